Source: an optimization exercise on an open RTL-to-GDS flow (aim: small area, a short achievable clock period and few clock cycles per item). Production flows keep margins and buffers that such runs may drop.
RTL that was checked went through simulation tests only; none was proved equivalent to the original.
Runs are listed by start time; runs that overlapped did not see each other's results, and the first one shown may already differ from the original design.
The series may have gaps, and a smaller design here may also do less where the tests do not look.
For runs 2 to 5, 20 and 27, only the layout was checked, not whether the RTL still works.
Power and IR drop assume default switching activity.

**design/flow/run.sh**
```bash
#!/bin/bash
# synth_recipe.tcl (not shown) runs the flow's synth.tcl, then flattens the netlist and writes it again
# the make line also repeats each setting of config.mk as NAME=value (left out here)
make -C /OpenROAD-flow-scripts/flow DESIGN_CONFIG=/design/flow/config.mk WORK_HOME=/design/flow/orfs CLKGATE_MAP_FILE= SYNTH_SCRIPT=/design/flow/synth_recipe.tcl finish
```
**design/flow/config.mk**
```make
export PLATFORM = sky130hd
export DESIGN_NAME = multicycle_arithmetic
export DESIGN_NICKNAME = multicycle_arithmetic
export VERILOG_FILES = /design/flow/design.v
export SDC_FILE = /design/flow/constraint.sdc
export NUM_CORES = 4
export LEC_CHECK = 0
export CAP_MARGIN = 20
export CORE_MARGIN = 2
export CORE_UTILIZATION = 40
export SLEW_MARGIN = 20
```
**design/flow/constraint.sdc**
```tcl
create_clock -name core_clock -period 35.0 [get_ports {clk}]
set_input_delay 7.0000 -clock core_clock [delete_from_list [all_inputs] [get_ports {clk}]]
set_output_delay 7.0000 -clock core_clock [all_outputs]
set_load 0.01 [all_outputs]
```
**design/flow/design.v**
```verilog
module multicycle_arithmetic(
    input clk, rst, start, 
    input [1:0] op, 
    input [7:0] a, b, 
    output reg done, 
    output reg [15:0] result
);
    reg [2:0] state;
    parameter IDLE = 3'b000, LOAD = 3'b001, ADD = 3'b010, SUB = 3'b011, 
              MUL = 3'b100, DIV = 3'b101, DONE = 3'b110;
    always @(posedge clk or posedge rst) begin
        if (rst) begin
            state <= IDLE;
            done <= 0;
            result <= 0;
        end else begin
            case (state)
                IDLE: begin
                    done <= 0;
                    if (start) state <= LOAD;
                end
                LOAD: begin
                    case (op)
                        2'b00: state <= ADD;
                        2'b01: state <= SUB;
                        2'b10: state <= MUL;
                        2'b11: state <= DIV;
                        default: state <= DONE;
                    endcase
                end
                ADD: begin
                    result <= a + b;
                    state <= DONE;
                end
                SUB: begin
                    result <= a - b;
                    state <= DONE;
                end
                MUL: begin
                    result <= a * b;
                    state <= DONE;
                end
                DIV: begin
                    result <= (b != 0) ? a / b : 16'hFFFF;  
                    state <= DONE;
                end
                DONE: begin
                    done <= 1;
                    state <= IDLE;
                end
                default: state <= IDLE;
            endcase
        end
    end
endmodule
```
==> results of run 1 <==
==> layout by cell type, fill, tap and decap left out, drive strengths merged, types with 8 or more instances in the layout <==
cell type and count:
buf 32, a21oi 88, or3 13, dfrtp 20, and2 9, nand3 21, o21ai 78, ha 154
xnor2 33, o21a 45, o31ai 15, xor2 23, nand2 110, nor3 53, conb 8, o211ai 10
nand4 15, fa 38, inv 99, clkdlybuf4s50 36, nor2b 11, o21bai 11, nor2 126, mux2 27
a21o 14, mux2i 14, nand2b 16
==> area by class of cell <==
class	count	area (sq um)
clock inverter	1	30.0
multi-input combinational	1038	8050
timing repair buffer	69	613
fill	2211	11900
sequential	20	500
tap	280	350
clock buffer	3	75.1
inverter	102	383
==> per-layer routing <==
| layer | up-vias | part of all wire, % |
|---|---|---|
| li1 | 4385 | - |
| met1 | 4145 | 49 |
| met2 | 223 | 45 |
| met3 | 34 | 4.8 |
| met4 | 0 | 1.8 |
| met5 | - | 0 |
==> per-stage QoR <==
step,hold slack [ns],TNS [ns]
5_1_grt,0.509,-0.0510
2_1_floorplan,0.516,0
3_5_place_dp,0.472,-0.302
3_3_place_gp,0.466,0
4_1_cts,0.486,0
6_report,0.484,0
==> worst paths after layout <==
| check | startpoint | to | slack [ns] | depth (start not counted) |
|---|---|---|---|---|
| setup / recovery | b[0] | result[0] | 1.60 | 122 |
| hold / removal | result[6] | result[6] | 0.48 | 2 |
| setup reg to reg | state[2] | result[3] | 32.31 | 9 |
| hold reg to reg | result[6] | result[6] | 0.48 | 2 |
| max in group asynchronous | rst | result[3] | 27.27 | 2 |
| min in group asynchronous | rst | result[12] | 7.21 | 2 |
==> where the power goes <==
part,internal (uW),switching (uW)
clock,22.8,10.1
sequential,34.4,14.5
combinational,405,492
==> flip-flops by register name, summed over array words and instances (netlist names) <==
register,flops
done,1
result,16
state,3
==> cell families after synthesis <==
family | Yosys count | synth area share (%)
compound gates | 337 | 25.7
xor+xnor | 56 | 5.49
fa+ha+maj | 192 | 30.1
buf+inv | 134 | 5.76
flops | 20 | 5.60
mux | 41 | 5.06
other cells | 1 | 0.0420
simple gates | 404 | 22.3
==> critical path: cells and delay by family <==
family | cells | cell delay (ns)
compound gates | 70 | 14.05
buf+inv | 7 | 1.53
mux | 6 | 1.90
simple gates | 25 | 4.91
fa+ha+maj | 14 | 4.09
==> repair_timing <==
item,in CTS,in global routing
buffers inserted,0,7
endpoints found under the hold margin,0,0
pin swaps,0,5
setup endpoints to repair,1,2
gates resized for setup,1,26
==> flow_metrics.tcl, run 1 <==
set metrics [dict create \
    period_needed_ns 33.40 \
    place_area_sq_um 9740 \
    synth.most_common_cell "ha_1" \
    syn_area_sq_um 8930 \
    die_h_um 153 \
    cts_buffer_depth 2 \
    synth-edff-count 0 \
    grt_pass1_vias 8373 \
    coreArea_sq_um 21900 \
    io_buffers 37 \
    synthTopCellsByCount "ha_1, nor2_1, nand2_1" \
    tritoncts_num_sinks 20 \
    dieArea_sq_um 23500 \
    clkTransAtPathRegs_ns 0.06 \
    dpl.hpwl_mm 21.6 \
    finalNonFillerCells 1513 \
    ant_nets 0 \
    grt_max_degree 32 \
    drt_iter0_markers 569 \
    cts_hold_buf 0 \
    p_leak_uw 0.00469 \
    power_density_nw_per_um2 97.8 \
    met2_usage_pct 37.3 \
    diodes 0 \
    synth_cell_type_count 90 \
    drv_slew 0 \
    path_max_fanout 16 \
    die-width_um 153 \
    fin_skew_ns 0.00216 \
    hold_viol_final 0 \
    yosysTopAreaCellShare_pct 21.6 \
    max-cap-violations 0 \
    utilization_pct 45.7 \
    synth-seq-area-share_pct 5.60 \
    grt_overflow 0 \
    netlist_top_cells_area "ha_1, fa_1, dfrtp_1" \
    fin_crit_sh_pct 95.4 \
    htree_levels 1 \
    area_growth_pct 11.9 \
    grt_util_met3_pct 1.90 \
    drt_first_pass_iters 5 \
    cts_made_buffers 3 \
    synthesis.instances 1185 \
    slowest_delay_ns 0.58 \
    vdd_drop_max_mv 0.0866 \
    slew_headroom_pct 30.9 \
    synth_seq_cells 20 \
    routed_wl_mm 27.2 \
    fin_ws_ns 1.60 \
    fin_total_pwr_uw 978 \
    crit_type "input port to flip-flop" \
    cts_tree "built" \
    yosys_warnings 1 \
    root_buffer "clkbuf_16" \
    hp-class "flip-flop to flip-flop" \
    dp_slack_ns -0.302 \
    wl_per_cell_um 18.0 \
    grtUsageMet1_pct 31.9 \
    rows 54 \
    dpl.cell_count 1502 \
    setup-violations-final 0 \
    critPathSlowestCell "or4_1" \
    max_freq_mhz 29.9 \
    postSynthAreaPerCell_sq_um 7.54 \
    final_net_count 1447 \
    crit_path_end_kind "flip-flop" \
    cp.arrival_ns 33.52 \
    pin_count 38 \
    gp_congestion 0.886 \
    vias_per_cell 5.81 \
    status "finished clean" \
    start_util_pct 40.8 \
    vias 8787 \
    cp_common_cell "o21a_1" \
    synth-async-reset-ratio_pct 100 \
    worst_pin_slew_ns 1.03 \
    clock_latency_ns 0.26 \
    yosys.area.top_type "ha_1" \
    drive_gt1_share_pct 9.00 \
    track_usage_pct 22.6 \
    post-route-cell-area_sq_um 10000 \
    cp.required_ns 35.12 \
    ys.flop_type "dfrtp_1" \
    route.detailed.drc 0 \
    antenna_found_initial 0 \
    grt_pass1_wl_mm 43.6 \
    cp-start-kind "input port" \
    top_usage_layer "met2" \
]
Testbench counts, summed over its fixed seeds: cycles 12,800, items 3,200.
==> inputs of run 2 (changes only) <==
==> design/flow/design.v (replaced) <==
module multicycle_arithmetic(
    input clk, rst, start,
    input [1:0] op,
    input [7:0] a, b,
    output reg done,
    output [15:0] result
);
    reg        busy;
    reg [1:0]  opr;
    reg [1:0]  cnt;
    reg [7:0]  B;
    reg [15:0] W;
    assign result = W;
    wire [1:0] j = (b[7] | b[6]) ? 2'd3 :
                   (b[5] | b[4]) ? 2'd2 :
                   (b[3] | b[2]) ? 2'd1 : 2'd0;
    reg [15:0] a_sh;
    always @* begin
        case (j)
            2'd0: a_sh = {8'b0, a};
            2'd1: a_sh = {6'b0, a, 2'b0};
            2'd2: a_sh = {4'b0, a, 4'b0};
            default: a_sh = {2'b0, a, 6'b0};
        endcase
    end
    wire is_mul = (opr == 2'd2);
    wire is_div = (opr == 2'd3);
    wire last   = (cnt == 2'd0);
    wire bz     = (B == 8'd0);
    wire [8:0] as_sum = {1'b0, W[7:0]} + {1'b0, B ^ {8{opr[0]}}} + {8'b0, opr[0]};
    wire [15:0] as_res = {{7{opr[0] & ~as_sum[8]}}, opr[0] ^ as_sum[8], as_sum[7:0]};
    wire [8:0] m1 = {1'b0, W[15:8]} + {1'b0, W[0] ? B : 8'd0};
    wire [8:0] m2 = {1'b0, m1[8:1]} + {1'b0, W[1] ? B : 8'd0};
    wire [15:0] mul_res = {m2, m1[0], W[7:2]};
    wire [8:0] x1 = {W[15:8], W[7]};
    wire [9:0] t1 = {1'b0, x1} - {2'b0, B};
    wire       g1 = ~t1[9];
    wire [7:0] r1 = g1 ? t1[7:0] : x1[7:0];
    wire [8:0] x2 = {r1, W[6]};
    wire [9:0] t2 = {1'b0, x2} - {2'b0, B};
    wire       g2 = ~t2[9];
    wire [7:0] r2 = g2 ? t2[7:0] : x2[7:0];
    wire [15:0] div_res = {last ? {8{bz}} : r2, W[5:0], g1, g2};
    always @(posedge clk or posedge rst) begin
        if (rst) begin
            busy <= 1'b0;
            done <= 1'b0;
        end else begin
            done <= busy & last;
            if (busy) begin
                if (last) busy <= 1'b0;
            end else if (start) begin
                busy <= 1'b1;
            end
        end
    end
    always @(posedge clk) begin
        if (busy) begin
            cnt <= cnt - 2'd1;
            case (opr)
                2'd0, 2'd1: W <= as_res;
                2'd2:       W <= mul_res;
                default:    W <= div_res;
            endcase
        end else begin
            B   <= b;
            opr <= op;
            if (op == 2'd3) begin
                W   <= a_sh;
                cnt <= 2'd3 - j;
            end else begin
                W   <= {8'b0, a};
                cnt <= op[1] ? 2'd3 : 2'd0;
            end
        end
    end
endmodule
==> run 2 against run 1 <==
Still clean. Flip-flop and latch count grew 10. Combinational power down 61%. Clock power decreased by 5%. Final cell count decreased by 63%. First-iteration DRC count shrank 69%. Worst setup slack improved by 25 ns. Die area decreased by 60%. Sequential power rose by 61%. Fmax grew to 3.9 times the previous value. Wire length decreased by 65%. Hold slack got worse by 0.018 ns. Critical path depth shrank 116. Critical path type unchanged. Largest cell class unchanged.
==> flow_metrics.tcl, run 2 <==
set metrics [dict create \
    cts_buffer_depth 2 \
    vias 3240 \
    mostFrequentLayoutCells "ha_1, clkdlybuf4s50_1, inv_1" \
    vias_per_cell 5.82 \
    grt_overflow 0 \
    cp.required_ns 35.20 \
    r2r.worst_path.cells 15 \
    route.detailed.drc 0 \
    synthTopCellsByCount "ha_1, inv_1, nor2_1" \
    ys.flop_type "dfxtp_1" \
    die_h_um 96.7 \
    die-width_um 96.7 \
    drt_iter0_markers 176 \
    io_buffers 37 \
    worst_pin_slew_ns 0.786 \
    n_fill_cell 842 \
    ant_nets 0 \
    period_needed_ns 8.62 \
    synth_top_family_by_area "compound AO/OA/AOI/OAI gates" \
    clock_latency_ns 0.29 \
    synth-seq-area-share_pct 20.7 \
    antenna_found_initial 0 \
    regMostFlops "W" \
    rows 33 \
    cp.arrival_ns 8.82 \
    r2r_start "B[6]" \
    tns_ns 0 \
    p_leak_uw 0.00171 \
    hp-start "cnt[0]" \
    root_buffer "clkbuf_8" \
    setup-violations-final 0 \
    crit_type "input port to flip-flop" \
    post_cts.repair.setup_buffers 0 \
    cts_tree "built" \
    final_common_cell "ha_1" \
    synth-edff-count 10 \
    cts_hold_buf 0 \
    rsz0062_at_grt "false" \
    yosys.area.top_type "ha_1" \
    path_max_fanout 6 \
    yosysTopAreaCellShare_pct 15.3 \
    synthMuxAreaShare_pct 4.91 \
    status "finished clean" \
    synth.most_common_cell "ha_1" \
    drt_first_pass_iters 5 \
    synth_xor_area_share_pct 6.88 \
    worst_hold_path.endpoint "cnt[0]" \
    max_freq_mhz 116 \
    reg2reg_slack_ns 30.09 \
    synth-async-reset-ratio_pct 6.67 \
    crit_path_end_kind "flip-flop" \
    largest_reg_flops 16 \
    area_growth_pct 15.7 \
    gp_congestion 0.889 \
    vdd_drop_max_mv 0.0484 \
    synthSimpleGateAreaFrac_pct 16.7 \
    max-cap-violations 0 \
    htree_levels 2 \
    cts_made_buffers 5 \
    pin_count 38 \
    diodes 0 \
    synth_seq_cells 30 \
    reg2reg_to "W[14]" \
    netlist_top_cells_area "ha_1, dfxtp_1, edfxtp_1" \
    fin_crit_sh_pct 24.6 \
    dieArea_sq_um 9360 \
    synth_cell_type_count 62 \
    final_net_count 519 \
    dpl.hpwl_mm 7.54 \
    synthesis.instances 418 \
    hp-class "flip-flop to flip-flop" \
    grt_pass1_wl_mm 15.3 \
    track_usage_pct 20.1 \
    coreArea_sq_um 8260 \
    fin_skew_ns 0.00926 \
    grt_pass1_vias 2876 \
    routed_wl_mm 9.54 \
    synthAdderAreaFrac_pct 18.2 \
    drive_gt1_share_pct 5.53 \
    postSynthAreaPerCell_sq_um 8.23 \
    holdPathStages 1 \
    wl_per_cell_um 17.1 \
    grt_max_degree 30 \
    power_density_nw_per_um2 116 \
    drv_slew 0 \
    syn_area_sq_um 3440 \
    largestRegisters "W: 16 flops, B: 8 flops" \
    start_util_pct 41.7 \
    slew_headroom_pct 47.5 \
    ctsResizeCount 0 \
    tritoncts_num_sinks 30 \
    cp-start-kind "input port" \
    clkTransAtPathRegs_ns 0.07 \
    synth_compound_area_share_pct 27.0 \
    yosys_warnings 1 \
    hold_viol_final 0 \
    utilization_pct 48.2 \
]
==> run 2: cell types whose count changed in the layout (fill, tap and decap cells not counted), sizes merged, moves of 19 or more <==
cell / before / now
o21ai: 78 / 33
nor3: 53 / 7
fa: 38 / 5
nor2: 126 / 31
inv: 99 / 35
ha: 154 / 42
mux2: 27 / 4
a21oi: 88 / 24
buf: 32 / 1
nand2: 110 / 26
xnor2: 33 / 14
o21a: 45 / 12
==> run 2: area by class of cell <==
cell class	instances	area [sq um]	area share, %
tap	105	131	3.30
timing repair buffer	38	378	9.49
clock inverter	2	12.5	0.314
multi-input combinational	341	2530	63.7
clock buffer	6	82.6	2.07
sequential	30	711	17.9
inverter	35	131	3.30
==> run 2: how the worst max path moves through the flow <==
stage | startpoint | end | slack [ns] | cells after the start
after CTS | b[2] | W[5] | 26.42 | 6
after global placement | b[2] | W[5] | 26.20 | 6
after detailed placement | b[2] | W[5] | 26.12 | 6
after global routing | b[2] | W[5] | 26.28 | 6
final | b[2] | W[5] | 26.38 | 6
after floorplan | b[2] | W[5] | 26.79 | 5
==> run 2: power by group <==
part / switching (uW) / leakage, uW / internal (uW) / total, uW
Combinational: 188 / 0.00139 / 163 / 352
Clock: 15.3 / 0.0000472 / 15.8 / 31.1
Sequential: 25.9 / 0.000274 / 52.9 / 78.8
Total: 230 / 0.00171 / 232 / 461
==> run 2: routing by layer <==
layer / vias up / share of wire, % / global-route usage, %
met3: 11 / 5.4 / 2.75
met5: - / 0 / 0
met1: 1524 / 46 / 28.2
met2: 110 / 47 / 32.6
met4: 0 / 1.8 / 5.31
li1: 1595 / - / -
==> run 2: logic make-up after synthesis <==
kind of cell,after synthesis
flip-flops,30
buffers and inverters,47
adder cells (fa/ha/maj),47
multiplexers,16
AND/OR/NAND/NOR,116
AO/OA/AOI/OAI,135
XOR/XNOR,27
==> run 2: worst max-delay path, cell delays in order <==
cell,delay (ns)
clkdlybuf4s50_1,0.44
nor2_1,0.41
mux2i_1,0.14
a2111oi_0,0.45
a21oi_1,0.08
a221oi_1,0.30
==> run 2: stage by stage <==
stage	hold slack, ns	instances	setup WS [ns]	total power, uW	area, sq um
finish	0.466	557	26.38	461	3980
global route	0.484	557	26.28	507	3980
CTS	0.469	557	26.42	460	3980
detailed placement	0.455	549	26.12	427	3880
global placement	0.446	549	26.20	423	3880
floorplan	0.427	418	26.79	344	3440
==> inputs of run 3 (changes only) <==
--- a/design/flow/design.v
+++ b/design/flow/design.v
@@ -23,12 +23,10 @@
             default: a_sh = {2'b0, a, 6'b0};
         endcase
     end
-    wire is_mul = (opr == 2'd2);
-    wire is_div = (opr == 2'd3);
-    wire last   = (cnt == 2'd0);
+        wire last   = (cnt == 2'd0);
     wire bz     = (B == 8'd0);
-    wire [8:0] as_sum = {1'b0, W[7:0]} + {1'b0, B ^ {8{opr[0]}}} + {8'b0, opr[0]};
-    wire [15:0] as_res = {{7{opr[0] & ~as_sum[8]}}, opr[0] ^ as_sum[8], as_sum[7:0]};
+    wire [8:0] as_sum = {1'b0, a} + {1'b0, b ^ {8{op[0]}}} + {8'b0, op[0]};
+    wire [15:0] as_res = {{7{op[0] & ~as_sum[8]}}, op[0] ^ as_sum[8], as_sum[7:0]};
     wire [8:0] m1 = {1'b0, W[15:8]} + {1'b0, W[0] ? B : 8'd0};
     wire [8:0] m2 = {1'b0, m1[8:1]} + {1'b0, W[1] ? B : 8'd0};
     wire [15:0] mul_res = {m2, m1[0], W[7:2]};
@@ -46,10 +44,10 @@
             busy <= 1'b0;
             done <= 1'b0;
         end else begin
-            done <= busy & last;
+            done <= busy ? last : (start & ~op[1]);
             if (busy) begin
                 if (last) busy <= 1'b0;
-            end else if (start) begin
+            end else if (start & op[1]) begin
                 busy <= 1'b1;
             end
         end
@@ -57,20 +55,19 @@
     always @(posedge clk) begin
         if (busy) begin
             cnt <= cnt - 2'd1;
-            case (opr)
-                2'd0, 2'd1: W <= as_res;
-                2'd2:       W <= mul_res;
-                default:    W <= div_res;
-            endcase
+            W <= opr[0] ? div_res : mul_res;
         end else begin
             B   <= b;
             opr <= op;
             if (op == 2'd3) begin
                 W   <= a_sh;
                 cnt <= 2'd3 - j;
+            end else if (op == 2'd2) begin
+                W   <= {8'b0, a};
+                cnt <= 2'd3;
             end else begin
-                W   <= {8'b0, a};
-                cnt <= op[1] ? 2'd3 : 2'd0;
+                W   <= as_res;
+                cnt <= 2'd0;
             end
         end
     end
==> run 3 against run 2 <==
Final cell count shrank 3.4%. Utilization down 0.63 points. First-iteration DRC count is 21% lower. Largest cell class unchanged.
==> flow_metrics.tcl, run 3 <==
set metrics [dict create \
    worstPathCellList "clkdlybuf4s50_1 -> xor2_1 -> inv_1 -> fa_1 -> nor2b_1 -> o21ai_0 -> a21boi_0 -> o21a_1 -> o21a_1 -> o21a_1 -> nor2_1 -> ha_1 -> nand2b_1 -> and2_1 -> o21ai_0 -> o211ai_1 -> a31oi_1" \
    yosysTopAreaCellShare_pct 15.3 \
    grt_max_degree 26 \
    path_max_fanout 16 \
    ys.flop_type "dfxtp_1" \
    die-width_um 95.6 \
    cp_common_cell "o21a_1" \
    clkTransAtPathRegs_ns 0.06 \
    track_usage_pct 20.9 \
    yosys_warnings 1 \
    p_leak_uw 0.00171 \
    postSynthAreaPerCell_sq_um 8.36 \
    cp.arrival_ns 10.42 \
    ctsResizeCount 0 \
    max_freq_mhz 97.5 \
    mostFrequentLayoutCells "ha_1, clkdlybuf4s50_1, inv_1" \
    power_density_nw_per_um2 114 \
    start_util_pct 41.1 \
    route.detailed.drc 0 \
    coreArea_sq_um 8180 \
    grt_pass1_vias 3049 \
    cts_made_buffers 5 \
    area_growth_pct 15.8 \
    dieArea_sq_um 9150 \
    p_comb_share_pct 77.1 \
    hp-class "flip-flop to flip-flop" \
    critical_path.top_delay_family "compound AO/OA/AOI/OAI gates" \
    reg2reg_slack_ns 30.05 \
    clock_latency_ns 0.29 \
    path_buf_inv 2 \
    regMostFlops "W" \
    final_net_count 499 \
    tritoncts_num_sinks 29 \
    drt_iter0_markers 139 \
    synth_cell_type_count 65 \
    grt_pass1_wl_mm 14.8 \
    ant_nets 0 \
    vias 3076 \
    drv_slew 0 \
    grt_overflow 0 \
    period_needed_ns 10.26 \
    critPathSlowestCell "clkdlybuf4s50_1" \
    syn_area_sq_um 3360 \
    cts_buffer_depth 2 \
    n_fill_cell 818 \
    rsz0062_at_grt "false" \
    io_buffers 37 \
    routed_wl_mm 8.94 \
    wl_per_cell_um 16.6 \
    synth.most_common_cell "ha_1" \
    status "finished clean" \
    fin_skew_ns 0.00673 \
    swShare_pct 49.7 \
    post_cts.repair.setup_buffers 0 \
    vias_per_cell 5.72 \
    antenna_found_initial 0 \
    gp_congestion 0.958 \
    synth-seq-area-share_pct 20.3 \
    pin_count 38 \
    largestRegisters "W: 16 flops, B: 8 flops, cnt: 2 flops" \
    drt_first_pass_iters 4 \
    post-route-cell-area_sq_um 3890 \
    p_switching_uw 221 \
    diodes 0 \
    slowest_delay_ns 0.89 \
    max-cap-violations 0 \
    worst_pin_slew_ns 1.00 \
    crit_path_end_kind "flip-flop" \
    seq_power_share_pct 16.6 \
    dpl.hpwl_mm 7.22 \
    place_area_sq_um 3800 \
    tns_ns 0 \
    cp.required_ns 35.16 \
    slew_headroom_pct 32.9 \
    synth_seq_cells 29 \
    setup-violations-final 0 \
    synthTopCellsByCount "ha_1, inv_1, a21oi_1" \
    vdd_drop_max_mv 0.0386 \
    crit_type "input port to flip-flop" \
    largest_reg_flops 16 \
    netlist_top_cells_area "ha_1, dfxtp_1, edfxtp_1" \
    synth-edff-count 9 \
    p_clk_share_pct 6.4 \
    final_common_cell "ha_1" \
    synthesis.instances 402 \
    hold_viol_final 0 \
    synth-async-reset-ratio_pct 6.90 \
    drive_gt1_share_pct 4.85 \
    rows 33 \
    fin_crit_sh_pct 29.3 \
    yosys.area.top_type "ha_1" \
    cts_tree "built" \
    p_int_uw 223 \
    root_buffer "clkbuf_8" \
    cp-start-kind "input port" \
    die_h_um 95.6 \
    htree_levels 2 \
    cts_hold_buf 0 \
]
run 3: changes by cell type after synthesis, sizes merged, moves of 6 or more:
| cell | change |
|---|---|
| inv | -6 |
| o21a | -6 |
| nand2 | -13 |
| nor3 | +6 |
| and2 | +12 |
| a211oi | +7 |
| o21ai | -8 |
run 3: metrics by stage:
step,cells,hold slack [ns],util [%],setup slack (ns),power [uW]
after floorplan,402,0.427,-,25.33,324
after global placement,530,0.444,46.5,24.49,408
after detailed placement,530,0.468,46.5,24.47,414
after CTS,538,0.480,47.6,24.74,444
after global routing,538,0.522,47.6,24.35,490
final,538,0.473,47.6,24.74,444
run 3: layout make-up:
class / instances / area [sq um] / area share, %
multi-input cells: 330 / 2510 / 64.5
flip-flops and latches: 29 / 681 / 17.5
repair buffers: 37 / 370 / 9.52
well taps: 105 / 131 / 3.38
inverters: 29 / 109 / 2.80
clock buffers: 8 / 90.1 / 2.32
run 3: worst paths after layout:
path                             start  endpoint  depth (start not counted)
worst max-delay path             op[0]     W[11]                         17
worst min-delay path            cnt[0]    cnt[0]                          1
worst max register to register    B[1]      W[9]                         15
worst min register to register  cnt[0]    cnt[0]                          1
max in group asynchronous          rst      busy                          2
min in group asynchronous          rst      done                          2
run 3: logic make-up after synthesis:
group	after synthesis	share of synthesized area, %
buffers and inverters	43	5.10
and+or+nand+nor	112	17.9
DFF	29	20.3
adders and majority gates	46	18.2
xor gates and xnor gates	27	7.04
AOI/OAI and AO/OA	125	25.2
muxes	20	6.26
run 3: routing by layer:
metal	routed length, um	track usage, %	part of all wire [%]	up-vias
met1	4110	28.6	46	1459
met5	0	0	0	-
met4	134	5.60	1.5	0
met2	4340	35.1	49	73
met3	350	2.06	3.9	11
li1	-	-	-	1533
run 3: power by group through the flow:
stage / Clock (uW) / Sequential [uW] / Combinational, uW
after CTS: 28.5 / 74.0 / 342
after floorplan: 0 / 67.5 / 256
after detailed placement: 0 / 74.9 / 339
after global placement: 0 / 74.6 / 333
final: 28.2 / 73.5 / 342
after global routing: 29.9 / 76.6 / 383
==> inputs of run 4 (changes only) <==
==> design/flow/design.v (replaced) <==
module multicycle_arithmetic(
    input clk, rst, start,
    input [1:0] op,
    input [7:0] a, b,
    output reg done,
    output [15:0] result
);
    reg        busy;
    reg [1:0]  opr;
    reg [1:0]  cnt;
    reg [7:0]  B;
    reg [16:0] W;
    assign result = W[15:0];
    function [8:0] rca8(input [7:0] x, input [7:0] y, input ci);
        integer i;
        reg c;
        begin
            c = ci;
            for (i = 0; i < 8; i = i + 1) begin
                rca8[i] = x[i] ^ y[i] ^ c;
                c = (x[i] & y[i]) | (x[i] & c) | (y[i] & c);
            end
            rca8[8] = c;
        end
    endfunction
    wire [1:0] j = (b[7] | b[6]) ? 2'd3 :
                   (b[5] | b[4]) ? 2'd2 :
                   (b[3] | b[2]) ? 2'd1 : 2'd0;
    reg [16:0] div_init;
    always @* begin
        case (j)
            2'd0: div_init = {8'b0, a, 1'b0};
            2'd1: div_init = {6'b0, a, 3'b0};
            2'd2: div_init = {4'b0, a, 5'b0};
            default: div_init = {2'b0, a, 7'b0};
        endcase
    end
    wire is_mul = (opr == 2'd2);
    wire is_div = (opr == 2'd3);
    wire inv    = opr[0];           
    wire last   = (cnt == 2'd0);
    wire bz     = (B == 8'd0);
    wire [7:0] y1 = (B & {8{~is_mul | W[0]}}) ^ {8{inv}};
    wire [8:0] s1 = rca8(W[15:8], y1, inv);
    wire       g1 = W[16] | s1[8];
    wire [7:0] r1 = g1 ? s1[7:0] : W[15:8];
    wire [7:0] x2 = is_mul ? s1[8:1] : {r1[6:0], W[7]};
    wire [7:0] y2 = (B & {8{~is_mul | W[1]}}) ^ {8{~is_mul}};
    wire [8:0] s2 = rca8(x2, y2, ~is_mul);
    wire       g2 = r1[7] | s2[8];
    wire [7:0] r2 = g2 ? s2[7:0] : x2;
    wire [16:0] as_res  = {1'b0, {7{inv & ~s1[8]}}, inv ^ s1[8], s1[7:0]};
    wire [16:0] mul_res = {1'b0, s2, s1[0], W[7:2]};
    wire [16:0] div_res = {last ? {9{bz}} : {r2, W[6]}, W[5:0], g1, g2};
    always @(posedge clk or posedge rst) begin
        if (rst) begin
            busy <= 1'b0;
            done <= 1'b0;
        end else begin
            done <= busy & last;
            if (busy) begin
                if (last) busy <= 1'b0;
            end else if (start) begin
                busy <= 1'b1;
            end
        end
    end
    always @(posedge clk) begin
        B   <= b;
        opr <= op;
        if (busy) begin
            cnt <= cnt - 2'd1;
            W   <= is_div ? div_res : is_mul ? mul_res : as_res;
        end else begin
            case (op)
                2'd3:    begin W <= div_init;            cnt <= 2'd3 - j; end
                2'd2:    begin W <= {9'b0, a};           cnt <= 2'd3;     end
                default: begin W <= {1'b0, a, 8'b0};     cnt <= 2'd0;     end
            endcase
        end
    end
endmodule
==> run 4 against run 3 <==
Still clean. Sequential power shrank 18%. Wire length down 21%. Flip-flop and latch count grew 2. Clock-buffer cell count decreased by 3. Largest cell class unchanged. Global-route usage is 0.48 points lower. Combinational power down 39%.
==> flow_metrics.tcl, run 4 <==
set metrics [dict create \
    drt_iter0_markers 237 \
    final-seq-area_sq_um 631 \
    fin_skew_ns 0.00930 \
    dp_slack_ns 26.02 \
    worst_pin_slew_ns 1.02 \
    synth_cell_type_count 54 \
    crit_path_end_kind "flip-flop" \
    path_max_fanout 11 \
    largestRegisters "W: 17 flops, B: 8 flops" \
    yosys.area.top_type "dfxtp_1" \
    yosysTopAreaCellShare_pct 22.3 \
    synth_seq_cells 31 \
    slowest_delay_ns 0.66 \
    ys.flop_type "dfxtp_1" \
    htree_levels 2 \
    worstPathCellList "clkdlybuf4s50_1 -> nor2_1 -> mux2_2 -> a221oi_1 -> a21oi_1" \
    fin_crit_sh_pct 24.8 \
    synth-edff-count 0 \
    antenna_found_initial 0 \
    drt_first_pass_iters 7 \
    critical_path.top_delay_family "simple AND/OR/NAND/NOR gates" \
    hold_viol_final 0 \
    root_buffer "clkbuf_8" \
    synth-async-reset-ratio_pct 6.45 \
    tritoncts_num_sinks 31 \
    dieArea_sq_um 7170 \
    critPathSlowestCell "nor2_1" \
    final_net_count 362 \
    rsz0062_at_grt "false" \
    post-route-cell-area_sq_um 2970 \
    cts_buffer_depth 2 \
    grt_overflow 0 \
    slew_headroom_pct 32.3 \
    area_growth_pct 14.2 \
    gp_congestion 0.969 \
    period_needed_ns 8.69 \
    cts_tree "built" \
    synth-seq-area-share_pct 24.2 \
    mostFrequentLayoutCells "clkdlybuf4s50_1, a21oi_1, dfxtp_1" \
    p_leak_uw 0.00117 \
    synthTopCellsByCount "a21oi_1, dfxtp_1, nor2_1" \
    routed_wl_mm 7.06 \
    power_density_nw_per_um2 99.9 \
    yosys_warnings 1 \
    fin_ws_ns 26.31 \
    clock_latency_ns 0.29 \
    die-width_um 84.7 \
    cp.arrival_ns 8.85 \
    multi_input_area_sq_um 1710 \
    setup-violations-final 0 \
    dpl.cell_count 395 \
    regMostFlops "W" \
    pin_count 38 \
    synth.most_common_cell "a21oi_1" \
    synthesis.instances 313 \
    vias_per_cell 5.86 \
    postSynthAreaPerCell_sq_um 8.32 \
    path_buf_inv 1 \
    grt_pass1_vias 2210 \
    cts_hold_buf 0 \
    io_buffers 37 \
    tns_ns 0 \
    hold_ws_ns 0.496 \
    cp-start-kind "input port" \
    drv_slew 0 \
    track_usage_pct 20.4 \
    crit_type "input port to flip-flop" \
    coreArea_sq_um 6310 \
    ctsResizeCount 0 \
    grt_max_degree 35 \
    status "finished clean" \
    clkTransAtPathRegs_ns 0.07 \
    cts_made_buffers 5 \
    start_util_pct 41.2 \
    n_fill_cell 645 \
    wl_per_cell_um 17.5 \
    dpl.hpwl_mm 5.38 \
    vias 2362 \
    diodes 0 \
    die_h_um 84.7 \
    netlist_top_cells_area "dfxtp_1, fa_1, mux2i_1" \
    final_common_cell "clkdlybuf4s50_1" \
    vdd_drop_max_mv 0.0428 \
    ant_nets 0 \
    syn_area_sq_um 2600 \
    cp.required_ns 35.16 \
    finalNonFillerCells 403 \
    grt_pass1_wl_mm 11.6 \
    post_cts.repair.setup_buffers 0 \
    route.detailed.drc 0 \
    drive_gt1_share_pct 8.28 \
    rows 29 \
    largest_reg_flops 17 \
    max_freq_mhz 115 \
    place_area_sq_um 2890 \
    max-cap-violations 0 \
    hp-class "flip-flop to flip-flop" \
]
run 4: metrics by stage:
stage	total power, uW	utilization [%]
finish	297	47.1
global route	319	47.1
detailed placement	265	45.7
CTS	295	47.1
floorplan	213	-
global placement	265	45.7
run 4: where the power goes:
part / leakage (uW) / total, uW / switching (uW) / internal, uW
logic: 0.000861 / 208 / 113 / 94.4
clock network: 0.0000402 / 28.8 / 15.0 / 13.8
registers: 0.000268 / 60.5 / 11.5 / 49.0
total: 0.00117 / 297 / 140 / 157
run 4: cell type report:
type / count / area share [%]
Tap cell: 77 / 3.24
Clock buffer: 5 / 2.31
Sequential cell: 31 / 21.2
Inverter: 14 / 1.77
Multi-Input combinational cell: 233 / 57.6
Clock inverter: 3 / 0.673
Timing Repair Buffer: 40 / 13.2
run 4: path summary, 6_finish.rpt:
| path | startpoint | to | slack (ns) | cells after the start |
|---|---|---|---|---|
| setup / recovery | b[2] | W[3] | 26.31 | 5 |
| hold / removal | cnt[0] | cnt[0] | 0.50 | 2 |
| setup reg to reg | opr[1] | W[12] | 26.61 | 29 |
| hold reg to reg | cnt[0] | cnt[0] | 0.50 | 2 |
| max in group asynchronous | rst | busy | 28.04 | 2 |
| min in group asynchronous | rst | done | 6.85 | 2 |
run 4: cells by family (layout without fill, tap and decap cells):
kind of cell | Yosys count | in the layout | share of synthesized area (%)
AO/OA/AOI/OAI | 98 | 98 | 24.1
XOR/XNOR | 4 | 4 | 1.35
adder cells (fa/ha/maj) | 16 | 16 | 11.7
buffers and inverters | 49 | 62 | 9.99
flip-flops | 31 | 31 | 24.2
multiplexers | 32 | 32 | 12.7
AND/OR/NAND/NOR | 83 | 83 | 15.9
run 4: per-layer routing:
metal	track usage [%]	vias to the layer above	wire length [um]
met5	0	-	0
met4	4.04	0	74
met3	3.24	11	415
met2	32.4	112	3210
met1	29.7	1111	3350
li1	-	1128	-
run 4: tightest hold or removal path: stages (launching register included):
cell,delay (ns)
dfxtp_1,0.30
inv_1,0.06
a21o_1,0.11
==> inputs of run 5 (changes only) <==
==> design/flow/flow/run.sh (new file) <==
#!/bin/bash
# Standard ORFS layout, with the port buffers made from the smallest
# plain buffer instead of the delay cell buffer_ports picks by default.
set -euo pipefail
export BUFFER_PORTS_ARGS="-buffer_cell sky130_fd_sc_hd__buf_1"
bash standard.sh > standard.log 2>&1
==> design/flow/standard.sh (new file) <==
#!/bin/bash
# synth_recipe.tcl (not shown) runs the flow's synth.tcl, then flattens the netlist and writes it again
# the make line also repeats each setting of config.mk as NAME=value (left out here)
make -C /OpenROAD-flow-scripts/flow DESIGN_CONFIG=/design/flow/config.mk WORK_HOME=/design/flow/orfs CLKGATE_MAP_FILE= SYNTH_SCRIPT=/design/flow/synth_recipe.tcl "${@:-finish}"
removed: design/flow/run.sh
==> run 5 against run 4 <==
Final cell count down 0.25%. Fmax up 1.9%. Utilization down 3.8 points. Design area down 8.0%. Die area unchanged.
==> flow_metrics.tcl, run 5 <==
set metrics [dict create \
    reg2reg_to "W[11]" \
    rows 29 \
    r2r_start "opr[1]" \
    coreArea_sq_um 6310 \
    die_h_um 84.7 \
    slew_headroom_pct 30.8 \
    cts_hold_buf 0 \
    cts_made_buffers 5 \
    htree_levels 2 \
    drive_gt1_share_pct 8.00 \
    dpl.hpwl_mm 5.68 \
    fin_skew_ns 0.00652 \
    status "finished clean" \
    final_net_count 361 \
    gp_congestion 0.943 \
    p_leak_uw 0.00107 \
    wl_per_cell_um 18.2 \
    area_growth_pct 5.05 \
    setup-violations-final 0 \
    synth_seq_cells 31 \
    synth_top_family_by_area "compound AO/OA/AOI/OAI gates" \
    fin_total_pwr_uw 283 \
    crit_type "input port to flip-flop" \
    cp.arrival_ns 8.69 \
    tritoncts_num_sinks 31 \
    route.detailed.drc 0 \
    power_density_nw_per_um2 103 \
    drv_slew 0 \
    hold_viol_final 0 \
    holdPathStages 2 \
    yosys.area.top_type "dfxtp_1" \
    clock_latency_ns 0.29 \
    start_util_pct 41.2 \
    synth-seq-area-share_pct 24.2 \
    cts_buffer_depth 2 \
    drt_first_pass_iters 5 \
    grt_max_degree 36 \
    syn_area_sq_um 2600 \
    synthSimpleGateAreaFrac_pct 15.9 \
    max-cap-violations 0 \
    synth.most_common_cell "a21oi_1" \
    synth_xor_area_share_pct 1.35 \
    tns_ns 0 \
    cts_tree "built" \
    clkTransAtPathRegs_ns 0.07 \
    crit_path_end_kind "flip-flop" \
    ctsResizeCount 0 \
    synthTopCellsByCount "a21oi_1, dfxtp_1, nor2_1" \
    reg2reg_slack_ns 26.54 \
    rsz0062_at_grt "false" \
    vias_per_cell 5.83 \
    grt_overflow 0 \
    cp-start-kind "input port" \
    synth-edff-count 0 \
    synth_cell_type_count 54 \
    cp.required_ns 35.16 \
    yosys_warnings 1 \
    ys.flop_type "dfxtp_1" \
    mostFrequentLayoutCells "buf_1, a21oi_1, dfxtp_1" \
    hp-class "flip-flop to flip-flop" \
    hp-start "cnt[0]" \
    synth-async-reset-ratio_pct 6.45 \
    die-width_um 84.7 \
    path_max_fanout 11 \
    dieArea_sq_um 7170 \
    synth_compound_area_share_pct 24.1 \
    routed_wl_mm 7.33 \
    root_buffer "clkbuf_8" \
    worst_pin_slew_ns 1.04 \
    r2r.worst_path.cells 28 \
    pin_count 38 \
    drt_iter0_markers 152 \
    antenna_found_initial 0 \
    synthMuxAreaShare_pct 12.7 \
    max_freq_mhz 117 \
    fin_crit_sh_pct 24.4 \
    largestRegisters "W: 17 flops, B: 8 flops" \
    io_buffers 37 \
    netlist_top_cells_area "dfxtp_1, fa_1, mux2i_1" \
    post_cts.repair.setup_buffers 0 \
    yosysTopAreaCellShare_pct 22.3 \
    ant_nets 0 \
    synthAdderAreaFrac_pct 11.7 \
    final_common_cell "buf_1" \
    grt_pass1_wl_mm 11.7 \
    regMostFlops "W" \
    diodes 0 \
    synthesis.instances 313 \
    vias 2344 \
    track_usage_pct 21.0 \
    period_needed_ns 8.52 \
    largest_reg_flops 17 \
    postSynthAreaPerCell_sq_um 8.32 \
    vdd_drop_max_mv 0.0435 \
    worst_hold_path.endpoint "cnt[0]" \
    grt_pass1_vias 2209 \
]
==> run 5: cells by family (layout without fill, tap and decap cells) <==
logic type,Yosys count,in the layout
xor+xnor,4,4
buf+inv,49,61
compound gates,98,98
mux,32,32
flops,31,31
fa+ha+maj,16,16
simple gates,83,83
==> run 5: area by class of cell <==
type / count / area (sq um)
Clock buffer: 5 / 68.8
Clock inverter: 3 / 20.0
Fill cell: 684 / 3580
Inverter: 14 / 52.6
Multi-Input combinational cell: 233 / 1710
Sequential cell: 31 / 631
Tap cell: 77 / 96.3
Timing Repair Buffer: 39 / 154
==> run 5: power breakdown <==
| part | switching [uW] | leakage [uW] | total (uW) | internal, uW |
|---|---|---|---|---|
| clock | 15.9 | 0.0000402 | 29.7 | 13.8 |
| combinational | 111 | 0.000757 | 192 | 80.9 |
| sequential | 12.6 | 0.000268 | 61.6 | 48.9 |
| total | 139 | 0.00107 | 283 | 144 |
==> run 5: worst max path at each step <==
| stage | from | to | slack (ns) | depth (start not counted) |
|---|---|---|---|---|
| after floorplan | b[4] | W[9] | 26.86 | 6 |
| after global placement | b[3] | W[4] | 26.26 | 5 |
| after detailed placement | b[3] | W[4] | 26.23 | 5 |
| after CTS | b[3] | W[4] | 26.54 | 5 |
| after global routing | opr[1] | W[16] | 25.98 | 28 |
| final | b[2] | W[4] | 26.48 | 5 |
==> run 5: stage by stage <==
stage	instance area, sq um	worst slack (ns)	instances	utilization, %	hold slack [ns]
finish	2740	26.48	402	43.3	0.493
global route	2740	25.98	402	43.3	0.538
CTS	2740	26.54	402	43.3	0.501
detailed placement	2650	26.23	394	41.9	0.483
global placement	2650	26.26	394	41.9	0.469
floorplan	2600	26.86	313	-	0.460
==> run 5: critical path: stages <==
cell,delay (ns)
buf_1,0.09
nor2_1,0.68
mux2_2,0.41
a221oi_1,0.43
a21oi_1,0.07
==> run 5: routing by layer <==
layer | GRT usage, % | share of wire [%] | up-vias
li1 | - | - | 1129
met1 | 30.1 | 47 | 1118
met2 | 32.8 | 46 | 88
met3 | 4.13 | 5.9 | 9
met4 | 4.62 | 0.93 | 0
met5 | 0 | 0 | -
==> inputs of run 6 (changes only) <==
--- a/design/flow/design.v
+++ b/design/flow/design.v
@@ -8,7 +8,7 @@
     reg        busy;
     reg [1:0]  opr;
     reg [1:0]  cnt;
-    reg [7:0]  B;
+    reg [7:0]  Bx;      
     reg [16:0] W;
     assign result = W[15:0];
     function [8:0] rca8(input [7:0] x, input [7:0] y, input ci);
@@ -23,29 +23,18 @@
             rca8[8] = c;
         end
     endfunction
-    wire [1:0] j = (b[7] | b[6]) ? 2'd3 :
-                   (b[5] | b[4]) ? 2'd2 :
-                   (b[3] | b[2]) ? 2'd1 : 2'd0;
-    reg [16:0] div_init;
-    always @* begin
-        case (j)
-            2'd0: div_init = {8'b0, a, 1'b0};
-            2'd1: div_init = {6'b0, a, 3'b0};
-            2'd2: div_init = {4'b0, a, 5'b0};
-            default: div_init = {2'b0, a, 7'b0};
-        endcase
-    end
+    wire big = b[7] | b[6];
     wire is_mul = (opr == 2'd2);
     wire is_div = (opr == 2'd3);
     wire inv    = opr[0];           
     wire last   = (cnt == 2'd0);
-    wire bz     = (B == 8'd0);
-    wire [7:0] y1 = (B & {8{~is_mul | W[0]}}) ^ {8{inv}};
+    wire bz     = &Bx;              
+    wire [7:0] y1 = Bx & {8{~is_mul | W[0]}};
     wire [8:0] s1 = rca8(W[15:8], y1, inv);
     wire       g1 = W[16] | s1[8];
     wire [7:0] r1 = g1 ? s1[7:0] : W[15:8];
     wire [7:0] x2 = is_mul ? s1[8:1] : {r1[6:0], W[7]};
-    wire [7:0] y2 = (B & {8{~is_mul | W[1]}}) ^ {8{~is_mul}};
+    wire [7:0] y2 = Bx & {8{~is_mul | W[1]}};
     wire [8:0] s2 = rca8(x2, y2, ~is_mul);
     wire       g2 = r1[7] | s2[8];
     wire [7:0] r2 = g2 ? s2[7:0] : x2;
@@ -66,14 +55,15 @@
         end
     end
     always @(posedge clk) begin
-        B   <= b;
+        Bx  <= b ^ {8{op[0]}};
         opr <= op;
         if (busy) begin
             cnt <= cnt - 2'd1;
             W   <= is_div ? div_res : is_mul ? mul_res : as_res;
         end else begin
             case (op)
-                2'd3:    begin W <= div_init;            cnt <= 2'd3 - j; end
+                2'd3:    begin W <= big ? {2'b0, a, 7'b0} : {8'b0, a, 1'b0};
+                               cnt <= big ? 2'd0 : 2'd3; end
                 2'd2:    begin W <= {9'b0, a};           cnt <= 2'd3;     end
                 default: begin W <= {1'b0, a, 8'b0};     cnt <= 2'd0;     end
             endcase
==> run 6 against run 5 <==
Still clean on timing, DRC and antenna. Flip-flop and latch count unchanged. Clock-buffer cell count up 1. Total power up 1.6%. Clock power down 4%. Synthesized cell count down 13%. Global-route usage down 0.30 points. Die area down 10%. Sequential power up 7.8%. Combinational power about the same. Register-to-register slack worse by 0.19 ns. Utilization up 0.47 points. Largest cell class unchanged.
==> flow_metrics.tcl, run 6 <==
set metrics [dict create \
    fin_crit_sh_pct 24.7 \
    max-cap-violations 0 \
    yosysTopAreaCellShare_pct 25.0 \
    synthesis.instances 272 \
    cp.arrival_ns 8.82 \
    period_needed_ns 8.65 \
    wl_per_cell_um 17.1 \
    final-seq-area_sq_um 631 \
    root_buffer "clkbuf_8" \
    yosys_warnings 1 \
    p_leak_uw 0.000980 \
    synth.most_common_cell "a21oi_1" \
    syn_area_sq_um 2320 \
    route.detailed.drc 0 \
    hp-class "flip-flop to flip-flop" \
    cts_buffer_depth 2 \
    antenna_found_initial 0 \
    fin_skew_ns 0.00792 \
    netlist_top_cells_area "dfxtp_1, fa_1, a21oi_1" \
    synth-async-reset-ratio_pct 6.45 \
    grt_pass1_vias 1898 \
    ys.flop_type "dfxtp_1" \
    mostFrequentLayoutCells "buf_1, a21oi_1, dfxtp_1" \
    pin_count 38 \
    cp_common_cell "fa_1" \
    grt_max_degree 30 \
    final_common_cell "buf_1" \
    synth_seq_cells 31 \
    coreArea_sq_um 5570 \
    track_usage_pct 20.7 \
    grt_pass1_wl_mm 9.93 \
    n_fill_cell 589 \
    slowest_delay_ns 0.80 \
    drv_slew 0 \
    synth-seq-area-share_pct 27.1 \
    power_density_nw_per_um2 118 \
    path_max_fanout 21 \
    routed_wl_mm 6.11 \
    ctsResizeCount 0 \
    p_clk_share_pct 9.9 \
    area_growth_pct 5.06 \
    multi_input_area_sq_um 1410 \
    worst_pin_slew_ns 1.00 \
    tns_ns 0 \
    critPathSlowestCell "dfxtp_1" \
    ant_nets 0 \
    grt_util_met3_pct 4.16 \
    dpl.hpwl_mm 4.67 \
    synth_cell_type_count 43 \
    largest_reg_flops 17 \
    post_cts.repair.setup_buffers 0 \
    diodes 0 \
    postSynthAreaPerCell_sq_um 8.54 \
    drive_gt1_share_pct 8.04 \
    gp_congestion 0.882 \
    status "finished clean" \
    clock_latency_ns 0.29 \
    max_freq_mhz 116 \
    p_comb_share_pct 67.0 \
    top_usage_layer "met2" \
    drt_first_pass_iters 4 \
    cp-start-kind "flip-flop" \
    setup-violations-final 0 \
    crit_type "flip-flop to flip-flop" \
    vias 2055 \
    post-route-cell-area_sq_um 2440 \
    cp.required_ns 35.17 \
    p_int_uw 146 \
    die-width_um 80.2 \
    tritoncts_num_sinks 31 \
    vdd_drop_max_mv 0.0531 \
    largestRegisters "W: 17 flops, Bx: 8 flops" \
    grt_overflow 0 \
    hold_viol_final 0 \
    place_area_sq_um 2360 \
    p_switching_uw 142 \
    cts_made_buffers 5 \
    cts_hold_buf 0 \
    dieArea_sq_um 6430 \
    synth-edff-count 0 \
    start_util_pct 41.7 \
    die_h_um 80.2 \
    final_net_count 324 \
    drt_iter0_markers 194 \
    met2_usage_pct 31.8 \
    crit_path_end_kind "flip-flop" \
    io_buffers 37 \
    rsz0062_at_grt "false" \
    yosys.area.top_type "dfxtp_1" \
    vias_per_cell 5.74 \
    clkTransAtPathRegs_ns 0.07 \
    regMostFlops "W" \
    synthTopCellsByCount "a21oi_1, dfxtp_1, nor2_1" \
    swShare_pct 49.3 \
    rows 27 \
    cts_tree "built" \
    htree_levels 2 \
    slew_headroom_pct 32.6 \
    grtUsageMet1_pct 27.3 \
    seq_power_share_pct 23.1 \
]
run 6: changes by cell type in the layout (fill, tap and decap cells not counted), moves of 4 or more:
cell and change:
inv_1 +6, or3_2 +4, nand2b_1 -4, o21ai_0 -5
o22ai_1 +4, mux2i_1 -13, a221oi_1 +7, xor2_1 +7
mux2_2 -4, nand2_1 -7, a211oi_1 -7, o211ai_1 -4
run 6: path summary, 6_finish.rpt:
check,start,end,slack (ns),depth (start not counted)
min,cnt[0],cnt[0],0.45,1
max reg2reg,opr[0],W[10],26.35,29
min reg2reg,cnt[0],cnt[0],0.45,1
max in group asynchronous,rst,done,28.38,2
max,opr[0],W[10],26.35,29
min in group asynchronous,rst,busy,6.52,2
run 6: logic make-up after synthesis:
kind of cell	synth area share, %
mux	6.73
fa+ha+maj	14.5
buf+inv	12.0
xor+xnor	3.39
simple gates	12.6
compound gates	23.6
flops	27.1
run 6: final cells by class:
class / count / share of cell area, %
tap: 72 / 3.69
multi-input combinational: 189 / 57.9
timing repair buffer: 38 / 6.00
sequential: 31 / 25.8
inverter: 20 / 3.08
clock inverter: 2 / 0.513
clock buffer: 6 / 2.97
run 6: critical path: cells and delay by family (launching register included):
| kind | cells | cell delay, ns |
|---|---|---|
| adder cells (fa/ha/maj) | 15 | 5.42 |
| flip-flops | 1 | 0.80 |
| AO/OA/AOI/OAI | 5 | 1.09 |
| buffers and inverters | 4 | 0.44 |
| AND/OR/NAND/NOR | 5 | 0.78 |
run 6: power by group through the flow:
stage	logic, uW	registers, uW	clock network, uW
floorplan	163	57.3	0
global placement	192	67.5	0
detailed placement	189	67.3	0
CTS	191	66.6	29.2
global route	214	68.9	30.8
finish	193	66.4	28.4
run 6: layer usage:
layer	routed length, um	up-vias	share of wire, %
met1	2490	971	41
met2	2850	98	47
met4	269	0	4.4
met5	0	-	0
met3	497	24	8.1
li1	-	962	-
run 6: per-stage QoR:
step	hold WS (ns)	power (uW)	util, %	std cells	setup WS [ns]
after global placement	0.432	259	42.3	350	26.15
after detailed placement	0.446	257	42.3	350	26.13
after CTS	0.458	287	43.8	358	26.40
after global routing	0.499	314	43.8	358	25.86
final	0.446	287	43.8	358	26.35
after floorplan	0.411	220	-	272	27.08
Testbench counts for the RTL of run 6, summed over its fixed seeds: cycles 9,343, items 3,200.
==> inputs of run 7 (changes only) <==
==> design/flow/flow/run.sh (replaced) <==
#!/bin/bash
# Standard ORFS layout, with the port buffers made from the smallest
# plain buffer, and timing repair asked to leave 27 ns of setup slack.
set -euo pipefail
export BUFFER_PORTS_ARGS="-buffer_cell sky130_fd_sc_hd__buf_1"
export SETUP_SLACK_MARGIN=27
bash standard.sh > standard.log 2>&1
==> run 7 against run 6 <==
Still clean on timing, DRC and antenna. Clock-buffer cell count unchanged. Global-route usage is 0.17 points higher. Flip-flop and latch count stayed put. Critical path depth fell by 24. Fmax increased by 8.5%. First-iteration DRC count is 2.6% lower. Non-clock buffer count increased by 7. Critical endpoint is now W[14]. Largest cell class unchanged.
==> flow_metrics.tcl, run 7 <==
set metrics [dict create \
    slew_headroom_pct 42.5 \
    p_clk_share_pct 9.2 \
    worstPathCellList "buf_2 -> nand2_1 -> nor2_2 -> a221oi_1 -> a21oi_1" \
    synth-async-reset-ratio_pct 6.45 \
    vdd_drop_max_mv 0.0494 \
    largestRegisters "W: 17 flops, Bx: 8 flops" \
    tns_ns 0 \
    die-width_um 80.2 \
    tritoncts_num_sinks 31 \
    slowest_delay_ns 0.31 \
    netlist_top_cells_area "dfxtp_1, fa_1, a21oi_1" \
    rows 27 \
    synth-edff-count 0 \
    dieArea_sq_um 6430 \
    p_switching_uw 150 \
    cp.depth 5 \
    grt_pass1_vias 1936 \
    synthTopCellsByCount "a21oi_1, dfxtp_1, nor2_1" \
    clock_latency_ns 0.29 \
    hold_viol_final 0 \
    power_density_nw_per_um2 119 \
    route.detailed.drc 0 \
    yosys_warnings 1 \
    dpl.hpwl_mm 4.67 \
    finalNonFillerCells 365 \
    grt_overflow 0 \
    start_util_pct 41.7 \
    yosysTopAreaCellShare_pct 25.0 \
    synthesis.instances 272 \
    vias 2119 \
    post-route-cell-area_sq_um 2590 \
    cp.arrival_ns 8.17 \
    cts_hold_buf 0 \
    period_needed_ns 7.97 \
    area_growth_pct 11.6 \
    seq_power_share_pct 21.7 \
    swShare_pct 48.9 \
    grt_pass1_wl_mm 10.0 \
    hp-class "flip-flop to flip-flop" \
    critPathSlowestCell "nor2_2" \
    max_freq_mhz 125 \
    p_int_uw 157 \
    max-cap-violations 0 \
    routed_wl_mm 6.50 \
    dpl.cell_count 350 \
    cts_made_buffers 5 \
    mostFrequentLayoutCells "buf_1, a21oi_1, dfxtp_1" \
    cp-start-kind "input port" \
    fin_crit_sh_pct 22.8 \
    fin_total_pwr_uw 307 \
    fin_skew_ns 0.00723 \
    crit_type "input port to flip-flop" \
    place_area_sq_um 2360 \
    crit_path_end_kind "flip-flop" \
    diodes 0 \
    path_buf_inv 1 \
    vias_per_cell 5.81 \
    final_common_cell "buf_1" \
    synth_cell_type_count 43 \
    synth.most_common_cell "a21oi_1" \
    largest_reg_flops 17 \
    drt_first_pass_iters 5 \
    drt_iter0_markers 189 \
    synth-seq-area-share_pct 27.1 \
    cp.required_ns 35.20 \
    clkTransAtPathRegs_ns 0.07 \
    wl_per_cell_um 17.8 \
    hold_ws_ns 0.449 \
    yosys.area.top_type "dfxtp_1" \
    status "finished clean" \
    antenna_found_initial 0 \
    cts_tree "built" \
    regMostFlops "W" \
    htree_levels 2 \
    final_net_count 331 \
    rsz0062_at_grt "true" \
    ant_nets 0 \
    die_h_um 80.2 \
    setup-violations-final 0 \
    root_buffer "clkbuf_8" \
    path_max_fanout 12 \
    synth_seq_cells 31 \
    gp_congestion 0.882 \
    syn_area_sq_um 2320 \
    worst_pin_slew_ns 0.862 \
    postSynthAreaPerCell_sq_um 8.54 \
    r2r.worst_path.cells 29 \
    io_buffers 37 \
    cts_buffer_depth 2 \
    ys.flop_type "dfxtp_1" \
    pin_count 38 \
    critical_path.top_delay_family "simple AND/OR/NAND/NOR gates" \
    p_leak_uw 0.00103 \
    drive_gt1_share_pct 15.0 \
    grt_max_degree 30 \
    n_fill_cell 566 \
    coreArea_sq_um 5570 \
    p_comb_share_pct 69.0 \
    holdPathStages 1 \
    drv_slew 0 \
    track_usage_pct 20.8 \
]
==> run 7: cell counts after synthesis <==
Identical to the previous run, type by type.
==> run 7: repair_timing <==
action                                  in CTS  in global routing
cloned                                       0                  0
endpoints found under the setup margin      17                 17
pin swaps                                    0                  5
gates resized for setup                     10                 12
buffers inserted                             0                  7
==> run 7: layer usage <==
metal | wire length (um) | share of wire [%] | global-route usage [%]
met3 | 472 | 7.3 | 4.27
met4 | 290 | 4.5 | 11.4
met2 | 3030 | 47 | 31.6
met5 | 0 | 0 | 0
met1 | 2710 | 42 | 27.6
==> run 7: worst register-to-register path, delay by kind of cell (launching register included) <==
kind / cells / cell delay [ns]
buffers and inverters: 4 / 0.37
adder cells (fa/ha/maj): 15 / 5.04
flip-flops: 1 / 0.39
AND/OR/NAND/NOR: 3 / 0.35
AO/OA/AOI/OAI: 7 / 1.39
==> run 7: area by class of cell <==
type                    count  area [sq um]  area share [%]
clock inverters             2          12.5           0.483
clock buffers               6          72.6            2.80
multi-input cells         189          1490            57.4
flip-flops and latches     31           638            24.6
inverters                  20          75.1            2.90
repair buffers             45           216            8.35
well taps                  72          90.1            3.47
==> run 7: final timing paths <==
check / from / to / slack [ns]
min in group asynchronous: rst / busy / 6.52
worst min register to register: cnt[0] / cnt[0] / 0.45
worst max register to register: opr[1] / W[14] / 27.35
max in group asynchronous: rst / done / 28.38
worst min-delay path: cnt[0] / cnt[0] / 0.45
worst max-delay path: op[0] / W[14] / 27.03
==> run 7: through the flow <==
stage	setup slack, ns	util (%)
after floorplan	27.08	-
after global placement	26.15	42.3
after detailed placement	26.13	42.3
after CTS	26.99	44.2
after global routing	26.97	46.5
final	27.03	46.5
==> run 7: power groups by stage <==
stage          clock [uW]  combinational, uW  sequential [uW]
2_1_floorplan           0                163             57.3
3_3_place_gp            0                192             67.5
3_5_place_dp            0                189             67.3
4_1_cts              29.2                193             66.7
5_1_grt              30.8                233             69.0
6_report             28.4                212             66.8
==> run 7: cell families after synthesis <==
group / share of synthesized area [%]
AO/OA/AOI/OAI: 23.6
multiplexers: 6.73
flip-flops: 27.1
buffers and inverters: 12.0
AND/OR/NAND/NOR: 12.6
XOR/XNOR: 3.39
adder cells (fa/ha/maj): 14.5
==> inputs of run 8 (changes only) <==
==> design/flow/flow/run.sh (replaced) <==
#!/bin/bash
# Standard ORFS layout, with the port buffers made from the smallest
# plain buffer, and timing repair asked to leave 26 ns of setup slack.
set -euo pipefail
export BUFFER_PORTS_ARGS="-buffer_cell sky130_fd_sc_hd__buf_1"
export SETUP_SLACK_MARGIN=26
bash standard.sh > standard.log 2>&1
==> run 8 against run 7 <==
Still clean on timing, DRC and antenna. Area after synthesis unchanged. Non-clock buffer count decreased by 7. Combinational power decreased by 9%. Clock skew increased by 0.00070 ns. Register-to-register slack got worse by 0.85 ns. Wire length decreased by 6.1%. Total power decreased by 6.5%. Design area decreased by 5.8%. Utilization decreased by 2.7 points. Critical path depth unchanged. Clock power about the same. Sequential share of layout area increased by 1.3 points. Critical endpoint is now W[6]. Largest cell class unchanged.
==> flow_metrics.tcl, run 8 <==
set metrics [dict create \
    max_freq_mhz 116 \
    coreArea_sq_um 5570 \
    synth_seq_cells 31 \
    grt_max_degree 30 \
    hold_viol_final 0 \
    synthMuxAreaShare_pct 6.73 \
    fin_ws_ns 26.37 \
    synth_compound_area_share_pct 23.6 \
    p_clk_share_pct 9.9 \
    hp-class "flip-flop to flip-flop" \
    netlist_top_cells_area "dfxtp_1, fa_1, a21oi_1" \
    slew_headroom_pct 32.6 \
    synthSimpleGateAreaFrac_pct 12.6 \
    start_util_pct 41.7 \
    regMostFlops "W" \
    period_needed_ns 8.63 \
    synth_top_family_by_area "compound AO/OA/AOI/OAI gates" \
    synthAdderAreaFrac_pct 14.5 \
    swShare_pct 49.3 \
    post_cts.repair.setup_buffers 0 \
    final_common_cell "buf_1" \
    yosys_warnings 1 \
    cts_made_buffers 5 \
    multi_input_area_sq_um 1410 \
    vias_per_cell 5.74 \
    vdd_drop_max_mv 0.0531 \
    tritoncts_num_sinks 31 \
    tns_ns 0 \
    crit_path_end_kind "flip-flop" \
    cts_hold_buf 0 \
    root_buffer "clkbuf_8" \
    die-width_um 80.2 \
    largestRegisters "W: 17 flops, Bx: 8 flops" \
    mostFrequentLayoutCells "buf_1, a21oi_1, dfxtp_1" \
    synth_cell_type_count 43 \
    p_switching_uw 142 \
    wl_per_cell_um 17.1 \
    synth-seq-area-share_pct 27.1 \
    r2r.worst_path.cells 29 \
    track_usage_pct 20.7 \
    r2r_start "opr[1]" \
    worst_hold_path.endpoint "cnt[0]" \
    postSynthAreaPerCell_sq_um 8.54 \
    cts_buffer_depth 2 \
    grt_overflow 0 \
    cp.required_ns 35.22 \
    max-cap-violations 0 \
    hp-start "cnt[0]" \
    synthesis.instances 272 \
    rsz0062_at_grt "false" \
    status "finished clean" \
    worst_pin_slew_ns 1.00 \
    final-seq-area_sq_um 632 \
    setup-violations-final 0 \
    cp.arrival_ns 8.85 \
    p_int_uw 146 \
    synth.most_common_cell "a21oi_1" \
    ant_nets 0 \
    drt_iter0_markers 194 \
    antenna_found_initial 0 \
    vias 2055 \
    rows 27 \
    syn_area_sq_um 2320 \
    fin_skew_ns 0.00792 \
    hold_ws_ns 0.446 \
    path_max_fanout 12 \
    synth-async-reset-ratio_pct 6.45 \
    cp-start-kind "input port" \
    p_leak_uw 0.000980 \
    area_growth_pct 5.12 \
    grt_pass1_vias 1898 \
    yosysTopAreaCellShare_pct 25.0 \
    routed_wl_mm 6.11 \
    finalNonFillerCells 358 \
    grt_pass1_wl_mm 9.93 \
    ys.flop_type "dfxtp_1" \
    fin_total_pwr_uw 287 \
    drv_slew 0 \
    io_buffers 37 \
    pin_count 38 \
    drt_first_pass_iters 4 \
    power_density_nw_per_um2 118 \
    largest_reg_flops 17 \
    synth_xor_area_share_pct 3.39 \
    clock_latency_ns 0.29 \
    die_h_um 80.2 \
    dp_slack_ns 26.13 \
    n_fill_cell 588 \
    dpl.hpwl_mm 4.67 \
    reg2reg_slack_ns 26.50 \
    crit_type "input port to flip-flop" \
    final_net_count 324 \
    holdPathStages 1 \
    clkTransAtPathRegs_ns 0.07 \
    yosys.area.top_type "dfxtp_1" \
    htree_levels 2 \
    dpl.cell_count 350 \
    ctsResizeCount 0 \
    reg2reg_to "W[10]" \
    fin_crit_sh_pct 24.7 \
    synthTopCellsByCount "a21oi_1, dfxtp_1, nor2_1" \
    cts_tree "built" \
    p_comb_share_pct 67.0 \
    seq_power_share_pct 23.1 \
    diodes 0 \
    dieArea_sq_um 6430 \
    route.detailed.drc 0 \
    gp_congestion 0.882 \
    drive_gt1_share_pct 8.39 \
    synth-edff-count 0 \
]
## run 8: cell counts after synthesis
No cell type changed its count.
## run 8: power by group through the flow
stage                     Clock (uW)  Sequential (uW)  Combinational [uW]
after floorplan                    0             57.3                 163
after global placement             0             67.5                 192
after detailed placement           0             67.3                 189
after CTS                       29.2             66.6                 191
after global routing            30.8             68.9                 214
final                           28.4             66.5                 193
## run 8: worst max-delay path, cell delays in order
cell and delay [ns]:
buf_1 0.48, nand2_1 0.15, nor3_1 0.79, a221oi_1 0.27
a21oi_1 0.16
## run 8: logic make-up after synthesis
kind of cell / after synthesis
buf+inv: 52
xor+xnor: 9
simple gates: 63
flops: 31
compound gates: 84
mux: 15
fa+ha+maj: 18
## run 8: metrics by stage
step	util, %	instance area [sq um]
floorplan	-	2320
global placement	42.3	2360
detailed placement	42.3	2360
CTS	43.8	2440
global route	43.8	2440
finish	43.8	2440
## run 8: cell type report
class,instances,share of cell area (%)
well taps,72,3.69
clock inverters,2,0.512
flip-flops and latches,31,25.9
multi-input cells,189,57.9
repair buffers,38,5.99
inverters,20,3.07
clock buffers,6,2.97
## run 8: worst max path at each step
| stage | to | start |
|---|---|---|
| floorplan | W[7] | op[0] |
| global placement | W[6] | op[0] |
| detailed placement | W[4] | op[0] |
| CTS | W[4] | op[0] |
| global route | W[16] | opr[1] |
| finish | W[6] | op[0] |
## run 8: metal layers
layer  vias up  GRT usage (%)  part of all wire, %
li1        962              -                    -
met1       971           27.3                   41
met2        98           31.8                   47
met3        24           4.16                  8.1
met4         0           10.5                  4.4
met5         -              0                    0
==> inputs of run 9 (changes only) <==
==> design/flow/flow/run.sh (replaced) <==
#!/bin/bash
# Standard ORFS layout, with the port buffers made from the smallest
# plain buffer, and timing repair asked to leave 28 ns of setup slack.
set -euo pipefail
export BUFFER_PORTS_ARGS="-buffer_cell sky130_fd_sc_hd__buf_1"
export SETUP_SLACK_MARGIN=28
bash standard.sh > standard.log 2>&1
==> run 9 against run 8 <==
Still clean. Wire length grew 20%. Sequential power grew 5.6%. Global-route usage grew 3.0 points. Critical endpoint is now result[6]. Highest routed layer unchanged.
==> flow_metrics.tcl, run 9 <==
set metrics [dict create \
    synth-edff-count 0 \
    slowest_delay_ns 0.37 \
    diodes 0 \
    rsz0062_at_grt "true" \
    dieArea_sq_um 6430 \
    final_common_cell "buf_4" \
    final-seq-area_sq_um 667 \
    coreArea_sq_um 5570 \
    synth_seq_cells 31 \
    grt_max_degree 30 \
    post-route-cell-area_sq_um 3460 \
    root_buffer "clkbuf_8" \
    drive_gt1_share_pct 49.4 \
    vias 2325 \
    htree_levels 2 \
    cp-start-kind "flip-flop" \
    path_max_fanout 3 \
    final_net_count 368 \
    cp.arrival_ns 0.77 \
    worst_hold_path.endpoint "cnt[0]" \
    grt_overflow 0 \
    worst_pin_slew_ns 0.734 \
    drv_slew 0 \
    tns_ns 0 \
    wl_per_cell_um 18.2 \
    hold_viol_final 0 \
    die_h_um 80.2 \
    period_needed_ns 7.77 \
    routed_wl_mm 7.32 \
    dpl.hpwl_mm 4.62 \
    reg2reg_to "W[14]" \
    tritoncts_num_sinks 31 \
    cts_tree "built" \
    io_buffers 37 \
    track_usage_pct 23.6 \
    vdd_drop_max_mv 0.0532 \
    fin_crit_sh_pct 22.2 \
    ys.flop_type "dfxtp_1" \
    largestRegisters "W: 17 flops, Bx: 8 flops" \
    die-width_um 80.2 \
    grt_pass1_vias 2264 \
    cts_buffer_depth 2 \
    place_area_sq_um 2440 \
    yosys_warnings 1 \
    r2r_start "opr[1]" \
    synth-seq-area-share_pct 27.1 \
    worstPathCellList "buf_6" \
    r2r.worst_path.cells 30 \
    synthTopCellsByCount "a21oi_1, dfxtp_1, nor2_1" \
    holdPathStages 1 \
    area_growth_pct 48.7 \
    start_util_pct 41.7 \
    max-cap-violations 0 \
    synth.most_common_cell "a21oi_1" \
    grt_pass1_wl_mm 11.5 \
    syn_area_sq_um 2320 \
    synthesis.instances 272 \
    status "finished clean" \
    pin_count 38 \
    vias_per_cell 5.78 \
    rows 27 \
    critPathSlowestCell "dfxtp_2" \
    multi_input_area_sq_um 1740 \
    clkTransAtPathRegs_ns 0.07 \
    ant_nets 0 \
    drt_first_pass_iters 5 \
    crit_path_end_kind "output pin" \
    hp-class "flip-flop to flip-flop" \
    yosys.area.top_type "dfxtp_1" \
    drt_iter0_markers 237 \
    regMostFlops "W" \
    fin_ws_ns 27.23 \
    n_fill_cell 460 \
    fin_skew_ns 0.00881 \
    p_leak_uw 0.00144 \
    mostFrequentLayoutCells "buf_4, buf_6, a21oi_1" \
    cts_made_buffers 5 \
    path_buf_inv 1 \
    postSynthAreaPerCell_sq_um 8.54 \
    setup-violations-final 0 \
    synth_cell_type_count 43 \
    slew_headroom_pct 51.1 \
    power_density_nw_per_um2 110 \
    reg2reg_slack_ns 27.91 \
    cp.required_ns 28.00 \
    gp_congestion 0.931 \
    cts_hold_buf 0 \
    hp-start "cnt[0]" \
    critical_path.top_delay_family "flip-flops" \
    yosysTopAreaCellShare_pct 25.0 \
    max_freq_mhz 129 \
    largest_reg_flops 17 \
    hold_ws_ns 0.437 \
    netlist_top_cells_area "dfxtp_1, fa_1, a21oi_1" \
    route.detailed.drc 0 \
    clock_latency_ns 0.29 \
    dp_slack_ns 26.41 \
    synth-async-reset-ratio_pct 6.45 \
    antenna_found_initial 0 \
    crit_type "flip-flop to output pin" \
]
run 9: changes by cell type in the layout (fill, tap and decap cells not counted), moves of 11 or more:
| cell | change |
|---|---|
| a221oi_1 | -15 |
| dfxtp_1 | -17 |
| fa_2 | +14 |
| a221oi_2 | +11 |
| buf_1 | -23 |
| fa_1 | -14 |
| buf_4 | +28 |
| buf_6 | +27 |
| dfxtp_2 | +12 |
run 9: cell type report:
type / count / area share [%]
Multi-Input combinational cell: 189 / 50.2
Timing Repair inverter: 1 / 0.471
Tap cell: 72 / 2.61
Inverter: 20 / 2.53
Clock inverter: 2 / 1.01
Sequential cell: 31 / 19.3
Clock buffer: 6 / 2.39
Timing Repair Buffer: 81 / 21.5
run 9: metal layers:
| layer | GRT usage (%) | part of all wire (%) | vias up |
|---|---|---|---|
| li1 | - | - | 1054 |
| met1 | 31.0 | 41 | 1133 |
| met2 | 38.3 | 49 | 114 |
| met3 | 4.38 | 6.8 | 24 |
| met4 | 9.49 | 3.3 | 0 |
| met5 | 0 | 0 | - |
run 9: logic make-up after synthesis:
kind of cell             after synthesis  share of synthesized area [%]
flip-flops                            31                           27.1
XOR/XNOR                               9                           3.39
adder cells (fa/ha/maj)               18                           14.5
buffers and inverters                 52                           12.0
AO/OA/AOI/OAI                         84                           23.6
multiplexers                          15                           6.73
AND/OR/NAND/NOR                       63                           12.6
run 9: worst max path at each step:
stage                     startpoint   endpoint  slack [ns]  depth (start not counted)
after floorplan                 b[6]       W[7]       27.27                          5
after global placement         op[0]       W[4]       26.47                          5
after detailed placement       op[0]       W[5]       26.41                          5
after CTS                       done       done       27.24                          1
after global routing            done       done       27.21                          1
final                           W[6]  result[6]       27.23                          1
run 9: repair_timing:
action | 4_1_cts | 5_1_grt
setup buffers | 33 | 10
pin swaps | 27 | 22
gates cloned | 1 | 0
gates resized for setup | 102 | 28
hold endpoints to repair | 0 | 0
setup endpoints to repair | 46 | 46
run 9: metrics by stage:
step                      util, %  std cells  power [uW]
after CTS                    57.8        392         360
after global placement       43.7        350         261
after floorplan                 -        272         234
after global routing         62.0        402         408
after detailed placement     43.7        350         264
final                        62.0        402         381
run 9: power by group:
part / internal (uW) / switching (uW) / total (uW)
clock network: 23.0 / 14.5 / 37.6
registers: 52.3 / 17.9 / 70.2
logic: 138 / 135 / 274
total: 214 / 168 / 381
==> inputs of run 10 (changes only) <==
==> design/flow/flow/run.sh (replaced) <==
#!/bin/bash
# Standard ORFS layout, with the port buffers made from the smallest
# plain buffer, and timing repair asked to leave 27.5 ns of setup slack.
set -euo pipefail
export BUFFER_PORTS_ARGS="-buffer_cell sky130_fd_sc_hd__buf_1"
export SETUP_SLACK_MARGIN=27.5
bash standard.sh > standard.log 2>&1
==> run 10 against run 9 <==
Critical path depth unchanged. Worst setup slack lost 0.0047 ns. Clock skew is 0.00061 ns lower. Still clean on timing, DRC and antenna. Utilization decreased by 5.0 points. Hold slack improved by 0.0076 ns. Critical endpoint is now done. Critical path type unchanged.
==> flow_metrics.tcl, run 10 <==
set metrics [dict create \
    status "finished clean" \
    largestRegisters "W: 17 flops, Bx: 8 flops" \
    mostFrequentLayoutCells "buf_4, a21oi_1, nor2_1, buf_6, inv_1" \
    htree_levels 2 \
    drt_first_pass_iters 5 \
    setup-violations-final 0 \
    pin_count 38 \
    clkTransAtPathRegs_ns 0.07 \
    path_buf_inv 1 \
    postSynthAreaPerCell_sq_um 8.54 \
    cts_buffer_depth 2 \
    fin_skew_ns 0.00820 \
    antenna_found_initial 0 \
    critPathSlowestCell "dfrtp_1" \
    synth-async-reset-ratio_pct 6.45 \
    synth_xor_area_share_pct 3.39 \
    hold_viol_final 0 \
    tritoncts_num_sinks 31 \
    synthesis.instances 272 \
    synthSimpleGateAreaFrac_pct 12.6 \
    final_net_count 360 \
    clock_latency_ns 0.29 \
    critical_path.top_delay_family "flip-flops" \
    drive_gt1_share_pct 41.6 \
    synth_top_family_by_area "compound AO/OA/AOI/OAI gates" \
    max_freq_mhz 129 \
    crit_type "flip-flop to output pin" \
    synthTopCellsByCount "a21oi_1, dfxtp_1, nor2_1" \
    cp.depth 1 \
    largest_reg_flops 17 \
    slowest_delay_ns 0.36 \
    wl_per_cell_um 17.9 \
    area_growth_pct 36.8 \
    rows 27 \
    holdPathStages 1 \
    vias_per_cell 5.64 \
    die-width_um 80.2 \
    route.detailed.drc 0 \
    grt_overflow 0 \
    grt_pass1_wl_mm 10.9 \
    grt_pass1_vias 2064 \
    rsz0062_at_grt "true" \
    path_max_fanout 1 \
    yosys.area.top_type "dfxtp_1" \
    synth-seq-area-share_pct 27.1 \
    regMostFlops "W" \
    diodes 0 \
    start_util_pct 41.7 \
    cp-start-kind "flip-flop" \
    die_h_um 80.2 \
    synthMuxAreaShare_pct 6.73 \
    yosys_warnings 1 \
    grt_max_degree 30 \
    cp.arrival_ns 0.77 \
    period_needed_ns 7.77 \
    cts_tree "built" \
    gp_congestion 0.976 \
    vias 2222 \
    synthAdderAreaFrac_pct 14.5 \
    place_area_sq_um 2390 \
    hold_ws_ns 0.445 \
    crit_path_end_kind "output pin" \
    syn_area_sq_um 2320 \
    vdd_drop_max_mv 0.0519 \
    synth_compound_area_share_pct 23.6 \
    n_fill_cell 505 \
    max-cap-violations 0 \
    routed_wl_mm 7.06 \
    dieArea_sq_um 6430 \
    p_leak_uw 0.00132 \
    drv_slew 0 \
    post-route-cell-area_sq_um 3180 \
    synth_seq_cells 31 \
    drt_iter0_markers 232 \
    fin_total_pwr_uw 351 \
    power_density_nw_per_um2 111 \
    cp.required_ns 28.00 \
    hp-class "flip-flop to flip-flop" \
    ys.flop_type "dfxtp_1" \
    final_common_cell "buf_4" \
    root_buffer "clkbuf_8" \
    track_usage_pct 22.6 \
    worstPathCellList "clkbuf_2" \
    yosysTopAreaCellShare_pct 25.0 \
    cts_made_buffers 5 \
    worst_pin_slew_ns 1.18 \
    synth_cell_type_count 43 \
    utilization_pct 57.0 \
    dpl.hpwl_mm 4.70 \
    coreArea_sq_um 5570 \
    tns_ns 0 \
    io_buffers 37 \
    netlist_top_cells_area "dfxtp_1, fa_1, a21oi_1" \
    synth-edff-count 0 \
    fin_crit_sh_pct 22.2 \
    slew_headroom_pct 21.1 \
    r2r.worst_path.cells 29 \
    ant_nets 0 \
    cts_hold_buf 0 \
    synth.most_common_cell "a21oi_1" \
]
## run 10: kinds of logic (layout without fill, tap and decap cells)
group	Yosys count	in the layout
adders and majority gates	18	18
AOI/OAI and AO/OA	84	84
xor gates and xnor gates	9	9
buffers and inverters	52	102
and+or+nand+nor	63	63
DFF	31	31
muxes	15	15
## run 10: cell type report
cell class	instances	area, sq um	area share (%)
Clock buffer	7	76.3	2.40
Clock inverter	1	5.00	0.157
Inverter	20	82.6	2.60
Multi-Input combinational cell	189	1640	51.7
Sequential cell	31	666	20.9
Tap cell	72	90.1	2.83
Timing Repair Buffer	74	614	19.3
## run 10: through the flow
step                std cells  setup slack [ns]
global placement          350             26.13
global route              394             27.20
CTS                       378             27.23
floorplan                 272             27.27
detailed placement        350             26.10
finish                    394             27.23
## run 10: layer usage
| layer | GRT usage (%) | wire length, um | vias to the layer above |
|---|---|---|---|
| met5 | 0 | 0 | - |
| li1 | - | - | 1035 |
| met1 | 30.0 | 3020 | 1068 |
| met4 | 8.47 | 150 | 0 |
| met2 | 37.0 | 3440 | 107 |
| met3 | 3.48 | 457 | 12 |
## run 10: repair_timing
action	in CTS	in global routing
gates cloned	0	0
endpoints found under the setup margin	44	34
buffers inserted	20	16
endpoints found under the hold margin	0	0
resized for setup	104	15
pin swaps	20	17
## run 10: path summary, 6_finish.rpt
check | start | to | slack [ns]
min in group asynchronous | rst | busy | 6.52
worst min register to register | cnt[0] | cnt[0] | 0.44
max in group asynchronous | rst | busy | 28.38
worst min-delay path | cnt[0] | cnt[0] | 0.44
worst max-delay path | done | done | 27.23
worst max register to register | opr[1] | W[10] | 27.72
## run 10: power by group
group | internal (uW) | leakage [uW] | total (uW) | switching [uW]
Combinational | 125 | 0.00101 | 254 | 129
Sequential | 52.2 | 0.000272 | 69.5 | 17.3
Clock | 13.9 | 0.0000422 | 27.7 | 13.8
==> inputs of run 11 (changes only) <==
==> design/flow/flow/run.sh (replaced) <==
#!/bin/bash
# Standard ORFS layout, with the port buffers made from the smallest
# plain buffer, and timing repair asked to leave 27 ns of setup slack.
set -euo pipefail
export BUFFER_PORTS_ARGS="-buffer_cell sky130_fd_sc_hd__buf_1"
export SETUP_SLACK_MARGIN=27
bash standard.sh > standard.log 2>&1
--- a/design/flow/config.mk
+++ b/design/flow/config.mk
@@ -7,5 +7,5 @@
 export LEC_CHECK = 0
 export CAP_MARGIN = 20
 export CORE_MARGIN = 2
-export CORE_UTILIZATION = 40
+export CORE_UTILIZATION = 65
 export SLEW_MARGIN = 20
==> run 11 against run 10 <==
Still clean on timing, DRC and antenna. Via count shrank 6.8%. Global-route usage grew 6.5 points. First-iteration DRC count shrank 4.7%. Clock power shrank 27%. Combinational power shrank 21%. Hold slack lost 0.0071 ns. Critical endpoint is now result[15]. Largest power group unchanged.
==> flow_metrics.tcl, run 11 <==
set metrics [dict create \
    cp.depth 1 \
    synthesis.instances 272 \
    dp_slack_ns 26.12 \
    mostFrequentLayoutCells "buf_1, a21oi_1, dfxtp_1" \
    start_util_pct 68.5 \
    yosysTopAreaCellShare_pct 25.0 \
    dieArea_sq_um 4070 \
    hold_ws_ns 0.438 \
    startpoint "W[15]" \
    utilization_pct 73.2 \
    synth_seq_cells 31 \
    final_common_cell "buf_1" \
    worstPathCellList "buf_1" \
    routed_wl_mm 5.76 \
    final_net_count 328 \
    worst_pin_slew_ns 0.821 \
    fin_total_pwr_uw 287 \
    critPathSlowestCell "dfxtp_1" \
    clock_latency_ns 0.34 \
    path_buf_inv 1 \
    grt_pass1_wl_mm 9.05 \
    cts_tree "built" \
    reg2reg_slack_ns 27.34 \
    slew_headroom_pct 45.3 \
    tritoncts_num_sinks 31 \
    antenna_found_initial 0 \
    max_freq_mhz 125 \
    synth-edff-count 0 \
    cts_made_buffers 5 \
    synth_cell_type_count 43 \
    drive_gt1_share_pct 14.1 \
    drt_first_pass_iters 5 \
    setup-violations-final 0 \
    fin_skew_ns 0.0109 \
    largestRegisters "W: 17 flops, Bx: 8 flops" \
    gp_congestion 0.964 \
    cp.required_ns 28.00 \
    drt_iter0_markers 221 \
    cp-start-kind "flip-flop" \
    ant_nets 0 \
    grt_pass1_vias 1827 \
    r2r_start "opr[0]" \
    hold_viol_final 0 \
    critical_path.top_delay_family "flip-flops" \
    regMostFlops "W" \
    cts_buffer_depth 2 \
    rsz0062_at_grt "false" \
    tns_ns 0 \
    crit_type "flip-flop to output pin" \
    area_growth_pct 6.79 \
    clkTransAtPathRegs_ns 0.09 \
    syn_area_sq_um 2320 \
    yosys_warnings 1 \
    cp.arrival_ns 0.97 \
    io_buffers 37 \
    drv_slew 0 \
    synth-async-reset-ratio_pct 6.45 \
    hp-class "flip-flop to flip-flop" \
    p_leak_uw 0.00100 \
    track_usage_pct 29.1 \
    root_buffer "clkbuf_4" \
    netlist_top_cells_area "dfxtp_1, fa_1, a21oi_1" \
    rows 21 \
    crit_path_end_kind "output pin" \
    synthTopCellsByCount "a21oi_1, dfxtp_1, nor2_1" \
    fin_crit_sh_pct 22.8 \
    diodes 0 \
    die-width_um 63.8 \
    reg2reg_to "W[11]" \
    vias 2072 \
    synth-seq-area-share_pct 27.1 \
    htree_levels 2 \
    path_max_fanout 4 \
    yosys.area.top_type "dfxtp_1" \
    grt_overflow 0 \
    postSynthAreaPerCell_sq_um 8.54 \
    largest_reg_flops 17 \
    r2r.worst_path.cells 30 \
    fin_ws_ns 27.03 \
    max-cap-violations 0 \
    slowest_delay_ns 0.47 \
    power_density_nw_per_um2 116 \
    pin_count 38 \
    die_h_um 63.8 \
    synth.most_common_cell "a21oi_1" \
    wl_per_cell_um 17.1 \
    ys.flop_type "dfxtp_1" \
    status "finished clean" \
    route.detailed.drc 0 \
    vias_per_cell 6.17 \
    crit_end "result[15]" \
    dpl.hpwl_mm 4.12 \
    period_needed_ns 7.97 \
    vdd_drop_max_mv 0.0822 \
    grt_max_degree 30 \
    coreArea_sq_um 3390 \
]
[run 11: cell type report]
class,instances,area (sq um)
multi-input cells,189,1470
clock buffers,7,45.0
fillers,300,908
inverters,20,75.1
repair buffers,42,190
clock inverters,1,5.00
flip-flops and latches,31,636
well taps,46,57.6
[run 11: repair_timing]
item                       in CTS  in global routing
hold buffers                    0                  0
buffers inserted                2                  1
gates resized for setup         8                 14
pin swaps                       1                  1
setup endpoints to repair      18                 16
[run 11: cell families (layout without fill, tap and decap cells)]
group	after synthesis	count (layout)	synth area share, %
AND/OR/NAND/NOR	63	63	12.6
buffers and inverters	52	70	12.0
multiplexers	15	15	6.73
AO/OA/AOI/OAI	84	84	23.6
XOR/XNOR	9	9	3.39
flip-flops	31	31	27.1
adder cells (fa/ha/maj)	18	18	14.5
[run 11: report_power, final]
| part | switching (uW) | leakage, uW | total (uW) | internal (uW) |
|---|---|---|---|---|
| sequential | 16.6 | 0.000270 | 66.1 | 49.5 |
| combinational | 112 | 0.000706 | 201 | 88.9 |
| clock | 12.4 | 0.0000293 | 20.2 | 7.82 |
| total | 141 | 0.00100 | 287 | 146 |
[run 11: per-stage QoR]
| step | cell area [sq um] | instances |
|---|---|---|
| after CTS | 2420 | 335 |
| after global placement | 2330 | 325 |
| after global routing | 2480 | 336 |
| final | 2480 | 336 |
| after detailed placement | 2330 | 325 |
| after floorplan | 2320 | 272 |
[run 11: worst min-delay path by stage]
stage	startpoint	endpoint	slack [ns]	depth (start not counted)
3_5_place_dp	cnt[0]	cnt[0]	0.43	1
2_1_floorplan	cnt[0]	cnt[0]	0.41	1
4_1_cts	cnt[0]	cnt[0]	0.45	1
3_3_place_gp	cnt[0]	cnt[0]	0.43	1
6_report	cnt[0]	cnt[0]	0.44	1
5_1_grt	cnt[0]	cnt[0]	0.48	1
[run 11: routing by layer]
metal	wire [um]	GRT usage [%]	up-vias	share of wire (%)
li1	-	-	975	-
met1	2390	40.1	984	41
met2	2870	46.9	105	50
met3	423	5.46	8	7.3
met4	78	7.88	0	1.4
met5	0	0	-	0
==> inputs of run 12 (changes only) <==
--- a/design/flow/config.mk
+++ b/design/flow/config.mk
@@ -7,5 +7,8 @@
 export LEC_CHECK = 0
 export CAP_MARGIN = 20
 export CORE_MARGIN = 2
-export CORE_UTILIZATION = 65
+export CORE_UTILIZATION = 40
+export CTS_BUF_LIST = sky130_fd_sc_hd__clkbuf_4
+export CTS_CLUSTER_DIAMETER = 100
+export CTS_CLUSTER_SIZE = 40
 export SLEW_MARGIN = 20
==> run 12 against run 11 <==
Via count increased by 2.8%. Design area increased by 2.3%. Synthesized cell count unchanged. Total power increased by 5.1%. Area after synthesis unchanged. Clock-buffer cell count decreased by 1. First-iteration DRC count increased by 3.2%. Fmax increased by 0.11%. Register-to-register slack got worse by 0.07 ns. Wire length increased by 12%. Highest routed layer unchanged. Combinational power increased by 6%.
==> flow_metrics.tcl, run 12 <==
set metrics [dict create \
    p_leak_uw 0.00101 \
    n_fill_cell 577 \
    tns_ns 0 \
    antenna_found_initial 0 \
    mostFrequentLayoutCells "buf_1, a21oi_1, dfxtp_1" \
    multi_input_area_sq_um 1480 \
    grt_pass1_wl_mm 10.0 \
    final_common_cell "buf_1" \
    syn_area_sq_um 2320 \
    synthTopCellsByCount "a21oi_1, dfxtp_1, nor2_1" \
    p_int_uw 152 \
    vdd_drop_max_mv 0.0500 \
    power_density_nw_per_um2 119 \
    dpl.hpwl_mm 4.67 \
    fin_skew_ns 0.0119 \
    root_buffer "clkbuf_4" \
    rows 27 \
    p_comb_share_pct 70.4 \
    synth.most_common_cell "a21oi_1" \
    final-seq-area_sq_um 641 \
    critPathSlowestCell "dfxtp_1" \
    p_clk_share_pct 7.4 \
    worstPathCellList "buf_1" \
    slowest_delay_ns 0.44 \
    netlist_top_cells_area "dfxtp_1, fa_1, a21oi_1" \
    swShare_pct 49.6 \
    r2r.worst_path.cells 29 \
    synth_seq_cells 31 \
    htree_levels 2 \
    cts_hold_buf 0 \
    path_max_fanout 4 \
    tritoncts_num_sinks 31 \
    rsz0062_at_grt "true" \
    crit_path_end_kind "output pin" \
    reg2reg_to "W[14]" \
    ant_nets 0 \
    cp.required_ns 28.00 \
    period_needed_ns 7.96 \
    largest_reg_flops 17 \
    diodes 0 \
    wl_per_cell_um 17.7 \
    path_buf_inv 1 \
    final_net_count 330 \
    route.detailed.drc 0 \
    ys.flop_type "dfxtp_1" \
    postSynthAreaPerCell_sq_um 8.54 \
    hold_ws_ns 0.456 \
    yosysTopAreaCellShare_pct 25.0 \
    hp-class "flip-flop to flip-flop" \
    regMostFlops "W" \
    grt_overflow 0 \
    hold_viol_final 0 \
    status "finished clean" \
    max-cap-violations 0 \
    crit_type "flip-flop to output pin" \
    area_growth_pct 9.26 \
    drive_gt1_share_pct 15.8 \
    critical_path.top_delay_family "flip-flops" \
    track_usage_pct 20.8 \
    vias 2129 \
    cp-start-kind "flip-flop" \
    seq_power_share_pct 22.2 \
    synth-seq-area-share_pct 27.1 \
    cts_tree "built" \
    coreArea_sq_um 5570 \
    yosys_warnings 1 \
    die-width_um 80.2 \
    clkTransAtPathRegs_ns 0.11 \
    fin_crit_sh_pct 22.8 \
    hp-start "cnt[0]" \
    synth-async-reset-ratio_pct 6.45 \
    cts_buffer_depth 2 \
    vias_per_cell 5.85 \
    drv_slew 0 \
    max_freq_mhz 126 \
    worst_hold_path.endpoint "cnt[0]" \
    r2r_start "opr[1]" \
    clock_latency_ns 0.35 \
    synthesis.instances 272 \
    grt_max_degree 30 \
    yosys.area.top_type "dfxtp_1" \
    drt_iter0_markers 228 \
    cp.arrival_ns 0.96 \
    largestRegisters "W: 17 flops, Bx: 8 flops" \
    drt_first_pass_iters 5 \
    setup-violations-final 0 \
    dieArea_sq_um 6430 \
    routed_wl_mm 6.44 \
    io_buffers 37 \
    holdPathStages 1 \
    gp_congestion 0.882 \
    die_h_um 80.2 \
    synth-edff-count 0 \
    worst_pin_slew_ns 0.852 \
    pin_count 38 \
    slew_headroom_pct 43.2 \
    cts_made_buffers 5 \
    p_switching_uw 150 \
    reg2reg_slack_ns 27.27 \
    start_util_pct 41.7 \
    grt_pass1_vias 1936 \
    synth_cell_type_count 43 \
]
## run 12: layout make-up
| type | count | share of cell area (%) |
|---|---|---|
| Inverter | 20 | 2.96 |
| Clock inverter | 2 | 0.493 |
| Timing Repair Buffer | 44 | 7.59 |
| Clock buffer | 6 | 1.77 |
| Sequential cell | 31 | 25.2 |
| Tap cell | 72 | 3.55 |
| Multi-Input combinational cell | 189 | 58.4 |
## run 12: power by group through the flow
| stage | logic [uW] | clock network [uW] | registers, uW |
|---|---|---|---|
| 2_1_floorplan | 163 | 0 | 57.3 |
| 3_3_place_gp | 192 | 0 | 67.5 |
| 3_5_place_dp | 189 | 0 | 67.3 |
| 4_1_cts | 193 | 22.9 | 66.8 |
| 5_1_grt | 233 | 24.8 | 69.2 |
| 6_report | 213 | 22.4 | 66.9 |
## run 12: per-layer routing
layer	vias to the layer above	GRT usage, %	wire length (um)
li1	980	-	-
met1	991	27.7	2560
met2	134	31.5	2990
met3	24	4.61	640
met4	0	10.3	247
met5	-	0	0
## run 12: stage by stage
step | setup WS (ns) | total power [uW] | cells | util, % | cell area, sq um
detailed placement | 26.13 | 257 | 350 | 42.3 | 2360
finish | 27.04 | 302 | 364 | 45.5 | 2540
global route | 26.92 | 327 | 364 | 45.5 | 2540
CTS | 27.00 | 283 | 358 | 43.8 | 2440
global placement | 26.15 | 259 | 350 | 42.3 | 2360
floorplan | 27.08 | 220 | 272 | - | 2320
## run 12: logic make-up (layout without fill, tap and decap cells)
logic type,count (synthesis),count (layout),share of synthesized area [%]
flip-flops,31,31,27.1
AND/OR/NAND/NOR,63,63,12.6
adder cells (fa/ha/maj),18,18,14.5
buffers and inverters,52,72,12.0
XOR/XNOR,9,9,3.39
multiplexers,15,15,6.73
AO/OA/AOI/OAI,84,84,23.6
## run 12: worst max path at each step
stage,cells after the start,slack (ns),start,to
after global placement,5,26.15,op[0],W[6]
after CTS,1,27.00,W[15],result[15]
after global routing,29,26.92,opr[1],W[14]
final,1,27.04,W[7],result[7]
after detailed placement,5,26.13,op[0],W[4]
after floorplan,5,27.08,op[0],W[7]
## run 12: what timing repair did
action | 4_1_cts | 5_1_grt
setup endpoints to repair | 18 | 18
setup buffers | 0 | 6
endpoints found under the hold margin | 0 | 0
gates resized for setup | 11 | 11
pin swaps | 0 | 4
==> inputs of run 13 (changes only) <==
--- a/design/flow/config.mk
+++ b/design/flow/config.mk
@@ -7,8 +7,8 @@
 export LEC_CHECK = 0
 export CAP_MARGIN = 20
 export CORE_MARGIN = 2
-export CORE_UTILIZATION = 40
-export CTS_BUF_LIST = sky130_fd_sc_hd__clkbuf_4
-export CTS_CLUSTER_DIAMETER = 100
+export CORE_UTILIZATION = 80
+export CTS_BUF_LIST = sky130_fd_sc_hd__clkbuf_2 sky130_fd_sc_hd__clkbuf_4
+export CTS_CLUSTER_DIAMETER = 200
 export CTS_CLUSTER_SIZE = 40
 export SLEW_MARGIN = 20
==> run 13 against run 12 <==
Utilization is 46 points higher. Total power up 3.3%. Area after synthesis unchanged. Register-to-register slack lost 0.21 ns. Hold slack better by 0.022 ns. Non-clock buffer count rose by 1. Combinational power increased by 4%. Critical endpoint is now result[1]. Highest routed layer unchanged.
==> flow_metrics.tcl, run 13 <==
set metrics [dict create \
    htree_levels 2 \
    cp.arrival_ns 0.95 \
    path_buf_inv 1 \
    clkTransAtPathRegs_ns 0.10 \
    dpl.hpwl_mm 4.21 \
    diodes 0 \
    worst_pin_slew_ns 0.905 \
    vdd_drop_max_mv 0.119 \
    slew_headroom_pct 39.7 \
    drive_gt1_share_pct 18.1 \
    cp.required_ns 28.00 \
    yosysTopAreaCellShare_pct 25.0 \
    critPathSlowestCell "dfxtp_2" \
    yosys.area.top_type "dfxtp_1" \
    max_freq_mhz 126 \
    antenna_found_initial 0 \
    start_util_pct 84.3 \
    swShare_pct 49.6 \
    gp_congestion 0.949 \
    io_buffers 37 \
    crit_path_end_kind "output pin" \
    synth-seq-area-share_pct 27.1 \
    regMostFlops "W" \
    final_common_cell "buf_1" \
    dp_slack_ns 26.14 \
    wl_per_cell_um 20.7 \
    fin_crit_sh_pct 22.7 \
    grt_pass1_wl_mm 9.24 \
    synth-async-reset-ratio_pct 6.45 \
    route.detailed.drc 0 \
    pin_count 38 \
    area_growth_pct 8.13 \
    hp-class "flip-flop to flip-flop" \
    slowest_delay_ns 0.44 \
    cts_buffer_depth 2 \
    period_needed_ns 7.95 \
    p_switching_uw 155 \
    cts_tree "built" \
    tritoncts_num_sinks 31 \
    synth_seq_cells 31 \
    worstPathCellList "buf_1" \
    synth.most_common_cell "a21oi_1" \
    syn_area_sq_um 2320 \
    drt_iter0_markers 360 \
    postSynthAreaPerCell_sq_um 8.54 \
    die-width_um 57.9 \
    ys.flop_type "dfxtp_1" \
    vias 2326 \
    synthesis.instances 272 \
    seq_power_share_pct 21.6 \
    netlist_top_cells_area "dfxtp_1, fa_1, a21oi_1" \
    p_int_uw 157 \
    hold_viol_final 0 \
    p_leak_uw 0.00102 \
    vias_per_cell 7.18 \
    drt_first_pass_iters 6 \
    track_usage_pct 36.9 \
    place_area_sq_um 2300 \
    post-route-cell-area_sq_um 2510 \
    grt_overflow 0 \
    yosys_warnings 1 \
    synth-edff-count 0 \
    cts_made_buffers 5 \
    p_clk_share_pct 7.1 \
    final_net_count 331 \
    ant_nets 0 \
    root_buffer "clkbuf_4" \
    largestRegisters "W: 17 flops, Bx: 8 flops" \
    routed_wl_mm 6.71 \
    crit_type "flip-flop to output pin" \
    status "finished clean" \
    tns_ns 0 \
    cp-start-kind "flip-flop" \
    fin_skew_ns 0.00911 \
    max-cap-violations 0 \
    path_max_fanout 7 \
    power_density_nw_per_um2 124 \
    setup-violations-final 0 \
    grt_max_degree 30 \
    die_h_um 57.9 \
    dieArea_sq_um 3350 \
    largest_reg_flops 17 \
    synthTopCellsByCount "a21oi_1, dfxtp_1, nor2_1" \
    p_comb_share_pct 71.3 \
    finalNonFillerCells 324 \
    fin_total_pwr_uw 312 \
    dpl.cell_count 309 \
    clock_latency_ns 0.34 \
    mostFrequentLayoutCells "buf_1, a21oi_1, dfxtp_1" \
    rsz0062_at_grt "true" \
    grt_pass1_vias 2005 \
    cts_hold_buf 0 \
    fin_ws_ns 27.05 \
    coreArea_sq_um 2760 \
    synth_cell_type_count 43 \
    critical_path.top_delay_family "flip-flops" \
    drv_slew 0 \
    rows 19 \
]
## run 13: worst paths after layout
kind | from | endpoint | slack [ns] | depth (start not counted)
min in group asynchronous | rst | done | 6.48 | 2
hold reg to reg | cnt[0] | cnt[0] | 0.48 | 1
setup reg to reg | opr[1] | W[9] | 27.06 | 30
max in group asynchronous | rst | busy | 28.41 | 2
setup / recovery | W[1] | result[1] | 27.05 | 1
hold / removal | cnt[0] | cnt[0] | 0.48 | 1
## run 13: power by group through the flow
stage                     sequential (uW)  combinational [uW]  clock (uW)
final                                67.4                 222        22.1
after global routing                 68.2                 240        23.2
after CTS                            65.9                 192        21.6
after detailed placement             66.1                 184           0
after global placement               65.4                 178           0
after floorplan                      57.3                 163           0
## run 13: stage by stage
step / utilization [%] / hold slack [ns]
floorplan: - / 0.411
global placement: 83.6 / 0.427
detailed placement: 83.6 / 0.432
CTS: 87.5 / 0.445
global route: 91.1 / 0.485
finish: 91.1 / 0.477
## run 13: routing by layer
metal  vias to the layer above  GRT usage [%]  routed length, um
li1                        985              -                  -
met1                      1057           46.8               2350
met2                       217           60.7               3110
met3                        67           7.37                794
met4                         0           17.3                454
met5                         -              0                  0
## run 13: cells by family (layout without fill, tap and decap cells)
group | Yosys count | count (layout) | synth area share [%]
compound gates | 84 | 84 | 23.6
simple gates | 63 | 63 | 12.6
buf+inv | 52 | 73 | 12.0
flops | 31 | 31 | 27.1
fa+ha+maj | 18 | 18 | 14.5
mux | 15 | 15 | 6.73
xor+xnor | 9 | 9 | 3.39
## run 13: repair_timing
action / CTS / global route
setup endpoints to repair: 18 / 18
pin swaps: 1 / 6
gates resized for setup: 12 / 16
hold endpoints to repair: 0 / 0
setup buffers: 2 / 5
## run 13: layout make-up
| cell class | instances | area, sq um |
|---|---|---|
| clock buffer | 7 | 52.6 |
| fill | 121 | 245 |
| inverter | 20 | 75.1 |
| clock inverter | 1 | 5.00 |
| multi-input combinational | 189 | 1500 |
| timing repair buffer | 45 | 200 |
| sequential | 31 | 641 |
| tap | 31 | 38.8 |
==> inputs of run 14 (changes only) <==
--- a/design/flow/config.mk
+++ b/design/flow/config.mk
@@ -7,8 +7,8 @@
 export LEC_CHECK = 0
 export CAP_MARGIN = 20
 export CORE_MARGIN = 2
-export CORE_UTILIZATION = 80
-export CTS_BUF_LIST = sky130_fd_sc_hd__clkbuf_2 sky130_fd_sc_hd__clkbuf_4
-export CTS_CLUSTER_DIAMETER = 200
+export CORE_UTILIZATION = 65
+export CTS_BUF_LIST = sky130_fd_sc_hd__clkbuf_4
+export CTS_CLUSTER_DIAMETER = 100
 export CTS_CLUSTER_SIZE = 40
 export SLEW_MARGIN = 20
==> run 14 against run 13 <==
Still clean on timing, DRC and antenna. Utilization decreased by 17 points. Final cell count grew 4.0%. Total power shrank 6.1%. Worst setup slack got worse by 0.020 ns. Hold slack worse by 0.039 ns. Critical path type unchanged. Critical endpoint is now result[15]. Largest cell class unchanged.
==> flow_metrics.tcl, run 14 <==
set metrics [dict create \
    track_usage_pct 29.0 \
    cp.arrival_ns 0.97 \
    htree_levels 2 \
    slowest_delay_ns 0.46 \
    cp-start-kind "flip-flop" \
    area_growth_pct 7.70 \
    seq_power_share_pct 22.6 \
    p_clk_share_pct 7.4 \
    worstPathCellList "buf_1" \
    synthAdderAreaFrac_pct 14.5 \
    gp_congestion 0.964 \
    n_fill_cell 291 \
    hold_viol_final 0 \
    grt_pass1_wl_mm 9.06 \
    mostFrequentLayoutCells "buf_1, a21oi_1, dfxtp_1" \
    slew_headroom_pct 44.2 \
    power_density_nw_per_um2 117 \
    tns_ns 0 \
    path_buf_inv 1 \
    cts_made_buffers 5 \
    drive_gt1_share_pct 15.5 \
    ys.flop_type "dfxtp_1" \
    regMostFlops "W" \
    clkTransAtPathRegs_ns 0.09 \
    grt_overflow 0 \
    synth_top_family_by_area "compound AO/OA/AOI/OAI gates" \
    status "finished clean" \
    yosys_warnings 1 \
    drt_iter0_markers 217 \
    io_buffers 37 \
    tritoncts_num_sinks 31 \
    cts_buffer_depth 2 \
    rows 21 \
    rsz0062_at_grt "false" \
    synth-edff-count 0 \
    path_max_fanout 4 \
    finalNonFillerCells 337 \
    p_comb_share_pct 70.0 \
    synth_xor_area_share_pct 3.39 \
    crit_type "flip-flop to output pin" \
    p_int_uw 150 \
    largestRegisters "W: 17 flops, Bx: 8 flops" \
    yosysTopAreaCellShare_pct 25.0 \
    vdd_drop_max_mv 0.0832 \
    critical_path.top_delay_family "flip-flops" \
    route.detailed.drc 0 \
    vias_per_cell 6.13 \
    ant_nets 0 \
    synth_compound_area_share_pct 23.6 \
    hp-class "flip-flop to flip-flop" \
    multi_input_area_sq_um 1480 \
    netlist_top_cells_area "dfxtp_1, fa_1, a21oi_1" \
    synthTopCellsByCount "a21oi_1, dfxtp_1, nor2_1" \
    synthMuxAreaShare_pct 6.73 \
    fin_skew_ns 0.00945 \
    syn_area_sq_um 2320 \
    crit_path_end_kind "output pin" \
    diodes 0 \
    postSynthAreaPerCell_sq_um 8.54 \
    dpl.hpwl_mm 4.12 \
    synth.most_common_cell "a21oi_1" \
    synth_seq_cells 31 \
    die_h_um 63.8 \
    wl_per_cell_um 17.1 \
    pin_count 38 \
    swShare_pct 48.7 \
    max-cap-violations 0 \
    cts_hold_buf 0 \
    synth-async-reset-ratio_pct 6.45 \
    clock_latency_ns 0.34 \
    start_util_pct 68.5 \
    grt_max_degree 30 \
    synth_cell_type_count 43 \
    largest_reg_flops 17 \
    fin_crit_sh_pct 22.8 \
    grt_pass1_vias 1813 \
    synth-seq-area-share_pct 27.1 \
    root_buffer "clkbuf_4" \
    coreArea_sq_um 3390 \
    dpl.cell_count 325 \
    synthesis.instances 272 \
    worst_pin_slew_ns 0.836 \
    dieArea_sq_um 4070 \
    synthSimpleGateAreaFrac_pct 12.6 \
    max_freq_mhz 125 \
    final-seq-area_sq_um 636 \
    routed_wl_mm 5.77 \
    utilization_pct 73.8 \
    cp.required_ns 28.00 \
    drv_slew 0 \
    period_needed_ns 7.97 \
    die-width_um 63.8 \
    final_common_cell "buf_1" \
    p_leak_uw 0.00102 \
    final_net_count 329 \
    yosys.area.top_type "dfxtp_1" \
    critPathSlowestCell "dfxtp_1" \
    p_switching_uw 143 \
    antenna_found_initial 0 \
    setup-violations-final 0 \
    drt_first_pass_iters 6 \
    cts_tree "built" \
    vias 2067 \
]
[run 14: cell types whose count changed in the layout (fill, tap and decap cells not counted), moves of 2 or more]
| cell | before | now |
|---|---|---|
| buf_4 | 7 | 5 |
| fa_1 | 9 | 12 |
| fa_2 | 6 | 3 |
| dfxtp_1 | 25 | 27 |
[run 14: path summary, 6_finish.rpt]
path | slack [ns] | start | cells after the start | endpoint
worst min-delay path | 0.44 | cnt[0] | 1 | cnt[0]
min in group asynchronous | 6.47 | rst | 2 | busy
worst max-delay path | 27.03 | W[15] | 1 | result[15]
worst min register to register | 0.44 | cnt[0] | 1 | cnt[0]
worst max register to register | 27.31 | opr[0] | 30 | W[11]
max in group asynchronous | 28.43 | rst | 2 | done
[run 14: power groups by stage]
stage	Sequential (uW)	Combinational (uW)	Clock [uW]
final	66.1	205	21.8
after CTS	65.4	188	22.3
after floorplan	57.3	163	0
after global placement	65.7	182	0
after detailed placement	65.9	183	0
after global routing	67.8	224	23.7
[run 14: layout make-up]
cell class / count / share of cell area [%]
Sequential cell: 31 / 25.4
Multi-Input combinational cell: 189 / 59.1
Clock inverter: 1 / 0.200
Clock buffer: 7 / 2.10
Inverter: 20 / 3.00
Tap cell: 46 / 2.30
Timing Repair Buffer: 43 / 7.90
[run 14: repair_timing]
action | in CTS | in global routing
pin swaps | 1 | 2
gates resized for setup | 8 | 15
buffers inserted | 2 | 2
endpoints found under the setup margin | 18 | 17
[run 14: cell families after synthesis]
kind of cell,count (synthesis)
multiplexers,15
XOR/XNOR,9
buffers and inverters,52
AO/OA/AOI/OAI,84
flip-flops,31
adder cells (fa/ha/maj),18
AND/OR/NAND/NOR,63
[run 14: through the flow]
step / worst slack (ns) / area [sq um] / power (uW) / hold WS (ns)
after floorplan: 27.08 / 2320 / 220 / 0.411
after global placement: 26.28 / 2330 / 248 / 0.427
after detailed placement: 26.12 / 2330 / 249 / 0.431
after CTS: 27.01 / 2420 / 276 / 0.448
after global routing: 26.96 / 2500 / 316 / 0.482
final: 27.03 / 2500 / 293 / 0.438
[run 14: metal layers]
| layer | global-route usage [%] | vias to the layer above | share of wire (%) |
|---|---|---|---|
| met5 | 0 | - | 0 |
| met4 | 7.61 | 0 | 1.2 |
| met3 | 5.46 | 12 | 6.6 |
| met2 | 46.9 | 95 | 50 |
| met1 | 40.0 | 984 | 43 |
| li1 | - | 976 | - |
==> inputs of run 15 (changes only) <==
==> design/flow/flow/run.sh (replaced) <==
#!/bin/bash
# The standard ORFS layout (standard.sh) with three changes:
#  - synthesis maps the logic with an area-oriented ABC script
#    (flow/abc_area.script, via flow/synth.tcl);
#  - port buffers are the smallest plain buffer (buf_1) instead of a
#    delay cell;
#  - timing repair keeps 27 ns of setup slack, i.e. aims at an 8 ns
#    period instead of stopping at the 35 ns clock.
# make's output goes to standard.log; ORFS keeps each step's log in orfs/logs.
set -euo pipefail
export FLOW_WORK=$PWD
export MY_ABC_SCRIPT=$PWD/flow/abc_area.script
export BUFFER_PORTS_ARGS="-buffer_cell sky130_fd_sc_hd__buf_1"
export SETUP_SLACK_MARGIN=27
sed "s#SYNTH_SCRIPT=[^ ]*#SYNTH_SCRIPT=$PWD/flow/synth.tcl#" standard.sh > flow_standard.sh
grep -q "SYNTH_SCRIPT=$PWD/flow/synth.tcl" flow_standard.sh
bash flow_standard.sh > standard.log 2>&1
==> design/flow/flow/abc_area.script (new file) <==
&get -n
&st

&dch -f
&nf -R 1000 -F 8 -A 4
&put
mfs2
&get -n
&st
&dch -f
&nf -R 1000 -F 8 -A 4
&put
topo
stime -c
buffer -c
upsize -c
dnsize -c
==> design/flow/flow/synth.tcl (new file) <==
# The standard synthesis (synth_recipe.tcl, which sources ORFS's
# synth.tcl), except that the final ABC technology mapping of the
# combinational logic uses flow/abc_area.script. Registers are mapped
# before ABC runs, so they are the standard synthesis's.
proc abc {args} {
  set i [lsearch -exact $args -script]
  if {$i >= 0} { lset args [expr {$i + 1}] $::env(MY_ABC_SCRIPT) }
  yosys abc {*}$args
}
source $::env(FLOW_WORK)/synth_recipe.tcl
--- a/design/flow/config.mk
+++ b/design/flow/config.mk
@@ -8,7 +8,4 @@
 export CAP_MARGIN = 20
 export CORE_MARGIN = 2
 export CORE_UTILIZATION = 65
-export CTS_BUF_LIST = sky130_fd_sc_hd__clkbuf_4
-export CTS_CLUSTER_DIAMETER = 100
-export CTS_CLUSTER_SIZE = 40
 export SLEW_MARGIN = 20
==> run 15 against run 14 <==
Still clean. Sequential power shrank 1%. Clock skew about the same. Clock power down 7%. Hold slack got worse by 0.0070 ns. Largest cell class unchanged. Largest power group unchanged. Highest routed layer unchanged.
==> flow_metrics.tcl, run 15 <==
set metrics [dict create \
    r2r.worst_path.cells 34 \
    synthTopCellsByCount "nand2_1, dfxtp_1, a21oi_1" \
    clkTransAtPathRegs_ns 0.10 \
    fin_ws_ns 27.04 \
    reg2reg_to "W[9]" \
    synth_seq_cells 31 \
    cp-start-kind "flip-flop" \
    p_clk_share_pct 7.4 \
    synthesis.instances 266 \
    synth-edff-count 0 \
    vdd_drop_max_mv 0.0770 \
    ant_nets 0 \
    yosysTopAreaCellShare_pct 26.8 \
    p_leak_uw 0.000919 \
    netlist_top_cells_area "dfxtp_1, fa_1, nand2_1" \
    final_net_count 326 \
    p_switching_uw 137 \
    die_h_um 61.8 \
    area_growth_pct 6.06 \
    die-width_um 61.8 \
    hp-start "cnt[0]" \
    grt_max_degree 29 \
    worstPathCellList "buf_1" \
    start_util_pct 69.9 \
    dpl.hpwl_mm 4.25 \
    period_needed_ns 7.96 \
    largest_reg_flops 17 \
    synth.most_common_cell "nand2_1" \
    fin_skew_ns 0.00921 \
    p_int_uw 136 \
    dieArea_sq_um 3820 \
    drt_iter0_markers 156 \
    pin_count 38 \
    cts_made_buffers 5 \
    post-route-cell-area_sq_um 2300 \
    mostFrequentLayoutCells "nand2_1, buf_1, a21oi_1" \
    r2r_start "opr[1]" \
    path_max_fanout 5 \
    yosys.area.top_type "dfxtp_1" \
    hold_viol_final 0 \
    largestRegisters "W: 17 flops, Bx: 8 flops" \
    io_buffers 37 \
    postSynthAreaPerCell_sq_um 8.16 \
    path_buf_inv 1 \
    synth_cell_type_count 35 \
    power_density_nw_per_um2 119 \
    cp.required_ns 28.00 \
    rows 20 \
    max_freq_mhz 126 \
    slew_headroom_pct 42.5 \
    holdPathStages 1 \
    dp_slack_ns 26.46 \
    cts_tree "built" \
    yosys_warnings 1 \
    track_usage_pct 32.7 \
    crit_path_end_kind "output pin" \
    htree_levels 2 \
    synth-async-reset-ratio_pct 6.45 \
    drv_slew 0 \
    vias 2055 \
    grt_pass1_wl_mm 8.71 \
    worst_hold_path.endpoint "cnt[0]" \
    fin_total_pwr_uw 273 \
    synth-seq-area-share_pct 29.1 \
    critPathSlowestCell "dfxtp_1" \
    grt_pass1_vias 1842 \
    drive_gt1_share_pct 10.4 \
    syn_area_sq_um 2170 \
    gp_congestion 0.956 \
    ys.flop_type "dfxtp_1" \
    clock_latency_ns 0.34 \
    route.detailed.drc 0 \
    root_buffer "clkbuf_4" \
    cts_buffer_depth 2 \
    worst_pin_slew_ns 0.860 \
    cp.arrival_ns 0.96 \
    diodes 0 \
    seq_power_share_pct 23.9 \
    routed_wl_mm 5.74 \
    regMostFlops "W" \
    grt_overflow 0 \
    drt_first_pass_iters 5 \
    hp-class "flip-flop to flip-flop" \
    vias_per_cell 6.19 \
    swShare_pct 50.3 \
    tns_ns 0 \
    setup-violations-final 0 \
    critical_path.top_delay_family "flip-flops" \
    coreArea_sq_um 3100 \
    wl_per_cell_um 17.3 \
    slowest_delay_ns 0.44 \
    place_area_sq_um 2190 \
    crit_type "flip-flop to output pin" \
    final_common_cell "nand2_1" \
    fin_crit_sh_pct 22.7 \
    max-cap-violations 0 \
    reg2reg_slack_ns 27.35 \
    antenna_found_initial 0 \
    p_comb_share_pct 68.7 \
    status "finished clean" \
    tritoncts_num_sinks 31 \
    rsz0062_at_grt "true" \
]
## run 15: cell types whose count changed in the layout (fill, tap and decap cells not counted), sizes merged, moves of 3 or more
| cell | change |
|---|---|
| a221oi | -5 |
| mux2 | -5 |
| mux2i | -10 |
| nand2 | +21 |
| o21a | +3 |
| o21ai | -3 |
| o221ai | +7 |
| o22ai | +3 |
| o31a | -3 |
| or3 | -3 |
## run 15: power by group through the flow
stage	Combinational [uW]	Clock (uW)	Sequential, uW
2_1_floorplan	151	0	57.7
3_3_place_gp	173	0	65.3
3_5_place_dp	176	0	65.2
4_1_cts	177	20.1	64.5
5_1_grt	210	21.8	66.9
6_report	188	20.2	65.2
## run 15: area by class of cell
cell class / count / area [sq um]
Multi-Input combinational cell: 189 / 1320
Clock inverter: 1 / 5.00
Inverter: 19 / 71.3
Fill cell: 267 / 802
Tap cell: 44 / 55.1
Timing Repair Buffer: 41 / 170
Sequential cell: 31 / 637
Clock buffer: 7 / 45.0
## run 15: cells by family after synthesis
kind of cell,count (synthesis),synth area share [%]
compound gates,86,25.5
xor+xnor,8,3.23
fa+ha+maj,18,15.6
buf+inv,46,11.4
flops,31,29.1
simple gates,77,15.2
## run 15: worst max-delay path by stage
stage                       from   endpoint  slack (ns)  cells past startpoint
final                       W[7]  result[7]       27.04                      1
after global routing       op[0]      W[11]       27.00                      5
after CTS                 opr[1]       W[9]       26.87                     34
after detailed placement   op[0]      W[11]       26.46                      5
after global placement     op[0]      W[11]       26.53                      5
after floorplan            op[0]       W[1]       27.00                      6
## run 15: timing repair
item	4_1_cts	5_1_grt
pin swaps	0	1
hold endpoints to repair	0	0
cloned	0	0
endpoints found under the setup margin	20	10
setup buffers	0	3
hold buffers	0	0
gates resized for setup	3	12
## run 15: layer usage
metal	up-vias	GRT usage, %	share of wire, %
met5	-	0	0
met1	978	45.5	43
met4	0	14.3	2.6
met3	18	6.63	7.0
li1	963	-	-
met2	96	49.6	48
## run 15: per-stage QoR
stage / hold WS, ns / cells / util, %
CTS: 0.435 / 329 / 72.6
global route: 0.457 / 332 / 74.2
detailed placement: 0.422 / 321 / 70.7
global placement: 0.416 / 321 / 70.7
floorplan: 0.404 / 266 / -
finish: 0.431 / 332 / 74.2
==> inputs of run 16 (changes only) <==
--- a/design/flow/config.mk
+++ b/design/flow/config.mk
@@ -8,4 +8,7 @@
 export CAP_MARGIN = 20
 export CORE_MARGIN = 2
 export CORE_UTILIZATION = 65
+export CTS_BUF_LIST = sky130_fd_sc_hd__clkbuf_4
+export CTS_CLUSTER_DIAMETER = 100
+export CTS_CLUSTER_SIZE = 40
 export SLEW_MARGIN = 20
==> run 16 against run 15 <==
Still clean on timing, DRC and antenna. Non-clock buffer count unchanged. Wire length is essentially flat. Fmax about the same. Sequential power barely moved. Combinational power about the same. Design area grew 0.33%. Largest cell class unchanged.
==> flow_metrics.tcl, run 16 <==
set metrics [dict create \
    root_buffer "clkbuf_4" \
    period_needed_ns 7.95 \
    route.detailed.drc 0 \
    antenna_found_initial 0 \
    synthTopCellsByCount "nand2_1, dfxtp_1, a21oi_1" \
    grt_pass1_vias 1836 \
    worstPathCellList "buf_1" \
    coreArea_sq_um 3100 \
    largest_reg_flops 17 \
    vias 2036 \
    cts_tree "built" \
    track_usage_pct 32.8 \
    worst_pin_slew_ns 0.867 \
    fin_crit_sh_pct 22.7 \
    synthesis.instances 266 \
    grtUsageMet1_pct 45.9 \
    hp-class "flip-flop to flip-flop" \
    cp.arrival_ns 0.95 \
    regMostFlops "W" \
    setup-violations-final 0 \
    crit_path_end_kind "output pin" \
    die_h_um 61.8 \
    finalNonFillerCells 332 \
    clkTransAtPathRegs_ns 0.10 \
    slowest_delay_ns 0.44 \
    grt_util_met3_pct 6.63 \
    netlist_top_cells_area "dfxtp_1, fa_1, nand2_1" \
    grt_pass1_wl_mm 8.76 \
    ant_nets 0 \
    drt_first_pass_iters 4 \
    tritoncts_num_sinks 31 \
    ys.flop_type "dfxtp_1" \
    critical_path.top_delay_family "flip-flops" \
    area_growth_pct 6.40 \
    cts_buffer_depth 2 \
    top_usage_layer "met2" \
    max_freq_mhz 126 \
    cts_made_buffers 5 \
    diodes 0 \
    crit_type "flip-flop to output pin" \
    cp-start-kind "flip-flop" \
    hold_viol_final 0 \
    yosys_warnings 1 \
    drt_iter0_markers 176 \
    power_density_nw_per_um2 119 \
    drive_gt1_share_pct 11.1 \
    n_fill_cell 264 \
    max-cap-violations 0 \
    synth_cell_type_count 35 \
    vdd_drop_max_mv 0.0780 \
    grt_max_degree 29 \
    drv_slew 0 \
    clock_latency_ns 0.34 \
    dpl.cell_count 321 \
    rows 20 \
    postSynthAreaPerCell_sq_um 8.16 \
    htree_levels 2 \
    grt_overflow 0 \
    pin_count 38 \
    path_max_fanout 5 \
    critPathSlowestCell "dfxtp_1" \
    vias_per_cell 6.13 \
    met2_usage_pct 49.9 \
    die-width_um 61.8 \
    final_net_count 326 \
    wl_per_cell_um 17.3 \
    dpl.hpwl_mm 4.25 \
    mostFrequentLayoutCells "nand2_1, buf_1, a21oi_1" \
    yosys.area.top_type "dfxtp_1" \
    fin_skew_ns 0.00530 \
    routed_wl_mm 5.74 \
    start_util_pct 69.9 \
    yosysTopAreaCellShare_pct 26.8 \
    final_common_cell "nand2_1" \
    status "finished clean" \
    p_leak_uw 0.000926 \
    io_buffers 37 \
    synth-async-reset-ratio_pct 6.45 \
    dieArea_sq_um 3820 \
    synth-edff-count 0 \
    synth_seq_cells 31 \
    cp.required_ns 28.00 \
    synth.most_common_cell "nand2_1" \
    syn_area_sq_um 2170 \
    slew_headroom_pct 42.0 \
    largestRegisters "W: 17 flops, Bx: 8 flops" \
    rsz0062_at_grt "true" \
    synth-seq-area-share_pct 29.1 \
    path_buf_inv 1 \
    gp_congestion 0.956 \
    tns_ns 0 \
]
[run 16: cell counts after synthesis]
Identical to the previous run, type by type.
[run 16: cell families after synthesis]
kind of cell / after synthesis / synth area share, %
AOI/OAI and AO/OA: 86 / 25.5
xor gates and xnor gates: 8 / 3.23
adders and majority gates: 18 / 15.6
buffers and inverters: 46 / 11.4
DFF: 31 / 29.1
and+or+nand+nor: 77 / 15.2
[run 16: power by group]
group          internal [uW]  switching, uW  total [uW]
clock network           9.37           12.3        21.7
logic                   78.7            109         188
registers               49.4           15.8        65.2
[run 16: path summary, 6_finish.rpt]
| path | startpoint | to | slack [ns] | depth (start not counted) |
|---|---|---|---|---|
| worst min register to register | cnt[0] | cnt[0] | 0.43 | 1 |
| worst max-delay path | W[7] | result[7] | 27.05 | 1 |
| worst min-delay path | cnt[0] | cnt[0] | 0.43 | 1 |
| max in group asynchronous | rst | done | 28.43 | 2 |
| min in group asynchronous | rst | busy | 6.47 | 2 |
| worst max register to register | opr[1] | W[9] | 27.34 | 34 |
[run 16: area by class of cell]
cell class	instances	area, sq um	share of cell area (%)
clock inverters	1	5.00	0.217
well taps	44	55.1	2.38
clock buffers	7	52.6	2.28
repair buffers	41	170	7.37
multi-input cells	189	1320	57.1
flip-flops and latches	31	637	27.6
inverters	19	71.3	3.09
[run 16: what timing repair did]
action                                  4_1_cts  5_1_grt
resized for setup                             3       12
buffers inserted                              0        3
pin swaps                                     0        1
endpoints found under the setup margin       20        9
hold buffers                                  0        0
gates cloned                                  0        0
[run 16: metal layers]
layer	vias to the layer above	share of wire [%]
li1	963	-
met1	958	41
met2	99	48
met3	16	8.6
met4	0	2.4
met5	-	0
[run 16: through the flow]
stage | power (uW) | setup WS [ns] | hold WS [ns] | area, sq um | utilization, %
6_report | 275 | 27.05 | 0.433 | 2310 | 74.4
5_1_grt | 301 | 27.00 | 0.458 | 2310 | 74.4
4_1_cts | 263 | 26.87 | 0.435 | 2260 | 72.8
3_5_place_dp | 241 | 26.46 | 0.422 | 2190 | 70.7
3_3_place_gp | 239 | 26.53 | 0.416 | 2190 | 70.7
2_1_floorplan | 208 | 27.00 | 0.404 | 2170 | -
==> inputs of run 17 (changes only) <==
==> design/flow/flow/abc_area.script (replaced) <==
&get -n
&st
&deepsyn -T 30
&nf -R 1000 -F 8 -A 4
&put
mfs2
&get -n
&st
&dch -f
&nf -R 1000 -F 8 -A 4
&put
topo
stime -c
buffer -c
upsize -c
dnsize -c
--- a/design/flow/config.mk
+++ b/design/flow/config.mk
@@ -8,7 +8,4 @@
 export CAP_MARGIN = 20
 export CORE_MARGIN = 2
 export CORE_UTILIZATION = 65
-export CTS_BUF_LIST = sky130_fd_sc_hd__clkbuf_4
-export CTS_CLUSTER_DIAMETER = 100
-export CTS_CLUSTER_SIZE = 40
 export SLEW_MARGIN = 20
==> run 17 against run 16 <==
Flip-flop and latch count unchanged. Final cell count shrank 3.6%. Sequential power fell by 3%. Hold slack improved by 0.015 ns. Worst setup slack worse by 0.0072 ns. Clock power up 34%. Combinational power fell by 4%. Clock-buffer cell count decreased by 2. Critical path type unchanged. Largest power group unchanged.
==> flow_metrics.tcl, run 17 <==
set metrics [dict create \
    yosys_warnings 1 \
    syn_area_sq_um 2110 \
    synthSimpleGateAreaFrac_pct 17.4 \
    path_max_fanout 3 \
    cp.arrival_ns 0.96 \
    clock_latency_ns 0.36 \
    wl_met2_mm 2.65 \
    r2r.worst_path.cells 30 \
    start_util_pct 68.6 \
    worst_hold_path.endpoint "cnt[0]" \
    rows 20 \
    final_common_cell "buf_1" \
    max-cap-violations 0 \
    synth_xor_area_share_pct 3.32 \
    drt_first_pass_iters 5 \
    routed_wl_mm 5.77 \
    reg2reg_slack_ns 27.27 \
    drt_iter0_markers 240 \
    synth_cell_type_count 40 \
    max_freq_mhz 126 \
    fin_crit_sh_pct 22.7 \
    synth_seq_cells 31 \
    dieArea_sq_um 3720 \
    r2r_start "opr[0]" \
    tritoncts_num_sinks 31 \
    clkTransAtPathRegs_ns 0.10 \
    critPathSlowestCell "dfxtp_1" \
    pin_count 38 \
    ys.flop_type "dfxtp_1" \
    synth-edff-count 0 \
    synth-seq-area-share_pct 29.9 \
    synth_compound_area_share_pct 21.6 \
    antenna_found_initial 0 \
    grt_pass1_vias 1826 \
    die_h_um 61 \
    synth-async-reset-ratio_pct 6.45 \
    setup-violations-final 0 \
    diodes 0 \
    worst_pin_slew_ns 0.832 \
    coreArea_sq_um 3080 \
    drv_slew 0 \
    area_growth_pct 10.5 \
    io_buffers 37 \
    die-width_um 61 \
    yosysTopAreaCellShare_pct 27.5 \
    synthTopCellsByCount "nand2_1, dfxtp_1, nor2_1" \
    postSynthAreaPerCell_sq_um 8.45 \
    tns_ns 0 \
    top_layer_used "met4" \
    worstPathCellList "buf_1" \
    hp-class "flip-flop to flip-flop" \
    slowest_delay_ns 0.44 \
    htree_levels 2 \
    track_usage_pct 34.3 \
    critical_path.top_delay_family "flip-flops" \
    cts_made_buffers 5 \
    synth.most_common_cell "nand2_1" \
    path_buf_inv 1 \
    gp_congestion 0.917 \
    vdd_drop_max_mv 0.0688 \
    slew_headroom_pct 44.4 \
    cts_buffer_depth 2 \
    yosys.area.top_type "dfxtp_1" \
    netlist_top_cells_area "dfxtp_1, fa_1, buf_4" \
    root_buffer "clkbuf_4" \
    synthAdderAreaFrac_pct 16.0 \
    wl_per_cell_um 18.0 \
    fin_total_pwr_uw 272 \
    mostFrequentLayoutCells "buf_1, nand2_1, dfxtp_1" \
    status "finished clean" \
    rsz0062_at_grt "false" \
    synthMuxAreaShare_pct 0.711 \
    p_leak_uw 0.000969 \
    hp-start "cnt[0]" \
    crit_type "flip-flop to output pin" \
    synthesis.instances 250 \
    largestRegisters "W: 17 flops, Bx: 8 flops" \
    cp-start-kind "flip-flop" \
    largest_reg_flops 17 \
    cts_tree "built" \
    grt_overflow 0 \
    grt_max_degree 14 \
    fin_skew_ns 0.0206 \
    reg2reg_to "W[14]" \
    power_density_nw_per_um2 117 \
    route.detailed.drc 0 \
    grt_pass1_wl_mm 9.03 \
    met3_length_um 706 \
    vias 1995 \
    hold_viol_final 0 \
    dpl.hpwl_mm 4.30 \
    ant_nets 0 \
    vias_per_cell 6.23 \
    holdPathStages 1 \
    drive_gt1_share_pct 13.0 \
    m1WireLength_mm 2.19 \
    period_needed_ns 7.96 \
    cp.required_ns 28.00 \
    regMostFlops "W" \
    crit_path_end_kind "output pin" \
    final_net_count 314 \
    synth_top_family_by_area "compound AO/OA/AOI/OAI gates" \
]
-- run 17: changes by cell type after synthesis, moves of 5 or more --
cell,before,now
a21oi_1,28,8
inv_1,15,21
nand2_1,38,30
nor3_1,0,5
o21ai_0,3,22
o21ai_1,12,1
o221ai_1,8,3
-- run 17: per-layer routing --
metal,vias to the layer above,track usage [%]
met2,164,53.5
li1,901,-
met5,-,0
met4,0,15.2
met3,31,9.81
met1,899,44.4
-- run 17: worst max path at each step --
stage | from | to | slack [ns] | cells after the start
after global placement | op[0] | W[1] | 26.16 | 6
after detailed placement | op[0] | W[1] | 26.16 | 6
final | W[0] | result[0] | 27.04 | 1
after global routing | opr[0] | W[9] | 26.98 | 31
after floorplan | b[7] | W[6] | 27.04 | 5
after CTS | opr[0] | W[12] | 27.00 | 29
-- run 17: final cells by class --
class                   instances  area [sq um]
repair buffers                 42           180
inverters                      21          78.8
clock inverters                 3          43.8
clock buffers                   5          37.5
fillers                       254           743
flip-flops and latches         31           633
well taps                      44          55.1
multi-input cells             174          1310
-- run 17: what timing repair did --
item,CTS,global route
gates cloned,1,0
setup buffers,1,4
pin swaps,2,3
hold buffers,0,0
gates resized for setup,10,9
endpoints found under the setup margin,18,14
-- run 17: cell families (layout without fill, tap and decap cells) --
family                     Yosys count  count (layout)
muxes                                1               1
xor gates and xnor gates             8               8
buffers and inverters               46              71
adders and majority gates           18              18
and+or+nand+nor                     81              82
DFF                                 31              31
AOI/OAI and AO/OA                   65              65
-- run 17: where the power goes --
part | total (uW) | internal, uW | leakage [uW] | switching, uW
Sequential | 63.2 | 49.0 | 0.000268 | 14.2
Combinational | 180 | 73.4 | 0.000656 | 107
Clock | 29.1 | 15.0 | 0.0000452 | 14.1
-- run 17: metrics by stage --
step / util (%) / instance area (sq um) / hold WS [ns] / worst slack [ns] / instances
after floorplan: - / 2110 / 0.411 / 27.04 / 250
after global placement: 69.8 / 2150 / 0.441 / 26.16 / 306
after detailed placement: 69.8 / 2150 / 0.438 / 26.16 / 306
after CTS: 74.1 / 2280 / 0.456 / 27.00 / 316
after global routing: 75.9 / 2330 / 0.502 / 26.98 / 320
final: 75.9 / 2330 / 0.449 / 27.04 / 320
==> inputs of run 18 (changes only) <==
==> design/flow/flow/run.sh (replaced) <==
#!/bin/bash
# The standard ORFS layout (standard.sh) with three changes:
#  - synthesis maps the logic with an area-oriented ABC script
#    (flow/abc_area.script, via flow/synth.tcl);
#  - port buffers are the smallest plain buffer (buf_1) instead of a
#    delay cell;
#  - timing repair keeps 26.6 ns of setup slack, i.e. aims at an 8 ns
#    period instead of stopping at the 35 ns clock.
# make's output goes to standard.log; ORFS keeps each step's log in orfs/logs.
set -euo pipefail
export FLOW_WORK=$PWD
export MY_ABC_SCRIPT=$PWD/flow/abc_area.script
export BUFFER_PORTS_ARGS="-buffer_cell sky130_fd_sc_hd__buf_1"
export SETUP_SLACK_MARGIN=26.6
sed "s#SYNTH_SCRIPT=[^ ]*#SYNTH_SCRIPT=$PWD/flow/synth.tcl#" standard.sh > flow_standard.sh
grep -q "SYNTH_SCRIPT=$PWD/flow/synth.tcl" flow_standard.sh
bash flow_standard.sh > standard.log 2>&1
==> design/flow/flow/abc_area.script (replaced) <==
&get -n
&st

&dch -f
&nf -R 1000 -F 8 -A 4
&put
mfs2
&get -n
&st
&dch -f
&nf -R 1000 -F 8 -A 4
&put
topo
stime -c
buffer -c
upsize -c
dnsize -c
==> run 18 against run 17 <==
Global-route usage decreased by 1.5 points. Hold slack got worse by 0.018 ns. Highest routed layer unchanged. Sequential share of layout area increased by 0.90 points. Critical endpoint is now W[11]. Flip-flop and latch count unchanged. Design area decreased by 3.2%. Utilization decreased by 3.0 points. Critical path depth increased by 4. Clock power decreased by 32%. Critical path type is now input port to flip-flop. Still clean on timing, DRC and antenna.
==> flow_metrics.tcl, run 18 <==
set metrics [dict create \
    final_net_count 323 \
    cts_tree "built" \
    drv_slew 0 \
    p_int_uw 131 \
    final-seq-area_sq_um 633 \
    cts_hold_buf 0 \
    coreArea_sq_um 3100 \
    vdd_drop_max_mv 0.0806 \
    start_util_pct 69.9 \
    mostFrequentLayoutCells "nand2_1, buf_1, dfxtp_1, a21oi_1, nor2_1" \
    grt_overflow 0 \
    hold_viol_final 0 \
    clock_latency_ns 0.34 \
    power_density_nw_per_um2 117 \
    synth-async-reset-ratio_pct 6.45 \
    p_clk_share_pct 7.5 \
    path_max_fanout 11 \
    synth_cell_type_count 35 \
    regMostFlops "W" \
    routed_wl_mm 5.50 \
    clkTransAtPathRegs_ns 0.09 \
    ctsResizeCount 0 \
    netlist_top_cells_area "dfxtp_1, fa_1, nand2_1" \
    p_leak_uw 0.000903 \
    slowest_delay_ns 0.48 \
    crit_path_end_kind "flip-flop" \
    tns_ns 0 \
    fin_skew_ns 0.0104 \
    pin_count 38 \
    largest_reg_flops 17 \
    fin_crit_sh_pct 23.5 \
    utilization_pct 72.8 \
    p_switching_uw 133 \
    cp.depth 5 \
    htree_levels 2 \
    antenna_found_initial 0 \
    yosys_warnings 1 \
    synth_seq_cells 31 \
    tritoncts_num_sinks 31 \
    route.detailed.drc 0 \
    path_buf_inv 1 \
    root_buffer "clkbuf_4" \
    max-cap-violations 0 \
    vias_per_cell 6.15 \
    final_common_cell "nand2_1" \
    largestRegisters "W: 17 flops, Bx: 8 flops" \
    synth-edff-count 0 \
    holdPathStages 1 \
    dpl.hpwl_mm 4.25 \
    cp.required_ns 35.25 \
    grt_pass1_wl_mm 8.73 \
    swShare_pct 50.4 \
    area_growth_pct 4.15 \
    die-width_um 61.8 \
    grt_pass1_vias 1850 \
    synth.most_common_cell "nand2_1" \
    p_comb_share_pct 67.9 \
    crit_type "input port to flip-flop" \
    postSynthAreaPerCell_sq_um 8.16 \
    rows 20 \
    critical_path.top_delay_family "simple AND/OR/NAND/NOR gates" \
    hp-class "flip-flop to flip-flop" \
    worst_pin_slew_ns 0.830 \
    status "finished clean" \
    cts_made_buffers 5 \
    syn_area_sq_um 2170 \
    drive_gt1_share_pct 7.02 \
    max_freq_mhz 122 \
    period_needed_ns 8.22 \
    dieArea_sq_um 3820 \
    slew_headroom_pct 44.5 \
    diodes 0 \
    reg2reg_slack_ns 27.08 \
    multi_input_area_sq_um 1300 \
    synthTopCellsByCount "nand2_1, dfxtp_1, a21oi_1" \
    drt_iter0_markers 161 \
    ant_nets 0 \
    yosys.area.top_type "dfxtp_1" \
    ys.flop_type "dfxtp_1" \
    synth-seq-area-share_pct 29.1 \
    yosysTopAreaCellShare_pct 26.8 \
    r2r.worst_path.cells 34 \
    cp-start-kind "input port" \
    critPathSlowestCell "buf_1" \
    drt_first_pass_iters 5 \
    vias 2024 \
    seq_power_share_pct 24.6 \
    post_cts.repair.setup_buffers 0 \
    wl_per_cell_um 16.7 \
    cp.arrival_ns 8.47 \
    n_fill_cell 275 \
    io_buffers 37 \
    cts_buffer_depth 2 \
    setup-violations-final 0 \
    die_h_um 61.8 \
    gp_congestion 0.956 \
    rsz0062_at_grt "false" \
    track_usage_pct 32.8 \
    grt_max_degree 29 \
    synthesis.instances 266 \
    worstPathCellList "buf_1 -> nand2_1 -> nor2_1 -> a221oi_1 -> o22ai_1" \
]
-- run 18: cell count changes after synthesis, sizes merged, moves of 3 or more --
cell	change
a21oi	+20
nand2	+8
o21ai	-8
o221ai	+5
a22oi	-4
buf	+4
nand3	-4
o21a	+4
o22ai	+4
a31oi	+3
nand2b	-3
nor3	-3
-- run 18: cell families (layout without fill, tap and decap cells) --
| logic type | Yosys count | after routing | synth area share [%] |
|---|---|---|---|
| AOI/OAI and AO/OA | 86 | 86 | 25.5 |
| and+or+nand+nor | 77 | 77 | 15.2 |
| adders and majority gates | 18 | 18 | 15.6 |
| buffers and inverters | 46 | 65 | 11.4 |
| DFF | 31 | 31 | 29.1 |
| xor gates and xnor gates | 8 | 8 | 3.23 |
-- run 18: metrics by stage --
| stage | setup WS, ns | hold slack (ns) | cell area [sq um] | power (uW) | cells |
|---|---|---|---|---|---|
| finish | 26.78 | 0.431 | 2260 | 264 | 329 |
| global route | 26.61 | 0.457 | 2260 | 292 | 329 |
| CTS | 26.68 | 0.435 | 2240 | 261 | 329 |
| detailed placement | 26.46 | 0.422 | 2190 | 241 | 321 |
| global placement | 26.53 | 0.416 | 2190 | 239 | 321 |
| floorplan | 27.00 | 0.404 | 2170 | 208 | 266 |
-- run 18: cell type report --
class	instances	area share, %
Clock buffer	7	1.99
Clock inverter	1	0.221
Inverter	19	3.16
Multi-Input combinational cell	189	57.7
Sequential cell	31	28.0
Tap cell	44	2.44
Timing Repair Buffer	38	6.48
-- run 18: power by group through the flow --
stage          Sequential, uW  Combinational [uW]  Clock (uW)
4_1_cts                  64.4                 176        20.1
3_3_place_gp             65.3                 173           0
3_5_place_dp             65.2                 176           0
2_1_floorplan            57.7                 151           0
5_1_grt                  66.8                 204        21.8
6_report                 65.0                 180        19.9
-- run 18: worst reg2reg max path: cells and delay by family, from the launching register on --
kind / cells / cell delay, ns
AO/OA/AOI/OAI: 7 / 0.72
buffers and inverters: 5 / 0.53
adder cells (fa/ha/maj): 15 / 5.28
AND/OR/NAND/NOR: 7 / 0.88
flip-flops: 1 / 0.40
-- run 18: path summary, 6_finish.rpt --
| path | from | endpoint |
|---|---|---|
| worst max-delay path | op[0] | W[11] |
| worst min-delay path | cnt[0] | cnt[0] |
| worst max register to register | opr[1] | W[9] |
| worst min register to register | cnt[0] | cnt[0] |
| max in group asynchronous | rst | busy |
| min in group asynchronous | rst | busy |
-- run 18: metal layers --
| metal | vias up | wire [um] | global-route usage [%] |
|---|---|---|---|
| met5 | - | 0 | 0 |
| met4 | 0 | 124 | 14.3 |
| met3 | 14 | 519 | 6.63 |
| met2 | 108 | 2600 | 49.9 |
| met1 | 947 | 2260 | 45.5 |
| li1 | 955 | - | - |
==> inputs of run 19 (changes only) <==
==> design/flow/flow/run.sh (replaced) <==
#!/bin/bash
# The standard ORFS layout (standard.sh) with three changes:
#  - synthesis maps the logic with an area-oriented ABC script
#    (flow/abc_area.script, via flow/synth.tcl);
#  - port buffers are the smallest plain buffer (buf_1) instead of a
#    delay cell;
#  - timing repair keeps 27.2 ns of setup slack, i.e. aims at an 8 ns
#    period instead of stopping at the 35 ns clock.
# make's output goes to standard.log; ORFS keeps each step's log in orfs/logs.
set -euo pipefail
export FLOW_WORK=$PWD
export MY_ABC_SCRIPT=$PWD/flow/abc_area.script
export BUFFER_PORTS_ARGS="-buffer_cell sky130_fd_sc_hd__buf_1"
export SETUP_SLACK_MARGIN=27.2
sed "s#SYNTH_SCRIPT=[^ ]*#SYNTH_SCRIPT=$PWD/flow/synth.tcl#" standard.sh > flow_standard.sh
grep -q "SYNTH_SCRIPT=$PWD/flow/synth.tcl" flow_standard.sh
bash flow_standard.sh > standard.log 2>&1
==> run 19 against run 18 <==
Still clean. Synthesized cell count stayed put. Worst setup slack better by 0.38 ns. Utilization is 13 points higher. Flip-flop and latch count stayed put. Die area stayed put. Fmax is 4.9% higher. Hold slack better by 0.027 ns. First-iteration DRC count is 120% higher. Sequential share of layout area is 3.2 points lower. Combinational power is 24% higher. Clock skew is 0.0013 ns lower. Highest routed layer unchanged.
==> flow_metrics.tcl, run 19 <==
set metrics [dict create \
    hp-start "cnt[0]" \
    wl_per_cell_um 18.0 \
    place_area_sq_um 2220 \
    p_leak_uw 0.00112 \
    ys.flop_type "dfxtp_1" \
    power_density_nw_per_um2 118 \
    max-cap-violations 0 \
    r2r.worst_path.cells 34 \
    drive_gt1_share_pct 28.8 \
    drt_iter0_markers 348 \
    vdd_drop_max_mv 0.0827 \
    rsz0062_at_grt "true" \
    worst_pin_slew_ns 0.927 \
    yosys.area.top_type "dfxtp_1" \
    synthTopCellsByCount "nand2_1, dfxtp_1, a21oi_1" \
    rows 20 \
    setup-violations-final 0 \
    drv_slew 0 \
    cts_made_buffers 5 \
    postSynthAreaPerCell_sq_um 8.16 \
    grt_max_degree 29 \
    coreArea_sq_um 3100 \
    yosysTopAreaCellShare_pct 26.8 \
    holdPathStages 1 \
    vias 2259 \
    largestRegisters "W: 17 flops, Bx: 8 flops" \
    routed_wl_mm 6.35 \
    regMostFlops "W" \
    path_max_fanout 1 \
    cts_buffer_depth 2 \
    cp.arrival_ns 0.83 \
    gp_congestion 0.977 \
    synth-seq-area-share_pct 29.1 \
    worstPathCellList "clkbuf_2" \
    r2r_start "opr[1]" \
    route.detailed.drc 0 \
    status "finished clean" \
    period_needed_ns 7.83 \
    ant_nets 0 \
    track_usage_pct 34.3 \
    synth-edff-count 0 \
    final_common_cell "nand2_1" \
    mostFrequentLayoutCells "nand2_1, a21oi_1, buf_4" \
    tns_ns 0 \
    grtUsageMet1_pct 46.9 \
    diodes 0 \
    crit_type "flip-flop to output pin" \
    critPathSlowestCell "dfrtp_1" \
    clkTransAtPathRegs_ns 0.10 \
    die-width_um 61.8 \
    slowest_delay_ns 0.38 \
    synth-async-reset-ratio_pct 6.45 \
    vias_per_cell 6.40 \
    htree_levels 2 \
    max_freq_mhz 128 \
    slew_headroom_pct 38.0 \
    netlist_top_cells_area "dfxtp_1, fa_1, nand2_1" \
    grt_pass1_wl_mm 9.24 \
    largest_reg_flops 17 \
    crit_path_end_kind "output pin" \
    area_growth_pct 22.6 \
    fin_skew_ns 0.00906 \
    cp.required_ns 28.00 \
    dieArea_sq_um 3820 \
    grt_util_met3_pct 8.70 \
    reg2reg_to "W[9]" \
    hp-class "flip-flop to flip-flop" \
    fin_crit_sh_pct 22.4 \
    grt_overflow 0 \
    clock_latency_ns 0.33 \
    yosys_warnings 1 \
    die_h_um 61.8 \
    syn_area_sq_um 2170 \
    worst_hold_path.endpoint "cnt[0]" \
    critical_path.top_delay_family "flip-flops" \
    hold_viol_final 0 \
    met2_usage_pct 52.8 \
    reg2reg_slack_ns 27.48 \
    start_util_pct 69.9 \
    top_usage_layer "met2" \
    dpl.hpwl_mm 4.20 \
    drt_first_pass_iters 6 \
    root_buffer "clkbuf_4" \
    synth_seq_cells 31 \
    cts_tree "built" \
    tritoncts_num_sinks 31 \
    synthesis.instances 266 \
    antenna_found_initial 0 \
    pin_count 38 \
    post-route-cell-area_sq_um 2660 \
    final_net_count 347 \
    path_buf_inv 1 \
    synth_cell_type_count 35 \
    grt_pass1_vias 1904 \
    io_buffers 37 \
    cp-start-kind "flip-flop" \
    synth.most_common_cell "nand2_1" \
]
-- run 19: power by group --
group          switching (uW)  internal [uW]  total, uW
Clock                    12.7           11.7       24.5
Sequential               14.1           51.8       65.9
Combinational             120            104        223
-- run 19: how the worst max path moves through the flow --
stage                       from  endpoint  cells past startpoint
after floorplan            op[0]      W[1]                      6
after global placement     op[0]      W[7]                      4
after detailed placement   op[0]      W[7]                      4
after CTS                   done      done                      1
after global routing      opr[1]      W[9]                     34
final                       done      done                      1
-- run 19: stage by stage --
| step | utilization, % | worst slack (ns) | power, uW | cells | hold WS [ns] |
|---|---|---|---|---|---|
| 2_1_floorplan | - | 27.19 | 209 | 266 | 0.404 |
| 3_3_place_gp | 71.5 | 26.50 | 236 | 322 | 0.420 |
| 3_5_place_dp | 71.5 | 26.45 | 241 | 322 | 0.452 |
| 4_1_cts | 80.9 | 27.17 | 290 | 345 | 0.468 |
| 5_1_grt | 85.7 | 27.03 | 339 | 353 | 0.478 |
| 6_report | 85.7 | 27.17 | 314 | 353 | 0.458 |
-- run 19: logic make-up (layout without fill, tap and decap cells) --
family / count (synthesis) / count (layout) / share of synthesized area [%]
AOI/OAI and AO/OA: 86 / 86 / 25.5
and+or+nand+nor: 77 / 78 / 15.2
buffers and inverters: 46 / 88 / 11.4
DFF: 31 / 31 / 29.1
adders and majority gates: 18 / 18 / 15.6
xor gates and xnor gates: 8 / 8 / 3.23
-- run 19: worst reg2reg max path: cells and delay by family, from the launching register on --
family	cells	cell delay, ns
AO/OA/AOI/OAI	7	0.75
adder cells (fa/ha/maj)	15	5.01
buffers and inverters	5	0.52
flip-flops	1	0.40
AND/OR/NAND/NOR	7	0.71
-- run 19: routing by layer --
| layer | share of wire (%) | wire, um |
|---|---|---|
| met5 | 0 | 0 |
| met4 | 6.3 | 399 |
| met1 | 37 | 2360 |
| met2 | 45 | 2880 |
| met3 | 11 | 707 |
-- run 19: what timing repair did --
action                                  in CTS  in global routing
pin swaps                                    2                  3
hold buffers                                 0                  0
gates resized for setup                     51                 21
endpoints found under the setup margin      36                 29
cloned                                       0                  1
setup buffers                               15                  7
-- run 19: area by class of cell --
type,instances,area (sq um)
multi-input cells,190,1350
clock inverters,1,7.51
repair buffers,61,444
well taps,44,55.1
clock buffers,7,65.1
fillers,191,443
flip-flops and latches,31,661
inverters,19,73.8
==> inputs of run 20 (changes only) <==
==> design/flow/design.v (replaced) <==
module multicycle_arithmetic(
    input clk, rst, start,
    input [1:0] op,
    input [7:0] a, b,
    output reg done,
    output [15:0] result
);
    reg        busy;
    reg        isdiv;   
    reg [1:0]  cnt;
    reg [7:0]  Bx;      
    reg [16:0] W;
    assign result = W[15:0];
    function [8:0] rca8(input [7:0] x, input [7:0] y, input ci);
        integer i;
        reg c;
        begin
            c = ci;
            for (i = 0; i < 8; i = i + 1) begin
                rca8[i] = x[i] ^ y[i] ^ c;
                c = (x[i] & y[i]) | (x[i] & c) | (y[i] & c);
            end
            rca8[8] = c;
        end
    endfunction
    wire big = b[7] | b[6];
    wire [8:0]  as_sum = {1'b0, a} + {1'b0, b ^ {8{op[0]}}} + {8'b0, op[0]};
    wire [16:0] as_res = {1'b0, {7{op[0] & ~as_sum[8]}}, op[0] ^ as_sum[8], as_sum[7:0]};
    wire last   = (cnt == 2'd0);
    wire bz     = &Bx;              
    wire [7:0] y1 = Bx & {8{isdiv | W[0]}};
    wire [8:0] s1 = rca8(W[15:8], y1, isdiv);
    wire       g1 = W[16] | s1[8];
    wire [7:0] r1 = g1 ? s1[7:0] : W[15:8];
    wire [7:0] x2 = isdiv ? {r1[6:0], W[7]} : s1[8:1];
    wire [7:0] y2 = Bx & {8{isdiv | W[1]}};
    wire [8:0] s2 = rca8(x2, y2, isdiv);
    wire       g2 = r1[7] | s2[8];
    wire [7:0] r2 = g2 ? s2[7:0] : x2;
    wire [16:0] mul_res = {1'b0, s2, s1[0], W[7:2]};
    wire [16:0] div_res = {last ? {9{bz}} : {r2, W[6]}, W[5:0], g1, g2};
    always @(posedge clk or posedge rst) begin
        if (rst) begin
            busy <= 1'b0;
            done <= 1'b0;
        end else begin
            if (busy) begin
                done <= last;
                if (last) busy <= 1'b0;
            end else begin
                done <= start & ~op[1];
                busy <= start & op[1];
            end
        end
    end
    always @(posedge clk) begin
        Bx    <= b ^ {8{op[0]}};
        isdiv <= op[0];
        if (busy) begin
            cnt <= cnt - 2'd1;
            W   <= isdiv ? div_res : mul_res;
        end else begin
            case (op)
                2'd3:    begin W <= big ? {2'b0, a, 7'b0} : {8'b0, a, 1'b0};
                               cnt <= big ? 2'd0 : 2'd3; end
                2'd2:    begin W <= {9'b0, a};   cnt <= 2'd3; end
                default: begin W <= as_res;      cnt <= 2'd3; end
            endcase
        end
    end
endmodule
==> design/flow/flow/run.sh (replaced) <==
#!/bin/bash
# The standard ORFS layout (standard.sh) with three changes:
#  - synthesis maps the logic with an area-oriented ABC script
#    (flow/abc_area.script, via flow/synth.tcl);
#  - port buffers are the smallest plain buffer (buf_1) instead of a
#    delay cell;
#  - timing repair keeps 26.3 ns of setup slack, i.e. aims at a 8.7 ns
#    period instead of stopping at the 35 ns clock.
# make's output goes to standard.log; ORFS keeps each step's log in orfs/logs.
set -euo pipefail
export FLOW_WORK=$PWD
export MY_ABC_SCRIPT=$PWD/flow/abc_area.script
export BUFFER_PORTS_ARGS="-buffer_cell sky130_fd_sc_hd__buf_1"
export SETUP_SLACK_MARGIN=26.3
sed "s#SYNTH_SCRIPT=[^ ]*#SYNTH_SCRIPT=$PWD/flow/synth.tcl#" standard.sh > flow_standard.sh
grep -q "SYNTH_SCRIPT=$PWD/flow/synth.tcl" flow_standard.sh
bash flow_standard.sh > standard.log 2>&1
==> run 20 against run 19 <==
Still clean. Clock power increased by 18%. Combinational power decreased by 27%. Synthesized cell count increased by 12%. Hold slack got worse by 0.021 ns. Largest cell class unchanged. Largest power group unchanged. Highest routed layer unchanged.
==> flow_metrics.tcl, run 20 <==
set metrics [dict create \
    synthAdderAreaFrac_pct 18.4 \
    postSynthAreaPerCell_sq_um 8.08 \
    vias_per_cell 5.95 \
    crit_path_end_kind "flip-flop" \
    netlist_top_cells_area "dfxtp_1, fa_1, buf_4" \
    synth_seq_cells 30 \
    fin_crit_sh_pct 25.1 \
    synth-seq-area-share_pct 25.3 \
    io_buffers 37 \
    regMostFlops "W" \
    coreArea_sq_um 3610 \
    r2r.worst_path.cells 32 \
    syn_area_sq_um 2420 \
    fin_skew_ns 0.00405 \
    htree_levels 2 \
    routed_wl_mm 6.42 \
    diodes 0 \
    crit_type "input port to flip-flop" \
    vdd_drop_max_mv 0.0376 \
    grt_pass1_vias 2168 \
    power_density_nw_per_um2 89.8 \
    antenna_found_initial 0 \
    final_net_count 373 \
    cts_made_buffers 5 \
    area_growth_pct 17.5 \
    synth_compound_area_share_pct 24.3 \
    cts_buffer_depth 2 \
    max_freq_mhz 114 \
    grt_overflow 0 \
    cp-start-kind "input port" \
    synth_xor_area_share_pct 5.07 \
    ys.flop_type "dfxtp_1" \
    hp-class "flip-flop to flip-flop" \
    synth_top_family_by_area "compound AO/OA/AOI/OAI gates" \
    drv_slew 0 \
    cp.depth 13 \
    root_buffer "clkbuf_8" \
    synthMuxAreaShare_pct 0.828 \
    start_util_pct 67.0 \
    period_needed_ns 8.78 \
    rows 22 \
    yosys_warnings 1 \
    ant_nets 0 \
    wl_per_cell_um 17.1 \
    cp.required_ns 35.12 \
    worst_pin_slew_ns 0.914 \
    cts_tree "built" \
    mostFrequentLayoutCells "nand2_1, buf_1, dfxtp_1" \
    p_leak_uw 0.00115 \
    synth.most_common_cell "nand2_1" \
    drive_gt1_share_pct 19.0 \
    route.detailed.drc 0 \
    clock_latency_ns 0.28 \
    largestRegisters "W: 17 flops, Bx: 8 flops, cnt: 2 flops" \
    critPathSlowestCell "ha_1" \
    drt_iter0_markers 178 \
    synthSimpleGateAreaFrac_pct 15.5 \
    track_usage_pct 31.5 \
    cp.arrival_ns 8.90 \
    holdPathStages 1 \
    vias 2232 \
    drt_first_pass_iters 4 \
    yosysTopAreaCellShare_pct 23.2 \
    hold_viol_final 0 \
    synthTopCellsByCount "nand2_1, dfxtp_1, nor2_1, o21ai_1, a21oi_1" \
    clkTransAtPathRegs_ns 0.07 \
    die-width_um 65.0 \
    die_h_um 65.0 \
    synthesis.instances 299 \
    grt_pass1_wl_mm 10.2 \
    status "finished clean" \
    synth_cell_type_count 44 \
    pin_count 38 \
    path_buf_inv 1 \
    largest_reg_flops 17 \
    gp_congestion 0.896 \
    dieArea_sq_um 4220 \
    tns_ns 0 \
    dpl.hpwl_mm 4.38 \
    synth-edff-count 0 \
    fin_ws_ns 26.22 \
    slew_headroom_pct 39.1 \
    worstPathCellList "buf_1 -> xor2_2 -> ha_1 -> a21oi_1 -> o21ai_4 -> nand3_2 -> nand2_2 -> a21o_1 -> a21oi_2 -> ha_1 -> nor2_1 -> a221oi_2 -> o22ai_1" \
    critical_path.top_delay_family "compound AO/OA/AOI/OAI gates" \
    slowest_delay_ns 0.33 \
    max-cap-violations 0 \
    cts_hold_buf 0 \
    tritoncts_num_sinks 30 \
    path_max_fanout 3 \
    rsz0062_at_grt "true" \
    dp_slack_ns 25.30 \
    synth-async-reset-ratio_pct 6.67 \
    cp_common_cell "ha_1" \
    yosys.area.top_type "dfxtp_1" \
    grt_max_degree 41 \
    setup-violations-final 0 \
]
run 20: cell count changes in the layout (fill, tap and decap cells not counted), moves of 6 or more:
cell,before,now
dfxtp_1,11,28
dfxtp_2,15,0
o21ai_1,12,26
buf_6,16,3
buf_1,19,31
buf_4,24,12
o21ai_0,3,11
a221oi_1,11,4
fa_1,8,15
clkbuf_4,6,0
fa_2,7,1
nand2_1,37,31
run 20: cell type report:
| cell class | count | area (sq um) |
|---|---|---|
| clock inverter | 1 | 5.00 |
| inverter | 20 | 75.1 |
| tap | 48 | 60.1 |
| fill | 256 | 764 |
| sequential | 30 | 611 |
| multi-input combinational | 219 | 1730 |
| timing repair buffer | 50 | 275 |
| clock buffer | 7 | 86.3 |
run 20: path summary, 6_finish.rpt:
kind,startpoint,to,slack (ns)
max,b[3],W[8],26.22
min,cnt[0],cnt[0],0.44
max reg2reg,isdiv,W[10],26.86
min reg2reg,cnt[0],cnt[0],0.44
max in group asynchronous,rst,busy,28.35
min in group asynchronous,rst,done,6.54
run 20: cells by family (layout without fill, tap and decap cells):
family          Yosys count  after routing
buf+inv                  50             78
mux                       2              2
xor+xnor                 14             14
fa+ha+maj                26             26
simple gates             83             83
compound gates           94             94
flops                    30             30
run 20: per-stage QoR:
| stage | util, % | total power (uW) | hold slack (ns) | cell area (sq um) | cells |
|---|---|---|---|---|---|
| floorplan | - | 188 | 0.412 | 2450 | 299 |
| global placement | 68.3 | 210 | 0.425 | 2460 | 355 |
| detailed placement | 68.3 | 214 | 0.430 | 2460 | 355 |
| CTS | 73.8 | 247 | 0.439 | 2660 | 372 |
| global route | 78.8 | 278 | 0.446 | 2840 | 375 |
| finish | 78.8 | 255 | 0.437 | 2840 | 375 |
run 20: per-layer routing:
layer / up-vias / wire length, um / global-route usage [%]
met4: 0 / 122 / 14.9
met3: 16 / 432 / 7.47
met2: 97 / 3100 / 50.0
met5: - / 0 / 0
met1: 1057 / 2770 / 40.5
li1: 1062 / - / -
run 20: what timing repair did:
item	in CTS	in global routing
endpoints found under the setup margin	14	8
gates resized for setup	13	29
pin swaps	8	14
buffers inserted	9	3
run 20: where the power goes:
part           internal, uW  switching, uW
Combinational          68.2           94.3
Clock                  15.8           13.2
Sequential             47.9           15.9
Total                   132            123
run 20: worst reg2reg max path: cells and delay by family, from the launching register on:
family | cells | cell delay (ns)
DFF | 1 | 0.31
adders and majority gates | 15 | 5.36
AOI/OAI and AO/OA | 6 | 0.79
and+or+nand+nor | 6 | 0.86
buffers and inverters | 5 | 0.71
==> inputs of run 21 (changes only) <==
==> design/flow/design.v (replaced) <==
module multicycle_arithmetic(
    input clk, rst, start,
    input [1:0] op,
    input [7:0] a, b,
    output reg done,
    output [15:0] result
);
    reg        busy;
    reg [1:0]  opr;
    reg [1:0]  cnt;
    reg [7:0]  Bx;      
    reg [16:0] W;
    assign result = W[15:0];
    function [8:0] rca8(input [7:0] x, input [7:0] y, input ci);
        integer i;
        reg c;
        begin
            c = ci;
            for (i = 0; i < 8; i = i + 1) begin
                rca8[i] = x[i] ^ y[i] ^ c;
                c = (x[i] & y[i]) | (x[i] & c) | (y[i] & c);
            end
            rca8[8] = c;
        end
    endfunction
    wire big = b[7] | b[6];
    wire is_mul = (opr == 2'd2);
    wire is_div = (opr == 2'd3);
    wire inv    = opr[0];           
    wire last   = (cnt == 2'd0);
    wire bz     = &Bx;              
    wire [7:0] y1 = Bx & {8{~is_mul | W[0]}};
    wire [8:0] s1 = rca8(W[15:8], y1, inv);
    wire       g1 = W[16] | s1[8];
    wire [7:0] r1 = g1 ? s1[7:0] : W[15:8];
    wire [7:0] x2 = is_mul ? s1[8:1] : {r1[6:0], W[7]};
    wire [7:0] y2 = Bx & {8{~is_mul | W[1]}};
    wire [8:0] s2 = rca8(x2, y2, ~is_mul);
    wire       g2 = r1[7] | s2[8];
    wire [7:0] r2 = g2 ? s2[7:0] : x2;
    wire [16:0] as_res  = {1'b0, {7{inv & ~s1[8]}}, inv ^ s1[8], s1[7:0]};
    wire [16:0] mul_res = {1'b0, s2, s1[0], W[7:2]};
    wire [16:0] div_res = {last ? {9{bz}} : {r2, W[6]}, W[5:0], g1, g2};
    always @(posedge clk or posedge rst) begin
        if (rst) begin
            busy <= 1'b0;
            done <= 1'b0;
        end else begin
            done <= busy & last;
            if (busy) begin
                if (last) busy <= 1'b0;
            end else if (start) begin
                busy <= 1'b1;
            end
        end
    end
    always @(posedge clk) begin
        Bx  <= b ^ {8{op[0]}};
        opr <= op;
        if (busy) begin
            cnt <= cnt - 2'd1;
            W   <= is_div ? div_res : is_mul ? mul_res : as_res;
        end else begin
            case (op)
                2'd3:    begin W <= big ? {2'b0, a, 7'b0} : {8'b0, a, 1'b0};
                               cnt <= big ? 2'd0 : 2'd3; end
                2'd2:    begin W <= {9'b0, a};           cnt <= 2'd3;     end
                default: begin W <= {1'b0, a, 8'b0};     cnt <= 2'd0;     end
            endcase
        end
    end
endmodule
==> design/flow/flow/run.sh (replaced) <==
#!/bin/bash
# The standard ORFS layout (standard.sh) with three changes:
#  - synthesis maps the logic with an area-oriented ABC script
#    (flow/abc_area.script, via flow/synth.tcl);
#  - port buffers are the smallest plain buffer (buf_1) instead of a
#    delay cell;
#  - timing repair keeps 27 ns of setup slack, i.e. aims at an 8 ns
#    period instead of stopping at the 35 ns clock.
# make's output goes to standard.log; ORFS keeps each step's log in orfs/logs.
set -euo pipefail
export FLOW_WORK=$PWD
export MY_ABC_SCRIPT=$PWD/flow/abc_area.script
export BUFFER_PORTS_ARGS="-buffer_cell sky130_fd_sc_hd__buf_1"
export SETUP_SLACK_MARGIN=27
sed "s#SYNTH_SCRIPT=[^ ]*#SYNTH_SCRIPT=$PWD/flow/synth.tcl#" standard.sh > flow_standard.sh
grep -q "SYNTH_SCRIPT=$PWD/flow/synth.tcl" flow_standard.sh
bash flow_standard.sh > standard.log 2>&1
--- a/design/flow/config.mk
+++ b/design/flow/config.mk
@@ -5,7 +5,7 @@
 export SDC_FILE = /design/flow/constraint.sdc
 export NUM_CORES = 4
 export LEC_CHECK = 0
-export CAP_MARGIN = 20
+export CAP_MARGIN = 0
 export CORE_MARGIN = 2
 export CORE_UTILIZATION = 65
-export SLEW_MARGIN = 20
+export SLEW_MARGIN = 0
==> run 21 against run 20 <==
Clock skew increased by 0.0052 ns. Register-to-register slack improved by 0.49 ns. Critical path depth decreased by 12. Via count decreased by 7.9%. Sequential share of layout area increased by 6.2 points. Worst setup slack improved by 0.82 ns. Critical endpoint is now result[7].
==> flow_metrics.tcl, run 21 <==
set metrics [dict create \
    start_util_pct 69.9 \
    finalNonFillerCells 332 \
    synthesis.instances 266 \
    tritoncts_num_sinks 31 \
    synth.most_common_cell "nand2_1" \
    status "finished clean" \
    cts_tree "built" \
    grt_pass1_vias 1842 \
    drt_iter0_markers 156 \
    grt_overflow 0 \
    cts_buffer_depth 2 \
    met2_usage_pct 49.6 \
    synth-async-reset-ratio_pct 6.45 \
    path_max_fanout 5 \
    yosys_warnings 1 \
    top_usage_layer "met2" \
    worst_pin_slew_ns 0.860 \
    fin_ws_ns 27.04 \
    fin_skew_ns 0.00921 \
    max-cap-violations 0 \
    mostFrequentLayoutCells "nand2_1, buf_1, a21oi_1" \
    coreArea_sq_um 3100 \
    drv_slew 0 \
    rsz0062_at_grt "true" \
    hp-class "flip-flop to flip-flop" \
    die_h_um 61.8 \
    ant_nets 0 \
    fin_total_pwr_uw 273 \
    area_growth_pct 6.06 \
    route.detailed.drc 0 \
    drive_gt1_share_pct 10.4 \
    crit_path_end_kind "output pin" \
    dpl.hpwl_mm 4.25 \
    cp.arrival_ns 0.96 \
    clock_latency_ns 0.34 \
    worstPathCellList "buf_1" \
    routed_wl_mm 5.74 \
    cp-start-kind "flip-flop" \
    gp_congestion 0.956 \
    startpoint "W[7]" \
    place_area_sq_um 2190 \
    post-route-cell-area_sq_um 2300 \
    vias 2055 \
    final_common_cell "nand2_1" \
    setup-violations-final 0 \
    largestRegisters "W: 17 flops, Bx: 8 flops" \
    synth_cell_type_count 35 \
    period_needed_ns 7.96 \
    pin_count 38 \
    vdd_drop_max_mv 0.0770 \
    antenna_found_initial 0 \
    htree_levels 2 \
    yosysTopAreaCellShare_pct 26.8 \
    reg2reg_to "W[9]" \
    synth-edff-count 0 \
    regMostFlops "W" \
    cp.depth 1 \
    yosys.area.top_type "dfxtp_1" \
    slew_headroom_pct 42.5 \
    p_leak_uw 0.000919 \
    r2r_start "opr[1]" \
    die-width_um 61.8 \
    cp.required_ns 28.00 \
    slowest_delay_ns 0.44 \
    drt_first_pass_iters 5 \
    grtUsageMet1_pct 45.5 \
    hold_viol_final 0 \
    cts_made_buffers 5 \
    netlist_top_cells_area "dfxtp_1, fa_1, nand2_1" \
    postSynthAreaPerCell_sq_um 8.16 \
    ys.flop_type "dfxtp_1" \
    path_buf_inv 1 \
    grt_pass1_wl_mm 8.71 \
    track_usage_pct 32.7 \
    synth_seq_cells 31 \
    vias_per_cell 6.19 \
    grt_max_degree 29 \
    power_density_nw_per_um2 119 \
    dpl.cell_count 321 \
    wl_per_cell_um 17.3 \
    clkTransAtPathRegs_ns 0.10 \
    dp_slack_ns 26.46 \
    fin_crit_sh_pct 22.7 \
    largest_reg_flops 17 \
    crit_end "result[7]" \
    syn_area_sq_um 2170 \
    io_buffers 37 \
    synthTopCellsByCount "nand2_1, dfxtp_1, a21oi_1" \
    rows 20 \
    diodes 0 \
    reg2reg_slack_ns 27.35 \
    critPathSlowestCell "dfxtp_1" \
    final_net_count 326 \
    grt_util_met3_pct 6.63 \
    critical_path.top_delay_family "flip-flops" \
    root_buffer "clkbuf_4" \
    dieArea_sq_um 3820 \
    crit_type "flip-flop to output pin" \
    tns_ns 0 \
    r2r.worst_path.cells 34 \
    synth-seq-area-share_pct 29.1 \
    cts_hold_buf 0 \
    max_freq_mhz 126 \
]
[run 21: cell count changes after synthesis, moves of 5 or more]
cell / delta
nand3_1: -5
a221oi_1: +5
o221ai_1: +5
o21ai_1: -14
clkbuf_1: -5
ha_1: -7
o21ai_0: -9
[run 21: metrics by stage]
| stage | util, % | hold slack (ns) |
|---|---|---|
| after floorplan | - | 0.404 |
| after global placement | 70.7 | 0.416 |
| after detailed placement | 70.7 | 0.422 |
| after CTS | 72.6 | 0.435 |
| after global routing | 74.2 | 0.457 |
| final | 74.2 | 0.431 |
[run 21: cell families after synthesis]
logic type               after synthesis  share of synthesized area [%]
AO/OA/AOI/OAI                         86                           25.5
flip-flops                            31                           29.1
XOR/XNOR                               8                           3.23
AND/OR/NAND/NOR                       77                           15.2
adder cells (fa/ha/maj)               18                           15.6
buffers and inverters                 46                           11.4
[run 21: how the worst min path moves through the flow]
stage            from  endpoint  slack, ns  cells past startpoint
2_1_floorplan  cnt[0]    cnt[0]       0.40                      1
3_3_place_gp   cnt[0]    cnt[0]       0.42                      1
3_5_place_dp   cnt[0]    cnt[0]       0.42                      1
4_1_cts        cnt[0]    cnt[0]       0.44                      1
5_1_grt        cnt[0]    cnt[0]       0.46                      1
6_report       cnt[0]    cnt[0]       0.43                      1
[run 21: layer usage]
layer | wire length, um | part of all wire [%]
met5 | 0 | 0
met4 | 148 | 2.6
met3 | 401 | 7.0
met2 | 2740 | 48
met1 | 2450 | 43
[run 21: repair_timing]
| item | in CTS | in global routing |
|---|---|---|
| cloned | 0 | 0 |
| endpoints found under the hold margin | 0 | 0 |
| setup buffers | 0 | 3 |
| setup endpoints to repair | 20 | 10 |
| resized for setup | 3 | 12 |
| pin swaps | 0 | 1 |
[run 21: layout make-up]
cell class              count  area (sq um)
inverters                  19          71.3
repair buffers             41           170
fillers                   267           802
clock buffers               7          45.0
well taps                  44          55.1
multi-input cells         189          1320
flip-flops and latches     31           637
clock inverters             1          5.00
[run 21: power by group]
part	internal [uW]	switching, uW	leakage (uW)
logic	78.5	109	0.000621
registers	49.4	15.8	0.000269
clock network	7.82	12.4	0.0000293
total	136	137	0.000919
Testbench counts for the RTL of run 21, summed over its fixed seeds: cycles 9,343, items 3,200.
==> inputs of run 22 (changes only) <==
--- a/design/flow/config.mk
+++ b/design/flow/config.mk
@@ -5,7 +5,7 @@
 export SDC_FILE = /design/flow/constraint.sdc
 export NUM_CORES = 4
 export LEC_CHECK = 0
-export CAP_MARGIN = 0
+export CAP_MARGIN = 20
 export CORE_MARGIN = 2
-export CORE_UTILIZATION = 65
-export SLEW_MARGIN = 0
+export CORE_UTILIZATION = 75
+export SLEW_MARGIN = 20
==> run 22 against run 21 <==
First-iteration DRC count rose by 56%. Non-clock buffer count fell by 2. Clock skew barely moved. Register-to-register slack improved by 0.02 ns. Fmax rose by 0.12%. Utilization rose by 8.1 points. Critical path depth did not move. Hold slack improved by 0.0053 ns. Area after synthesis did not move.
==> flow_metrics.tcl, run 22 <==
set metrics [dict create \
    critPathSlowestCell "dfxtp_1" \
    p_comb_share_pct 68.3 \
    clock_latency_ns 0.33 \
    vias_per_cell 6.52 \
    reg2reg_to "W[9]" \
    setup-violations-final 0 \
    synth-seq-area-share_pct 29.1 \
    seq_power_share_pct 24.2 \
    vias 2067 \
    gp_congestion 0.934 \
    hold_ws_ns 0.436 \
    antenna_found_initial 0 \
    finalNonFillerCells 317 \
    crit_path_end_kind "output pin" \
    post-route-cell-area_sq_um 2270 \
    synth.most_common_cell "nand2_1" \
    ys.flop_type "dfxtp_1" \
    netlist_top_cells_area "dfxtp_1, fa_1, nand2_1" \
    cts_hold_buf 0 \
    tritoncts_num_sinks 31 \
    synthAdderAreaFrac_pct 15.6 \
    cts_made_buffers 5 \
    final-seq-area_sq_um 637 \
    max-cap-violations 0 \
    hp-class "flip-flop to flip-flop" \
    drv_slew 0 \
    max_freq_mhz 126 \
    met3_length_um 492 \
    rows 19 \
    htree_levels 2 \
    routed_wl_mm 5.38 \
    coreArea_sq_um 2760 \
    fin_crit_sh_pct 22.7 \
    wl_met2_mm 2.52 \
    place_area_sq_um 2180 \
    postSynthAreaPerCell_sq_um 8.16 \
    area_growth_pct 4.56 \
    mostFrequentLayoutCells "nand2_1, buf_1, a21oi_1" \
    diodes 0 \
    power_density_nw_per_um2 118 \
    worst_pin_slew_ns 0.841 \
    slew_headroom_pct 43.7 \
    fin_skew_ns 0.00907 \
    die_h_um 57.8 \
    worst_hold_path.endpoint "cnt[0]" \
    grt_pass1_wl_mm 8.67 \
    top_layer_used "met4" \
    pin_count 38 \
    yosysTopAreaCellShare_pct 26.8 \
    tns_ns 0 \
    synth_xor_area_share_pct 3.23 \
    cts_tree "built" \
    root_buffer "clkbuf_4" \
    synthMuxAreaShare_pct 0 \
    hold_viol_final 0 \
    synth_compound_area_share_pct 25.5 \
    critical_path.top_delay_family "flip-flops" \
    synthesis.instances 266 \
    largestRegisters "W: 17 flops, Bx: 8 flops" \
    die-width_um 57.8 \
    dieArea_sq_um 3340 \
    dpl.hpwl_mm 4.11 \
    clkTransAtPathRegs_ns 0.10 \
    synth_seq_cells 31 \
    reg2reg_slack_ns 27.37 \
    cts_buffer_depth 2 \
    largest_reg_flops 17 \
    status "finished clean" \
    grt_max_degree 29 \
    drive_gt1_share_pct 9.44 \
    route.detailed.drc 0 \
    synthTopCellsByCount "nand2_1, dfxtp_1, a21oi_1" \
    final_common_cell "nand2_1" \
    worstPathCellList "buf_1" \
    wl_per_cell_um 17.0 \
    holdPathStages 1 \
    p_leak_uw 0.000909 \
    rsz0062_at_grt "false" \
    r2r.worst_path.cells 34 \
    path_max_fanout 5 \
    hp-start "cnt[0]" \
    track_usage_pct 35.0 \
    drt_first_pass_iters 7 \
    io_buffers 37 \
    p_clk_share_pct 7.5 \
    swShare_pct 50.1 \
    vdd_drop_max_mv 0.119 \
    grt_overflow 0 \
    multi_input_area_sq_um 1310 \
    cp-start-kind "flip-flop" \
    n_fill_cell 199 \
    regMostFlops "W" \
    crit_type "flip-flop to output pin" \
    drt_iter0_markers 244 \
    p_int_uw 134 \
    syn_area_sq_um 2170 \
    synthSimpleGateAreaFrac_pct 15.2 \
    start_util_pct 78.7 \
    final_net_count 324 \
    yosys.area.top_type "dfxtp_1" \
    yosys_warnings 1 \
    period_needed_ns 7.95 \
    r2r_start "opr[1]" \
    synth-async-reset-ratio_pct 6.45 \
    synth-edff-count 0 \
    m1WireLength_mm 2.18 \
    slowest_delay_ns 0.44 \
    cp.required_ns 28.00 \
    synth_top_family_by_area "compound AO/OA/AOI/OAI gates" \
    cp.arrival_ns 0.95 \
    path_buf_inv 1 \
    dpl.cell_count 308 \
    p_switching_uw 135 \
    grt_pass1_vias 1796 \
    synth_cell_type_count 35 \
    ant_nets 0 \
]
==> run 22: cell counts after synthesis <==
No cell type changed its count.
==> run 22: timing repair <==
action | CTS | global route
resized for setup | 3 | 10
cloned | 0 | 0
setup buffers | 0 | 1
pin swaps | 0 | 2
endpoints found under the setup margin | 20 | 9
==> run 22: metrics by stage <==
step / power, uW / utilization [%] / setup WS [ns]
2_1_floorplan: 208 / - / 27.00
3_3_place_gp: 236 / 79.0 / 26.55
3_5_place_dp: 240 / 79.0 / 26.50
4_1_cts: 261 / 81.2 / 26.87
5_1_grt: 291 / 82.3 / 27.01
6_report: 268 / 82.3 / 27.05
==> run 22: kinds of logic after synthesis <==
kind of cell    Yosys count
compound gates           86
simple gates             77
buf+inv                  46
flops                    31
fa+ha+maj                18
xor+xnor                  8
==> run 22: per-layer routing <==
metal / GRT usage, % / up-vias
met5: 0 / -
met4: 14.3 / 0
met3: 8.48 / 20
met2: 55.4 / 146
met1: 46.4 / 947
li1: - / 954
==> run 22: final cells by class <==
class                      count  area share (%)
clock buffer                   6            1.82
inverter                      19            3.14
sequential                    31            28.1
clock inverter                 2           0.552
multi-input combinational    189            57.9
timing repair buffer          39            6.84
tap                           31            1.71
==> run 22: worst register-to-register path: cells and delay by family (launching register included) <==
kind	cells	cell delay (ns)
adder cells (fa/ha/maj)	15	5.13
AO/OA/AOI/OAI	7	0.76
buffers and inverters	5	0.51
AND/OR/NAND/NOR	7	0.72
flip-flops	1	0.39
==> run 22: worst max path at each step <==
stage | depth (start not counted) | startpoint | to | slack, ns
2_1_floorplan | 6 | op[0] | W[1] | 27.00
3_3_place_gp | 5 | op[0] | W[10] | 26.55
6_report | 1 | W[7] | result[7] | 27.05
3_5_place_dp | 5 | op[0] | W[12] | 26.50
4_1_cts | 34 | opr[1] | W[9] | 26.87
5_1_grt | 1 | W[7] | result[7] | 27.01
==> run 22: power by group through the flow <==
stage / logic, uW / clock network [uW] / registers, uW
global placement: 171 / 0 / 65.0
CTS: 176 / 20.1 / 64.6
floorplan: 151 / 0 / 57.7
global route: 203 / 22.0 / 66.6
detailed placement: 175 / 0 / 65.3
finish: 183 / 20.1 / 65.1
==> inputs of run 23 (changes only) <==
==> design/flow/flow/abc_area.script (replaced) <==
&get -n
&st
&dch -f
&nf -R 1000 -F 8 -A 4
&put
mfs2
&get -n
&st
&dch -f
&nf -R 1000 -F 8 -A 4
&put
mfs2
&get -n
&st
&dch -f
&nf -R 1000 -F 8 -A 4
&put
topo
stime -c
buffer -c
upsize -c
dnsize -c
--- a/design/flow/config.mk
+++ b/design/flow/config.mk
@@ -7,5 +7,5 @@
 export LEC_CHECK = 0
 export CAP_MARGIN = 20
 export CORE_MARGIN = 2
-export CORE_UTILIZATION = 75
+export CORE_UTILIZATION = 65
 export SLEW_MARGIN = 20
==> run 23 against run 22 <==
Highest routed layer unchanged. Sequential power about the same. Combinational power about the same. Clock skew decreased by 0.0020 ns. Area after synthesis increased by 0.23%.
==> flow_metrics.tcl, run 23 <==
set metrics [dict create \
    crit_type "flip-flop to output pin" \
    synth_cell_type_count 39 \
    n_fill_cell 269 \
    tritoncts_num_sinks 31 \
    yosysTopAreaCellShare_pct 26.7 \
    fin_total_pwr_uw 278 \
    worst_pin_slew_ns 0.876 \
    synthTopCellsByCount "nand2_1, a21oi_1, dfxtp_1" \
    final-seq-area_sq_um 637 \
    cp.arrival_ns 0.96 \
    clock_latency_ns 0.34 \
    synthSimpleGateAreaFrac_pct 15.1 \
    dieArea_sq_um 3820 \
    synth_compound_area_share_pct 25.8 \
    fin_crit_sh_pct 22.7 \
    drv_slew 0 \
    io_buffers 37 \
    die_h_um 61.8 \
    slowest_delay_ns 0.44 \
    hold_viol_final 0 \
    power_density_nw_per_um2 115 \
    synth-async-reset-ratio_pct 6.45 \
    grt_pass1_wl_mm 8.74 \
    drive_gt1_share_pct 12.4 \
    regMostFlops "W" \
    track_usage_pct 32.4 \
    place_area_sq_um 2230 \
    cts_buffer_depth 2 \
    worst_hold_path.endpoint "cnt[0]" \
    mostFrequentLayoutCells "buf_1, nand2_1, a21oi_1" \
    route.detailed.drc 0 \
    rows 21 \
    swShare_pct 48.6 \
    ant_nets 0 \
    crit_path_end_kind "output pin" \
    die-width_um 61.8 \
    post-route-cell-area_sq_um 2410 \
    critPathSlowestCell "dfxtp_1" \
    start_util_pct 66.2 \
    drt_iter0_markers 198 \
    diodes 0 \
    synthMuxAreaShare_pct 0 \
    hp-start "cnt[0]" \
    final_common_cell "buf_1" \
    synth_xor_area_share_pct 3.22 \
    netlist_top_cells_area "dfxtp_1, fa_1, a21oi_1" \
    synth_seq_cells 31 \
    yosys_warnings 1 \
    gp_congestion 0.917 \
    rsz0062_at_grt "true" \
    holdPathStages 1 \
    postSynthAreaPerCell_sq_um 8.21 \
    coreArea_sq_um 3280 \
    max_freq_mhz 126 \
    cts_made_buffers 5 \
    dp_slack_ns 26.21 \
    vias_per_cell 6.02 \
    fin_skew_ns 0.00708 \
    critical_path.top_delay_family "flip-flops" \
    final_net_count 329 \
    drt_first_pass_iters 5 \
    status "finished clean" \
    max-cap-violations 0 \
    grt_pass1_vias 1796 \
    ys.flop_type "dfxtp_1" \
    synthAdderAreaFrac_pct 15.5 \
    synth-edff-count 0 \
    reg2reg_slack_ns 27.39 \
    cts_tree "built" \
    r2r.worst_path.cells 34 \
    pin_count 38 \
    htree_levels 2 \
    reg2reg_to "W[9]" \
    clkTransAtPathRegs_ns 0.10 \
    worstPathCellList "buf_1" \
    period_needed_ns 7.96 \
    r2r_start "opr[1]" \
    slew_headroom_pct 41.4 \
    path_max_fanout 5 \
    cp.required_ns 28.00 \
    area_growth_pct 10.8 \
    dpl.hpwl_mm 4.22 \
    p_leak_uw 0.000964 \
    vdd_drop_max_mv 0.0848 \
    root_buffer "clkbuf_4" \
    cts_hold_buf 0 \
    largest_reg_flops 17 \
    cp.depth 1 \
    synth_top_family_by_area "compound AO/OA/AOI/OAI gates" \
    tns_ns 0 \
    wl_per_cell_um 16.4 \
    grt_max_degree 27 \
    seq_power_share_pct 23.4 \
    vias 2029 \
    fin_ws_ns 27.04 \
    synth.most_common_cell "nand2_1" \
    path_buf_inv 1 \
    setup-violations-final 0 \
    syn_area_sq_um 2170 \
    grt_overflow 0 \
    p_switching_uw 135 \
    hp-class "flip-flop to flip-flop" \
    dpl.cell_count 322 \
    p_int_uw 143 \
    yosys.area.top_type "dfxtp_1" \
    antenna_found_initial 0 \
    finalNonFillerCells 337 \
    p_comb_share_pct 66.0 \
    routed_wl_mm 5.52 \
    cp-start-kind "flip-flop" \
    multi_input_area_sq_um 1350 \
    synth-seq-area-share_pct 29.0 \
    p_clk_share_pct 10.6 \
    synthesis.instances 265 \
    largestRegisters "W: 17 flops, Bx: 8 flops" \
]
==> run 23: through the flow <==
| stage | hold slack, ns | utilization, % |
|---|---|---|
| floorplan | 0.411 | - |
| global placement | 0.427 | 67.9 |
| detailed placement | 0.453 | 67.9 |
| CTS | 0.469 | 71.3 |
| global route | 0.528 | 73.3 |
| finish | 0.468 | 73.3 |
==> run 23: repair_timing <==
action                     4_1_cts  5_1_grt
resized for setup                6       10
buffers inserted                 1        6
pin swaps                        1        1
setup endpoints to repair       18       15
gates cloned                     0        0
==> run 23: routing by layer <==
metal  share of wire, %  routed length (um)  track usage, %  vias to the layer above
met2                 48                2670            50.5                       85
met5                  0                   0               0                        -
li1                   -                   -               -                      960
met1                 43                2360            45.2                      970
met4                2.1                 115            9.73                        0
met3                6.8                 376            7.45                       14
==> run 23: worst max path at each step <==
| stage | slack [ns] | to | from |
|---|---|---|---|
| after detailed placement | 26.21 | W[8] | op[0] |
| after floorplan | 26.89 | W[8] | op[0] |
| final | 27.04 | result[7] | W[7] |
| after CTS | 27.01 | W[9] | opr[1] |
| after global placement | 26.26 | W[8] | op[0] |
| after global routing | 26.96 | W[12] | op[1] |
==> run 23: kinds of logic (layout without fill, tap and decap cells) <==
family / Yosys count / in the layout
compound gates: 88 / 88
simple gates: 74 / 74
buf+inv: 46 / 72
flops: 31 / 31
fa+ha+maj: 18 / 18
xor+xnor: 8 / 8
==> run 23: cell type report <==
class	instances	share of cell area [%]
Sequential cell	31	26.4
Clock inverter	2	1.45
Timing Repair Buffer	45	8.31
Multi-Input combinational cell	188	56.2
Clock buffer	6	2.13
Inverter	19	3.12
Tap cell	46	2.39
==> run 23: power by group through the flow <==
stage	clock network, uW	logic [uW]	registers (uW)
after global routing	31.1	209	67.3
after CTS	29.9	176	64.6
after floorplan	0	151	57.6
final	29.5	184	65.0
after global placement	0	173	65.2
after detailed placement	0	174	65.3
==> inputs of run 24 (changes only) <==
==> design/flow/flow/abc_area.script (replaced) <==
&get -n
&st
&dch -f
&nf -R 1000
&put
mfs2
&get -n
&st
&dch -f
&nf -R 1000
&put
topo
stime -c
buffer -c
upsize -c
dnsize -c
==> run 24 against run 23 <==
Design area fell by 2.0%. Die area rose by 2.1%. Flip-flop and latch count unchanged. Hold slack got worse by 0.021 ns. Wire length rose by 7.8%. Global-route usage is essentially flat. Total power grew 3.9%. Non-clock buffer count fell by 7. First-iteration DRC count increased by 12%. Fmax about the same. Sequential power up 1%. Clock-buffer cell count up 1.
==> flow_metrics.tcl, run 24 <==
set metrics [dict create \
    path_buf_inv 1 \
    antenna_found_initial 0 \
    hp-class "flip-flop to flip-flop" \
    synthTopCellsByCount "nand2_1, dfxtp_1, a21oi_1" \
    power_density_nw_per_um2 122 \
    clock_latency_ns 0.34 \
    cp-start-kind "flip-flop" \
    postSynthAreaPerCell_sq_um 8.42 \
    yosys_warnings 1 \
    slew_headroom_pct 45.9 \
    tritoncts_num_sinks 31 \
    fin_total_pwr_uw 289 \
    start_util_pct 67.2 \
    route.detailed.drc 0 \
    r2r.worst_path.cells 31 \
    yosysTopAreaCellShare_pct 26.1 \
    grt_pass1_wl_mm 9.88 \
    coreArea_sq_um 3310 \
    synthesis.instances 264 \
    crit_path_end_kind "output pin" \
    reg2reg_to "W[9]" \
    grt_pass1_vias 1999 \
    period_needed_ns 7.95 \
    wl_per_cell_um 18.1 \
    path_max_fanout 7 \
    clkTransAtPathRegs_ns 0.09 \
    cts_buffer_depth 2 \
    dpl.cell_count 320 \
    synth_cell_type_count 44 \
    dieArea_sq_um 3900 \
    tns_ns 0 \
    met3_length_um 615 \
    die-width_um 62.5 \
    dpl.hpwl_mm 4.45 \
    grt_max_degree 28 \
    drv_slew 0 \
    p_switching_uw 145 \
    synth-seq-area-share_pct 28.4 \
    p_leak_uw 0.000925 \
    htree_levels 2 \
    vdd_drop_max_mv 0.0667 \
    status "finished clean" \
    crit_type "flip-flop to output pin" \
    setup-violations-final 0 \
    max-cap-violations 0 \
    ys.flop_type "dfxtp_1" \
    cp.required_ns 28.00 \
    largestRegisters "W: 17 flops, Bx: 8 flops" \
    rsz0062_at_grt "false" \
    track_usage_pct 32.4 \
    hp-start "cnt[0]" \
    area_growth_pct 6.13 \
    holdPathStages 1 \
    swShare_pct 50.3 \
    vias 2043 \
    drt_iter0_markers 222 \
    final_common_cell "buf_1" \
    worst_pin_slew_ns 0.811 \
    diodes 0 \
    pin_count 38 \
    drt_first_pass_iters 6 \
    drive_gt1_share_pct 12.0 \
    startpoint "W[1]" \
    gp_congestion 0.914 \
    worst_hold_path.endpoint "cnt[0]" \
    largest_reg_flops 17 \
    synth-edff-count 0 \
    routed_wl_mm 5.95 \
    seq_power_share_pct 22.7 \
    fin_skew_ns 0.0108 \
    rows 21 \
    cts_tree "built" \
    ant_nets 0 \
    m1WireLength_mm 2.46 \
    critPathSlowestCell "dfxtp_2" \
    top_layer_used "met4" \
    regMostFlops "W" \
    hold_viol_final 0 \
    cts_made_buffers 5 \
    wl_met2_mm 2.64 \
    io_buffers 37 \
    worstPathCellList "buf_1" \
    final_net_count 321 \
    root_buffer "clkbuf_4" \
    slowest_delay_ns 0.44 \
    syn_area_sq_um 2220 \
    synth.most_common_cell "nand2_1" \
    fin_crit_sh_pct 22.7 \
    yosys.area.top_type "dfxtp_1" \
    grt_overflow 0 \
    netlist_top_cells_area "dfxtp_1, fa_1, buf_4" \
    die_h_um 62.5 \
    reg2reg_slack_ns 27.33 \
    max_freq_mhz 126 \
    critical_path.top_delay_family "flip-flops" \
    p_comb_share_pct 68.6 \
    vias_per_cell 6.21 \
    synth-async-reset-ratio_pct 6.45 \
    p_clk_share_pct 8.6 \
    cp.arrival_ns 0.95 \
    synth_seq_cells 31 \
    p_int_uw 143 \
    r2r_start "opr[1]" \
    mostFrequentLayoutCells "buf_1, nand2_1, dfxtp_1" \
    finalNonFillerCells 329 \
]
[run 24: cell types whose count changed in the layout (fill, tap and decap cells not counted), sizes merged, moves of 2 or more]
cell and change:
buf -7, a21oi -4, nand3 -2, nor2 +2
[run 24: how the worst max path moves through the flow]
stage | to | depth (start not counted)
floorplan | W[10] | 5
global placement | W[10] | 5
detailed placement | W[10] | 5
CTS | W[10] | 31
global route | W[13] | 5
finish | result[1] | 1
[run 24: metrics by stage]
step / utilization [%] / hold WS [ns] / setup WS, ns / instance area, sq um
final: 71.3 / 0.446 / 27.05 / 2360
after global routing: 71.3 / 0.480 / 27.00 / 2360
after CTS: 70.0 / 0.454 / 27.05 / 2320
after detailed placement: 67.5 / 0.437 / 26.44 / 2230
after global placement: 67.5 / 0.428 / 26.54 / 2230
after floorplan: - / 0.411 / 27.03 / 2220
[run 24: layout make-up]
cell class	instances	area, sq um
flip-flops and latches	31	634
inverters	19	73.8
clock inverters	1	7.51
well taps	46	57.6
multi-input cells	187	1370
repair buffers	38	148
clock buffers	7	65.1
fillers	301	951
[run 24: kinds of logic after synthesis]
group / after synthesis / share of synthesized area (%)
adders and majority gates: 18 / 15.2
xor gates and xnor gates: 8 / 3.15
and+or+nand+nor: 75 / 15.8
AOI/OAI and AO/OA: 86 / 25.8
DFF: 31 / 28.4
buffers and inverters: 46 / 11.6
[run 24: per-layer routing]
layer	global-route usage (%)	vias to the layer above
met1	45.5	934
met5	0	-
met4	13.9	0
met2	50.1	131
met3	4.86	29
li1	-	949
[run 24: power groups by stage]
stage          Clock, uW  Sequential, uW  Combinational [uW]
2_1_floorplan          0            57.6                 160
3_3_place_gp           0            65.1                 183
3_5_place_dp           0            65.6                 184
4_1_cts             24.8            64.9                 187
5_1_grt             26.5            67.3                 220
6_report            24.9            65.7                 198
[run 24: repair_timing]
item / in CTS / in global routing
gates resized for setup: 4 / 12
endpoints found under the setup margin: 19 / 12
pin swaps: 0 / 1
hold endpoints to repair: 0 / 0
buffers inserted: 0 / 1
hold buffers: 0 / 0
==> inputs of run 25 (changes only) <==
==> design/flow/flow/abc_area.script (replaced) <==
&get -n
&st

&dch -f
&nf -R 1000 -F 8 -A 4
&put
mfs2
&get -n
&st
&dch -f
&nf -R 1000 -F 8 -A 4
&put
topo
stime -c
buffer -c
upsize -c
dnsize -c
--- a/design/flow/config.mk
+++ b/design/flow/config.mk
@@ -7,5 +7,5 @@
 export LEC_CHECK = 0
 export CAP_MARGIN = 20
 export CORE_MARGIN = 2
-export CORE_UTILIZATION = 65
+export CORE_UTILIZATION = 70
 export SLEW_MARGIN = 20
==> run 25 against run 24 <==
Non-clock buffer count is 2 higher. Design area is 2.5% lower. Critical path depth stayed put. Clock power is 3% lower. Final cell count is 2.7% lower. Still clean on timing, DRC and antenna.
==> flow_metrics.tcl, run 25 <==
set metrics [dict create \
    fin_skew_ns 0.0157 \
    synth-async-reset-ratio_pct 6.45 \
    setup-violations-final 0 \
    clock_latency_ns 0.34 \
    synthAdderAreaFrac_pct 15.6 \
    synth_top_family_by_area "compound AO/OA/AOI/OAI gates" \
    path_buf_inv 1 \
    fin_crit_sh_pct 22.7 \
    utilization_pct 76.6 \
    dpl.cell_count 311 \
    max_freq_mhz 126 \
    synth_seq_cells 31 \
    io_buffers 37 \
    antenna_found_initial 0 \
    drv_slew 0 \
    netlist_top_cells_area "dfxtp_1, fa_1, nand2_1" \
    largest_reg_flops 17 \
    cp-start-kind "flip-flop" \
    status "finished clean" \
    ys.flop_type "dfxtp_1" \
    post-route-cell-area_sq_um 2300 \
    hp-class "flip-flop to flip-flop" \
    grt_pass1_vias 1804 \
    swShare_pct 49.5 \
    route.detailed.drc 0 \
    coreArea_sq_um 3000 \
    mostFrequentLayoutCells "nand2_1, buf_1, a21oi_1" \
    vdd_drop_max_mv 0.0818 \
    dieArea_sq_um 3560 \
    cts_buffer_depth 2 \
    power_density_nw_per_um2 119 \
    yosys_warnings 1 \
    die_h_um 59.7 \
    start_util_pct 72.3 \
    synth_cell_type_count 35 \
    synthesis.instances 266 \
    p_switching_uw 135 \
    synthMuxAreaShare_pct 0 \
    rsz0062_at_grt "true" \
    synth-edff-count 0 \
    ant_nets 0 \
    gp_congestion 0.948 \
    synth_xor_area_share_pct 3.23 \
    critPathSlowestCell "dfxtp_2" \
    rows 20 \
    synth_compound_area_share_pct 25.5 \
    seq_power_share_pct 24.1 \
    cp.arrival_ns 0.94 \
    wl_per_cell_um 17.3 \
    slowest_delay_ns 0.43 \
    postSynthAreaPerCell_sq_um 8.16 \
    cts_tree "built" \
    crit_path_end_kind "output pin" \
    period_needed_ns 7.94 \
    die-width_um 59.7 \
    drt_iter0_markers 195 \
    area_growth_pct 6.06 \
    final_common_cell "nand2_1" \
    htree_levels 2 \
    slew_headroom_pct 41.1 \
    max-cap-violations 0 \
    cts_hold_buf 0 \
    root_buffer "clkbuf_4" \
    synthSimpleGateAreaFrac_pct 15.2 \
    synthTopCellsByCount "nand2_1, dfxtp_1, a21oi_1" \
    worst_pin_slew_ns 0.880 \
    synth-seq-area-share_pct 29.1 \
    routed_wl_mm 5.55 \
    path_max_fanout 7 \
    p_leak_uw 0.000923 \
    synth.most_common_cell "nand2_1" \
    yosysTopAreaCellShare_pct 26.8 \
    critical_path.top_delay_family "flip-flops" \
    dpl.hpwl_mm 4.28 \
    drt_first_pass_iters 6 \
    final_net_count 325 \
    finalNonFillerCells 320 \
    track_usage_pct 33.3 \
    vias 2028 \
    tritoncts_num_sinks 31 \
    grt_max_degree 29 \
    yosys.area.top_type "dfxtp_1" \
    worstPathCellList "buf_1" \
    vias_per_cell 6.34 \
    syn_area_sq_um 2170 \
    crit_type "flip-flop to output pin" \
    p_comb_share_pct 67.0 \
    place_area_sq_um 2190 \
    grt_pass1_wl_mm 8.53 \
    hold_viol_final 0 \
    clkTransAtPathRegs_ns 0.09 \
    pin_count 38 \
    n_fill_cell 257 \
    drive_gt1_share_pct 10.5 \
    regMostFlops "W" \
    p_clk_share_pct 8.8 \
    cp.required_ns 28.00 \
    grt_overflow 0 \
    tns_ns 0 \
    p_int_uw 138 \
    largestRegisters "W: 17 flops, Bx: 8 flops" \
    diodes 0 \
    cts_made_buffers 5 \
]
-- run 25: changes by cell type after synthesis, moves of 2 or more --
cell	change
nor2_2	-3
buf_4	-3
nand2_1	+3
o21ai_0	-8
inv_2	+3
buf_2	+2
a21oi_1	+3
o21ai_1	+8
nor2_1	+3
-- run 25: logic make-up after synthesis --
logic type	after synthesis
compound gates	86
simple gates	77
buf+inv	46
flops	31
fa+ha+maj	18
xor+xnor	8
-- run 25: layout make-up --
type	count	area (sq um)	share of cell area, %
Clock buffer	7	65.1	2.83
Clock inverter	1	7.51	0.326
Inverter	19	73.8	3.21
Multi-Input combinational cell	189	1310	57.0
Sequential cell	31	638	27.7
Tap cell	33	41.3	1.79
Timing Repair Buffer	40	163	7.07
-- run 25: power by group through the flow --
stage	Clock (uW)	Sequential (uW)	Combinational, uW
after detailed placement	0	65.6	175
after global placement	0	65.3	172
final	24.1	65.8	183
after CTS	24.1	64.9	176
after global routing	25.9	67.2	205
after floorplan	0	57.7	151
-- run 25: final timing paths --
kind / slack (ns) / depth (start not counted) / to / start
setup / recovery: 27.06 / 1 / result[1] / W[1]
setup reg to reg: 27.37 / 34 / W[9] / opr[1]
hold reg to reg: 0.45 / 1 / cnt[0] / cnt[0]
hold / removal: 0.45 / 1 / cnt[0] / cnt[0]
max in group asynchronous: 28.42 / 2 / busy / rst
min in group asynchronous: 6.47 / 2 / busy / rst
-- run 25: timing repair --
item,CTS,global route
setup endpoints to repair,19,10
buffers inserted,0,1
resized for setup,3,12
cloned,0,0
pin swaps,0,2
-- run 25: through the flow --
| stage | hold slack (ns) | power [uW] | setup WS, ns |
|---|---|---|---|
| detailed placement | 0.436 | 241 | 26.50 |
| global placement | 0.418 | 237 | 26.53 |
| floorplan | 0.404 | 208 | 27.00 |
| finish | 0.452 | 273 | 27.06 |
| CTS | 0.451 | 265 | 26.88 |
| global route | 0.469 | 298 | 26.96 |
-- run 25: metal layers --
metal / GRT usage [%] / part of all wire, %
met1: 43.1 / 39
met2: 54.3 / 49
met3: 7.36 / 9.9
met4: 12.7 / 2.2
met5: 0 / 0
==> inputs of run 26 (changes only) <==
--- a/design/flow/flow/run.sh
+++ b/design/flow/flow/run.sh
@@ -12,6 +12,7 @@
 export MY_ABC_SCRIPT=$PWD/flow/abc_area.script
 export BUFFER_PORTS_ARGS="-buffer_cell sky130_fd_sc_hd__buf_1"
 export SETUP_SLACK_MARGIN=27
+export RECOVER_POWER=100
 sed "s#SYNTH_SCRIPT=[^ ]*#SYNTH_SCRIPT=$PWD/flow/synth.tcl#" standard.sh > flow_standard.sh
 grep -q "SYNTH_SCRIPT=$PWD/flow/synth.tcl" flow_standard.sh
 bash flow_standard.sh > standard.log 2>&1
--- a/design/flow/config.mk
+++ b/design/flow/config.mk
@@ -7,5 +7,5 @@
 export LEC_CHECK = 0
 export CAP_MARGIN = 20
 export CORE_MARGIN = 2
-export CORE_UTILIZATION = 70
+export CORE_UTILIZATION = 65
 export SLEW_MARGIN = 20
==> run 26 against run 25 <==
Clock-buffer cell count unchanged. Worst setup slack got worse by 0.48 ns. Sequential share of layout area grew 0.058 points. Total power shrank 0.61%. Area after synthesis is the same. Clock skew is 0.0058 ns lower. Sequential power shrank 1%. Largest cell class unchanged. Largest power group unchanged.
==> flow_metrics.tcl, run 26 <==
set metrics [dict create \
    status "finished clean" \
    htree_levels 2 \
    route.detailed.drc 0 \
    die-width_um 61.8 \
    reg2reg_slack_ns 27.28 \
    setup-violations-final 0 \
    clkTransAtPathRegs_ns 0.09 \
    rows 20 \
    cts_made_buffers 5 \
    ant_nets 0 \
    synthAdderAreaFrac_pct 15.6 \
    fin_skew_ns 0.00983 \
    area_growth_pct 5.42 \
    antenna_found_initial 0 \
    finalNonFillerCells 332 \
    synthTopCellsByCount "nand2_1, dfxtp_1, a21oi_1" \
    r2r_start "opr[1]" \
    regMostFlops "W" \
    synth_cell_type_count 35 \
    start_util_pct 69.9 \
    synth-async-reset-ratio_pct 6.45 \
    cp-start-kind "input port" \
    worst_pin_slew_ns 0.838 \
    final_common_cell "nand2_1" \
    ys.flop_type "dfxtp_1" \
    gp_congestion 0.956 \
    pin_count 38 \
    hp-start "cnt[0]" \
    synth_xor_area_share_pct 3.23 \
    vias 2023 \
    cts_hold_buf 0 \
    drt_first_pass_iters 5 \
    grt_overflow 0 \
    synthSimpleGateAreaFrac_pct 15.2 \
    grt_max_degree 29 \
    p_leak_uw 0.000917 \
    final-seq-area_sq_um 636 \
    hp-class "flip-flop to flip-flop" \
    vias_per_cell 6.09 \
    path_max_fanout 11 \
    cts_buffer_depth 2 \
    crit_path_end_kind "flip-flop" \
    r2r.worst_path.cells 34 \
    yosysTopAreaCellShare_pct 26.8 \
    drive_gt1_share_pct 8.33 \
    synth_seq_cells 31 \
    mostFrequentLayoutCells "nand2_1, buf_1, a21oi_1" \
    syn_area_sq_um 2170 \
    cp.arrival_ns 8.68 \
    dpl.hpwl_mm 4.25 \
    crit_type "input port to flip-flop" \
    wl_per_cell_um 17.3 \
    power_density_nw_per_um2 119 \
    period_needed_ns 8.41 \
    synthesis.instances 266 \
    max-cap-violations 0 \
    drt_iter0_markers 154 \
    clock_latency_ns 0.34 \
    cp.required_ns 35.26 \
    reg2reg_to "W[9]" \
    synth_compound_area_share_pct 25.5 \
    largestRegisters "W: 17 flops, Bx: 8 flops" \
    synth-edff-count 0 \
    synthMuxAreaShare_pct 0 \
    track_usage_pct 32.7 \
    multi_input_area_sq_um 1310 \
    tritoncts_num_sinks 31 \
    final_net_count 326 \
    coreArea_sq_um 3100 \
    vdd_drop_max_mv 0.0798 \
    drv_slew 0 \
    die_h_um 61.8 \
    yosys_warnings 1 \
    dpl.cell_count 321 \
    largest_reg_flops 17 \
    dieArea_sq_um 3820 \
    postSynthAreaPerCell_sq_um 8.16 \
    diodes 0 \
    max_freq_mhz 119 \
    fin_crit_sh_pct 24.0 \
    synth-seq-area-share_pct 29.1 \
    io_buffers 37 \
    tns_ns 0 \
    synth.most_common_cell "nand2_1" \
    worst_hold_path.endpoint "cnt[0]" \
    cts_tree "built" \
    synth_top_family_by_area "compound AO/OA/AOI/OAI gates" \
    holdPathStages 1 \
    rsz0062_at_grt "true" \
    routed_wl_mm 5.73 \
    grt_pass1_vias 1842 \
    grt_pass1_wl_mm 8.71 \
    slew_headroom_pct 44.0 \
    netlist_top_cells_area "dfxtp_1, fa_1, nand2_1" \
    n_fill_cell 270 \
    hold_viol_final 0 \
    root_buffer "clkbuf_4" \
    yosys.area.top_type "dfxtp_1" \
]
run 26: cell counts after synthesis:
Identical to the previous run, type by type.
run 26: per-stage QoR:
stage               cell area, sq um  hold WS (ns)  total power [uW]  util (%)  setup WS [ns]
floorplan                       2170         0.404               208         -          27.00
CTS                             2250         0.435               261      72.6          26.87
detailed placement              2190         0.422               241      70.7          26.46
global route                    2290         0.457               297      73.7          26.40
finish                          2290         0.431               271      73.7          26.59
global placement                2190         0.416               239      70.7          26.53
run 26: timing repair:
item | 4_1_cts | 5_1_grt
setup buffers | 0 | 3
gates cloned | 0 | 0
gates resized for setup | 3 | 12
setup endpoints to repair | 20 | 10
pin swaps | 0 | 1
run 26: metal layers:
metal	GRT usage, %	wire length, um	up-vias
met5	0	0	-
met1	45.5	2390	948
li1	-	-	962
met3	6.63	471	14
met4	14.3	127	0
met2	49.6	2740	99
run 26: layout make-up:
type                            count  area share, %
Multi-Input combinational cell    189           57.1
Sequential cell                    31           27.8
Timing Repair Buffer               41           7.39
Inverter                           19           3.12
Tap cell                           44           2.41
Clock buffer                        7           1.97
Clock inverter                      1          0.219
run 26: worst max path at each step:
stage | depth (start not counted) | start | end | slack [ns]
floorplan | 6 | op[0] | W[1] | 27.00
global placement | 5 | op[0] | W[11] | 26.53
detailed placement | 5 | op[0] | W[11] | 26.46
CTS | 34 | opr[1] | W[9] | 26.87
global route | 5 | op[0] | cnt[1] | 26.40
finish | 6 | op[0] | W[1] | 26.59
run 26: logic make-up after synthesis:
group,count (synthesis)
flops,31
fa+ha+maj,18
compound gates,86
simple gates,77
xor+xnor,8
buf+inv,46
run 26: worst max-delay path: stages:
cell and delay, ns:
clkbuf_1 0.48, nand2_1 0.15, nor3_1 0.66, and3_1 0.25, a21oi_1 0.04, o21ai_0 0.10
run 26: power by group:
part | total, uW | internal, uW | switching, uW
clock | 20.1 | 7.82 | 12.3
sequential | 64.9 | 49.3 | 15.6
combinational | 186 | 77.7 | 108
total | 271 | 135 | 136
==> inputs of run 27 (changes only) <==
--- a/design/flow/design.v
+++ b/design/flow/design.v
@@ -23,7 +23,8 @@
             rca8[8] = c;
         end
     endfunction
-    wire big = b[7] | b[6];
+    wire big6 = b[7] | b[6];
+    wire big4 = b[5] | b[4];
     wire is_mul = (opr == 2'd2);
     wire is_div = (opr == 2'd3);
     wire inv    = opr[0];           
@@ -62,8 +63,8 @@
             W   <= is_div ? div_res : is_mul ? mul_res : as_res;
         end else begin
             case (op)
-                2'd3:    begin W <= big ? {2'b0, a, 7'b0} : {8'b0, a, 1'b0};
-                               cnt <= big ? 2'd0 : 2'd3; end
+                2'd3:    begin W <= big6 ? {2'b0, a, 7'b0} : big4 ? {4'b0, a, 5'b0} : {8'b0, a, 1'b0};
+                               cnt <= big6 ? 2'd0 : big4 ? 2'd1 : 2'd3; end
                 2'd2:    begin W <= {9'b0, a};           cnt <= 2'd3;     end
                 default: begin W <= {1'b0, a, 8'b0};     cnt <= 2'd0;     end
             endcase
--- a/design/flow/flow/run.sh
+++ b/design/flow/flow/run.sh
@@ -12,7 +12,6 @@
 export MY_ABC_SCRIPT=$PWD/flow/abc_area.script
 export BUFFER_PORTS_ARGS="-buffer_cell sky130_fd_sc_hd__buf_1"
 export SETUP_SLACK_MARGIN=27
-export RECOVER_POWER=100
 sed "s#SYNTH_SCRIPT=[^ ]*#SYNTH_SCRIPT=$PWD/flow/synth.tcl#" standard.sh > flow_standard.sh
 grep -q "SYNTH_SCRIPT=$PWD/flow/synth.tcl" flow_standard.sh
 bash flow_standard.sh > standard.log 2>&1
==> run 27 against run 26 <==
Non-clock buffer count increased by 1. Worst setup slack improved by 0.46 ns. Die area increased by 8.8%. Critical endpoint is now result[1]. Design area increased by 10%. Hold slack improved by 0.011 ns. Utilization increased by 0.25 points. First-iteration DRC count increased by 82%. Clock skew increased by 0.0022 ns.
==> flow_metrics.tcl, run 27 <==
set metrics [dict create \
    status "finished clean" \
    holdPathStages 1 \
    synthMuxAreaShare_pct 1.37 \
    dpl.hpwl_mm 4.50 \
    power_density_nw_per_um2 119 \
    hold_viol_final 0 \
    synth_cell_type_count 56 \
    route.detailed.drc 0 \
    cts_buffer_depth 2 \
    yosys_warnings 1 \
    synth_compound_area_share_pct 27.4 \
    synth_seq_cells 31 \
    cts_made_buffers 5 \
    crit_type "flip-flop to output pin" \
    die-width_um 64.4 \
    ant_nets 0 \
    setup-violations-final 0 \
    final_net_count 336 \
    ys.flop_type "dfxtp_1" \
    tns_ns 0 \
    fin_total_pwr_uw 302 \
    root_buffer "clkbuf_4" \
    synth-seq-area-share_pct 26.6 \
    clock_latency_ns 0.32 \
    coreArea_sq_um 3420 \
    worst_pin_slew_ns 0.816 \
    worstPathCellList "buf_1" \
    drv_slew 0 \
    yosysTopAreaCellShare_pct 24.5 \
    reg2reg_to "W[15]" \
    tritoncts_num_sinks 31 \
    hp-start "cnt[0]" \
    vdd_drop_max_mv 0.0526 \
    gp_congestion 0.922 \
    r2r_start "opr[1]" \
    slew_headroom_pct 45.4 \
    utilization_pct 74.0 \
    max-cap-violations 0 \
    period_needed_ns 7.95 \
    startpoint "W[1]" \
    synth_top_family_by_area "compound AO/OA/AOI/OAI gates" \
    track_usage_pct 30.6 \
    area_growth_pct 6.43 \
    p_leak_uw 0.000998 \
    die_h_um 64.4 \
    io_buffers 37 \
    hp-class "flip-flop to flip-flop" \
    path_buf_inv 1 \
    clkTransAtPathRegs_ns 0.09 \
    start_util_pct 69.5 \
    synth_xor_area_share_pct 2.95 \
    vias_per_cell 6.40 \
    drt_first_pass_iters 5 \
    cp.arrival_ns 0.95 \
    slowest_delay_ns 0.45 \
    dieArea_sq_um 4150 \
    diodes 0 \
    pin_count 38 \
    cp.required_ns 28.00 \
    worst_hold_path.endpoint "cnt[0]" \
    grt_pass1_vias 1868 \
    vias 2201 \
    rsz0062_at_grt "false" \
    largestRegisters "W: 17 flops, Bx: 8 flops" \
    mostFrequentLayoutCells "buf_1, dfxtp_1, a21oi_1" \
    routed_wl_mm 6.02 \
    htree_levels 2 \
    n_fill_cell 282 \
    regMostFlops "W" \
    fin_crit_sh_pct 22.7 \
    reg2reg_slack_ns 27.28 \
    fin_skew_ns 0.0120 \
    crit_path_end_kind "output pin" \
    cp-start-kind "flip-flop" \
    critical_path.top_delay_family "flip-flops" \
    synthTopCellsByCount "dfxtp_1, a21oi_1, nand2_1" \
    grt_pass1_wl_mm 9.65 \
    r2r.worst_path.cells 30 \
    antenna_found_initial 0 \
    synth-edff-count 0 \
    drive_gt1_share_pct 15.4 \
    grt_max_degree 36 \
    max_freq_mhz 126 \
    synth.most_common_cell "dfxtp_1" \
    final_common_cell "buf_1" \
    synthSimpleGateAreaFrac_pct 14.8 \
    drt_iter0_markers 280 \
    synthAdderAreaFrac_pct 14.2 \
    wl_per_cell_um 17.5 \
    postSynthAreaPerCell_sq_um 8.54 \
    synthesis.instances 278 \
    synth-async-reset-ratio_pct 6.45 \
    critPathSlowestCell "dfxtp_2" \
    syn_area_sq_um 2370 \
    yosys.area.top_type "dfxtp_1" \
    largest_reg_flops 17 \
    rows 21 \
    grt_overflow 0 \
    cts_tree "built" \
    netlist_top_cells_area "dfxtp_1, fa_1, buf_4" \
    path_max_fanout 7 \
]
-- run 27: changes by cell type after synthesis, sizes merged, moves of 3 or more --
cell and change:
a22oi +5, a31oi +4, buf +4, nand2 -15
o21a -3, o21ai +9, o221ai -6, o22ai -6
-- run 27: layer usage --
layer	vias to the layer above	GRT usage (%)	routed length, um
li1	1021	-	-
met1	997	45.5	2590
met2	165	45.1	2660
met3	18	5.90	639
met4	0	9.84	129
met5	-	0	0
-- run 27: power by group --
| part | total, uW | leakage [uW] | switching (uW) | internal [uW] |
|---|---|---|---|---|
| combinational | 215 | 0.000691 | 124 | 91.0 |
| clock | 23.9 | 0.0000386 | 12.1 | 11.8 |
| sequential | 63.2 | 0.000269 | 13.2 | 50.0 |
-- run 27: logic make-up after synthesis --
| kind of cell | after synthesis |
|---|---|
| flip-flops | 31 |
| AO/OA/AOI/OAI | 99 |
| XOR/XNOR | 8 |
| adder cells (fa/ha/maj) | 18 |
| buffers and inverters | 49 |
| AND/OR/NAND/NOR | 70 |
| multiplexers | 3 |
-- run 27: final cells by class --
cell class / count / area (sq um) / area share (%)
Clock buffer: 8 / 68.8 / 2.72
Multi-Input combinational cell: 199 / 1510 / 59.9
Inverter: 18 / 70.1 / 2.77
Timing Repair Buffer: 42 / 178 / 7.03
Sequential cell: 31 / 638 / 25.3
Tap cell: 46 / 57.6 / 2.28
-- run 27: worst max path at each step --
stage | cells past startpoint | slack (ns) | end
after floorplan | 5 | 26.96 | W[6]
after global placement | 4 | 26.60 | W[7]
after detailed placement | 4 | 26.58 | W[7]
after CTS | 31 | 27.00 | W[11]
after global routing | 31 | 27.00 | W[11]
final | 1 | 27.05 | result[1]
-- run 27: what timing repair did --
| action | in CTS | in global routing |
|---|---|---|
| cloned | 0 | 1 |
| setup buffers | 0 | 4 |
| hold buffers | 0 | 0 |
| gates resized for setup | 5 | 10 |
| pin swaps | 0 | 3 |
| setup endpoints to repair | 17 | 16 |
-- run 27: through the flow --
stage               area, sq um  hold WS, ns  setup slack, ns  cells
global placement           2380        0.423            26.60    331
CTS                        2470        0.439            27.00    339
finish                     2530        0.443            27.05    344
floorplan                  2410        0.412            26.96    278
detailed placement         2380        0.425            26.58    331
global route               2530        0.451            27.00    344
==> inputs of run 28 (changes only) <==
--- a/design/flow/design.v
+++ b/design/flow/design.v
@@ -23,8 +23,7 @@
             rca8[8] = c;
         end
     endfunction
-    wire big6 = b[7] | b[6];
-    wire big4 = b[5] | b[4];
+    wire big = b[7] | b[6];
     wire is_mul = (opr == 2'd2);
     wire is_div = (opr == 2'd3);
     wire inv    = opr[0];           
@@ -63,8 +62,8 @@
             W   <= is_div ? div_res : is_mul ? mul_res : as_res;
         end else begin
             case (op)
-                2'd3:    begin W <= big6 ? {2'b0, a, 7'b0} : big4 ? {4'b0, a, 5'b0} : {8'b0, a, 1'b0};
-                               cnt <= big6 ? 2'd0 : big4 ? 2'd1 : 2'd3; end
+                2'd3:    begin W <= big ? {2'b0, a, 7'b0} : {8'b0, a, 1'b0};
+                               cnt <= big ? 2'd0 : 2'd3; end
                 2'd2:    begin W <= {9'b0, a};           cnt <= 2'd3;     end
                 default: begin W <= {1'b0, a, 8'b0};     cnt <= 2'd0;     end
             endcase
--- a/design/flow/config.mk
+++ b/design/flow/config.mk
@@ -8,4 +8,5 @@
 export CAP_MARGIN = 20
 export CORE_MARGIN = 2
 export CORE_UTILIZATION = 65
+export PLACE_DENSITY = 0.85
 export SLEW_MARGIN = 20
==> run 28 against run 27 <==
Flip-flop and latch count stayed put. Critical path type unchanged. Largest power group unchanged. Highest routed layer unchanged. Fmax hardly changed. Design area is 9.4% lower. Non-clock buffer count is 3 lower.
==> flow_metrics.tcl, run 28 <==
set metrics [dict create \
    yosysTopAreaCellShare_pct 26.8 \
    dpl.hpwl_mm 4.22 \
    synth-async-reset-ratio_pct 6.45 \
    place_area_sq_um 2190 \
    synthesis.instances 266 \
    crit_path_end_kind "output pin" \
    final_net_count 324 \
    largestRegisters "W: 17 flops, Bx: 8 flops" \
    diodes 0 \
    slowest_delay_ns 0.44 \
    drt_first_pass_iters 5 \
    worst_pin_slew_ns 0.927 \
    die-width_um 61.8 \
    cts_buffer_depth 2 \
    clkTransAtPathRegs_ns 0.10 \
    yosys_warnings 1 \
    post-route-cell-area_sq_um 2290 \
    routed_wl_mm 5.49 \
    hp-class "flip-flop to flip-flop" \
    coreArea_sq_um 3100 \
    track_usage_pct 31.9 \
    clock_latency_ns 0.35 \
    grt_pass1_wl_mm 8.51 \
    tritoncts_num_sinks 31 \
    vias_per_cell 6.30 \
    mostFrequentLayoutCells "nand2_1, buf_1, a21oi_1" \
    gp_congestion 1.02 \
    ys.flop_type "dfxtp_1" \
    largest_reg_flops 17 \
    status "finished clean" \
    worstPathCellList "buf_1" \
    rows 20 \
    wl_per_cell_um 16.6 \
    postSynthAreaPerCell_sq_um 8.16 \
    synth_cell_type_count 35 \
    cp.arrival_ns 0.95 \
    critical_path.top_delay_family "flip-flops" \
    ant_nets 0 \
    grt_overflow 0 \
    io_buffers 37 \
    cts_made_buffers 5 \
    max_freq_mhz 126 \
    route.detailed.drc 0 \
    hold_viol_final 0 \
    cp-start-kind "flip-flop" \
    path_max_fanout 7 \
    final_common_cell "nand2_1" \
    area_growth_pct 5.48 \
    critPathSlowestCell "dfxtp_2" \
    rsz0062_at_grt "false" \
    power_density_nw_per_um2 117 \
    grt_pass1_vias 1813 \
    path_buf_inv 1 \
    die_h_um 61.8 \
    syn_area_sq_um 2170 \
    pin_count 38 \
    synthTopCellsByCount "nand2_1, dfxtp_1, a21oi_1" \
    fin_crit_sh_pct 22.7 \
    p_leak_uw 0.000912 \
    netlist_top_cells_area "dfxtp_1, fa_1, nand2_1" \
    vias 2078 \
    drt_iter0_markers 236 \
    cts_tree "built" \
    start_util_pct 69.9 \
    grt_max_degree 29 \
    regMostFlops "W" \
    slew_headroom_pct 38.0 \
    dieArea_sq_um 3820 \
    max-cap-violations 0 \
    drive_gt1_share_pct 9.09 \
    yosys.area.top_type "dfxtp_1" \
    synth-seq-area-share_pct 29.1 \
    cp.required_ns 28.00 \
    synth-edff-count 0 \
    root_buffer "clkbuf_4" \
    synth.most_common_cell "nand2_1" \
    vdd_drop_max_mv 0.0613 \
    antenna_found_initial 0 \
    synth_seq_cells 31 \
    period_needed_ns 7.95 \
    fin_skew_ns 0.00892 \
    drv_slew 0 \
    setup-violations-final 0 \
    htree_levels 2 \
    tns_ns 0 \
    crit_type "flip-flop to output pin" \
]
run 28: kinds of logic (layout without fill, tap and decap cells):
kind of cell	after synthesis	after routing	synth area share, %
AOI/OAI and AO/OA	86	86	25.5
and+or+nand+nor	77	77	15.2
buffers and inverters	46	66	11.4
DFF	31	31	29.1
adders and majority gates	18	18	15.6
xor gates and xnor gates	8	8	3.23
run 28: final cells by class:
type / instances / area [sq um]
multi-input cells: 189 / 1320
inverters: 19 / 71.3
repair buffers: 39 / 155
fillers: 283 / 815
clock inverters: 2 / 12.5
well taps: 44 / 55.1
flip-flops and latches: 31 / 637
clock buffers: 6 / 41.3
run 28: final timing paths:
kind                         from         to  slack [ns]  cells after the start
min reg2reg                cnt[0]     cnt[0]        0.44                      1
min                        cnt[0]     cnt[0]        0.44                      1
max                          W[1]  result[1]       27.05                      1
min in group asynchronous     rst       done        6.46                      2
max reg2reg                opr[1]      W[14]       27.36                     33
max in group asynchronous     rst       busy       28.43                      2
run 28: through the flow:
| stage | util, % | power [uW] | cells | hold slack, ns | setup slack, ns |
|---|---|---|---|---|---|
| floorplan | - | 208 | 266 | 0.404 | 27.00 |
| global placement | 70.7 | 237 | 321 | 0.418 | 26.58 |
| detailed placement | 70.7 | 240 | 321 | 0.428 | 26.49 |
| CTS | 72.7 | 261 | 329 | 0.441 | 26.87 |
| global route | 73.8 | 294 | 330 | 0.457 | 27.01 |
| finish | 73.8 | 269 | 330 | 0.444 | 27.05 |
run 28: power breakdown:
group / total (uW) / switching, uW / internal [uW]
clock network: 20.4 / 12.7 / 7.72
logic: 183 / 107 / 76.0
registers: 65.7 / 16.2 / 49.4
run 28: what timing repair did:
| action | in CTS | in global routing |
|---|---|---|
| hold buffers | 0 | 0 |
| gates resized for setup | 3 | 10 |
| gates cloned | 0 | 0 |
| pin swaps | 0 | 1 |
| endpoints found under the setup margin | 17 | 10 |
| setup buffers | 0 | 1 |
run 28: layer usage:
layer,vias up,GRT usage [%],part of all wire [%]
li1,959,-,-
met1,968,41.0,39
met2,132,50.2,47
met3,19,9.52,11
met4,0,14.0,3.2
met5,-,0,0
Testbench counts for the RTL of run 28, summed over its fixed seeds: cycles 9,343, items 3,200.

==> re-timing with driven ports <==
Ports are ideal in the flow. The routed layouts listed here were re-timed in OpenROAD.
Step 1, drivers: a clkbuf_16 drives clk and a buf_2 each remaining input, both assumed.
Step 2 also shifts input and output timing later by t, the mid clock arrival at the registers, as if the neighbouring blocks saw the same clock.
Slacks: ideal / step 1 / step 2; pairs: ideal / step 1.
run | t, ns | setup WS [ns] | hold slack, ns | worst data-port slew with drivers (ns)
run 1 | 0.293 | 1.602 / 1.602 / 1.309 | 0.484 / 0.484 / 0.484 | 0.03
run 2 | 0.323 | 26.384 / 26.393 / 26.070 | 0.466 / 0.466 / 0.466 | 0.04
run 3 | 0.310 | 24.741 / 24.744 / 24.433 | 0.473 / 0.473 / 0.473 | 0.03
run 4 | 0.319 | 26.312 / 26.321 / 26.003 | 0.496 / 0.496 / 0.496 | 0.03
run 5 | 0.322 | 26.476 / 26.489 / 26.167 | 0.493 / 0.493 / 0.493 | 0.03
run 6 | 0.318 | 26.348 / 26.348 / 26.058 | 0.446 / 0.446 / 0.446 | 0.03
run 7 | 0.318 | 27.029 / 26.999 / 26.721 | 0.449 / 0.449 / 0.449 | 0.03
run 8 | 0.318 | 26.371 / 26.376 / 26.058 | 0.446 / 0.446 / 0.446 | 0.03
run 9 | 0.314 | 27.233 / 27.205 / 26.937 | 0.437 / 0.437 / 0.437 | 0.08
run 10 | 0.317 | 27.229 / 27.199 / 26.996 | 0.445 / 0.445 / 0.445 | 0.06
run 11 | 0.354 | 27.026 / 27.004 / 26.791 | 0.438 / 0.438 / 0.438 | 0.03
run 12 | 0.370 | 27.035 / 27.009 / 26.743 | 0.456 / 0.456 / 0.456 | 0.03
run 13 | 0.360 | 27.049 / 27.024 / 26.701 | 0.477 / 0.477 / 0.477 | 0.04
run 14 | 0.356 | 27.029 / 27.007 / 26.790 | 0.438 / 0.438 / 0.438 | 0.03
run 15 | 0.357 | 27.044 / 27.021 / 26.713 | 0.431 / 0.431 / 0.431 | 0.03
run 16 | 0.357 | 27.051 / 27.026 / 26.734 | 0.433 / 0.433 / 0.433 | 0.03
run 17 | 0.369 | 27.044 / 27.021 / 26.764 | 0.449 / 0.449 / 0.449 | 0.03
run 18 | 0.354 | 26.784 / 26.783 / 26.429 | 0.431 / 0.431 / 0.431 | 0.03
run 19 | 0.349 | 27.165 / 27.141 / 26.867 | 0.458 / 0.458 / 0.458 | 0.03
run 20 | 0.307 | 26.220 / 26.201 / 25.894 | 0.437 / 0.437 / 0.437 | 0.06
run 21 | 0.357 | 27.044 / 27.021 / 26.713 | 0.431 / 0.431 / 0.431 | 0.03
run 22 | 0.350 | 27.053 / 27.028 / 26.741 | 0.436 / 0.436 / 0.436 | 0.03
run 23 | 0.356 | 27.044 / 27.019 / 26.690 | 0.468 / 0.468 / 0.468 | 0.03
run 24 | 0.359 | 27.049 / 27.029 / 26.760 | 0.446 / 0.446 / 0.446 | 0.04
run 25 | 0.358 | 27.061 / 27.038 / 26.722 | 0.452 / 0.452 / 0.452 | 0.03
run 26 | 0.356 | 26.585 / 26.583 / 26.226 | 0.431 / 0.431 / 0.431 | 0.03
run 27 | 0.343 | 27.049 / 27.026 / 26.780 | 0.443 / 0.443 / 0.443 | 0.03
run 28 | 0.367 | 27.045 / 27.021 / 26.735 | 0.444 / 0.444 / 0.444 | 0.03
After both steps every run listed still meets setup and hold. The setup slack of run 26, which loses most, moves by -0.002 ns with the drivers and by -0.359 ns with both steps.
